This is an optimization exercise on Yosys and OpenROAD, whose aim is small area, not a production implementation.
Only simulation tests tie the RTL to the original design; equivalence was not proved.
Order is by start time. A run may have started before the one above it ended, and the first run may already hold edits.
Some runs may be left out. An edit can pass the tests and still lose a function that they never use.
Power figures rest on the tool's default switching activity, not on a simulated workload.

==> flow/constraint.sdc <==
create_clock -name core_clock -period 8.0 [get_ports {clk}]
set_input_delay 1.6000 -clock core_clock [delete_from_list [all_inputs] [get_ports {clk}]]
set_output_delay 1.6000 -clock core_clock [all_outputs]
set_load 0.01 [all_outputs]
==> flow/run.sh <==
#!/bin/bash
# synth_recipe.tcl (not shown) runs the flow's synth.tcl, then flattens the netlist and writes it again
# the make line also repeats each setting of config.mk as NAME=value (left out here)
make -C /OpenROAD-flow-scripts/flow DESIGN_CONFIG=/design/flow/config.mk WORK_HOME=/design/flow/orfs CLKGATE_MAP_FILE= SYNTH_SCRIPT=/design/flow/synth_recipe.tcl finish
==> flow/design.v <==
module RoundRobinPortPriority #(
    parameter PORTCOUNT = 4,
    parameter PORTADDRWIDTH = 2,
    parameter ROUNDROBINEN = 1
)(
    input clk,
    input clk_en,
    input sync_rst,
    input [PORTCOUNT-1:0] PortACKVector,
    output [PORTADDRWIDTH-1:0] PortSelection
);
        reg  [PORTADDRWIDTH-1:0] PriorityIndex;
        wire                     PriorityIndexTrigger = ((|PortACKVector) && clk_en) || sync_rst;
        wire [PORTADDRWIDTH-1:0] NextPriorityIndex = (sync_rst) ? 0 : PriorityIndex + 1;
        always_ff @(posedge clk) begin
            if (PriorityIndexTrigger) begin
                PriorityIndex <= NextPriorityIndex;
            end
        end
        wire [PORTADDRWIDTH:0] ShiftAmount = {'0, PriorityIndex[PORTADDRWIDTH-1:0]};
        wire [(2*PORTCOUNT)-1:0] DoubledPortACKVector = {PortACKVector, PortACKVector};
        wire [(2*PORTCOUNT)-1:0] ShiftedPortACKVector_Tmp = DoubledPortACKVector >> ShiftAmount;
        wire [PORTCOUNT-1:0] ShiftedPortACKVector = ShiftedPortACKVector_Tmp[PORTCOUNT-1:0];
        wire [PORTCOUNT-1:0] IsolatedLowerBit = ShiftedPortACKVector & -ShiftedPortACKVector;
        wire [PORTCOUNT-1:0] Bitmask [PORTADDRWIDTH-1:0];
        wire [PORTADDRWIDTH-1:0] BitScanResult;
        genvar CurrentMask;
        genvar CurrentBit;
        generate
            for (CurrentMask = 0; CurrentMask < PORTADDRWIDTH; CurrentMask = CurrentMask + 1) begin : MaskScan
                for (CurrentBit = 0; CurrentBit < PORTCOUNT; CurrentBit = CurrentBit + 1) begin : BitScan
                    assign Bitmask[CurrentMask][CurrentBit] = (CurrentBit & (1 << CurrentMask)) >> CurrentMask;
                end
                assign BitScanResult[CurrentMask] = |(IsolatedLowerBit & Bitmask[CurrentMask]);
            end
        endgenerate
        assign PortSelection = BitScanResult + PriorityIndex;
endmodule
module MemWritebackMux #(
    parameter DATABITWIDTH = 16,
    parameter INPUTPORTCOUNT = 4,
    parameter PORTADDRWIDTH = 2,
    parameter REGADDRBITWIDTH = 4
)(
    input clk,
    input clk_en,
    input sync_rst,
    output [INPUTPORTCOUNT-1:0]                       MemWritebackREQ,
    input  [INPUTPORTCOUNT-1:0]                       MemWritebackACK,
    input  [INPUTPORTCOUNT-1:0]    [DATABITWIDTH-1:0] MemWritebackDataIn,
    input  [INPUTPORTCOUNT-1:0] [REGADDRBITWIDTH-1:0] MemWritebackAddrIn,
    output                       RegWriteEn,
    output    [DATABITWIDTH-1:0] RegWriteData,
    output [REGADDRBITWIDTH-1:0] RegWriteAddr
);
    wire [INPUTPORTCOUNT-1:0] PortACKVector = MemWritebackACK;
    wire  [PORTADDRWIDTH-1:0] PortSelection;
    RoundRobinPortPriority #(
        .PORTCOUNT    (INPUTPORTCOUNT),
        .PORTADDRWIDTH(PORTADDRWIDTH)
    ) RRPortPriority (
        .clk          (clk),
        .clk_en       (clk_en),
        .sync_rst     (sync_rst),
        .PortACKVector(PortACKVector),
        .PortSelection(PortSelection)
    );
    logic [INPUTPORTCOUNT-1:0] RequestMask;
    always_comb begin : RequestMaskGen
        RequestMask = 0;
        RequestMask[PortSelection] = 1'b1;
    end
    assign MemWritebackREQ = MemWritebackACK & RequestMask;
    assign RegWriteEn = |MemWritebackACK;
    assign RegWriteData = MemWritebackDataIn[PortSelection];
    assign RegWriteAddr = MemWritebackAddrIn[PortSelection];
endmodule
module HandshakeFIFO #(
	parameter DATABITWIDTH = 16,
	parameter FIFODEPTH = 4,
	parameter FIFODEPTHBITWIDTH = 2
)(
	input clk,
    input clk_en,
	input sync_rst,
	output 				      dInREQ,
	input  				      dInACK,
	input  [DATABITWIDTH-1:0] dIN,
	input  					  dOutREQ,
	output 					  dOutACK,
	output [DATABITWIDTH-1:0] dOUT
);
	reg  [FIFODEPTHBITWIDTH:0] Head;
	wire 					   FIFOWriteEn = dInREQ && dInACK;
	wire       				   HeadTrigger = FIFOWriteEn || sync_rst;
	wire [FIFODEPTHBITWIDTH:0] NextHead = (sync_rst) ? 0 : Head + 1;
	always_ff @(posedge clk) begin
		if (HeadTrigger) begin
			Head <= NextHead;
		end
	end
	reg  [FIFODEPTHBITWIDTH:0] Tail;
	wire					   FIFOReadEn = dOutREQ && dOutACK;
	wire       				   TailTrigger = FIFOReadEn || sync_rst;
	wire [FIFODEPTHBITWIDTH:0] NextTail = (sync_rst) ? 0 : Tail + 1;
	always_ff @(posedge clk) begin
		if (TailTrigger) begin
			Tail <= NextTail;
		end
	end
	wire HeadTailLowerCompare = Head[FIFODEPTHBITWIDTH-1:0] == Tail[FIFODEPTHBITWIDTH-1:0];
	wire HeadTailUpperCompare = Head[FIFODEPTHBITWIDTH] ^ Tail[FIFODEPTHBITWIDTH];
	wire FIFOFullCheck = HeadTailLowerCompare && HeadTailUpperCompare;
	wire FIFOEmtpyCheck = HeadTailLowerCompare && ~HeadTailUpperCompare;
	reg  [DATABITWIDTH-1:0] FIFOMem [FIFODEPTH-1:0];
	always_ff @(posedge clk) begin
		if (FIFOWriteEn) begin
			FIFOMem[Head[FIFODEPTHBITWIDTH-1:0]] <= dIN;
		end
	end
	assign dOUT = ~FIFOEmtpyCheck ? FIFOMem[Tail[FIFODEPTHBITWIDTH-1:0]] : 0;
	assign dInREQ = ~FIFOFullCheck && clk_en;
	assign dOutACK = ~FIFOEmtpyCheck && clk_en;
endmodule
module FixedMemory #(
    parameter DATABITWIDTH = 16,
    parameter REGADDRBITWIDTH = 4
)(
    input clk,
    input clk_en,
    input        FlashEn,
    input  [9:0] FlashAddr,
    input [15:0] FlashData,
    output                       LoadStore_REQ,
    input                        LoadStore_ACK,
    input                  [3:0] MinorOpcodeIn,
    input  [REGADDRBITWIDTH-1:0] DestRegisterIn,
    input     [DATABITWIDTH-1:0] DataAddrIn,
    input     [DATABITWIDTH-1:0] DataIn,
    input                        Writeback_REQ,
    output                       Writeback_ACK,
    output [REGADDRBITWIDTH-1:0] DestRegisterOut,
    output    [DATABITWIDTH-1:0] DataOut
);
        logic [DATABITWIDTH-1:0] StoreValue_Tmp;
        always_comb begin : DataInMux
            case (MinorOpcodeIn[1:0])
                2'b01  : StoreValue_Tmp = DataIn;  
                2'b10  : StoreValue_Tmp = 16'hFFFF;  
                2'b11  : StoreValue_Tmp = 16'hFFFF;  
                default: StoreValue_Tmp = DataAddrIn[0] ? {DataIn[7:0], DataRead[7:0]} : {DataRead[15:8], DataIn[7:0]} ;  
            endcase
        end
    reg  [DATABITWIDTH-1:0] DataMemory [31:0];
    wire              [4:0] MemAddr = FlashEn ? FlashAddr[5:1] : {DataAddrIn[5:1]};
    wire                    DataMemoryWriteTrigger = (~MinorOpcodeIn[3] && MinorOpcodeIn[2] && LoadStore_ACK && clk_en) || (FlashEn && clk_en);
    wire [DATABITWIDTH-1:0] NextStoreData = FlashEn ? FlashData : StoreValue_Tmp;
    always_ff @(posedge clk) begin
        if (DataMemoryWriteTrigger) begin
            DataMemory[MemAddr] <= NextStoreData;
        end
    end
    wire[DATABITWIDTH-1:0] DataRead = DataMemoryWriteTrigger ? '0 : DataMemory[DataAddrIn[5:1]];
        logic [DATABITWIDTH-1:0] DataOut_Tmp;
        always_comb begin : DataOutMux
            case (MinorOpcodeIn[1:0])
                2'b01  : DataOut_Tmp = DataRead;  
                2'b10  : DataOut_Tmp = 16'hFFFF;  
                2'b11  : DataOut_Tmp = 16'hFFFF;  
                default: DataOut_Tmp = DataAddrIn[0] ? {'0, DataRead[15:8]} : {'0, DataRead[7:0]} ;  
            endcase
        end
    assign DataOut = DataOut_Tmp;
    assign LoadStore_REQ = (~MinorOpcodeIn[3] && MinorOpcodeIn[2]) ? LoadStore_ACK : Writeback_REQ;
    assign Writeback_ACK = LoadStore_ACK && ~DataMemoryWriteTrigger;
    assign DestRegisterOut = DestRegisterIn;
endmodule
module LoadStoreUnit #(
    parameter DATABITWIDTH = 16,
    parameter REGADDRBITWIDTH = 4
)(
    input clk,
    input clk_en,
    input sync_rst,
    output                       LoadStore_REQ,
    input                        LoadStore_ACK,
    input                  [3:0] LoadStore_MinorOpcode,
    input     [DATABITWIDTH-1:0] LoadStore_MemoryAddress,
    input     [DATABITWIDTH-1:0] LoadStore_StoreValue,
    input  [REGADDRBITWIDTH-1:0] LoadStore_DestinationRegister,
    input                        IOManager_REQ,
    output                       IOManager_ACK,
    output                 [3:0] IOManager_MinorOpcode,
    output    [DATABITWIDTH-1:0] IOManager_MemoryAddress,
    output    [DATABITWIDTH-1:0] IOManager_StoreValue,
    output [REGADDRBITWIDTH-1:0] IOManager_DestinationRegister,
    input                        Cache_REQ,
    output                       Cache_ACK,
    output                 [3:0] Cache_MinorOpcode,
    output    [DATABITWIDTH-1:0] Cache_MemoryAddress,
    output    [DATABITWIDTH-1:0] Cache_StoreValue,
    output [REGADDRBITWIDTH-1:0] Cache_DestinationRegister,
    input                        FixedMemory_REQ,
    output                       FixedMemory_ACK,
    output                 [3:0] FixedMemory_MinorOpcode,
    output    [DATABITWIDTH-1:0] FixedMemory_MemoryAddress,
    output    [DATABITWIDTH-1:0] FixedMemory_StoreValue,
    output [REGADDRBITWIDTH-1:0] FixedMemory_DestinationRegister
);
        wire [DATABITWIDTH-1:0] MemoryAddress = LoadStore_MemoryAddress;
        wire CacheSel = MemoryAddress > 1023;
        wire IOSel = (MemoryAddress < 512) && (MemoryAddress > 383);
        wire [1:0] PortSel = {CacheSel, IOSel};
        logic [3:0] ACKMask;
        always_comb begin : ACKMaskGen
            ACKMask = 0;
            ACKMask[PortSel] = LoadStore_ACK;
        end
        logic LoadStore_REQ_Tmp;
        always_comb begin : LoadStore_REQMux
            case (PortSel)
                2'b01  : LoadStore_REQ_Tmp = IOManager_REQ;
                2'b10  : LoadStore_REQ_Tmp = Cache_REQ;
                2'b11  : LoadStore_REQ_Tmp = 1'b0;
                default: LoadStore_REQ_Tmp = FixedMemory_REQ;  
            endcase
        end
        assign LoadStore_REQ = LoadStore_REQ_Tmp;
        assign IOManager_ACK = ACKMask[1];
        assign IOManager_MinorOpcode = LoadStore_MinorOpcode;
        assign IOManager_MemoryAddress = LoadStore_MemoryAddress;
        assign IOManager_StoreValue = LoadStore_StoreValue;
        assign IOManager_DestinationRegister = LoadStore_DestinationRegister;
        assign Cache_ACK = ACKMask[2];
        assign Cache_MinorOpcode = LoadStore_MinorOpcode;
        assign Cache_MemoryAddress = LoadStore_MemoryAddress;
        assign Cache_StoreValue = LoadStore_StoreValue;
        assign Cache_DestinationRegister = LoadStore_DestinationRegister;
        assign FixedMemory_ACK = ACKMask[0];
        assign FixedMemory_MinorOpcode = LoadStore_MinorOpcode;
        assign FixedMemory_MemoryAddress = LoadStore_MemoryAddress;
        assign FixedMemory_StoreValue = LoadStore_StoreValue;
        assign FixedMemory_DestinationRegister = LoadStore_DestinationRegister;
endmodule
module WritebackMux #(
    parameter DATABITWIDTH = 16,
    parameter REGADDRBITWIDTH = 4
)(
    input                        RegAWriteEn,
    input                        JumpAndLinkEn,
    input  [REGADDRBITWIDTH-1:0] RegWriteAddr,
    input                  [1:0] WritebackSource,
    input     [DATABITWIDTH-1:0] JumpAndLinkResultIn,
    input     [DATABITWIDTH-1:0] ALU0ResultIn,
    input     [DATABITWIDTH-1:0] ALU1ResultIn,
    output    [DATABITWIDTH-1:0] WritebackResultOut,
    output [REGADDRBITWIDTH-1:0] WritebackRegAddr,
    output                       RegisterWriteEn
);
    logic  [DATABITWIDTH:0] Result_tmp;
    wire              [1:0] WritebackSourceCond;
    assign                  WritebackSourceCond[0] = WritebackSource[0];
    assign                  WritebackSourceCond[1] = WritebackSource[1];
    always_comb begin : ResultMux
        case (WritebackSourceCond)
            2'b01  : Result_tmp = JumpAndLinkResultIn;
            2'b10  : Result_tmp = ALU0ResultIn;
            2'b11  : Result_tmp = ALU1ResultIn;
            default: Result_tmp = '0;  
        endcase
    end
    assign WritebackResultOut = Result_tmp;
    assign WritebackRegAddr = JumpAndLinkEn ? 4'hf : RegWriteAddr;
    assign RegisterWriteEn = RegAWriteEn;
endmodule
module ALU_Simple0 #(
    parameter BITWIDTH = 16
)(
    input  [BITWIDTH-1:0] Data_InA,
    input  [BITWIDTH-1:0] Data_InB,
    input                 ALU_Enable,
    input           [3:0] Opcode,
    output [BITWIDTH-1:0] ResultOut
);
    wire [BITWIDTH-1:0] ANDResult = Data_InA & Data_InB;
    wire [BITWIDTH-1:0] XORResult = Data_InA ^ Data_InB;
    wire [BITWIDTH-1:0] ORResult = Data_InA | Data_InB;
    wire   [BITWIDTH:0] AddResultTmp = {1'b0, Data_InA} + {1'b0, Data_InB};
    wire [BITWIDTH-1:0] AddResult = AddResultTmp[BITWIDTH-1:0];
    wire [BITWIDTH-1:0] CarryCheckResult = {'0, AddResultTmp[BITWIDTH]};
    wire   [BITWIDTH:0] SubResultTmp = {1'b0, Data_InA} + {1'b0, Data_InB};
    wire [BITWIDTH-1:0] SubResult = SubResultTmp[BITWIDTH-1:0];
    wire [BITWIDTH-1:0] BorrowCheckResult = {'0, SubResultTmp[BITWIDTH]};
    logic [BITWIDTH-1:0] TempOutput;
    always_comb begin : ALU_Simple0_OperationSelectionMux
        case (Opcode)
            4'h1   : TempOutput = Data_InB + 1;       
            4'h2   : TempOutput = SubResult;          
            4'h3   : TempOutput = Data_InB - 1;       
            4'h4   : TempOutput = ANDResult;          
            4'h5   : TempOutput = XORResult;          
            4'h6   : TempOutput = ORResult;           
            4'h7   : TempOutput = Data_InB;           
            4'h8   : TempOutput = CarryCheckResult;   
            4'h9   : TempOutput = 16'h0;              
            4'hA   : TempOutput = BorrowCheckResult;  
            4'hB   : TempOutput = 16'h0;              
            4'hC   : TempOutput = ~ANDResult;         
            4'hD   : TempOutput = ~XORResult;         
            4'hE   : TempOutput = ~ORResult;          
            4'hF   : TempOutput = ~Data_InB;          
            default: TempOutput = AddResult;          
        endcase
    end
    assign ResultOut = TempOutput;
endmodule
module ALU_Simple1 #(
    parameter BITWIDTH = 16
)(
    input  [BITWIDTH-1:0] Data_InA,
    input  [BITWIDTH-1:0] Data_InB,
    input                 ALU_Enable,
    input           [3:0] Opcode,
    output [BITWIDTH-1:0] ResultOut
);
    localparam INDEXBITWIDTH = $clog2(BITWIDTH);
    wire                     IndexZeroCheck = Data_InB[INDEXBITWIDTH:0] == 0;
    wire                     OutOfBoundsCheck = (Data_InB[INDEXBITWIDTH:0] > BITWIDTH);
    wire   [INDEXBITWIDTH:0] BitIndex_temp = Data_InB[INDEXBITWIDTH:0] - 1;
    wire [INDEXBITWIDTH-1:0] BitIndex = BitIndex_temp[INDEXBITWIDTH-1:0];
    logic [BITWIDTH-1:0] BitSelectOneHot_tmp;
    always_comb begin : BitSelection
        BitSelectOneHot_tmp = 0;
        BitSelectOneHot_tmp[BitIndex] = 1'b1;
    end
    wire [BITWIDTH-1:0] BitSelectOneHot = (IndexZeroCheck || OutOfBoundsCheck) ? 0 : BitSelectOneHot_tmp;
    wire [BITWIDTH-1:0] BitSetResult = Data_InA | BitSelectOneHot;
    wire [BITWIDTH-1:0] BitClearResult = Data_InA & ~BitSelectOneHot;     
    wire [BITWIDTH-1:0] BitFlipResult = Data_InA ^ BitSelectOneHot;      
    wire [BITWIDTH-1:0] BitSelectResult = {BITWIDTH{Data_InA[BitIndex]}};
    wire IfSignedGreater = $signed(Data_InA) >= $signed(Data_InB);
    wire IfUnsignedGreater = $unsigned(Data_InA) >= $unsigned(Data_InB); 
    wire [INDEXBITWIDTH:0] ShiftAmount = {'0, Data_InB[INDEXBITWIDTH-1:0]};
    wire [(2*BITWIDTH)-1:0] RotateRightInput = {Data_InA, Data_InA};
    wire [(2*BITWIDTH)-1:0] RotateRightResult = RotateRightInput >> ShiftAmount;
    wire [BITWIDTH-1:0] ShiftRightResult = Data_InA >> ShiftAmount[INDEXBITWIDTH-1:0];
    wire [BITWIDTH-1:0] ArithmeticRightResult = $signed(Data_InA) >>> ShiftAmount[INDEXBITWIDTH-1:0];
    wire [BITWIDTH-1:0] ShiftLeftResult = Data_InA << ShiftAmount[INDEXBITWIDTH-1:0];
        genvar ReversingIndex;
        wire [BITWIDTH-1:0] ReversedData_InB;
        generate
            for (ReversingIndex = 0; ReversingIndex < BITWIDTH; ReversingIndex = ReversingIndex + 1) begin : BitFlip
                assign ReversedData_InB[ReversingIndex] = Data_InB[BITWIDTH-ReversingIndex-1];
            end
        endgenerate
        wire [BITWIDTH-1:0] ScanInput = Opcode[0] ? Data_InB : ReversedData_InB;
        wire [BITWIDTH-1:0] IsolatedLowerBit = ScanInput & -ScanInput;
        wire [BITWIDTH-1:0] Bitmask [INDEXBITWIDTH-1:0];
        wire [INDEXBITWIDTH-1:0] BitScanResult_temp;
        genvar CurrentMask;
        genvar CurrentBit;
        generate
            for (CurrentMask = 0; CurrentMask < INDEXBITWIDTH; CurrentMask = CurrentMask + 1) begin : MaskScan
                for (CurrentBit = 0; CurrentBit < BITWIDTH; CurrentBit = CurrentBit + 1) begin : BitScan
                    assign Bitmask[CurrentMask][CurrentBit] = (CurrentBit & (1 << CurrentMask)) >> CurrentMask;
                end
                assign BitScanResult_temp[CurrentMask] = |(IsolatedLowerBit & Bitmask[CurrentMask]);
            end
        endgenerate
        wire                    IfBZero = Data_InB == 0;
        logic [INDEXBITWIDTH:0] BitScanResult_Offset;
        wire              [1:0] BitScanResult_Condition;
        assign                  BitScanResult_Condition[0] = Opcode[0];
        assign                  BitScanResult_Condition[1] = IfBZero;
        always_comb begin : BitScanResultMux
            case (BitScanResult_Condition)
                2'b01  : BitScanResult_Offset = BitScanResult_temp + 1;
                2'b10  : BitScanResult_Offset = 0;
                2'b11  : BitScanResult_Offset = 0;
                default: BitScanResult_Offset = BITWIDTH - BitScanResult_temp;
            endcase
        end
        wire [INDEXBITWIDTH:0] BitScanResult = BitScanResult_Offset;
    logic [BITWIDTH-1:0] TempOutput;
    always_comb begin : ALU_Simple0_OperationSelectionMux
        case (Opcode)
            4'h1   : TempOutput = BitClearResult;                   
            4'h2   : TempOutput = BitFlipResult;                    
            4'h3   : TempOutput = BitSelectResult;                  
            4'h4   : TempOutput = ShiftRightResult;                 
            4'h5   : TempOutput = RotateRightResult[BITWIDTH-1:0];  
            4'h6   : TempOutput = ArithmeticRightResult;            
            4'h7   : TempOutput = ShiftLeftResult;                  
            4'h8   : TempOutput = {'0, IfSignedGreater};            
            4'h9   : TempOutput = {'0, ~IfSignedGreater};           
            4'hA   : TempOutput = {'0, IfUnsignedGreater};          
            4'hB   : TempOutput = {'0, ~IfUnsignedGreater};         
            4'hC   : TempOutput = {'0, BitScanResult};              
            4'hD   : TempOutput = {'0, BitScanResult};              
            4'hE   : TempOutput = ReversedData_InB;                 
            4'hF   : TempOutput = '0;                               
            default: TempOutput = BitSetResult;                     
        endcase
    end
    assign ResultOut = TempOutput;
endmodule                
module ProgramCounter #(
    parameter DATABITWIDTH = 16
)(
    input clk,
    input clk_en,
    input sync_rst,
    input                     PCEn,
    input                     StallEn,
    input                     BranchEn,
    input                     RelativeEn,
    input  [DATABITWIDTH-1:0] BranchOffset,
    input  [DATABITWIDTH-1:0] ComparisonValue,
    input  [DATABITWIDTH-1:0] BranchDest,
    input                     JumpEn,
    input                     JumpRelativeEn,
    input  [DATABITWIDTH-1:0] JumpOffset,
    input  [DATABITWIDTH-1:0] JumpDest,
    output [DATABITWIDTH-1:0] InstructionAddrOut,
    output [DATABITWIDTH-1:0] JumpAndLinkAddrOut
);
    reg    [DATABITWIDTH-1:0] PCReg;
    wire                      AEqualsZero = ComparisonValue == 0;
    wire                      ProgramCounterTrigger = (JumpEn && PCEn && ~StallEn && clk_en) || (AEqualsZero && BranchEn && PCEn && ~StallEn && clk_en) || (~BranchEn && PCEn && ~StallEn && clk_en) || sync_rst;
    logic  [DATABITWIDTH-1:0] NextProgramCounter;
    wire   [DATABITWIDTH-1:0] ProgramCounterPlusOne = PCReg + 1;
    wire   [1:0] NextPCCondition;
    assign       NextPCCondition[0] = ~JumpEn && PCEn && ~sync_rst;
    assign       NextPCCondition[1] = (JumpEn || BranchEn) && ~sync_rst;
    always_comb begin : NextRegMux
        case (NextPCCondition)
            2'b01  : NextProgramCounter = ProgramCounterPlusOne;
            2'b10  : NextProgramCounter = JumpRelativeEn ? (PCReg + JumpDest) : (JumpDest + JumpOffset);
            2'b11  : NextProgramCounter = RelativeEn ? (PCReg + BranchDest) : (BranchDest + BranchOffset);
            default: NextProgramCounter = '0;  
        endcase
    end
    always_ff @(posedge clk) begin
        if (ProgramCounterTrigger) begin
            PCReg <= NextProgramCounter;
        end
    end
    assign InstructionAddrOut = PCReg;
    assign JumpAndLinkAddrOut = PCReg - 1;
endmodule
module InstructionIssue #(
    parameter DATABITWIDTH = 16,
    parameter TAGBITWIDTH = 6,
    parameter REGADDRBITWIDTH = 4
)(
    input                  [3:0] MinorOpcode,
    input                  [4:0] FunctionalUnitEnable,
    input                  [1:0] WriteBackSourceIn,
    input                        WritebackEnIn,
    input  [REGADDRBITWIDTH-1:0] WritebackRegAddr,
    input     [DATABITWIDTH-1:0] RegADataIn,
    input     [DATABITWIDTH-1:0] RegBDataIn,
    output                    BranchEn,
    output                    ALU0_Enable,
    output                    ALU1_Enable,
    output              [3:0] ALU_MinorOpcode,
    output [DATABITWIDTH-1:0] Data_A,
    output [DATABITWIDTH-1:0] Data_B,
    input                         LoadStore_REQ,
    output                        LoadStore_ACK,
    output  IssueCongestionStallOut,
    output                       RegWriteEn,
    output                 [1:0] WriteBackSourceOut,
    output [REGADDRBITWIDTH-1:0] RegWriteAddrOut
);
    assign BranchEn = FunctionalUnitEnable[4];
    assign ALU0_Enable = FunctionalUnitEnable[0];
    assign ALU1_Enable = FunctionalUnitEnable[1];
    assign ALU_MinorOpcode = MinorOpcode;
    assign Data_A = RegADataIn;
    assign Data_B = RegBDataIn;
    assign WriteBackSourceOut = WriteBackSourceIn;
    assign RegWriteAddrOut = WritebackRegAddr;
    assign RegWriteEn = WritebackEnIn;
    assign IssueCongestionStallOut = LoadStore_ACK && ~LoadStore_REQ;
    assign LoadStore_ACK = FunctionalUnitEnable[3];
endmodule
module ImmediateMux #(
    parameter DATABITWIDTH = 16
)(
    input                     ImmediateEn,
    input                     UpperImmediateEn,
    input  [DATABITWIDTH-1:0] ADataIn,
    input  [DATABITWIDTH-1:0] BDataIn,
    input  [DATABITWIDTH-1:0] ImmediateIn, 
    output [DATABITWIDTH-1:0] BDataOut
);
    wire [DATABITWIDTH-1:0] UpperImmediateResult = {ImmediateIn[DATABITWIDTH-1:(DATABITWIDTH/2)], ADataIn[(DATABITWIDTH/2)-1:0]};
    logic [DATABITWIDTH-1:0] NextBDataOut;
    wire  [1:0] NextBDataOutCondition;
    assign NextBDataOutCondition[0] = ImmediateEn;
    assign NextBDataOutCondition[1] = UpperImmediateEn;
    always_comb begin : NextBMux
        case (NextBDataOutCondition)
            2'b01  : NextBDataOut = ImmediateIn;
            2'b11  : NextBDataOut = UpperImmediateResult;
            default: NextBDataOut = BDataIn;  
        endcase
    end
    assign BDataOut = NextBDataOut;
endmodule
module ForwardingSystem #(
    parameter DATABITWIDTH = 16,
    parameter REGISTERCOUNT = 16,
    parameter REGADDRBITWIDTH = 4
)(
    input clk,
    input clk_en,
    input sync_rst,
    input                        RegAWriteEn,
    input                        RegAReadEn,
    input  [REGADDRBITWIDTH-1:0] RegAAddr,
    input     [DATABITWIDTH-1:0] RegAData,
    input                        RegBReadEn,
    input  [REGADDRBITWIDTH-1:0] RegBAddr,
    input     [DATABITWIDTH-1:0] RegBData,
    input     [DATABITWIDTH-1:0] Forward0Data,
    input                        Forward1Valid,
    input     [DATABITWIDTH-1:0] Forward1Data,
    input  [REGADDRBITWIDTH-1:0] Forward1RegAddr,
    output    [DATABITWIDTH-1:0] FwdADataOut,
    output    [DATABITWIDTH-1:0] FwdBDataOut
);
        reg  [REGADDRBITWIDTH:0] WriteAddressCheck;
        wire                     WriteAddressCheckTrigger = clk_en || sync_rst;
        wire [REGADDRBITWIDTH:0] NextWriteAddressCheck = (sync_rst) ? 0 : {RegAWriteEn, RegAAddr};
        always_ff @(posedge clk) begin
            if (WriteAddressCheckTrigger) begin
                WriteAddressCheck <= NextWriteAddressCheck;
            end
        end
        wire Forward0toAEn = WriteAddressCheck[REGADDRBITWIDTH] && RegAReadEn && (WriteAddressCheck[REGADDRBITWIDTH-1:0] == RegAAddr[REGADDRBITWIDTH-1:0]);
        wire Forward0toBEn = WriteAddressCheck[REGADDRBITWIDTH] && RegBReadEn && (WriteAddressCheck[REGADDRBITWIDTH-1:0] == RegBAddr[REGADDRBITWIDTH-1:0]);
        wire Forward1toAEn = Forward1Valid && RegAReadEn && (Forward1RegAddr == RegAAddr);
        wire Forward1toBEn = Forward1Valid && RegBReadEn && (Forward1RegAddr == RegBAddr);
        logic [DATABITWIDTH-1:0] NextADataOut;
        wire  [1:0] NextADataOutCondition;
        assign NextADataOutCondition[0] = Forward0toAEn;
        assign NextADataOutCondition[1] = Forward1toAEn;
        always_comb begin : NextAMux
            case (NextADataOutCondition)
                2'b01  : NextADataOut = Forward0Data;
                2'b10  : NextADataOut = Forward1Data;
                default: NextADataOut = RegAData;  
            endcase
        end
        assign FwdADataOut = NextADataOut;
        logic [DATABITWIDTH-1:0] NextBDataOut;
        wire  [1:0] NextBDataOutCondition;
        assign NextBDataOutCondition[0] = Forward0toBEn;
        assign NextBDataOutCondition[1] = Forward1toBEn;
        always_comb begin : NextBMux
            case (NextBDataOutCondition)
                2'b01  : NextBDataOut = Forward0Data;
                2'b10  : NextBDataOut = Forward1Data;
                default: NextBDataOut = RegBData;  
            endcase
        end
        assign FwdBDataOut = NextBDataOut;
endmodule
module RegisterFile_Cell #(
    parameter BITWIDTH = 16,
    parameter REGADDRBITWIDTH = 4
)(
    input clk,
    input clk_en,
    input sync_rst,
    input                 Write_En,
    input  [BITWIDTH-1:0] DataIn,
    input                 Dirty_Set,
    input                 Mem_Write_En,
    input  [BITWIDTH-1:0] Mem_DataIn,
    output [BITWIDTH-1:0] DataOut,
    output                DirtyBitOut
);
    reg   [BITWIDTH-1:0] Register;
    wire                 RegisterTrigger = (Write_En && clk_en) || (Mem_Write_En && clk_en) || sync_rst;
    logic [BITWIDTH-1:0] NextRegister;
    wire  [1:0] NextRegisterCondition;
    assign NextRegisterCondition[0] = (Write_En) && ~sync_rst;
    assign NextRegisterCondition[1] = (Mem_Write_En) && ~sync_rst;
    always_comb begin : NextRegisterMux
        case (NextRegisterCondition)
            2'b01  : NextRegister = DataIn;
            2'b10  : NextRegister = Mem_DataIn;
            2'b11  : NextRegister = Mem_DataIn;
            default: NextRegister = 0;  
        endcase
    end
    always_ff @(posedge clk) begin
        if (RegisterTrigger) begin
            Register <= NextRegister;
        end
    end
    reg  DirtyBit;
    wire DirtyBitTrigger = (Dirty_Set && clk_en) || (Mem_Write_En && clk_en) || sync_rst;
    wire NextDirtyBit = Dirty_Set && ~Mem_Write_En && ~sync_rst;
    always_ff @(posedge clk) begin
        if (DirtyBitTrigger) begin
            DirtyBit <= NextDirtyBit;
        end
    end
    assign DataOut = Register;
    assign DirtyBitOut = DirtyBit && ~Mem_Write_En;
endmodule
module RegisterFile #(
    parameter DATABITWIDTH = 16,
    parameter REGISTERCOUNT = 16,
    parameter REGADDRBITWIDTH = 4
)(
    input clk,
    input clk_en,
    input sync_rst,
    input                        DirtyBitTrigger,
    input  [REGADDRBITWIDTH-1:0] ReadA_Address,
    input                        ReadA_En,
    output    [DATABITWIDTH-1:0] ReadA_Data,
    input  [REGADDRBITWIDTH-1:0] ReadB_Address,
    input                        ReadB_En,
    output    [DATABITWIDTH-1:0] ReadB_Data,
    input  [REGADDRBITWIDTH-1:0] Mem_Write_Address,
    input                        Mem_Write_En,
    input     [DATABITWIDTH-1:0] Mem_Write_Data,
    input  [REGADDRBITWIDTH-1:0] Write_Address,
    input                        Write_En,
    input     [DATABITWIDTH-1:0] Write_Data,
    output RegistersSync,
    output RegisterStallOut
);
    logic [REGISTERCOUNT-1:0] WriteDecodeVector;
    always_comb begin : WriteDecoder
        WriteDecodeVector = 0;
        WriteDecodeVector[Write_Address] = 1'b1;
    end
    logic [REGISTERCOUNT-1:0] MemWriteDecodeVector;
    always_comb begin : MemWriteDecoder
        MemWriteDecodeVector = 0;
        MemWriteDecodeVector[Mem_Write_Address] = 1'b1;
    end
    logic [REGISTERCOUNT-1:0] DirtyBitDecodeVector;
    always_comb begin : DirtyBitDecoder
        DirtyBitDecodeVector = 0;
        DirtyBitDecodeVector[ReadA_Address] = 1'b1;
    end
    wire  [DATABITWIDTH-1:0] DataOutVector [REGISTERCOUNT-1:0];
    wire [REGISTERCOUNT-1:0] DirtyBitOutVector;
    generate
        genvar RegisterIndex;
        for (RegisterIndex = 0; RegisterIndex < REGISTERCOUNT; RegisterIndex = RegisterIndex + 1) begin : RegisterGeneration
            if (RegisterIndex == 0) begin
                assign DataOutVector[RegisterIndex] = 0;
                assign DirtyBitOutVector[RegisterIndex] = 1'b0;
            end
            else begin
                wire LocalDirtyBitSet = DirtyBitDecodeVector[RegisterIndex] && DirtyBitTrigger;
                wire LocalMemWriteEn = MemWriteDecodeVector[RegisterIndex] && Mem_Write_En;
                wire LocalWriteEn = WriteDecodeVector[RegisterIndex] && Write_En;
                RegisterFile_Cell #(
                    .BITWIDTH(DATABITWIDTH),
                    .REGADDRBITWIDTH(REGADDRBITWIDTH)
                ) RegisterCell (
                    .clk           (clk),
                    .clk_en        (clk_en),
                    .sync_rst      (sync_rst),
                    .Write_En      (LocalWriteEn),
                    .DataIn        (Write_Data),
                    .Dirty_Set     (LocalDirtyBitSet),
                    .Mem_Write_En  (LocalMemWriteEn),
                    .Mem_DataIn    (Mem_Write_Data),
                    .DataOut       (DataOutVector[RegisterIndex]),
                    .DirtyBitOut   (DirtyBitOutVector[RegisterIndex])
                );
            end
        end
    endgenerate
    wire   StallA = DirtyBitOutVector[ReadA_Address] && ReadA_En;
    wire   StallB = DirtyBitOutVector[ReadB_Address] && ReadB_En;
    reg  RegisterStallBuffer;
    wire RegisterStall = StallA || StallB;
    wire RegisterStallBufferTrigger = (Mem_Write_En && clk_en) || (DirtyBitTrigger && clk_en) || sync_rst;
    wire NextRegisterStallBuffer = RegisterStall && ~sync_rst;
    always_ff @(posedge clk) begin
        if (RegisterStallBufferTrigger) begin
            RegisterStallBuffer <= NextRegisterStallBuffer;
        end
    end
    assign RegistersSync = DirtyBitOutVector == 0;
    assign RegisterStallOut = RegisterStall || RegisterStallBuffer;
    assign ReadA_Data = DataOutVector[ReadA_Address];
    assign ReadB_Data = DataOutVector[ReadB_Address];
endmodule
module StallControl (
    input clk,
    input clk_en,
    input sync_rst,
    input  InstructionValid,
    input  BranchStallIn,
    input  RegisterStallIn,
    input  IssueCongestionStallIn,
    input  HaltStallIn,
    output Halted,
    output StallEn
);
    reg  BranchStallDelay;
    wire BranchStallDelayTrigger = clk_en || sync_rst;
    wire NextBranchStallDelay = InstructionValid && BranchStallIn && ~sync_rst;
    always_ff @(posedge clk) begin
        if (BranchStallDelayTrigger) begin
            BranchStallDelay <= NextBranchStallDelay;
        end
    end
    reg  HaltCapture;
    wire HaltCaptureTrigger = (~HaltCapture && clk_en) || sync_rst;
    wire NextHaltCapture = HaltStallIn && ~sync_rst;
    always_ff @(posedge clk) begin
        if (HaltCaptureTrigger) begin
            HaltCapture <= NextHaltCapture;
        end
    end
    assign Halted = HaltCapture;
    assign StallEn = BranchStallDelay || RegisterStallIn || IssueCongestionStallIn || HaltStallIn || HaltCapture;
endmodule
module InstructionDecoder #(
    parameter DATABITWIDTH = 16
)(
    input                     clk,
    input              [15:0] InstructionIn,
    input                     InstructionInValid,
    output                    DirtyBitTrigger,
    output              [4:0] FunctionalUnitEnable,
    output              [1:0] WritebackSource,
    output              [3:0] MinorOpcodeOut,
    output                    ImmediateEn,
    output                    UpperImmediateEn,
    output [DATABITWIDTH-1:0] ImmediateOut,
    output                    RegAReadEn,
    output                    RegAWriteEn,
    output              [3:0] RegAAddr,
    output                    RegBReadEn,
    output              [3:0] RegBAddr,
    output                    BranchStall,
    output                    RelativeEn,
    output [DATABITWIDTH-1:0] BranchOffset,
    output                    JumpEn,
    output                    JumpAndLinkEn,
    output                    HaltEn
);
    wire   [7:0] HaltingComparison = {InstructionIn[15:12], InstructionIn[7:4]}; 
    assign       HaltEn = (HaltingComparison == 8'h2F) && InstructionInValid;
    assign JumpEn = ~BranchStall && ~JumpAndLink && OperationBitVector[15];
    wire   JumpAndLink = OperationBitVector[14];
    assign JumpAndLinkEn = JumpAndLink;
    assign RelativeEn = InstructionIn[12];
    assign BranchOffset = {'0, InstructionIn[7:4], 3'b0};
    wire   UpperAAddrEn = InstructionIn[15] && InstructionIn[12];
    assign RegAAddr = UpperAAddrEn ? {InstructionIn[11:10], 1'b0, InstructionIn[14]} : InstructionIn[11:8];
    assign RegBAddr = InstructionIn[3:0];
    assign MinorOpcodeOut = ImmediateEn ? 4'h7 : InstructionIn[7:4];
    logic [DATABITWIDTH:0] ImmediateOut_tmp;
    wire [1:0] ImmediateCondition;
    assign ImmediateCondition[0] = InstructionIn[12] || JumpEn || FunctionalUnitEnable[4];
    assign ImmediateCondition[1] = InstructionIn[13] || JumpEn || FunctionalUnitEnable[4];
    wire [DATABITWIDTH-1:0] SignedImmediate = (JumpEn || FunctionalUnitEnable[4]) ? {{DATABITWIDTH-10{InstructionIn[9]}}, InstructionIn[9:0]} : {{DATABITWIDTH-10{~OperationBitVector[15]}}, InstructionIn[9:0]};
    always_comb begin : ImmediateMux
		  case (ImmediateCondition)
            2'b01  : ImmediateOut_tmp = {'0, InstructionIn[9:0]};
            2'b10  : ImmediateOut_tmp = {'0, InstructionIn[7:0], 8'h0}; 
            2'b11  : ImmediateOut_tmp =  SignedImmediate;
            default: ImmediateOut_tmp = {'0, InstructionIn[7:0]}; 
        endcase
    end
    assign ImmediateOut = ImmediateOut_tmp[DATABITWIDTH-1:0];
    logic [15:0] OperationBitVector;
    wire BranchStall_tmp = ~(RegAAddr == 0);
    wire [4:0] InstructionConditon = {InstructionInValid, InstructionIn[15:12]};
    always_comb begin : InstructionDecoderDecoder
        casez (InstructionConditon)
            5'b1_0000 : OperationBitVector = 16'b00_0_1_1_1_0_0_10_00001_0;  
            5'b1_0001 : OperationBitVector = 16'b00_0_1_1_1_0_0_11_00010_0;  
            5'b1_0010 : OperationBitVector = 16'b00_0_1_0_1_0_0_00_00100_1;  
            5'b1_0011 : OperationBitVector = 16'b00_0_1_0_1_0_0_00_01000_1;  
            5'b1_1000 : OperationBitVector = {2'b11, 1'b1, 13'b1_1_1_0_0_01_10000_0};  
            5'b1_1001 : OperationBitVector = {2'b11, 1'b1, 13'b0_1_1_0_1_01_10000_0};  
            5'b1_1010 : OperationBitVector = {2'b10, BranchStall_tmp, 7'b1_0_1_0_0_00, BranchStall_tmp, 5'b0000_0};  
            5'b1_1011 : OperationBitVector = {2'b10, BranchStall_tmp, 7'b0_0_1_0_1_00, BranchStall_tmp, 5'b0000_0};  
            5'b1_1110 : OperationBitVector = 16'b00_0_0_1_1_1_1_10_00000_0;  
            5'b1_11?? : OperationBitVector = 16'b00_0_0_1_0_0_1_10_00000_0;  
            default   : OperationBitVector = 0;
        endcase
    end
    assign DirtyBitTrigger = OperationBitVector[0] && ~MinorOpcodeOut[3] && ~MinorOpcodeOut[2];
    assign FunctionalUnitEnable = OperationBitVector[5:1];
    assign WritebackSource = OperationBitVector[7:6];
    assign ImmediateEn = OperationBitVector[8];
    assign UpperImmediateEn = OperationBitVector[9];
    assign RegAReadEn = OperationBitVector[10];
    assign RegAWriteEn = OperationBitVector[11];
    assign RegBReadEn = OperationBitVector[12];
    assign BranchStall = OperationBitVector[13];
endmodule
module CPU #(
    parameter DATABITWIDTH = 16
)(
    input clk,
    input clk_en,
    input sync_rst,
    input  SystemEn,
    output HaltOut,
    output             [15:0] InstAddr,
    input              [15:0] InstData,
    input                    DataFlashEn,
    input              [9:0] FlashAddr,
    input [DATABITWIDTH-1:0] FlashData,
    output                    IOOutACK,
    input                     IOOutREQ,
    output              [3:0] IOMinorOpcode,
    output [DATABITWIDTH-1:0] IOOutAddress,
    output [DATABITWIDTH-1:0] IOOutData,
    output              [3:0] IOOutDestReg,
    input                     IOInACK,
    output                    IOInREQ,
    input               [3:0] IOInDestReg,
    input  [DATABITWIDTH-1:0] IOInData,
    output [DATABITWIDTH-1:0] RegisterWriteData_OUT,
    output                    RegisterWriteEn_OUT,
    output              [3:0] RegisterWriteAddr_OUT    
);
    localparam REGISTERCOUNT = 16;
    localparam REGADDRBITWIDTH = (REGISTERCOUNT == 1) ? 1 : $clog2(REGISTERCOUNT);
    localparam TAGADDRESSPADDING = 2;
    localparam TAGBITWIDTH = REGADDRBITWIDTH + TAGADDRESSPADDING;
    localparam MEMWB_INPUTPORTCOUNT = 4;
    localparam MEMWB_PORTADDRWIDTH = (MEMWB_INPUTPORTCOUNT == 1) ? 1 : $clog2(MEMWB_INPUTPORTCOUNT);
    localparam MEMWB_COMPLEXALUPORT = 0;
    localparam MEMWB_FIXEDMEMPORT = 1;
    localparam MEMWB_CACHEPORT = 2;
    localparam MEMWB_IOPORT = 3;
    assign RegisterWriteData_OUT = Write_Data;
    assign RegisterWriteEn_OUT = Write_En;
    assign RegisterWriteAddr_OUT = Write_Address;
            wire [15:0] InstructionAddress = InstructionAddrOut[15:0];
            wire [15:0] s0_InstructionOut;
            assign InstAddr = InstructionAddress;
            assign s0_InstructionOut = InstData;
            wire s0_InstructionValid = SystemEn && ~StallEn;
            reg  [16:0] Stage0Buffer;
            wire        Stage0BufferTrigger = (SystemEn && clk_en) || sync_rst;
            wire [16:0] NextStage0Buffer = (sync_rst) ? 0 : {s0_InstructionValid, s0_InstructionOut};
            always_ff @(posedge clk) begin
                if (Stage0BufferTrigger) begin
                    Stage0Buffer <= NextStage0Buffer;
                end
            end
            wire        s1_InstructionValid = Stage0Buffer[16];
            wire [15:0] s1_InstructionOut = Stage0Buffer[15:0];
            wire                [15:0] InstructionIn = s1_InstructionOut;
            wire                       InstructionInValid = s1_InstructionValid;
            wire                       DirtyBitTrigger;
            wire                 [4:0] FunctionalUnitEnable;
            wire                 [1:0] WritebackSource;
            wire                 [3:0] MinorOpcodeOut;
            wire                       ImmediateEn;
            wire                       UpperImmediateEn;
            wire    [DATABITWIDTH-1:0] ImmediateOut;
            wire                       RegAReadEn;
            wire                       RegAWriteEn;
            wire [REGADDRBITWIDTH-1:0] RegAAddr;
            wire                       RegBReadEn;
            wire [REGADDRBITWIDTH-1:0] RegBAddr;
            wire                       BranchStall;
            wire                       s1_RelativeEn;
            wire    [DATABITWIDTH-1:0] s1_BranchOffset;
            wire                       JumpEn;
            wire                       s1_JumpAndLinkEn;
            wire                       HaltEn;
            InstructionDecoder #(
                .DATABITWIDTH(DATABITWIDTH)
            ) InstDecoder (
                .clk                 (clk),
                .InstructionIn       (InstructionIn),
                .InstructionInValid  (InstructionInValid),
                .DirtyBitTrigger     (DirtyBitTrigger),
                .FunctionalUnitEnable(FunctionalUnitEnable),
                .WritebackSource     (WritebackSource), 
                .MinorOpcodeOut      (MinorOpcodeOut),
                .ImmediateEn         (ImmediateEn),
                .UpperImmediateEn    (UpperImmediateEn),
                .ImmediateOut        (ImmediateOut),
                .RegAReadEn          (RegAReadEn),
                .RegAWriteEn         (RegAWriteEn),
                .RegAAddr            (RegAAddr),
                .RegBReadEn          (RegBReadEn),
                .RegBAddr            (RegBAddr),
                .BranchStall         (BranchStall),
                .RelativeEn          (s1_RelativeEn),
                .BranchOffset        (s1_BranchOffset),
                .JumpEn              (JumpEn),
                .JumpAndLinkEn       (s1_JumpAndLinkEn),
                .HaltEn              (HaltEn)
            );
            wire InstructionValid = s1_InstructionValid;
            wire BranchStallIn = BranchStall;
            wire RegisterStallIn = RegisterStall;
            wire IssueCongestionStallIn = IssueCongestionStallOut;
            wire Halted;
            wire StallEn;
            StallControl StallCtl (
                .clk                   (clk),
                .clk_en                (clk_en),
                .sync_rst              (sync_rst),
                .InstructionValid      (InstructionValid),
                .BranchStallIn         (BranchStallIn),
                .RegisterStallIn       (RegisterStallIn),
                .IssueCongestionStallIn(IssueCongestionStallIn),
                .HaltStallIn           (HaltEn),
                .Halted                (Halted), 
                .StallEn               (StallEn)
            );
            wire                       Reg_DirtyBitTrigger = DirtyBitTrigger;
            wire [REGADDRBITWIDTH-1:0] ReadA_Address = RegAAddr;
            wire                       ReadA_En = RegAReadEn;
            wire    [DATABITWIDTH-1:0] ReadA_Data;
            wire [REGADDRBITWIDTH-1:0] ReadB_Address = RegBAddr;
            wire                       ReadB_En = RegBReadEn;
            wire    [DATABITWIDTH-1:0] ReadB_Data;
            wire [REGADDRBITWIDTH-1:0] Mem_Write_Address = MemWBMux_RegWriteAddr;
            wire                       Mem_Write_En = MemWBMux_RegWriteEn;
            wire    [DATABITWIDTH-1:0] Mem_Write_Data = MemWBMux_RegWriteData;
            wire [REGADDRBITWIDTH-1:0] Write_Address = WritebackRegAddr;
            wire                       Write_En = RegisterWriteEn;
            wire    [DATABITWIDTH-1:0] Write_Data = WritebackResultOut;
            wire                       RegistersSync;
            wire                       RegisterStall;
            RegisterFile #(
                .DATABITWIDTH(DATABITWIDTH),
                .REGISTERCOUNT(REGISTERCOUNT),
                .REGADDRBITWIDTH(REGADDRBITWIDTH)
            ) RegFile (
                .clk              (clk),
                .clk_en           (clk_en),
                .sync_rst         (sync_rst),
                .DirtyBitTrigger  (Reg_DirtyBitTrigger),
                .ReadA_Address    (ReadA_Address),
                .ReadA_En         (ReadA_En),
                .ReadA_Data       (ReadA_Data),
                .ReadB_Address    (ReadB_Address),
                .ReadB_En         (ReadB_En),
                .ReadB_Data       (ReadB_Data),
                .Mem_Write_Address(Mem_Write_Address),
                .Mem_Write_En     (Mem_Write_En),
                .Mem_Write_Data   (Mem_Write_Data),
                .Write_Address    (Write_Address),
                .Write_En         (Write_En),
                .Write_Data       (Write_Data),
                .RegistersSync    (RegistersSync),
                .RegisterStallOut (RegisterStall)
            );
            assign HaltOut = RegistersSync && StallEn && Halted;
            wire                       RegAWriteEnIn = RegAWriteEn;
            wire                       Fwd_RegAReadEn = RegAReadEn;
            wire [REGADDRBITWIDTH-1:0] Fwd_RegAAddr = RegAAddr;
            wire    [DATABITWIDTH-1:0] RegAData = ReadA_Data;
            wire                       Fwd_RegBReadEn = RegBReadEn;
            wire [REGADDRBITWIDTH-1:0] Fwd_RegBAddr = RegBAddr;
            wire    [DATABITWIDTH-1:0] RegBData = ReadB_Data;
            wire    [DATABITWIDTH-1:0] Forward0Data = WritebackResultOut;
            wire                       Forward1Valid = MemWBMux_RegWriteEn;
            wire    [DATABITWIDTH-1:0] Forward1Data = MemWBMux_RegWriteData;
            wire [REGADDRBITWIDTH-1:0] Forward1RegAddr = MemWBMux_RegWriteAddr;
            wire    [DATABITWIDTH-1:0] FwdADataOut;
            wire    [DATABITWIDTH-1:0] FwdBDataOut;
            ForwardingSystem #(
                .DATABITWIDTH   (DATABITWIDTH),
                .REGISTERCOUNT  (REGISTERCOUNT),
                .REGADDRBITWIDTH(REGADDRBITWIDTH)
            ) ForwardingSys (
                .clk            (clk),
                .clk_en         (clk_en),
                .sync_rst       (sync_rst),
                .RegAWriteEn    (RegAWriteEnIn),
                .RegAReadEn     (Fwd_RegAReadEn),
                .RegAAddr       (Fwd_RegAAddr),
                .RegAData       (RegAData),
                .RegBReadEn     (Fwd_RegBReadEn),
                .RegBAddr       (Fwd_RegBAddr),
                .RegBData       (RegBData),
                .Forward0Data   (Forward0Data),
                .Forward1Valid  (Forward1Valid),
                .Forward1Data   (Forward1Data),
                .Forward1RegAddr(Forward1RegAddr),
                .FwdADataOut    (FwdADataOut),
                .FwdBDataOut    (FwdBDataOut)
            );
            wire                    Imm_ImmediateEn = ImmediateEn;
            wire                    Imm_UpperImmediateEn = UpperImmediateEn;
            wire [DATABITWIDTH-1:0] BDataIn = FwdBDataOut;
            wire [DATABITWIDTH-1:0] ADataIn = FwdADataOut;
            wire [DATABITWIDTH-1:0] ImmediateIn = ImmediateOut;
            wire [DATABITWIDTH-1:0] BDataOut;
            ImmediateMux #(
                .DATABITWIDTH(DATABITWIDTH)
            ) ImmMux (
                .ImmediateEn     (Imm_ImmediateEn),
                .UpperImmediateEn(Imm_UpperImmediateEn),
                .ADataIn         (ADataIn),
                .BDataIn         (BDataIn),
                .ImmediateIn     (ImmediateIn),
                .BDataOut        (BDataOut)
            );
            wire                 [3:0] MinorOpcode = MinorOpcodeOut;
            wire                 [4:0] FunctionalUnitEnableIn = FunctionalUnitEnable;
            wire                 [1:0] WriteBackSourceIn = WritebackSource;
            wire                       WritebackEnIn = RegAWriteEn;
            wire [REGADDRBITWIDTH-1:0] WritebackRegAddrIn = RegAAddr;
            wire    [DATABITWIDTH-1:0] RegADataIn = FwdADataOut;
            wire    [DATABITWIDTH-1:0] RegBDataIn = BDataOut;
            wire                       s1_BranchEn;
            wire    [DATABITWIDTH-1:0] s1_BranchComparisonValue;
            wire    [DATABITWIDTH-1:0] s1_BranchDest;
            wire                       s1_ALU0_Enable;
            wire                       s1_ALU1_Enable;
            wire                 [3:0] s1_MinorOpcode;
            wire    [DATABITWIDTH-1:0] s1_Data_InA;
            wire    [DATABITWIDTH-1:0] s1_Data_InB;
            wire                       s1_LoadStore_REQ = s1_LoadStoreFIFO_dInREQ;
            wire                       s1_LoadStore_ACK;
            wire                       IssueCongestionStallOut;
            wire                       s1_RegWriteEn;
            wire                 [1:0] s1_WriteBackSourceOut;
            wire [REGADDRBITWIDTH-1:0] s1_RegWriteAddrOut;
            InstructionIssue #(
                .DATABITWIDTH   (DATABITWIDTH),
                .TAGBITWIDTH    (TAGBITWIDTH),
                .REGADDRBITWIDTH(REGADDRBITWIDTH)
            ) InstIssue (
                .MinorOpcode            (MinorOpcode),
                .FunctionalUnitEnable   (FunctionalUnitEnableIn),
                .WriteBackSourceIn      (WriteBackSourceIn),
                .WritebackEnIn          (WritebackEnIn),
                .WritebackRegAddr       (WritebackRegAddrIn),
                .RegADataIn             (RegADataIn),
                .RegBDataIn             (RegBDataIn),
                .BranchEn               (s1_BranchEn),
                .ALU0_Enable            (s1_ALU0_Enable),
                .ALU1_Enable            (s1_ALU1_Enable),
                .ALU_MinorOpcode        (s1_MinorOpcode),
                .Data_A                 (s1_Data_InA),
                .Data_B                 (s1_Data_InB),
                .LoadStore_REQ          (s1_LoadStore_REQ),
                .LoadStore_ACK          (s1_LoadStore_ACK),
                .IssueCongestionStallOut(IssueCongestionStallOut),
                .RegWriteEn             (s1_RegWriteEn),
                .WriteBackSourceOut     (s1_WriteBackSourceOut),
                .RegWriteAddrOut        (s1_RegWriteAddrOut)
            );
            localparam S1BUFFERINBITWIDTH_FUE = DATABITWIDTH + 4;
            localparam S1BUFFERINBITWIDTH_META = (DATABITWIDTH * 2) + 4;
            localparam S1BUFFERINBITWIDTH_WRITEBACK = REGADDRBITWIDTH + 4;
            wire [S1BUFFERINBITWIDTH_FUE-1:0]s1_FunctionalUnitEnable = {s1_BranchEn, s1_ALU0_Enable, s1_ALU1_Enable, s1_RelativeEn, s1_BranchOffset};
            wire [S1BUFFERINBITWIDTH_META-1:0]s1_MetaDataIssue = {s1_MinorOpcode, s1_Data_InA, s1_Data_InB};
            wire [S1BUFFERINBITWIDTH_WRITEBACK-1:0] s1_RegWriteIssue = {s1_JumpAndLinkEn, s1_RegWriteEn, s1_WriteBackSourceOut, s1_RegWriteAddrOut};
            localparam S1BUFFERBITWIDTH = S1BUFFERINBITWIDTH_FUE + S1BUFFERINBITWIDTH_META + S1BUFFERINBITWIDTH_WRITEBACK;
            reg  [S1BUFFERBITWIDTH-1:0] Stage1Buffer;
            wire                        Stage1BufferTrigger = (SystemEn && clk_en) || sync_rst;
            wire [S1BUFFERBITWIDTH-1:0] NextStage1Buffer = (sync_rst) ? 0 : {s1_FunctionalUnitEnable, s1_MetaDataIssue, s1_RegWriteIssue};
            always_ff @(posedge clk) begin
                if (Stage1BufferTrigger) begin
                    Stage1Buffer <= NextStage1Buffer;
                end
            end
            localparam S1BUFFEROUTBITWIDTH_METAUPPER = S1BUFFERINBITWIDTH_META + S1BUFFERINBITWIDTH_WRITEBACK;
            wire [S1BUFFERINBITWIDTH_FUE-1:0]s2_FunctionalUnitEnable = Stage1Buffer[S1BUFFERBITWIDTH-1:S1BUFFEROUTBITWIDTH_METAUPPER];
            wire [S1BUFFERINBITWIDTH_META-1:0]s2_MetaDataIssue = Stage1Buffer[S1BUFFEROUTBITWIDTH_METAUPPER-1:S1BUFFERINBITWIDTH_WRITEBACK];
            wire [S1BUFFERINBITWIDTH_WRITEBACK-1:0]s2_RegWriteIssue = Stage1Buffer[S1BUFFERINBITWIDTH_WRITEBACK-1:0];
            localparam S1LSUFIFOBITWIDTH = 4 + (DATABITWIDTH*2) + REGADDRBITWIDTH;
            wire                         s1_LoadStoreFIFO_dInREQ;
            wire                         s1_LoadStoreFIFO_dInACK = s1_LoadStore_ACK;
            wire [S1LSUFIFOBITWIDTH-1:0] s1_LoadStoreFIFO_dIN = {s1_MinorOpcode, s1_Data_InB, s1_Data_InA, s1_RegWriteAddrOut};   
            wire                         s1_LoadStoreFIFO_dOutREQ = s2_LoadStore_REQ;
            wire                         s1_LoadStoreFIFO_dOutACK;
            wire [S1LSUFIFOBITWIDTH-1:0] s1_LoadStoreFIFO_dOUT;
            HandshakeFIFO #(
                .DATABITWIDTH     (S1LSUFIFOBITWIDTH),
                .FIFODEPTH        (4),
                .FIFODEPTHBITWIDTH(2)
            ) s1_LoadStoreFIFO (
                .clk     (clk),
                .clk_en  (clk_en),
                .sync_rst(sync_rst),
                .dInREQ  (s1_LoadStoreFIFO_dInREQ),
                .dInACK  (s1_LoadStoreFIFO_dInACK),
                .dIN     (s1_LoadStoreFIFO_dIN),
                .dOutREQ (s1_LoadStoreFIFO_dOutREQ),
                .dOutACK (s1_LoadStoreFIFO_dOutACK),
                .dOUT    (s1_LoadStoreFIFO_dOUT)
            );
            wire                    s2_BranchEn = s2_FunctionalUnitEnable[DATABITWIDTH+3];
            wire                    s2_ALU0_Enable = s2_FunctionalUnitEnable[DATABITWIDTH+2];
            wire                    s2_ALU1_Enable = s2_FunctionalUnitEnable[DATABITWIDTH+1];
            wire                    s2_RelativeEn = s2_FunctionalUnitEnable[DATABITWIDTH];
            wire [DATABITWIDTH-1:0] s2_BranchOffset = s2_FunctionalUnitEnable[DATABITWIDTH-1:0];
            wire              [3:0] s2_MinorOpcode = s2_MetaDataIssue[((DATABITWIDTH*2)+4)-1:(DATABITWIDTH*2)];
            wire [DATABITWIDTH-1:0] s2_Data_A = s2_MetaDataIssue[(DATABITWIDTH*2)-1:DATABITWIDTH];
            wire [DATABITWIDTH-1:0] s2_Data_B = s2_MetaDataIssue[DATABITWIDTH-1:0];
            wire                       s2_JumpAndLinkEn = s2_RegWriteIssue[REGADDRBITWIDTH+3];
            wire                       s2_RegWriteEn = s2_RegWriteIssue[REGADDRBITWIDTH+2];
            wire                 [1:0] s2_WriteBackSourceOut = s2_RegWriteIssue[(REGADDRBITWIDTH+2)-1:REGADDRBITWIDTH];
            wire [REGADDRBITWIDTH-1:0] s2_RegWriteAddrOut = s2_RegWriteIssue[REGADDRBITWIDTH-1:0];
            wire                    PCEn = SystemEn;
            wire                    PC_StallEn = StallEn;
            wire                    BranchEn = s2_BranchEn;
            wire [DATABITWIDTH-1:0] ComparisonValue = s2_Data_A;
            wire [DATABITWIDTH-1:0] BranchDest = s2_Data_B;
            wire                    PC_JumpEn = JumpEn;
            wire [DATABITWIDTH-1:0] PC_JumpDest = s1_Data_InB;
            wire [DATABITWIDTH-1:0] InstructionAddrOut;
            wire [DATABITWIDTH-1:0] JumpAndLinkAddrOut;
            ProgramCounter #(
                .DATABITWIDTH(DATABITWIDTH)
            ) PC (
                .clk               (clk),
                .clk_en            (clk_en),
                .sync_rst          (sync_rst),
                .PCEn              (PCEn),
                .StallEn           (PC_StallEn),
                .BranchEn          (BranchEn),
                .RelativeEn        (s2_RelativeEn),
                .BranchOffset      (s2_BranchOffset),
                .ComparisonValue   (ComparisonValue),
                .BranchDest        (BranchDest),
                .JumpEn            (PC_JumpEn),
                .JumpRelativeEn    (s1_RelativeEn),
                .JumpOffset        (s1_BranchOffset),
                .JumpDest          (PC_JumpDest),
                .InstructionAddrOut(InstructionAddrOut),
                .JumpAndLinkAddrOut(JumpAndLinkAddrOut)
            );
            wire [DATABITWIDTH-1:0] ALU0_Data_InA = s2_Data_A;
            wire [DATABITWIDTH-1:0] ALU0_Data_InB = s2_Data_B;
            wire                    ALU0_Enable = s2_ALU0_Enable;
            wire              [3:0] ALU0_Opcode = s2_MinorOpcode;
            wire [DATABITWIDTH-1:0] ALU0_ResultOut;
            ALU_Simple0 #(
                .BITWIDTH(16)
            ) ALU_0 (
                .Data_InA  (ALU0_Data_InA),
                .Data_InB  (ALU0_Data_InB),
                .ALU_Enable(ALU0_Enable),
                .Opcode    (ALU0_Opcode),
                .ResultOut (ALU0_ResultOut)
            );
            wire [DATABITWIDTH-1:0] ALU1_Data_InA = s2_Data_A;
            wire [DATABITWIDTH-1:0] ALU1_Data_InB = s2_Data_B;
            wire                    ALU1_Enable = s2_ALU1_Enable;
            wire              [3:0] ALU1_Opcode = s2_MinorOpcode;
            wire [DATABITWIDTH-1:0] ALU1_ResultOut;
            ALU_Simple1 #(
                .BITWIDTH(16)
            ) ALU_1 (
                .Data_InA  (ALU1_Data_InA),
                .Data_InB  (ALU1_Data_InB),
                .ALU_Enable(ALU1_Enable),
                .Opcode    (ALU1_Opcode),
                .ResultOut (ALU1_ResultOut)
            );
            wire                       WBMux_RegAWriteEn = s2_RegWriteEn;
            wire                       WBMux_JumpAndLinkEn = s2_JumpAndLinkEn;
            wire [REGADDRBITWIDTH-1:0] WBMux_RegWriteAddr = s2_RegWriteAddrOut;
            wire                 [1:0] WBMux_WritebackSource = s2_WriteBackSourceOut;
            wire    [DATABITWIDTH-1:0] JumpAndLinkResultIn = JumpAndLinkAddrOut;
            wire    [DATABITWIDTH-1:0] ALU0ResultIn = ALU0_ResultOut;
            wire    [DATABITWIDTH-1:0] ALU1ResultIn = ALU1_ResultOut;
            wire    [DATABITWIDTH-1:0] WritebackResultOut;
            wire [REGADDRBITWIDTH-1:0] WritebackRegAddr;
            wire                       RegisterWriteEn;
            WritebackMux #(
                .DATABITWIDTH(16)
            ) WBMux (
                .RegAWriteEn        (WBMux_RegAWriteEn),
                .JumpAndLinkEn      (WBMux_JumpAndLinkEn),
                .RegWriteAddr       (WBMux_RegWriteAddr),
                .WritebackSource    (WBMux_WritebackSource),
                .JumpAndLinkResultIn(JumpAndLinkResultIn),
                .ALU0ResultIn       (ALU0ResultIn),
                .ALU1ResultIn       (ALU1ResultIn),
                .WritebackResultOut (WritebackResultOut),
                .WritebackRegAddr   (WritebackRegAddr),
                .RegisterWriteEn    (RegisterWriteEn)
            );
            localparam S2LSUMAUPPERLIMIT = REGADDRBITWIDTH + (DATABITWIDTH*2);
            localparam S2LSUSVUPPERLIMIT = REGADDRBITWIDTH + DATABITWIDTH;
            wire s2_LoadStore_REQ;
            wire s2_LoadStore_ACK = s1_LoadStoreFIFO_dOutACK;
            wire                  [3:0] s2_LoadStore_MinorOpcode = s1_LoadStoreFIFO_dOUT[S1LSUFIFOBITWIDTH-1:S2LSUMAUPPERLIMIT];
            wire     [DATABITWIDTH-1:0] s2_LoadStore_MemoryAddress = s1_LoadStoreFIFO_dOUT[S2LSUMAUPPERLIMIT-1:S2LSUSVUPPERLIMIT];
            wire     [DATABITWIDTH-1:0] s2_LoadStore_StoreValue = s1_LoadStoreFIFO_dOUT[S2LSUSVUPPERLIMIT-1:REGADDRBITWIDTH];
            wire  [REGADDRBITWIDTH-1:0] s2_LoadStore_DestinationRegister = s1_LoadStoreFIFO_dOUT[REGADDRBITWIDTH-1:0];
            wire                       Cache_REQ = 1'b0;
            wire                       Cache_ACK;
            wire                 [3:0] Cache_MinorOpcode;
            wire    [DATABITWIDTH-1:0] Cache_MemoryAddress;
            wire    [DATABITWIDTH-1:0] Cache_StoreValue;
            wire [REGADDRBITWIDTH-1:0] Cache_DestinationRegister;
            wire                       FixedMemory_REQ = FixedMem_LoadStore_REQ;
            wire                       FixedMemory_ACK;
            wire                 [3:0] FixedMemory_MinorOpcode;
            wire    [DATABITWIDTH-1:0] FixedMemory_MemoryAddress;
            wire    [DATABITWIDTH-1:0] FixedMemory_StoreValue;
            wire [REGADDRBITWIDTH-1:0] FixedMemory_DestinationRegister;
            LoadStoreUnit #(
                .DATABITWIDTH   (DATABITWIDTH),
                .REGADDRBITWIDTH(REGADDRBITWIDTH)
            ) LSUnit (
                .clk                            (clk),
                .clk_en                         (clk_en),
                .sync_rst                       (sync_rst),
                .LoadStore_REQ                  (s2_LoadStore_REQ),
                .LoadStore_ACK                  (s2_LoadStore_ACK),
                .LoadStore_MinorOpcode          (s2_LoadStore_MinorOpcode),
                .LoadStore_MemoryAddress        (s2_LoadStore_MemoryAddress),
                .LoadStore_StoreValue           (s2_LoadStore_StoreValue),
                .LoadStore_DestinationRegister  (s2_LoadStore_DestinationRegister),
                .IOManager_REQ                  (IOOutREQ),
                .IOManager_ACK                  (IOOutACK),
                .IOManager_MinorOpcode          (IOMinorOpcode),
                .IOManager_MemoryAddress        (IOOutAddress),
                .IOManager_StoreValue           (IOOutData),
                .IOManager_DestinationRegister  (IOOutDestReg),
                .Cache_REQ                      (Cache_REQ),
                .Cache_ACK                      (Cache_ACK),
                .Cache_MinorOpcode              (Cache_MinorOpcode),
                .Cache_MemoryAddress            (Cache_MemoryAddress),
                .Cache_StoreValue               (Cache_StoreValue),
                .Cache_DestinationRegister      (Cache_DestinationRegister),
                .FixedMemory_REQ                (FixedMemory_REQ),
                .FixedMemory_ACK                (FixedMemory_ACK),
                .FixedMemory_MinorOpcode        (FixedMemory_MinorOpcode),
                .FixedMemory_MemoryAddress      (FixedMemory_MemoryAddress),
                .FixedMemory_StoreValue         (FixedMemory_StoreValue),
                .FixedMemory_DestinationRegister(FixedMemory_DestinationRegister)
            );
            wire                       FixedMem_LoadStore_REQ;
            wire                       FixedMem_LoadStore_ACK = FixedMemory_ACK;
            wire                 [3:0] FixedMem_MinorOpcodeIn = FixedMemory_MinorOpcode;
            wire [REGADDRBITWIDTH-1:0] FixedMem_DestRegisterIn = FixedMemory_DestinationRegister;
            wire    [DATABITWIDTH-1:0] FixedMem_DataAddrIn = FixedMemory_MemoryAddress;
            wire    [DATABITWIDTH-1:0] FixedMem_DataIn = FixedMemory_StoreValue;
            wire                       FixedMem_Writeback_REQ = s3_FixedMemoryFIFO_dInREQ;
            wire                       FixedMem_Writeback_ACK;
            wire [REGADDRBITWIDTH-1:0] FixedMem_DestRegisterOut;
            wire    [DATABITWIDTH-1:0] FixedMem_DataOut;
            FixedMemory #(
                .DATABITWIDTH   (DATABITWIDTH),
                .REGADDRBITWIDTH(REGADDRBITWIDTH)
            ) FixedMem (
                .clk            (clk),
                .clk_en         (clk_en),
                .FlashEn        (DataFlashEn),
                .FlashAddr      (FlashAddr),
                .FlashData      (FlashData),
                .LoadStore_REQ  (FixedMem_LoadStore_REQ),
                .LoadStore_ACK  (FixedMem_LoadStore_ACK),
                .MinorOpcodeIn  (FixedMem_MinorOpcodeIn),
                .DestRegisterIn (FixedMem_DestRegisterIn),
                .DataAddrIn     (FixedMem_DataAddrIn),
                .DataIn         (FixedMem_DataIn),
                .Writeback_REQ  (FixedMem_Writeback_REQ),
                .Writeback_ACK  (FixedMem_Writeback_ACK),
                .DestRegisterOut(FixedMem_DestRegisterOut),
                .DataOut        (FixedMem_DataOut)
            );
            localparam S3FMFIFOBITWIDTH = REGADDRBITWIDTH + DATABITWIDTH;
            wire                        s3_FixedMemoryFIFO_dInREQ;
            wire                        s3_FixedMemoryFIFO_dInACK = FixedMem_Writeback_ACK;
            wire [S3FMFIFOBITWIDTH-1:0] s3_FixedMemoryFIFO_dIN = {FixedMem_DestRegisterOut, FixedMem_DataOut};   
            wire                        s3_FixedMemoryFIFO_dOutREQ = MemWritebackREQ[MEMWB_FIXEDMEMPORT];
            wire                        s3_FixedMemoryFIFO_dOutACK;
            wire [S3FMFIFOBITWIDTH-1:0] s3_FixedMemoryFIFO_dOUT;
            HandshakeFIFO #(
                .DATABITWIDTH     (S3FMFIFOBITWIDTH),
                .FIFODEPTH        (4),
                .FIFODEPTHBITWIDTH(2)
            ) s3_FixedMemoryFIFO (
                .clk     (clk),
                .clk_en  (clk_en),
                .sync_rst(sync_rst),
                .dInREQ  (s3_FixedMemoryFIFO_dInREQ),
                .dInACK  (s3_FixedMemoryFIFO_dInACK),
                .dIN     (s3_FixedMemoryFIFO_dIN),
                .dOutREQ (s3_FixedMemoryFIFO_dOutREQ),
                .dOutACK (s3_FixedMemoryFIFO_dOutACK),
                .dOUT    (s3_FixedMemoryFIFO_dOUT)
            );
            wire [REGADDRBITWIDTH-1:0] s3_FixedMemory_AddrOut = s3_FixedMemoryFIFO_dOUT[S3FMFIFOBITWIDTH-1:DATABITWIDTH];
            wire    [DATABITWIDTH-1:0] s3_FixedMemory_dOut = s3_FixedMemoryFIFO_dOUT[DATABITWIDTH-1:0];
            wire   [MEMWB_INPUTPORTCOUNT-1:0] MemWritebackREQ;
            wire   [MEMWB_INPUTPORTCOUNT-1:0] MemWritebackACK;
            assign                            MemWritebackACK[MEMWB_COMPLEXALUPORT] = 1'b0;
            assign                            MemWritebackACK[MEMWB_FIXEDMEMPORT] = s3_FixedMemoryFIFO_dOutACK;
            assign                            MemWritebackACK[MEMWB_CACHEPORT] = 1'b0;
            assign                            MemWritebackACK[MEMWB_IOPORT] = IOInACK;
            wire   [MEMWB_INPUTPORTCOUNT-1:0] [DATABITWIDTH-1:0] MemWritebackDataIn;
            assign                            MemWritebackDataIn[MEMWB_COMPLEXALUPORT] = '0;
            assign                            MemWritebackDataIn[MEMWB_FIXEDMEMPORT] = s3_FixedMemory_dOut;
            assign                            MemWritebackDataIn[MEMWB_CACHEPORT] = '0;
            assign                            MemWritebackDataIn[MEMWB_IOPORT] = IOInData;
            wire   [MEMWB_INPUTPORTCOUNT-1:0] [REGADDRBITWIDTH-1:0] MemWritebackAddrIn;
            assign                            MemWritebackAddrIn[MEMWB_COMPLEXALUPORT] = '0;
            assign                            MemWritebackAddrIn[MEMWB_FIXEDMEMPORT] = s3_FixedMemory_AddrOut;
            assign                            MemWritebackAddrIn[MEMWB_CACHEPORT] = '0;
            assign                            MemWritebackAddrIn[MEMWB_IOPORT] = IOInDestReg;
            wire                              MemWBMux_RegWriteEn;
            wire           [DATABITWIDTH-1:0] MemWBMux_RegWriteData;
            wire        [REGADDRBITWIDTH-1:0] MemWBMux_RegWriteAddr;
            MemWritebackMux #(
                .DATABITWIDTH   (DATABITWIDTH),
                .INPUTPORTCOUNT (MEMWB_INPUTPORTCOUNT),
                .PORTADDRWIDTH  (MEMWB_PORTADDRWIDTH),
                .REGADDRBITWIDTH(REGADDRBITWIDTH)
            ) MemWBMux (
                .clk     (clk),
                .clk_en  (clk_en),
                .sync_rst(sync_rst),
                .MemWritebackREQ   (MemWritebackREQ),
                .MemWritebackACK   (MemWritebackACK),
                .MemWritebackDataIn(MemWritebackDataIn),
                .MemWritebackAddrIn(MemWritebackAddrIn),
                .RegWriteEn        (MemWBMux_RegWriteEn),
                .RegWriteData      (MemWBMux_RegWriteData),
                .RegWriteAddr      (MemWBMux_RegWriteAddr)
            );
            assign IOInREQ = MemWritebackREQ[MEMWB_IOPORT];
endmodule
==> flow/config.mk <==
export PLATFORM = sky130hd
export DESIGN_NAME = CPU
export DESIGN_NICKNAME = CPU
export VERILOG_FILES = /design/flow/design.v
export SDC_FILE = /design/flow/constraint.sdc
export NUM_CORES = 4
export LEC_CHECK = 0
export CAP_MARGIN = 20
export CORE_MARGIN = 2
export CORE_UTILIZATION = 40
export SLEW_MARGIN = 20
==> results.yml, run 1 <==
critical_path:
  worst_path_max_delay_cell: "clkdlybuf4s50_1"
  path_buf_inv: 5
  start_kind: "input port"
  path_class: "in2out"
  critPathMostFrequentCell: "buf_4"
  crit_path_max_incr_delay_ns: 0.54
  cp_top_family: "buffers and inverters"
  arrival_ns: 6.17
  worstPathMaxFanout: 7
  crit_chain: "clkdlybuf4s50_1 > o31ai_2 > nor2b_4 > nor2_1 > ha_1 > o21ba_2 > a221oi_4 > and3_1 > a41oi_2 > buf_4 > ha_2 > o31ai_1 > a41oi_1 > nor2b_1 > nor2b_1 > buf_4 > nand2_1 > nand2_1 > nand4_1 > nor4_4 > buf_4 > clkdlybuf4s50_1"
  cp-end-kind: "primary output"
  cp.required_ns: 6.40
final_layout:
  layout-drive-gt1-share_pct: 14.21
  area_growth_pct: 15.53
  design_area_sq_mm: 0.07067
  nNetsFinal: 6012
drt:
  totalWireLength_um: 251000
  post_drt_wl_per_cell_um: 31.78
  antenna_left: 0
  drtIter0Drc: 8232
  vias: 51660
  firstDrtPassIters: 7
  routed_via_density: 6.542
  drc: 0
sta:
  relSlewSlack_pct: 11.93
  finalCritPeriodShare_pct: 97.12
  tightest_slew_ns: 1.321
  grt_setup_unrepaired: "yes"
  setup_violations: 0
  clock.fmax_ghz: 0.1287
  hold_violations: 0
  maxSlewViolCount: 0
  fin_skew_ns: 0.08071
  final.min_clock_period_ns: 7.769
  tns_ns: 0
floorplan:
  die_y_um: 395.1
  core_area_sq_mm: 0.1519
  pin_count: 149
  rows: 143
  die_area_sq_mm: 0.1561
  start_util_pct: 40.27
  die_width_um: 395.1
clock_network:
  cts_hold_buf: 0
  clock_path_buffers: 3
  cts_sinks: 1116
  root_buffer: "clkbuf_16"
  h-tree-depth: 3
  cts_tree: "done"
  cts-buffers-inserted: 117
  clock_latency_ns: 0.76
  clk_pin_slew_ns: 0.06
grt:
  grt_overflow: 0
  grt_pass1_vias: 48120
  antenna_found_initial: 18
  grt_pass1_wl_um: 353900
  grt_usage_pct: 31.07
  grt_max_degree: 131
logic_synthesis:
  synth_cell_type_count: 109
  yosys_warnings: 17
  synth_most_common_cell: "edfxtp_1"
  ys_async_sr_fraction_pct: 0
  synth-edff-count: 1112
  synth_top_area_cell: "edfxtp_1"
  yosys-top-cells-count: "edfxtp_1 (1112), nand2_1 (773), nand3_1 (350)"
  synth_area_sq_mm: 0.06117
  syn_inst: 5540
  ys_seq_elements: 1116
  ys_top_cells_by_area: "edfxtp_1 (55%), nand2_1 (4.7%), ha_1 (3.4%), mux4_2 (3.1%), o22ai_1 (2.9%)"
  yosysSeqAreaShare_pct: 54.72
  synth_top_area_share_pct: 54.59
  synth_ff_type: "edfxtp_1"
  synth.avg_cell_area_sq_um: 11.04
placed_design:
  place.gp.congestion: 1.042
  portBuffers: 143
  dp_hpwl_um: 167600
  placed_area_sq_mm: 0.06672
power:
  powerDensity_mw_per_mm2: 243.0
  p_leak_nw: 24.86
  total_power_w: 0.01717
  ir_drop_mv: 0.1892
run:
  drv_cap: 0
status:
  status: "finished clean"
hold_path:
  min_path_type: "reg2reg"
==> timing repair <==
action | in CTS | in global routing
gates resized for setup | 3 | 19
setup endpoints to repair | 1 | 5
gates cloned | 0 | 0
pin swaps | 0 | 3
setup buffers | 0 | 1
==> power breakdown <==
group          internal [W]  switching (W)
Clock               0.00302        0.00239
Sequential          0.00678       0.000229
Combinational       0.00156        0.00320
Total                0.0114        0.00582
==> layout make-up <==
| type | count | area (sq um) |
|---|---|---|
| Antenna cell | 2 | 5.005 |
| Clock buffer | 140 | 3014 |
| Clock inverter | 73 | 744.5 |
| Fill cell | 13950 | 81230 |
| Inverter | 140 | 541.8 |
| Multi-Input combinational cell | 3846 | 25820 |
| Sequential cell | 1116 | 33470 |
| Tap cell | 2030 | 2540 |
| Timing Repair Buffer | 549 | 4537 |
==> worst reg2reg max path: cells and delay by family, from the launching register on <==
kind | cells | cell delay, ns
and+or+nand+nor | 5 | 0.89
adders and majority gates | 2 | 0.62
DFF | 1 | 0.50
xor gates and xnor gates | 1 | 0.15
buffers and inverters | 4 | 0.82
AOI/OAI and AO/OA | 18 | 4.13
==> path summary, 6_finish.rpt <==
| kind | startpoint | endpoint | slack [ns] | depth (start not counted) |
|---|---|---|---|---|
| hold reg to reg | s1_LoadStoreFIFO.Tail[1]$_SDFFCE_PP0N_ | register | 0.60 | 2 |
| setup / recovery | clk_en | HaltOut | 0.23 | 22 |
| setup reg to reg | Stage1Buffer[8]$_SDFFCE_PP0P_ | PC.PCReg[14]$_DFFE_PP_ | 0.62 | 30 |
| hold / removal | s1_LoadStoreFIFO.Tail[1]$_SDFFCE_PP0N_ | register | 0.60 | 2 |
==> cells in the final DEF, fill, tap and decap left out, types with 96 or more instances in the layout <==
cell / Yosys / routed
a21oi_1: 166 / 158
a22oi_1: 169 / 168
a311oi_1: 103 / 103
buf_4: 6 / 400
clkbuf_16: 0 / 117
clkdlybuf4s50_1: 0 / 141
edfxtp_1: 1112 / 1112
ha_1: 167 / 164
inv_1: 130 / 130
nand2_1: 773 / 770
nand3_1: 350 / 348
nor2_1: 302 / 301
nor2b_1: 97 / 96
o21ai_0: 168 / 159
o22ai_1: 282 / 282
xnor2_1: 110 / 110
==> layer usage <==
layer / GRT usage (%) / wire (um)
met5: 0 / 50
met4: 15.63 / 15000
met3: 9.359 / 32460
met2: 44.88 / 105400
met1: 42.21 / 98050
==> per-stage QoR <==
stage / util, % / hold slack, ns / setup WS (ns) / cells
after floorplan: - / 0.4798 / 0.01094 / 5540
after detailed placement: 43.92 / 0.5962 / -0.7162 / 7677
after CTS: 46.40 / 0.6040 / 0.04232 / 7890
after global routing: 46.52 / 0.6267 / -0.09754 / 7894
final: 46.53 / 0.5997 / 0.2306 / 7896
after global placement: 43.91 / 0.5801 / -0.7018 / 7676
==> state kept, by name, summed over array words and instances (netlist names), named ones only <==
name,flops
MemWBMux.RRPortPriority.PriorityIndex,2
s1_LoadStoreFIFO.Tail,3
StallCtl.BranchStallDelay,1
s1_LoadStoreFIFO.FIFOMem,160
s1_LoadStoreFIFO.Head,3
StallCtl.HaltCapture,1
s3_FixedMemoryFIFO.Head,3
ForwardingSys.WriteAddressCheck,5
FixedMem.DataMemory,512
s3_FixedMemoryFIFO.Tail,3
Stage1Buffer,50
RegFile.RegisterGeneration.genblk1.RegisterCell.Register,240
RegFile.RegisterGeneration.genblk1.RegisterCell.DirtyBit,15
PC.PCReg,16
RegFile.RegisterStallBuffer,1
Stage0Buffer,17
s3_FixedMemoryFIFO.FIFOMem,80
==> cell families after synthesis <==
group | Yosys count | share of synthesized area, %
multiplexers | 164 | 4.469
flip-flops | 1116 | 54.72
AND/OR/NAND/NOR | 1957 | 14.95
buffers and inverters | 578 | 3.749
adder cells (fa/ha/maj) | 173 | 3.612
AO/OA/AOI/OAI | 1393 | 16.22
XOR/XNOR | 159 | 2.289
==> run 2: changes to the inputs <==
==> flow/design.v (replaced) <==
module RoundRobinPortPriority #(
    parameter PORTCOUNT = 4,
    parameter PORTADDRWIDTH = 2,
    parameter ROUNDROBINEN = 1
)(
    input clk,
    input clk_en,
    input sync_rst,
    input [PORTCOUNT-1:0] PortACKVector,
    output [PORTADDRWIDTH-1:0] PortSelection
);
        reg  [PORTADDRWIDTH-1:0] PriorityIndex;
        wire                     PriorityIndexTrigger = ((|PortACKVector) && clk_en) || sync_rst;
        wire [PORTADDRWIDTH-1:0] NextPriorityIndex = (sync_rst) ? 0 : PriorityIndex + 1;
        always_ff @(posedge clk) begin
            if (PriorityIndexTrigger) begin
                PriorityIndex <= NextPriorityIndex;
            end
        end
        wire [PORTADDRWIDTH:0] ShiftAmount = {'0, PriorityIndex[PORTADDRWIDTH-1:0]};
        wire [(2*PORTCOUNT)-1:0] DoubledPortACKVector = {PortACKVector, PortACKVector};
        wire [(2*PORTCOUNT)-1:0] ShiftedPortACKVector_Tmp = DoubledPortACKVector >> ShiftAmount;
        wire [PORTCOUNT-1:0] ShiftedPortACKVector = ShiftedPortACKVector_Tmp[PORTCOUNT-1:0];
        wire [PORTCOUNT-1:0] IsolatedLowerBit = ShiftedPortACKVector & -ShiftedPortACKVector;
        wire [PORTCOUNT-1:0] Bitmask [PORTADDRWIDTH-1:0];
        wire [PORTADDRWIDTH-1:0] BitScanResult;
        genvar CurrentMask;
        genvar CurrentBit;
        generate
            for (CurrentMask = 0; CurrentMask < PORTADDRWIDTH; CurrentMask = CurrentMask + 1) begin : MaskScan
                for (CurrentBit = 0; CurrentBit < PORTCOUNT; CurrentBit = CurrentBit + 1) begin : BitScan
                    assign Bitmask[CurrentMask][CurrentBit] = (CurrentBit & (1 << CurrentMask)) >> CurrentMask;
                end
                assign BitScanResult[CurrentMask] = |(IsolatedLowerBit & Bitmask[CurrentMask]);
            end
        endgenerate
        assign PortSelection = BitScanResult + PriorityIndex;
endmodule
module MemWritebackMux #(
    parameter DATABITWIDTH = 16,
    parameter INPUTPORTCOUNT = 4,
    parameter PORTADDRWIDTH = 2,
    parameter REGADDRBITWIDTH = 4
)(
    input clk,
    input clk_en,
    input sync_rst,
    output [INPUTPORTCOUNT-1:0]                       MemWritebackREQ,
    input  [INPUTPORTCOUNT-1:0]                       MemWritebackACK,
    input  [INPUTPORTCOUNT-1:0]    [DATABITWIDTH-1:0] MemWritebackDataIn,
    input  [INPUTPORTCOUNT-1:0] [REGADDRBITWIDTH-1:0] MemWritebackAddrIn,
    output                       RegWriteEn,
    output    [DATABITWIDTH-1:0] RegWriteData,
    output [REGADDRBITWIDTH-1:0] RegWriteAddr
);
    wire [INPUTPORTCOUNT-1:0] PortACKVector = MemWritebackACK;
    wire  [PORTADDRWIDTH-1:0] PortSelection;
    RoundRobinPortPriority #(
        .PORTCOUNT    (INPUTPORTCOUNT),
        .PORTADDRWIDTH(PORTADDRWIDTH)
    ) RRPortPriority (
        .clk          (clk),
        .clk_en       (clk_en),
        .sync_rst     (sync_rst),
        .PortACKVector(PortACKVector),
        .PortSelection(PortSelection)
    );
    logic [INPUTPORTCOUNT-1:0] RequestMask;
    always_comb begin : RequestMaskGen
        RequestMask = 0;
        RequestMask[PortSelection] = 1'b1;
    end
    assign MemWritebackREQ = MemWritebackACK & RequestMask;
    assign RegWriteEn = |MemWritebackACK;
    assign RegWriteData = MemWritebackDataIn[PortSelection];
    assign RegWriteAddr = MemWritebackAddrIn[PortSelection];
endmodule
module HandshakeFIFO #(
    parameter DATABITWIDTH = 16
)(
    input clk,
    input sync_rst,
    input                     Push,
    input  [DATABITWIDTH-1:0] dIN,
    input                     Pop,
    output                    Full,
    output                    NotEmpty,
    output [DATABITWIDTH-1:0] dOUT
);
    reg [2:0] Head;
    always_ff @(posedge clk) begin
        if (sync_rst) begin
            Head <= 3'b000;
        end
        else if (Push) begin
            Head <= Head + 3'b001;
        end
    end
    reg [2:0] Tail;
    always_ff @(posedge clk) begin
        if (sync_rst) begin
            Tail <= 3'b000;
        end
        else if (Pop) begin
            Tail <= Tail + 3'b001;
        end
    end
    wire LowerEqual = Head[1:0] == Tail[1:0];
    wire UpperDiffer = Head[2] ^ Tail[2];
    assign Full = LowerEqual && UpperDiffer;
    assign NotEmpty = ~(LowerEqual && ~UpperDiffer);
    reg [DATABITWIDTH-1:0] FIFOMem [3:0];
    always_ff @(posedge clk) begin
        if (Push) begin
            FIFOMem[Head[1:0]] <= dIN;
        end
    end
    assign dOUT = (FIFOMem[0] & {DATABITWIDTH{Tail[1:0] == 2'd0}}) | (FIFOMem[1] & {DATABITWIDTH{Tail[1:0] == 2'd1}}) |
                  (FIFOMem[2] & {DATABITWIDTH{Tail[1:0] == 2'd2}}) | (FIFOMem[3] & {DATABITWIDTH{Tail[1:0] == 2'd3}});
endmodule
module FixedMemory #(
    parameter DATABITWIDTH = 16,
    parameter REGADDRBITWIDTH = 4
)(
    input clk,
    input clk_en,
    input        FlashEn,
    input  [9:0] FlashAddr,
    input [15:0] FlashData,
    output                       LoadStore_REQ,
    input                        LoadStore_ACK,
    input                  [3:0] MinorOpcodeIn,
    input  [REGADDRBITWIDTH-1:0] DestRegisterIn,
    input     [DATABITWIDTH-1:0] DataAddrIn,
    input     [DATABITWIDTH-1:0] DataIn,
    input                        Writeback_REQ,
    output                       Writeback_ACK,
    output [REGADDRBITWIDTH-1:0] DestRegisterOut,
    output    [DATABITWIDTH-1:0] DataOut
);
        logic [DATABITWIDTH-1:0] StoreValue_Tmp;
        always_comb begin : DataInMux
            case (MinorOpcodeIn[1:0])
                2'b01  : StoreValue_Tmp = DataIn;  
                2'b10  : StoreValue_Tmp = 16'hFFFF;  
                2'b11  : StoreValue_Tmp = 16'hFFFF;  
                default: StoreValue_Tmp = DataAddrIn[0] ? {DataIn[7:0], DataRead[7:0]} : {DataRead[15:8], DataIn[7:0]} ;  
            endcase
        end
    reg  [DATABITWIDTH-1:0] DataMemory [31:0];
    wire              [4:0] MemAddr = FlashEn ? FlashAddr[5:1] : {DataAddrIn[5:1]};
    wire                    DataMemoryWriteTrigger = (~MinorOpcodeIn[3] && MinorOpcodeIn[2] && LoadStore_ACK && clk_en) || (FlashEn && clk_en);
    wire [DATABITWIDTH-1:0] NextStoreData = FlashEn ? FlashData : StoreValue_Tmp;
    always_ff @(posedge clk) begin
        if (DataMemoryWriteTrigger) begin
            DataMemory[MemAddr] <= NextStoreData;
        end
    end
    wire[DATABITWIDTH-1:0] DataRead = DataMemoryWriteTrigger ? '0 : DataMemory[DataAddrIn[5:1]];
        logic [DATABITWIDTH-1:0] DataOut_Tmp;
        always_comb begin : DataOutMux
            case (MinorOpcodeIn[1:0])
                2'b01  : DataOut_Tmp = DataRead;  
                2'b10  : DataOut_Tmp = 16'hFFFF;  
                2'b11  : DataOut_Tmp = 16'hFFFF;  
                default: DataOut_Tmp = DataAddrIn[0] ? {'0, DataRead[15:8]} : {'0, DataRead[7:0]} ;  
            endcase
        end
    assign DataOut = DataOut_Tmp;
    assign LoadStore_REQ = (~MinorOpcodeIn[3] && MinorOpcodeIn[2]) ? LoadStore_ACK : Writeback_REQ;
    assign Writeback_ACK = LoadStore_ACK && ~DataMemoryWriteTrigger;
    assign DestRegisterOut = DestRegisterIn;
endmodule
module LoadStoreUnit #(
    parameter DATABITWIDTH = 16,
    parameter REGADDRBITWIDTH = 4
)(
    input clk,
    input clk_en,
    input sync_rst,
    output                       LoadStore_REQ,
    input                        LoadStore_ACK,
    input                  [3:0] LoadStore_MinorOpcode,
    input     [DATABITWIDTH-1:0] LoadStore_MemoryAddress,
    input     [DATABITWIDTH-1:0] LoadStore_StoreValue,
    input  [REGADDRBITWIDTH-1:0] LoadStore_DestinationRegister,
    input                        IOManager_REQ,
    output                       IOManager_ACK,
    output                 [3:0] IOManager_MinorOpcode,
    output    [DATABITWIDTH-1:0] IOManager_MemoryAddress,
    output    [DATABITWIDTH-1:0] IOManager_StoreValue,
    output [REGADDRBITWIDTH-1:0] IOManager_DestinationRegister,
    input                        Cache_REQ,
    output                       Cache_ACK,
    output                 [3:0] Cache_MinorOpcode,
    output    [DATABITWIDTH-1:0] Cache_MemoryAddress,
    output    [DATABITWIDTH-1:0] Cache_StoreValue,
    output [REGADDRBITWIDTH-1:0] Cache_DestinationRegister,
    input                        FixedMemory_REQ,
    output                       FixedMemory_ACK,
    output                 [3:0] FixedMemory_MinorOpcode,
    output    [DATABITWIDTH-1:0] FixedMemory_MemoryAddress,
    output    [DATABITWIDTH-1:0] FixedMemory_StoreValue,
    output [REGADDRBITWIDTH-1:0] FixedMemory_DestinationRegister
);
        wire [DATABITWIDTH-1:0] MemoryAddress = LoadStore_MemoryAddress;
        wire CacheSel = MemoryAddress > 1023;
        wire IOSel = (MemoryAddress < 512) && (MemoryAddress > 383);
        wire [1:0] PortSel = {CacheSel, IOSel};
        logic [3:0] ACKMask;
        always_comb begin : ACKMaskGen
            ACKMask = 0;
            ACKMask[PortSel] = LoadStore_ACK;
        end
        logic LoadStore_REQ_Tmp;
        always_comb begin : LoadStore_REQMux
            case (PortSel)
                2'b01  : LoadStore_REQ_Tmp = IOManager_REQ;
                2'b10  : LoadStore_REQ_Tmp = Cache_REQ;
                2'b11  : LoadStore_REQ_Tmp = 1'b0;
                default: LoadStore_REQ_Tmp = FixedMemory_REQ;  
            endcase
        end
        assign LoadStore_REQ = LoadStore_REQ_Tmp;
        assign IOManager_ACK = ACKMask[1];
        assign IOManager_MinorOpcode = LoadStore_MinorOpcode;
        assign IOManager_MemoryAddress = LoadStore_MemoryAddress;
        assign IOManager_StoreValue = LoadStore_StoreValue;
        assign IOManager_DestinationRegister = LoadStore_DestinationRegister;
        assign Cache_ACK = ACKMask[2];
        assign Cache_MinorOpcode = LoadStore_MinorOpcode;
        assign Cache_MemoryAddress = LoadStore_MemoryAddress;
        assign Cache_StoreValue = LoadStore_StoreValue;
        assign Cache_DestinationRegister = LoadStore_DestinationRegister;
        assign FixedMemory_ACK = ACKMask[0];
        assign FixedMemory_MinorOpcode = LoadStore_MinorOpcode;
        assign FixedMemory_MemoryAddress = LoadStore_MemoryAddress;
        assign FixedMemory_StoreValue = LoadStore_StoreValue;
        assign FixedMemory_DestinationRegister = LoadStore_DestinationRegister;
endmodule
module WritebackMux #(
    parameter DATABITWIDTH = 16,
    parameter REGADDRBITWIDTH = 4
)(
    input                        RegAWriteEn,
    input                        JumpAndLinkEn,
    input  [REGADDRBITWIDTH-1:0] RegWriteAddr,
    input                  [1:0] WritebackSource,
    input     [DATABITWIDTH-1:0] JumpAndLinkResultIn,
    input     [DATABITWIDTH-1:0] ALU0ResultIn,
    input     [DATABITWIDTH-1:0] ALU1ResultIn,
    output    [DATABITWIDTH-1:0] WritebackResultOut,
    output [REGADDRBITWIDTH-1:0] WritebackRegAddr,
    output                       RegisterWriteEn
);
    logic  [DATABITWIDTH:0] Result_tmp;
    wire              [1:0] WritebackSourceCond;
    assign                  WritebackSourceCond[0] = WritebackSource[0];
    assign                  WritebackSourceCond[1] = WritebackSource[1];
    always_comb begin : ResultMux
        case (WritebackSourceCond)
            2'b01  : Result_tmp = JumpAndLinkResultIn;
            2'b10  : Result_tmp = ALU0ResultIn;
            2'b11  : Result_tmp = ALU1ResultIn;
            default: Result_tmp = '0;  
        endcase
    end
    assign WritebackResultOut = Result_tmp;
    assign WritebackRegAddr = JumpAndLinkEn ? 4'hf : RegWriteAddr;
    assign RegisterWriteEn = RegAWriteEn;
endmodule
module ALU_Simple0 (
    input  [15:0] Data_InA,
    input  [15:0] Data_InB,
    input         Unit,
    input   [3:0] Opcode,
    output [15:0] ResultOut
);
    wire [15:0] A = Data_InA;
    wire [15:0] B = Data_InB;
    wire [4:0]  Op = {Unit, Opcode};
    wire        Signed  = ~Opcode[1];
    wire        XZero = ~Unit && (Opcode[1:0] == 2'b01);
    wire        XOnes = ~Unit && (Opcode[1:0] == 2'b11);
    wire [15:0] AddX = XOnes ? 16'hffff : XZero ? 16'h0000 : {A[15] ^ (Unit && Signed), A[14:0]};
    wire [15:0] AddY = B ^ {16{Unit}} ^ {Unit && Signed, 15'h0};
    wire        AddCin = Unit || XZero;
    wire [15:0] Sum;
    wire        Carry;
    assign {Carry, Sum} = {1'b0, AddX} + {1'b0, AddY} + {16'h0, AddCin};
    wire [4:0]  Index5 = B[4:0];
    wire        IndexInvalid = (Index5 == 5'd0) || (Index5[4] && |Index5[3:0]);
    wire [3:0]  BitIndex = B[3:0] - 4'd1;
    logic [15:0] OneHot;
    always_comb begin
        OneHot = 16'h0;
        OneHot[BitIndex] = ~IndexInvalid;
    end
    wire [15:0] Z = Unit ? OneHot : B;
    logic [3:0] Table;
    always_comb begin
        case (Op)
            5'h04  : Table = 4'b1000;  
            5'h05  : Table = 4'b0110;  
            5'h06  : Table = 4'b1110;  
            5'h07  : Table = 4'b1010;  
            5'h0C  : Table = 4'b0111;  
            5'h0D  : Table = 4'b1001;  
            5'h0E  : Table = 4'b0001;  
            5'h0F  : Table = 4'b0101;  
            5'h10  : Table = 4'b1110;  
            5'h11  : Table = 4'b0100;  
            5'h12  : Table = 4'b0110;  
            default: Table = 4'b0000;
        endcase
    end
    logic [15:0] LogicOut;
    always_comb begin
        for (int k = 0; k < 16; k = k + 1) begin
            LogicOut[k] = Table[{A[k], Z[k]}];
        end
    end
    wire [3:0]  ShiftAmt = B[3:0];
    wire        IsBitSel = (Opcode[2:0] == 3'b011);
    wire        IsLeft = (Opcode[1:0] == 2'b11);
    wire [3:0]  RotAmt = IsBitSel ? BitIndex : IsLeft ? (4'd0 - ShiftAmt) : ShiftAmt;
    wire [31:0] RotFull = {A, A} >> RotAmt;
    wire [15:0] Rot = RotFull[15:0];
    logic [15:0] Thermo;
    always_comb begin
        for (int k = 0; k < 16; k = k + 1) begin
            Thermo[k] = (ShiftAmt <= k);
        end
    end
    logic [15:0] ShiftMask;  
    logic [15:0] ShiftOut;
    always_comb begin
        for (int k = 0; k < 16; k = k + 1) begin
            ShiftMask[k] = (Opcode[1:0] == 2'b01) ? 1'b1 : (Opcode[1:0] == 2'b11) ? Thermo[k] : Thermo[15-k];
        end
        for (int k = 0; k < 16; k = k + 1) begin
            ShiftOut[k] = ShiftMask[k] ? Rot[k] : (Opcode[1:0] == 2'b10) && A[15];
        end
    end
    logic [15:0] ReversedB;
    always_comb begin
        for (int k = 0; k < 16; k = k + 1) begin
            ReversedB[k] = B[15-k];
        end
    end
    wire [15:0] ScanInput = Opcode[0] ? B : ReversedB;
    logic [3:0] LowIndex;
    always_comb begin
        LowIndex = 4'd0;
        for (int k = 15; k >= 0; k = k - 1) begin
            if (ScanInput[k]) LowIndex = k[3:0];
        end
    end
    wire        BZero = (B == 16'h0);
    wire [4:0]  ScanResult = BZero ? 5'd0 : Opcode[0] ? ({1'b0, LowIndex} + 5'd1) : (5'd16 - {1'b0, LowIndex});
    wire SelSum   = ~Unit && (Opcode[3:2] == 2'b00);
    wire SelShift = Unit && (Opcode[3:2] == 2'b01);
    wire SelBitSel = Unit && (Opcode == 4'h3);
    wire SelFlag  = (Opcode[3:2] == 2'b10) && (Unit || ~Opcode[0]);
    wire SelScan  = Unit && (Opcode[3:1] == 3'b110);
    wire SelRev   = Unit && (Opcode == 4'he);
    wire Flag = Carry ^ (Unit && Opcode[0]);
    assign ResultOut = ({16{SelSum}} & Sum) | LogicOut | ({16{SelShift}} & ShiftOut) | ({16{SelBitSel}} & {16{Rot[0]}}) |
                       {15'h0, SelFlag && Flag} | ({16{SelScan}} & {11'h0, ScanResult}) | ({16{SelRev}} & ReversedB);
endmodule
module ALU_Simple1 #(
    parameter BITWIDTH = 16
)(
    input  [BITWIDTH-1:0] A,
    input  [BITWIDTH-1:0] B,
    input                 Cin,
    output [BITWIDTH-1:0] Sum,
    output                Cout
);
    wire [BITWIDTH:0] Carry;
    assign Carry[0] = Cin;
    genvar i;
    generate
        for (i = 0; i < BITWIDTH; i = i + 1) begin : FullAdders
            assign Sum[i] = A[i] ^ B[i] ^ Carry[i];
            assign Carry[i+1] = (A[i] & B[i]) | (Carry[i] & (A[i] ^ B[i]));
        end
    endgenerate
    assign Cout = Carry[BITWIDTH];
endmodule
module ProgramCounter #(
    parameter DATABITWIDTH = 16
)(
    input clk,
    input clk_en,
    input sync_rst,
    input                     PCEn,
    input                     StallEn,
    input                     BranchEn,
    input                     RelativeEn,
    input  [DATABITWIDTH-1:0] BranchOffset,
    input  [DATABITWIDTH-1:0] ComparisonValue,
    input  [DATABITWIDTH-1:0] BranchDest,
    input                     JumpEn,
    input                     JumpRelativeEn,
    input  [DATABITWIDTH-1:0] JumpOffset,
    input  [DATABITWIDTH-1:0] JumpDest,
    output [DATABITWIDTH-1:0] InstructionAddrOut,
    output [DATABITWIDTH-1:0] JumpAndLinkAddrOut
);
    reg    [DATABITWIDTH-1:0] PCReg;
    wire                      AEqualsZero = ComparisonValue == 0;
    wire                      ProgramCounterTrigger = (JumpEn && PCEn && ~StallEn && clk_en) || (AEqualsZero && BranchEn && PCEn && ~StallEn && clk_en) || (~BranchEn && PCEn && ~StallEn && clk_en) || sync_rst;
    logic  [DATABITWIDTH-1:0] NextProgramCounter;
    wire   [DATABITWIDTH-1:0] ProgramCounterPlusOne = PCReg + 1;
    wire   [1:0] NextPCCondition;
    assign       NextPCCondition[0] = ~JumpEn && PCEn && ~sync_rst;
    assign       NextPCCondition[1] = (JumpEn || BranchEn) && ~sync_rst;
    always_comb begin : NextRegMux
        case (NextPCCondition)
            2'b01  : NextProgramCounter = ProgramCounterPlusOne;
            2'b10  : NextProgramCounter = JumpRelativeEn ? (PCReg + JumpDest) : (JumpDest + JumpOffset);
            2'b11  : NextProgramCounter = RelativeEn ? (PCReg + BranchDest) : (BranchDest + BranchOffset);
            default: NextProgramCounter = '0;  
        endcase
    end
    always_ff @(posedge clk) begin
        if (ProgramCounterTrigger) begin
            PCReg <= NextProgramCounter;
        end
    end
    assign InstructionAddrOut = PCReg;
    assign JumpAndLinkAddrOut = PCReg - 1;
endmodule
module InstructionIssue #(
    parameter DATABITWIDTH = 16,
    parameter TAGBITWIDTH = 6,
    parameter REGADDRBITWIDTH = 4
)(
    input                  [3:0] MinorOpcode,
    input                  [4:0] FunctionalUnitEnable,
    input                  [1:0] WriteBackSourceIn,
    input                        WritebackEnIn,
    input  [REGADDRBITWIDTH-1:0] WritebackRegAddr,
    input     [DATABITWIDTH-1:0] RegADataIn,
    input     [DATABITWIDTH-1:0] RegBDataIn,
    output                    BranchEn,
    output                    ALU0_Enable,
    output                    ALU1_Enable,
    output              [3:0] ALU_MinorOpcode,
    output [DATABITWIDTH-1:0] Data_A,
    output [DATABITWIDTH-1:0] Data_B,
    input                         LoadStore_REQ,
    output                        LoadStore_ACK,
    output  IssueCongestionStallOut,
    output                       RegWriteEn,
    output                 [1:0] WriteBackSourceOut,
    output [REGADDRBITWIDTH-1:0] RegWriteAddrOut
);
    assign BranchEn = FunctionalUnitEnable[4];
    assign ALU0_Enable = FunctionalUnitEnable[0];
    assign ALU1_Enable = FunctionalUnitEnable[1];
    assign ALU_MinorOpcode = MinorOpcode;
    assign Data_A = RegADataIn;
    assign Data_B = RegBDataIn;
    assign WriteBackSourceOut = WriteBackSourceIn;
    assign RegWriteAddrOut = WritebackRegAddr;
    assign RegWriteEn = WritebackEnIn;
    assign IssueCongestionStallOut = LoadStore_ACK && ~LoadStore_REQ;
    assign LoadStore_ACK = FunctionalUnitEnable[3];
endmodule
module ImmediateMux #(
    parameter DATABITWIDTH = 16
)(
    input                     ImmediateEn,
    input                     UpperImmediateEn,
    input  [DATABITWIDTH-1:0] ADataIn,
    input  [DATABITWIDTH-1:0] BDataIn,
    input  [DATABITWIDTH-1:0] ImmediateIn, 
    output [DATABITWIDTH-1:0] BDataOut
);
    wire [DATABITWIDTH-1:0] UpperImmediateResult = {ImmediateIn[DATABITWIDTH-1:(DATABITWIDTH/2)], ADataIn[(DATABITWIDTH/2)-1:0]};
    logic [DATABITWIDTH-1:0] NextBDataOut;
    wire  [1:0] NextBDataOutCondition;
    assign NextBDataOutCondition[0] = ImmediateEn;
    assign NextBDataOutCondition[1] = UpperImmediateEn;
    always_comb begin : NextBMux
        case (NextBDataOutCondition)
            2'b01  : NextBDataOut = ImmediateIn;
            2'b11  : NextBDataOut = UpperImmediateResult;
            default: NextBDataOut = BDataIn;  
        endcase
    end
    assign BDataOut = NextBDataOut;
endmodule
module ForwardingSystem #(
    parameter DATABITWIDTH = 16,
    parameter REGISTERCOUNT = 16,
    parameter REGADDRBITWIDTH = 4
)(
    input clk,
    input clk_en,
    input sync_rst,
    input                        RegAWriteEn,
    input                        RegAReadEn,
    input  [REGADDRBITWIDTH-1:0] RegAAddr,
    input     [DATABITWIDTH-1:0] RegAData,
    input                        RegBReadEn,
    input  [REGADDRBITWIDTH-1:0] RegBAddr,
    input     [DATABITWIDTH-1:0] RegBData,
    input     [DATABITWIDTH-1:0] Forward0Data,
    input                        Forward1Valid,
    input     [DATABITWIDTH-1:0] Forward1Data,
    input  [REGADDRBITWIDTH-1:0] Forward1RegAddr,
    output    [DATABITWIDTH-1:0] FwdADataOut,
    output    [DATABITWIDTH-1:0] FwdBDataOut
);
        reg  [REGADDRBITWIDTH:0] WriteAddressCheck;
        wire                     WriteAddressCheckTrigger = clk_en || sync_rst;
        wire [REGADDRBITWIDTH:0] NextWriteAddressCheck = (sync_rst) ? 0 : {RegAWriteEn, RegAAddr};
        always_ff @(posedge clk) begin
            if (WriteAddressCheckTrigger) begin
                WriteAddressCheck <= NextWriteAddressCheck;
            end
        end
        wire Forward0toAEn = WriteAddressCheck[REGADDRBITWIDTH] && RegAReadEn && (WriteAddressCheck[REGADDRBITWIDTH-1:0] == RegAAddr[REGADDRBITWIDTH-1:0]);
        wire Forward0toBEn = WriteAddressCheck[REGADDRBITWIDTH] && RegBReadEn && (WriteAddressCheck[REGADDRBITWIDTH-1:0] == RegBAddr[REGADDRBITWIDTH-1:0]);
        wire Forward1toAEn = Forward1Valid && RegAReadEn && (Forward1RegAddr == RegAAddr);
        wire Forward1toBEn = Forward1Valid && RegBReadEn && (Forward1RegAddr == RegBAddr);
        logic [DATABITWIDTH-1:0] NextADataOut;
        wire  [1:0] NextADataOutCondition;
        assign NextADataOutCondition[0] = Forward0toAEn;
        assign NextADataOutCondition[1] = Forward1toAEn;
        always_comb begin : NextAMux
            case (NextADataOutCondition)
                2'b01  : NextADataOut = Forward0Data;
                2'b10  : NextADataOut = Forward1Data;
                default: NextADataOut = RegAData;  
            endcase
        end
        assign FwdADataOut = NextADataOut;
        logic [DATABITWIDTH-1:0] NextBDataOut;
        wire  [1:0] NextBDataOutCondition;
        assign NextBDataOutCondition[0] = Forward0toBEn;
        assign NextBDataOutCondition[1] = Forward1toBEn;
        always_comb begin : NextBMux
            case (NextBDataOutCondition)
                2'b01  : NextBDataOut = Forward0Data;
                2'b10  : NextBDataOut = Forward1Data;
                default: NextBDataOut = RegBData;  
            endcase
        end
        assign FwdBDataOut = NextBDataOut;
endmodule
module RegisterFile_Cell #(
    parameter BITWIDTH = 16,
    parameter REGADDRBITWIDTH = 4
)(
    input clk,
    input clk_en,
    input sync_rst,
    input                 Write_En,
    input  [BITWIDTH-1:0] DataIn,
    input                 Dirty_Set,
    input                 Mem_Write_En,
    input  [BITWIDTH-1:0] Mem_DataIn,
    output [BITWIDTH-1:0] DataOut,
    output                DirtyBitOut
);
    reg   [BITWIDTH-1:0] Register;
    wire                 RegisterTrigger = (Write_En && clk_en) || (Mem_Write_En && clk_en) || sync_rst;
    logic [BITWIDTH-1:0] NextRegister;
    wire  [1:0] NextRegisterCondition;
    assign NextRegisterCondition[0] = (Write_En) && ~sync_rst;
    assign NextRegisterCondition[1] = (Mem_Write_En) && ~sync_rst;
    always_comb begin : NextRegisterMux
        case (NextRegisterCondition)
            2'b01  : NextRegister = DataIn;
            2'b10  : NextRegister = Mem_DataIn;
            2'b11  : NextRegister = Mem_DataIn;
            default: NextRegister = 0;  
        endcase
    end
    always_ff @(posedge clk) begin
        if (RegisterTrigger) begin
            Register <= NextRegister;
        end
    end
    reg  DirtyBit;
    wire DirtyBitTrigger = (Dirty_Set && clk_en) || (Mem_Write_En && clk_en) || sync_rst;
    wire NextDirtyBit = Dirty_Set && ~Mem_Write_En && ~sync_rst;
    always_ff @(posedge clk) begin
        if (DirtyBitTrigger) begin
            DirtyBit <= NextDirtyBit;
        end
    end
    assign DataOut = Register;
    assign DirtyBitOut = DirtyBit && ~Mem_Write_En;
endmodule
module RegisterFile #(
    parameter DATABITWIDTH = 16,
    parameter REGISTERCOUNT = 16,
    parameter REGADDRBITWIDTH = 4
)(
    input clk,
    input clk_en,
    input sync_rst,
    input                        DirtyBitTrigger,
    input  [REGADDRBITWIDTH-1:0] ReadA_Address,
    input                        ReadA_En,
    output    [DATABITWIDTH-1:0] ReadA_Data,
    input  [REGADDRBITWIDTH-1:0] ReadB_Address,
    input                        ReadB_En,
    output    [DATABITWIDTH-1:0] ReadB_Data,
    input  [REGADDRBITWIDTH-1:0] Mem_Write_Address,
    input                        Mem_Write_En,
    input     [DATABITWIDTH-1:0] Mem_Write_Data,
    input  [REGADDRBITWIDTH-1:0] Write_Address,
    input                        Write_En,
    input     [DATABITWIDTH-1:0] Write_Data,
    output RegistersSync,
    output RegisterStallOut
);
    logic [REGISTERCOUNT-1:0] WriteDecodeVector;
    always_comb begin : WriteDecoder
        WriteDecodeVector = 0;
        WriteDecodeVector[Write_Address] = 1'b1;
    end
    logic [REGISTERCOUNT-1:0] MemWriteDecodeVector;
    always_comb begin : MemWriteDecoder
        MemWriteDecodeVector = 0;
        MemWriteDecodeVector[Mem_Write_Address] = 1'b1;
    end
    logic [REGISTERCOUNT-1:0] DirtyBitDecodeVector;
    always_comb begin : DirtyBitDecoder
        DirtyBitDecodeVector = 0;
        DirtyBitDecodeVector[ReadA_Address] = 1'b1;
    end
    wire  [DATABITWIDTH-1:0] DataOutVector [REGISTERCOUNT-1:0];
    wire [REGISTERCOUNT-1:0] DirtyBitOutVector;
    generate
        genvar RegisterIndex;
        for (RegisterIndex = 0; RegisterIndex < REGISTERCOUNT; RegisterIndex = RegisterIndex + 1) begin : RegisterGeneration
            if (RegisterIndex == 0) begin
                assign DataOutVector[RegisterIndex] = 0;
                assign DirtyBitOutVector[RegisterIndex] = 1'b0;
            end
            else begin
                wire LocalDirtyBitSet = DirtyBitDecodeVector[RegisterIndex] && DirtyBitTrigger;
                wire LocalMemWriteEn = MemWriteDecodeVector[RegisterIndex] && Mem_Write_En;
                wire LocalWriteEn = WriteDecodeVector[RegisterIndex] && Write_En;
                RegisterFile_Cell #(
                    .BITWIDTH(DATABITWIDTH),
                    .REGADDRBITWIDTH(REGADDRBITWIDTH)
                ) RegisterCell (
                    .clk           (clk),
                    .clk_en        (clk_en),
                    .sync_rst      (sync_rst),
                    .Write_En      (LocalWriteEn),
                    .DataIn        (Write_Data),
                    .Dirty_Set     (LocalDirtyBitSet),
                    .Mem_Write_En  (LocalMemWriteEn),
                    .Mem_DataIn    (Mem_Write_Data),
                    .DataOut       (DataOutVector[RegisterIndex]),
                    .DirtyBitOut   (DirtyBitOutVector[RegisterIndex])
                );
            end
        end
    endgenerate
    wire   StallA = DirtyBitOutVector[ReadA_Address] && ReadA_En;
    wire   StallB = DirtyBitOutVector[ReadB_Address] && ReadB_En;
    reg  RegisterStallBuffer;
    wire RegisterStall = StallA || StallB;
    wire RegisterStallBufferTrigger = (Mem_Write_En && clk_en) || (DirtyBitTrigger && clk_en) || sync_rst;
    wire NextRegisterStallBuffer = RegisterStall && ~sync_rst;
    always_ff @(posedge clk) begin
        if (RegisterStallBufferTrigger) begin
            RegisterStallBuffer <= NextRegisterStallBuffer;
        end
    end
    assign RegistersSync = DirtyBitOutVector == 0;
    assign RegisterStallOut = RegisterStall || RegisterStallBuffer;
    assign ReadA_Data = DataOutVector[ReadA_Address];
    assign ReadB_Data = DataOutVector[ReadB_Address];
endmodule
module StallControl (
    input clk,
    input clk_en,
    input sync_rst,
    input  InstructionValid,
    input  BranchStallIn,
    input  RegisterStallIn,
    input  IssueCongestionStallIn,
    input  HaltStallIn,
    output Halted,
    output StallEn
);
    reg  BranchStallDelay;
    wire BranchStallDelayTrigger = clk_en || sync_rst;
    wire NextBranchStallDelay = InstructionValid && BranchStallIn && ~sync_rst;
    always_ff @(posedge clk) begin
        if (BranchStallDelayTrigger) begin
            BranchStallDelay <= NextBranchStallDelay;
        end
    end
    reg  HaltCapture;
    wire HaltCaptureTrigger = (~HaltCapture && clk_en) || sync_rst;
    wire NextHaltCapture = HaltStallIn && ~sync_rst;
    always_ff @(posedge clk) begin
        if (HaltCaptureTrigger) begin
            HaltCapture <= NextHaltCapture;
        end
    end
    assign Halted = HaltCapture;
    assign StallEn = BranchStallDelay || RegisterStallIn || IssueCongestionStallIn || HaltStallIn || HaltCapture;
endmodule
module InstructionDecoder #(
    parameter DATABITWIDTH = 16
)(
    input                     clk,
    input              [15:0] InstructionIn,
    input                     InstructionInValid,
    output                    DirtyBitTrigger,
    output              [4:0] FunctionalUnitEnable,
    output              [1:0] WritebackSource,
    output              [3:0] MinorOpcodeOut,
    output                    ImmediateEn,
    output                    UpperImmediateEn,
    output [DATABITWIDTH-1:0] ImmediateOut,
    output                    RegAReadEn,
    output                    RegAWriteEn,
    output              [3:0] RegAAddr,
    output                    RegBReadEn,
    output              [3:0] RegBAddr,
    output                    BranchStall,
    output                    RelativeEn,
    output [DATABITWIDTH-1:0] BranchOffset,
    output                    JumpEn,
    output                    JumpAndLinkEn,
    output                    HaltEn
);
    wire   [7:0] HaltingComparison = {InstructionIn[15:12], InstructionIn[7:4]}; 
    assign       HaltEn = (HaltingComparison == 8'h2F) && InstructionInValid;
    assign JumpEn = ~BranchStall && ~JumpAndLink && OperationBitVector[15];
    wire   JumpAndLink = OperationBitVector[14];
    assign JumpAndLinkEn = JumpAndLink;
    assign RelativeEn = InstructionIn[12];
    assign BranchOffset = {'0, InstructionIn[7:4], 3'b0};
    wire   UpperAAddrEn = InstructionIn[15] && InstructionIn[12];
    assign RegAAddr = UpperAAddrEn ? {InstructionIn[11:10], 1'b0, InstructionIn[14]} : InstructionIn[11:8];
    assign RegBAddr = InstructionIn[3:0];
    assign MinorOpcodeOut = ImmediateEn ? 4'h7 : InstructionIn[7:4];
    logic [DATABITWIDTH:0] ImmediateOut_tmp;
    wire [1:0] ImmediateCondition;
    assign ImmediateCondition[0] = InstructionIn[12] || JumpEn || FunctionalUnitEnable[4];
    assign ImmediateCondition[1] = InstructionIn[13] || JumpEn || FunctionalUnitEnable[4];
    wire [DATABITWIDTH-1:0] SignedImmediate = (JumpEn || FunctionalUnitEnable[4]) ? {{DATABITWIDTH-10{InstructionIn[9]}}, InstructionIn[9:0]} : {{DATABITWIDTH-10{~OperationBitVector[15]}}, InstructionIn[9:0]};
    always_comb begin : ImmediateMux
		  case (ImmediateCondition)
            2'b01  : ImmediateOut_tmp = {'0, InstructionIn[9:0]};
            2'b10  : ImmediateOut_tmp = {'0, InstructionIn[7:0], 8'h0}; 
            2'b11  : ImmediateOut_tmp =  SignedImmediate;
            default: ImmediateOut_tmp = {'0, InstructionIn[7:0]}; 
        endcase
    end
    assign ImmediateOut = ImmediateOut_tmp[DATABITWIDTH-1:0];
    logic [15:0] OperationBitVector;
    wire BranchStall_tmp = ~(RegAAddr == 0);
    wire [4:0] InstructionConditon = {InstructionInValid, InstructionIn[15:12]};
    always_comb begin : InstructionDecoderDecoder
        casez (InstructionConditon)
            5'b1_0000 : OperationBitVector = 16'b00_0_1_1_1_0_0_10_00001_0;  
            5'b1_0001 : OperationBitVector = 16'b00_0_1_1_1_0_0_11_00010_0;  
            5'b1_0010 : OperationBitVector = 16'b00_0_1_0_1_0_0_00_00100_1;  
            5'b1_0011 : OperationBitVector = 16'b00_0_1_0_1_0_0_00_01000_1;  
            5'b1_1000 : OperationBitVector = {2'b11, 1'b1, 13'b1_1_1_0_0_01_10000_0};  
            5'b1_1001 : OperationBitVector = {2'b11, 1'b1, 13'b0_1_1_0_1_01_10000_0};  
            5'b1_1010 : OperationBitVector = {2'b10, BranchStall_tmp, 7'b1_0_1_0_0_00, BranchStall_tmp, 5'b0000_0};  
            5'b1_1011 : OperationBitVector = {2'b10, BranchStall_tmp, 7'b0_0_1_0_1_00, BranchStall_tmp, 5'b0000_0};  
            5'b1_1110 : OperationBitVector = 16'b00_0_0_1_1_1_1_10_00000_0;  
            5'b1_11?? : OperationBitVector = 16'b00_0_0_1_0_0_1_10_00000_0;  
            default   : OperationBitVector = 0;
        endcase
    end
    assign DirtyBitTrigger = OperationBitVector[0] && ~MinorOpcodeOut[3] && ~MinorOpcodeOut[2];
    assign FunctionalUnitEnable = OperationBitVector[5:1];
    assign WritebackSource = OperationBitVector[7:6];
    assign ImmediateEn = OperationBitVector[8];
    assign UpperImmediateEn = OperationBitVector[9];
    assign RegAReadEn = OperationBitVector[10];
    assign RegAWriteEn = OperationBitVector[11];
    assign RegBReadEn = OperationBitVector[12];
    assign BranchStall = OperationBitVector[13];
endmodule
module CPU #(
    parameter DATABITWIDTH = 16
)(
    input clk,
    input clk_en,
    input sync_rst,
    input  SystemEn,
    output HaltOut,
    output             [15:0] InstAddr,
    input              [15:0] InstData,
    input                    DataFlashEn,
    input              [9:0] FlashAddr,
    input [DATABITWIDTH-1:0] FlashData,
    output                    IOOutACK,
    input                     IOOutREQ,
    output              [3:0] IOMinorOpcode,
    output [DATABITWIDTH-1:0] IOOutAddress,
    output [DATABITWIDTH-1:0] IOOutData,
    output              [3:0] IOOutDestReg,
    input                     IOInACK,
    output                    IOInREQ,
    input               [3:0] IOInDestReg,
    input  [DATABITWIDTH-1:0] IOInData,
    output [DATABITWIDTH-1:0] RegisterWriteData_OUT,
    output                    RegisterWriteEn_OUT,
    output              [3:0] RegisterWriteAddr_OUT
);
    wire        StallEn;
    reg         s1_Valid;
    reg  [15:0] s1_Inst;
    always_ff @(posedge clk) begin
        if (sync_rst) begin
            s1_Valid <= 1'b0;
        end
        else if (SystemEn && clk_en) begin
            s1_Valid <= ~StallEn;
        end
    end
    always_ff @(posedge clk) begin
        if (SystemEn && clk_en) begin
            s1_Inst <= InstData;
        end
    end
    wire [3:0] Opc = s1_Inst[15:12];
    wire       OpALU0   = (Opc == 4'h0);
    wire       OpALU1   = (Opc == 4'h1);
    wire       OpCplx   = (Opc == 4'h2);
    wire       OpMem    = (Opc == 4'h3);
    wire       OpJAL    = (Opc[3:1] == 3'b100);
    wire       OpBranch = (Opc[3:1] == 3'b101);
    wire       OpImmAny = (Opc[3:2] == 2'b11);
    wire       OpUpper  = (Opc == 4'he);
    wire [3:0] RegAAddr = (s1_Inst[15] && s1_Inst[12]) ? {s1_Inst[11:10], 1'b0, s1_Inst[14]} : s1_Inst[11:8];
    wire [3:0] RegBAddr = s1_Inst[3:0];
    wire       RegANonZero = |RegAAddr;
    wire       JAL       = s1_Valid && OpJAL;
    wire       BranchV   = s1_Valid && OpBranch;
    wire       JumpEn    = BranchV && ~RegANonZero;
    wire       BranchFUE = JAL || (BranchV && RegANonZero);
    wire       BranchStall = BranchFUE;
    wire       MemEn     = s1_Valid && OpMem;
    wire       RegAReadEn  = s1_Valid && (~Opc[2] || OpUpper);
    wire       RegBReadEn  = s1_Valid && ((Opc[3:2] == 2'b00) || (Opc == 4'h8) || (Opc == 4'ha));
    wire       RegAWriteEn = s1_Valid && (OpALU0 || OpALU1 || OpJAL || OpImmAny);
    wire       ImmOp     = (Opc == 4'h9) || (Opc == 4'hb) || OpImmAny;
    wire [3:0] MinorOp   = ImmOp ? 4'h7 : s1_Inst[7:4];
    wire       DirtyBitTrigger = s1_Valid && (OpCplx || OpMem) && ~s1_Inst[7] && ~s1_Inst[6];
    wire       HaltEn    = s1_Valid && OpCplx && (s1_Inst[7:4] == 4'hf);
    wire [1:0] WBSrc = {s1_Valid && (OpALU0 || OpALU1 || OpImmAny), s1_Valid && (OpALU1 || OpJAL)};
    wire RegisterStall;
    wire IssueCongestionStall;
    reg  BranchStallDelay;
    reg  HaltCapture;
    always_ff @(posedge clk) begin
        if (sync_rst) begin
            BranchStallDelay <= 1'b0;
        end
        else if (clk_en) begin
            BranchStallDelay <= BranchStall;
        end
    end
    always_ff @(posedge clk) begin
        if (sync_rst) begin
            HaltCapture <= 1'b0;
        end
        else if (~HaltCapture && clk_en) begin
            HaltCapture <= HaltEn;
        end
    end
    assign StallEn = BranchStallDelay || RegisterStall || IssueCongestionStall || HaltEn || HaltCapture;
    wire        FM_NotEmpty;
    wire [3:0]  FM_DestOut;
    wire [15:0] FM_DataOut;
    reg  [1:0]  PriorityIndex;
    wire        FM_Offer = FM_NotEmpty && clk_en;
    wire        SelIO = IOInACK && (~FM_Offer || PriorityIndex[1]);
    wire        SelFM = FM_Offer && ~SelIO;
    wire        MemWE = FM_Offer || IOInACK;
    wire [3:0]  MemWAddr = SelIO ? IOInDestReg : FM_DestOut;
    wire [15:0] MemWData = SelIO ? IOInData : FM_DataOut;
    assign IOInREQ = SelIO;
    always_ff @(posedge clk) begin
        if (sync_rst) begin
            PriorityIndex <= 2'b00;
        end
        else if (MemWE && clk_en) begin
            PriorityIndex <= PriorityIndex + 2'b01;
        end
    end
    wire        s2_WE;
    wire [3:0]  s2_WA;
    wire [15:0] WBResult;
    reg  [15:0] Regs  [15:1];
    wire [15:0] MemWDataRst = MemWData & {16{~sync_rst}};
    wire [15:0] WBResultRst = WBResult & {16{~sync_rst}};
    reg  [15:1] Dirty;
    wire [15:0] DirtyOut;
    assign DirtyOut[0] = 1'b0;
    genvar r;
    generate
        for (r = 1; r < 16; r = r + 1) begin : RF
            wire LocalWE  = s2_WE && (s2_WA == r);
            wire LocalMWE = (SelIO && (IOInDestReg == r)) || (SelFM && (FM_DestOut == r));
            wire LocalDS  = DirtyBitTrigger && (RegAAddr == r);
            always_ff @(posedge clk) begin
                if (((LocalMWE || LocalWE) && clk_en) || sync_rst) begin
                    Regs[r] <= LocalMWE ? MemWDataRst : WBResultRst;
                end
            end
            always_ff @(posedge clk) begin
                if (sync_rst) begin
                    Dirty[r] <= 1'b0;
                end
                else if ((LocalDS || LocalMWE) && clk_en) begin
                    Dirty[r] <= LocalDS && ~LocalMWE;
                end
            end
            assign DirtyOut[r] = Dirty[r] && ~LocalMWE;
        end
    endgenerate
    wire StallA = DirtyOut[RegAAddr] && RegAReadEn;
    wire StallB = DirtyOut[RegBAddr] && RegBReadEn;
    reg  RegisterStallBuffer;
    always_ff @(posedge clk) begin
        if (sync_rst) begin
            RegisterStallBuffer <= 1'b0;
        end
        else if ((MemWE || DirtyBitTrigger) && clk_en) begin
            RegisterStallBuffer <= StallA || StallB;
        end
    end
    assign RegisterStall = StallA || StallB || RegisterStallBuffer;
    wire RegistersSync = ~|DirtyOut;
    reg        WAC_Valid;
    reg  [3:0] WAC_Addr;
    always_ff @(posedge clk) begin
        if (sync_rst) begin
            WAC_Valid <= 1'b0;
        end
        else if (clk_en) begin
            WAC_Valid <= RegAWriteEn;
        end
    end
    always_ff @(posedge clk) begin
        if (clk_en) begin
            WAC_Addr <= RegAAddr;
        end
    end
    wire F0A = WAC_Valid && RegAReadEn && (WAC_Addr == RegAAddr);
    wire F0B = WAC_Valid && RegBReadEn && (WAC_Addr == RegBAddr);
    wire F1A_IO = SelIO && RegAReadEn && (IOInDestReg == RegAAddr);
    wire F1A_FM = SelFM && RegAReadEn && (FM_DestOut == RegAAddr);
    wire F1B_IO = SelIO && RegBReadEn && (IOInDestReg == RegBAddr);
    wire F1B_FM = SelFM && RegBReadEn && (FM_DestOut == RegBAddr);
    wire F1A = F1A_IO || F1A_FM;
    wire F1B = F1B_IO || F1B_FM;
    wire SelA0   = F0A && ~F1A;
    wire SelA1IO = F1A_IO && ~F0A;
    wire SelA1FM = F1A_FM && ~F0A;
    wire SelAR   = ~(F0A ^ F1A);
    wire SelB0   = F0B && ~F1B;
    wire SelB1IO = F1B_IO && ~F0B;
    wire SelB1FM = F1B_FM && ~F0B;
    wire SelBR   = ~(F0B ^ F1B);
    logic [15:0] DataA;
    logic [15:0] FwdB;
    always_comb begin
        DataA = ({16{SelA0}} & WBResult) | ({16{SelA1IO}} & IOInData) | ({16{SelA1FM}} & FM_DataOut);
        FwdB  = ({16{SelB0}} & WBResult) | ({16{SelB1IO}} & IOInData) | ({16{SelB1FM}} & FM_DataOut);
        for (int i = 1; i < 16; i = i + 1) begin
            DataA = DataA | (Regs[i] & {16{SelAR && (RegAAddr == i)}});
            FwdB  = FwdB  | (Regs[i] & {16{SelBR && (RegBAddr == i)}});
        end
    end
    logic [15:0] DataB;
    always_comb begin
        if (~ImmOp) begin
            DataB = FwdB;
        end
        else if (~Opc[2]) begin
            DataB = {{6{s1_Inst[9]}}, s1_Inst[9:0]};
        end
        else begin
            case (Opc[1:0])
                2'b00  : DataB = {8'h00, s1_Inst[7:0]};
                2'b01  : DataB = {6'h00, s1_Inst[9:0]};
                2'b10  : DataB = {s1_Inst[7:0], DataA[7:0]};
                default: DataB = {6'h3f, s1_Inst[9:0]};
            endcase
        end
    end
    wire [15:0] ALUResult;
    ALU_Simple0 ALU (
        .Data_InA (DataA),
        .Data_InB (DataB),
        .Unit     (OpALU1),
        .Opcode   (MinorOp),
        .ResultOut(ALUResult)
    );
    wire [15:0] TargetAbs;
    wire        TargetCarry;
    assign TargetAbs[2:0] = DataB[2:0];
    assign {TargetCarry, TargetAbs[15:3]} = {1'b0, DataB[15:3]} + {10'h0, s1_Inst[7:4]};
    wire [15:0] NextV = (OpALU0 || OpALU1) ? ALUResult :
                        (OpImmAny || s1_Inst[12]) ? DataB : TargetAbs;
    reg         s2_WE_r;
    reg  [1:0]  s2_WB;
    reg         s2_BranchEn;
    reg  [3:0]  s2_WA_r;
    reg  [15:0] s2_V;
    reg         s2_AZero;
    reg         s2_Rel;
    wire        Stage1Load = SystemEn && clk_en;
    always_ff @(posedge clk) begin
        if (sync_rst) begin
            s2_WE_r     <= 1'b0;
            s2_WB       <= 2'b00;
            s2_BranchEn <= 1'b0;
        end
        else if (Stage1Load) begin
            s2_WE_r     <= RegAWriteEn;
            s2_WB       <= WBSrc;
            s2_BranchEn <= BranchFUE;
        end
    end
    always_ff @(posedge clk) begin
        if (Stage1Load) begin
            s2_WA_r  <= OpJAL ? 4'hf : RegAAddr;
            s2_V     <= NextV;
            s2_AZero <= (DataA == 16'h0);
            s2_Rel   <= s1_Inst[12];
        end
    end
    assign s2_WE = s2_WE_r;
    assign s2_WA = s2_WA_r;
    reg  [15:0] PCReg;
    wire [15:0] PCAddend = JumpEn ? DataB : s2_BranchEn ? s2_V : 16'h1;
    wire [15:0] PCSum;
    wire        PCSumCarry;
    assign {PCSumCarry, PCSum} = {1'b0, PCReg} + {1'b0, PCAddend};
    wire [15:0] NextPC = JumpEn ? (s1_Inst[12] ? PCSum : TargetAbs) :
                         (s2_BranchEn && ~s2_Rel) ? s2_V : PCSum;
    always_ff @(posedge clk) begin
        if (sync_rst) begin
            PCReg <= 16'h0;
        end
        else if (SystemEn && ~StallEn && clk_en && (JumpEn || ~s2_BranchEn || s2_AZero)) begin
            PCReg <= NextPC;
        end
    end
    assign InstAddr = PCReg;
    wire [15:0] PCMinusOne;
    wire        PCMinusOneCarry;
    assign {PCMinusOneCarry, PCMinusOne} = {1'b0, PCReg} + 17'h0ffff;
    assign WBResult = (s2_WB == 2'b01) ? PCMinusOne : s2_WB[1] ? s2_V : 16'h0;
    assign RegisterWriteData_OUT = WBResult;
    assign RegisterWriteEn_OUT = s2_WE;
    assign RegisterWriteAddr_OUT = s2_WA;
    assign HaltOut = RegistersSync && StallEn && HaltCapture;
    wire        LS_Full;
    wire        LS_NotEmpty;
    wire        LS_Push = ~LS_Full && clk_en && MemEn;
    wire        LS_Pop;
    wire [39:0] LS_Out;
    assign IssueCongestionStall = MemEn && ~(~LS_Full && clk_en);
    HandshakeFIFO #(
        .DATABITWIDTH(40)
    ) LSFIFO (
        .clk     (clk),
        .sync_rst(sync_rst),
        .Push    (LS_Push),
        .dIN     ({MinorOp, DataB, DataA, RegAAddr}),
        .Pop     (LS_Pop),
        .Full    (LS_Full),
        .NotEmpty(LS_NotEmpty),
        .dOUT    (LS_Out)
    );
    wire [3:0]  LS_Minor = LS_Out[39:36];
    wire [15:0] LS_Addr  = LS_Out[35:20];
    wire [15:0] LS_Value = LS_Out[19:4];
    wire [3:0]  LS_Dest  = LS_Out[3:0];
    wire LS_Offer = LS_NotEmpty && clk_en;
    wire CacheSel = |LS_Addr[15:10];
    wire IOSel    = ~|LS_Addr[15:9] && LS_Addr[8] && LS_Addr[7];
    wire FMSel    = ~CacheSel && ~IOSel;
    assign IOOutACK      = IOSel && LS_Offer;
    assign IOMinorOpcode = LS_Minor;
    assign IOOutAddress  = LS_Addr;
    assign IOOutData     = LS_Value;
    assign IOOutDestReg  = LS_Dest;
    wire FM_Full;
    wire IsStore   = ~LS_Minor[3] && LS_Minor[2];
    wire FM_ACK    = FMSel && LS_Offer;
    wire FM_InREQ  = ~FM_Full && clk_en;
    wire MemWrite  = (IsStore && FM_ACK) || (DataFlashEn && clk_en);
    wire FM_Push   = FM_InREQ && FM_ACK && ~MemWrite;
    assign LS_Pop  = LS_Offer && ((IOSel && IOOutREQ) || (FMSel && (IsStore || FM_InREQ)));
    logic [15:0] StoreValue;
    always_comb begin
        case (LS_Minor[1:0])
            2'b01  : StoreValue = LS_Value;
            2'b10  : StoreValue = 16'hffff;
            2'b11  : StoreValue = 16'hffff;
            default: StoreValue = LS_Addr[0] ? {LS_Value[7:0], 8'h00} : {8'h00, LS_Value[7:0]};
        endcase
    end
    reg  [15:0] DataMemory [31:0];
    wire [4:0]  MemAddr = DataFlashEn ? FlashAddr[5:1] : LS_Addr[5:1];
    wire [15:0] MemWriteData = DataFlashEn ? FlashData : StoreValue;
    always_ff @(posedge clk) begin
        if (MemWrite) begin
            DataMemory[MemAddr] <= MemWriteData;
        end
    end
    logic [15:0] DataRead;
    always_comb begin
        DataRead = 16'h0;
        for (int i = 0; i < 32; i = i + 1) begin
            DataRead = DataRead | (DataMemory[i] & {16{LS_Addr[5:1] == i}});
        end
    end
    logic [15:0] LoadValue;
    always_comb begin
        case (LS_Minor[1:0])
            2'b01  : LoadValue = DataRead;
            2'b10  : LoadValue = 16'hffff;
            2'b11  : LoadValue = 16'hffff;
            default: LoadValue = LS_Addr[0] ? {8'h00, DataRead[15:8]} : {8'h00, DataRead[7:0]};
        endcase
    end
    wire [19:0] FM_Out;
    HandshakeFIFO #(
        .DATABITWIDTH(20)
    ) FMFIFO (
        .clk     (clk),
        .sync_rst(sync_rst),
        .Push    (FM_Push),
        .dIN     ({LS_Dest, LoadValue}),
        .Pop     (SelFM),
        .Full    (FM_Full),
        .NotEmpty(FM_NotEmpty),
        .dOUT    (FM_Out)
    );
    assign FM_DestOut = FM_Out[19:16];
    assign FM_DataOut = FM_Out[15:0];
endmodule
--- a/flow/config.mk
+++ b/flow/config.mk
@@ -5,7 +5,8 @@
 export SDC_FILE = /design/flow/constraint.sdc
 export NUM_CORES = 4
 export LEC_CHECK = 0
+export ABC_AREA = 1
 export CAP_MARGIN = 20
 export CORE_MARGIN = 2
-export CORE_UTILIZATION = 40
+export CORE_UTILIZATION = 50
 export SLEW_MARGIN = 20
==> run 2 against run 1 <==
Compared with the run above: fmax grew 3.7%; die area is 28% lower; synthesized cell count grew 2.7%; global-route usage is 6.5 points higher; final cell count fell by 3.4%; area after synthesis decreased by 10%; worst hold slack worse by 0.15 ns; sequential share of layout area up 2.6 points; clock skew fell by 0.039 ns; clock-buffer cell count is 11 lower; non-clock buffer count is 23 higher; routed wire length shrank 15%.
==> results.yml, run 2 <==
status:
  status: "finished clean"
floorplan:
  die_y_um: 335.1
  core_area_sq_mm: 0.1089
  die_area_sq_mm: 0.1123
  start_util_pct: 50.35
  pin_count: 149
  rows: 121
  die_width_um: 335.1
final_layout:
  final_util_pct: 59.08
  fillers: 9281
  largest_reg_flops: 512
  final_cell_mix: "nand2_1 (1566), edfxtp_1 (1034), o21ai_0 (460)"
  largest_register: "DataMemory"
  layout-drive-gt1-share_pct: 12.84
  nNetsFinal: 6260
  mostFrequentLayoutCell: "nand2_1"
  area_growth_pct: 17.34
power:
  p_leak_nw: 24.50
  powerDensity_mw_per_mm2: 221.1
  ir_drop_mv: 0.2025
drt:
  post_drt_wl_per_cell_um: 28.06
  routed_via_density: 6.103
  drc: 0
  vias: 46540
  drtIter0Drc: 6149
  totalWireLength_um: 214000
  antenna_left: 0
  firstDrtPassIters: 6
grt:
  grt-busiest-layer: "met2"
  grt_usage_pct: 37.58
  grt_max_degree: 43
  antenna_found_initial: 13
  gr-usage-met1_pct: 51.24
  use_met3_pct: 7.126
  use_met2_pct: 58.57
  grt_pass1_wl_um: 303300
  grt_pass1_vias: 43010
  grt_overflow: 0
logic_synthesis:
  yosys-top-cells-count: "nand2_1 (1566), edfxtp_1 (1034), o21ai_0 (471)"
  synth_top_area_cell: "edfxtp_1"
  syn_inst: 5691
  synth_most_common_cell: "nand2_1"
  synth_area_sq_mm: 0.05481
  ys_async_sr_fraction_pct: 0
  synth.avg_cell_area_sq_um: 9.631
  synth_cell_type_count: 71
  yosys_warnings: 5
  ys_seq_elements: 1088
  synth_ff_type: "edfxtp_1"
  synth_top_area_share_pct: 56.65
  ys_top_cells_by_area: "edfxtp_1 (57%), nand2_1 (11%), o21ai_0 (4.3%), inv_1 (3.1%), nor2_1 (2.9%)"
  yosysSeqAreaShare_pct: 58.62
  synth-edff-count: 1034
critical_path:
  arrival_ns: 8.07
  reg2reg_from: "FMFIFO.Tail[0]$_SDFFE_PP0P_"
  cp.required_ns: 8.58
  start_kind: "input port"
  worst_path_max_delay_cell: "clkdlybuf4s50_1"
  worstPathMaxFanout: 5
  ff2ff_setup_slack_ns: 0.72
  worst_r2r_path_depth: 52
  path_class: "in2reg"
  critPathMostFrequentCell: "nand2_1"
  crit_path_max_incr_delay_ns: 0.61
  r2r_end: "s2_V[0]$_DFFE_PP_"
  cp-end-kind: "register"
clock_network:
  cts_tree: "done"
  clk_pin_slew_ns: 0.06
  cts_hold_buf: 0
  cts-buffers-inserted: 113
  root_buffer: "clkbuf_16"
  clock_latency_ns: 0.74
  postCtsSetupRepairBufs: 0
  cts_sinks: 1088
  h-tree-depth: 3
  clock_path_buffers: 3
hold_path:
  whs_endpoint: "PriorityIndex[0]$_SDFFE_PP0P_"
  min_path_type: "reg2reg"
  whs_path_depth: 1
  min_from: "PriorityIndex[0]$_SDFFE_PP0P_"
sta:
  tns_ns: 0
  grt_setup_unrepaired: "no"
  clock.fmax_ghz: 0.1335
  finalCritPeriodShare_pct: 93.61
  hold_violations: 0
  fin_skew_ns: 0.04127
  maxSlewViolCount: 0
  tightest_slew_ns: 1.206
  setup_violations: 0
  relSlewSlack_pct: 19.58
  final.min_clock_period_ns: 7.489
placed_design:
  portBuffers: 143
  place.gp.congestion: 1.022
  dp_hpwl_um: 151400
run:
  drv_cap: 0
-- run 2: cell count changes in the layout (fill, tap and decap cells not counted), sizes merged, moves of 97 or more --
cell | previous run | this run
nand2 | 773 | 1587
inv | 141 | 487
o21ai | 180 | 500
o22ai | 283 | 64
a22oi | 169 | 21
nor2 | 303 | 444
nand4 | 40 | 144
a311oi | 103 | 0
xnor2 | 110 | 8
ha | 167 | 67
nor2b | 97 | 0
-- run 2: worst max-delay path: cells and delay by family --
family,cells,cell delay (ns)
compound gates,12,2.14
simple gates,23,2.09
buf+inv,10,1.63
fa+ha+maj,2,0.59
-- run 2: how the worst max path moves through the flow --
stage,start,to,slack (ns),depth (start not counted)
after floorplan,IOInACK,s2_V[0]$_DFFE_PP_,0.74,44
after global placement,IOInACK,s2_V[0]$_DFFE_PP_,-0.29,48
after detailed placement,clk_en,s2_V[0]$_DFFE_PP_,-0.31,46
after CTS,FMFIFO.Tail[0]$_SDFFE_PP0P_,s2_V[0]$_DFFE_PP_,0.27,51
after global routing,IOInDestReg[1],s2_V[0]$_DFFE_PP_,0.02,49
final,IOInACK,s2_V[0]$_DFFE_PP_,0.51,47
-- run 2: cells by family (layout without fill, tap and decap cells) --
kind of cell | after synthesis | in the layout | share of synthesized area [%]
AOI/OAI and AO/OA | 1186 | 1186 | 13.64
xor gates and xnor gates | 48 | 48 | 0.7670
adders and majority gates | 71 | 71 | 1.676
buffers and inverters | 752 | 1270 | 5.497
DFF | 1088 | 1088 | 58.62
other | 0 | 3 | 0
and+or+nand+nor | 2546 | 2546 | 19.80
-- run 2: repair_timing --
action / in CTS / in global routing
hold endpoints to repair: 0 / 0
setup endpoints to repair: 0 / 10
resized for setup: 0 / 14
-- run 2: stage by stage --
stage	power, W	worst slack (ns)	instance area (sq um)	std cells	hold WS (ns)
6_report	0.01422	0.5110	64310	7626	0.4528
5_1_grt	0.01463	0.02138	64310	7624	0.4844
4_1_cts	0.01416	0.2696	64200	7620	0.4496
3_3_place_gp	0.008911	-0.2860	60450	7415	0.4343
2_1_floorplan	0.007854	0.7414	54810	5691	0.4227
3_5_place_dp	0.008922	-0.3050	60480	7416	0.4411
-- run 2: cell type report --
class	count	area, sq um	area share [%]
multi-input combinational	3851	20090	31.23
inverter	494	1862	2.895
tap	1414	1769	2.751
antenna	3	7.507	0.01167
timing repair buffer	572	4747	7.381
sequential	1088	32130	49.96
clock inverter	75	803.3	1.249
clock buffer	129	2909	4.523
-- run 2: routing by layer --
layer | wire length, um | vias to the layer above
li1 | - | 20950
met1 | 84080 | 22340
met2 | 95390 | 2683
met3 | 22510 | 558
met4 | 11950 | 12
met5 | 70 | -
-- run 2: where the power goes --
group	leakage (nW)	internal, W	switching (W)
Combinational	12.6	0.000748	0.00169
Clock	1.80	0.00303	0.00229
Sequential	10.1	0.00638	0.0000885
==> run 3: changes to the inputs <==
--- a/flow/design.v
+++ b/flow/design.v
@@ -1,80 +1,3 @@
-module RoundRobinPortPriority #(
-    parameter PORTCOUNT = 4,
-    parameter PORTADDRWIDTH = 2,
-    parameter ROUNDROBINEN = 1
-)(
-    input clk,
-    input clk_en,
-    input sync_rst,
-    input [PORTCOUNT-1:0] PortACKVector,
-    output [PORTADDRWIDTH-1:0] PortSelection
-);
-        reg  [PORTADDRWIDTH-1:0] PriorityIndex;
-        wire                     PriorityIndexTrigger = ((|PortACKVector) && clk_en) || sync_rst;
-        wire [PORTADDRWIDTH-1:0] NextPriorityIndex = (sync_rst) ? 0 : PriorityIndex + 1;
-        always_ff @(posedge clk) begin
-            if (PriorityIndexTrigger) begin
-                PriorityIndex <= NextPriorityIndex;
-            end
-        end
-        wire [PORTADDRWIDTH:0] ShiftAmount = {'0, PriorityIndex[PORTADDRWIDTH-1:0]};
-        wire [(2*PORTCOUNT)-1:0] DoubledPortACKVector = {PortACKVector, PortACKVector};
-        wire [(2*PORTCOUNT)-1:0] ShiftedPortACKVector_Tmp = DoubledPortACKVector >> ShiftAmount;
-        wire [PORTCOUNT-1:0] ShiftedPortACKVector = ShiftedPortACKVector_Tmp[PORTCOUNT-1:0];
-        wire [PORTCOUNT-1:0] IsolatedLowerBit = ShiftedPortACKVector & -ShiftedPortACKVector;
-        wire [PORTCOUNT-1:0] Bitmask [PORTADDRWIDTH-1:0];
-        wire [PORTADDRWIDTH-1:0] BitScanResult;
-        genvar CurrentMask;
-        genvar CurrentBit;
-        generate
-            for (CurrentMask = 0; CurrentMask < PORTADDRWIDTH; CurrentMask = CurrentMask + 1) begin : MaskScan
-                for (CurrentBit = 0; CurrentBit < PORTCOUNT; CurrentBit = CurrentBit + 1) begin : BitScan
-                    assign Bitmask[CurrentMask][CurrentBit] = (CurrentBit & (1 << CurrentMask)) >> CurrentMask;
-                end
-                assign BitScanResult[CurrentMask] = |(IsolatedLowerBit & Bitmask[CurrentMask]);
-            end
-        endgenerate
-        assign PortSelection = BitScanResult + PriorityIndex;
-endmodule
-module MemWritebackMux #(
-    parameter DATABITWIDTH = 16,
-    parameter INPUTPORTCOUNT = 4,
-    parameter PORTADDRWIDTH = 2,
-    parameter REGADDRBITWIDTH = 4
-)(
-    input clk,
-    input clk_en,
-    input sync_rst,
-    output [INPUTPORTCOUNT-1:0]                       MemWritebackREQ,
-    input  [INPUTPORTCOUNT-1:0]                       MemWritebackACK,
-    input  [INPUTPORTCOUNT-1:0]    [DATABITWIDTH-1:0] MemWritebackDataIn,
-    input  [INPUTPORTCOUNT-1:0] [REGADDRBITWIDTH-1:0] MemWritebackAddrIn,
-    output                       RegWriteEn,
-    output    [DATABITWIDTH-1:0] RegWriteData,
-    output [REGADDRBITWIDTH-1:0] RegWriteAddr
-);
-    wire [INPUTPORTCOUNT-1:0] PortACKVector = MemWritebackACK;
-    wire  [PORTADDRWIDTH-1:0] PortSelection;
-    RoundRobinPortPriority #(
-        .PORTCOUNT    (INPUTPORTCOUNT),
-        .PORTADDRWIDTH(PORTADDRWIDTH)
-    ) RRPortPriority (
-        .clk          (clk),
-        .clk_en       (clk_en),
-        .sync_rst     (sync_rst),
-        .PortACKVector(PortACKVector),
-        .PortSelection(PortSelection)
-    );
-    logic [INPUTPORTCOUNT-1:0] RequestMask;
-    always_comb begin : RequestMaskGen
-        RequestMask = 0;
-        RequestMask[PortSelection] = 1'b1;
-    end
-    assign MemWritebackREQ = MemWritebackACK & RequestMask;
-    assign RegWriteEn = |MemWritebackACK;
-    assign RegWriteData = MemWritebackDataIn[PortSelection];
-    assign RegWriteAddr = MemWritebackAddrIn[PortSelection];
-endmodule
 module HandshakeFIFO #(
     parameter DATABITWIDTH = 16
 )(
@@ -238,36 +161,33 @@
         assign FixedMemory_StoreValue = LoadStore_StoreValue;
         assign FixedMemory_DestinationRegister = LoadStore_DestinationRegister;
 endmodule
-module WritebackMux #(
-    parameter DATABITWIDTH = 16,
-    parameter REGADDRBITWIDTH = 4
-)(
-    input                        RegAWriteEn,
-    input                        JumpAndLinkEn,
-    input  [REGADDRBITWIDTH-1:0] RegWriteAddr,
-    input                  [1:0] WritebackSource,
-    input     [DATABITWIDTH-1:0] JumpAndLinkResultIn,
-    input     [DATABITWIDTH-1:0] ALU0ResultIn,
-    input     [DATABITWIDTH-1:0] ALU1ResultIn,
-    output    [DATABITWIDTH-1:0] WritebackResultOut,
-    output [REGADDRBITWIDTH-1:0] WritebackRegAddr,
-    output                       RegisterWriteEn
+module WritebackMux (
+    input  A1,
+    input  A2,
+    input  B1,
+    input  B2,
+    input  C1,
+    input  C2,
+    output Y
 );
-    logic  [DATABITWIDTH:0] Result_tmp;
-    wire              [1:0] WritebackSourceCond;
-    assign                  WritebackSourceCond[0] = WritebackSource[0];
-    assign                  WritebackSourceCond[1] = WritebackSource[1];
-    always_comb begin : ResultMux
-        case (WritebackSourceCond)
-            2'b01  : Result_tmp = JumpAndLinkResultIn;
-            2'b10  : Result_tmp = ALU0ResultIn;
-            2'b11  : Result_tmp = ALU1ResultIn;
-            default: Result_tmp = '0;  
-        endcase
-    end
-    assign WritebackResultOut = Result_tmp;
-    assign WritebackRegAddr = JumpAndLinkEn ? 4'hf : RegWriteAddr;
-    assign RegisterWriteEn = RegAWriteEn;
+    assign Y = ~((A1 & A2) | (B1 & B2) | (C1 & C2));
+endmodule
+module MemWritebackMux (
+    input  S,
+    input  A0,
+    input  A1,
+    output Y
+);
+    assign Y = ~(S ? A1 : A0);
+endmodule
+module RoundRobinPortPriority (
+    input  A1,
+    input  A2,
+    input  B1,
+    input  B2,
+    output Y
+);
+    assign Y = ~((A1 & A2) | (B1 & B2));
 endmodule
 module ALU_Simple0 (
     input  [15:0] Data_InA,
@@ -905,8 +825,8 @@
     wire [3:0]  s2_WA;
     wire [15:0] WBResult;
     reg  [15:0] Regs  [15:1];
-    wire [15:0] MemWDataRst = MemWData & {16{~sync_rst}};
-    wire [15:0] WBResultRst = WBResult & {16{~sync_rst}};
+    wire [15:0] MemWDataRstN = ~(MemWData & {16{~sync_rst}});
+    wire [15:0] WBResultRstN = ~(WBResult & {16{~sync_rst}});
     reg  [15:1] Dirty;
     wire [15:0] DirtyOut;
     assign DirtyOut[0] = 1'b0;
@@ -916,9 +836,18 @@
             wire LocalWE  = s2_WE && (s2_WA == r);
             wire LocalMWE = (SelIO && (IOInDestReg == r)) || (SelFM && (FM_DestOut == r));
             wire LocalDS  = DirtyBitTrigger && (RegAAddr == r);
+            wire [15:0] NextReg;
+            for (genvar wb = 0; wb < 16; wb = wb + 1) begin : WriteMux
+                MemWritebackMux WriteMuxBit (
+                    .S (LocalMWE),
+                    .A0(WBResultRstN[wb]),
+                    .A1(MemWDataRstN[wb]),
+                    .Y (NextReg[wb])
+                );
+            end
             always_ff @(posedge clk) begin
                 if (((LocalMWE || LocalWE) && clk_en) || sync_rst) begin
-                    Regs[r] <= LocalMWE ? MemWDataRst : WBResultRst;
+                    Regs[r] <= NextReg;
                 end
             end
             always_ff @(posedge clk) begin
@@ -976,16 +905,65 @@
     wire SelB1IO = F1B_IO && ~F0B;
     wire SelB1FM = F1B_FM && ~F0B;
     wire SelBR   = ~(F0B ^ F1B);
-    logic [15:0] DataA;
-    logic [15:0] FwdB;
+    logic [14:0] RegSelA;
+    logic [14:0] RegSelB;
     always_comb begin
-        DataA = ({16{SelA0}} & WBResult) | ({16{SelA1IO}} & IOInData) | ({16{SelA1FM}} & FM_DataOut);
-        FwdB  = ({16{SelB0}} & WBResult) | ({16{SelB1IO}} & IOInData) | ({16{SelB1FM}} & FM_DataOut);
-        for (int i = 1; i < 16; i = i + 1) begin
-            DataA = DataA | (Regs[i] & {16{SelAR && (RegAAddr == i)}});
-            FwdB  = FwdB  | (Regs[i] & {16{SelBR && (RegBAddr == i)}});
+        for (int i = 0; i < 15; i = i + 1) begin
+            RegSelA[i] = (RegAAddr == i + 1);
+            RegSelB[i] = (RegBAddr == i + 1);
         end
     end
+    wire [15:0] RegAGroupN [4:0];
+    wire [15:0] RegBGroupN [4:0];
+    wire [15:0] FwdAN;
+    wire [15:0] FwdBN;
+    genvar rg, rb;
+    generate
+        for (rb = 0; rb < 16; rb = rb + 1) begin : RegReadBits
+            for (rg = 0; rg < 5; rg = rg + 1) begin : RegReadGroups
+                WritebackMux ReadAOIA (
+                    .A1(RegSelA[3*rg]),
+                    .A2(Regs[3*rg+1][rb]),
+                    .B1(RegSelA[3*rg+1]),
+                    .B2(Regs[3*rg+2][rb]),
+                    .C1(RegSelA[3*rg+2]),
+                    .C2(Regs[3*rg+3][rb]),
+                    .Y (RegAGroupN[rg][rb])
+                );
+                WritebackMux ReadAOIB (
+                    .A1(RegSelB[3*rg]),
+                    .A2(Regs[3*rg+1][rb]),
+                    .B1(RegSelB[3*rg+1]),
+                    .B2(Regs[3*rg+2][rb]),
+                    .C1(RegSelB[3*rg+2]),
+                    .C2(Regs[3*rg+3][rb]),
+                    .Y (RegBGroupN[rg][rb])
+                );
+            end
+            WritebackMux FwdAOIA (
+                .A1(SelA0),
+                .A2(WBResult[rb]),
+                .B1(SelA1IO),
+                .B2(IOInData[rb]),
+                .C1(SelA1FM),
+                .C2(FM_DataOut[rb]),
+                .Y (FwdAN[rb])
+            );
+            WritebackMux FwdAOIB (
+                .A1(SelB0),
+                .A2(WBResult[rb]),
+                .B1(SelB1IO),
+                .B2(IOInData[rb]),
+                .C1(SelB1FM),
+                .C2(FM_DataOut[rb]),
+                .Y (FwdBN[rb])
+            );
+        end
+    endgenerate
+    wire [15:0] ReadA = ~(RegAGroupN[0] & RegAGroupN[1] & RegAGroupN[2] & RegAGroupN[3] & RegAGroupN[4]);
+    wire [15:0] ReadB = ~(RegBGroupN[0] & RegBGroupN[1] & RegBGroupN[2] & RegBGroupN[3] & RegBGroupN[4]);
+    wire [15:0] DataA = ~FwdAN | (ReadA & {16{SelAR}});
+    wire [15:0] FwdB  = ~FwdBN | (ReadB & {16{SelBR}});
     logic [15:0] DataB;
     always_comb begin
         if (~ImmOp) begin
@@ -1004,13 +982,101 @@
         end
     end
     wire [15:0] ALUResult;
-    ALU_Simple0 ALU (
-        .Data_InA (DataA),
-        .Data_InB (DataB),
-        .Unit     (OpALU1),
-        .Opcode   (MinorOp),
-        .ResultOut(ALUResult)
-    );
+    if (1) begin : ALU
+        wire [15:0] A = DataA;
+        wire [15:0] B = DataB;
+        wire        Unit = OpALU1;
+        wire [3:0]  Opcode = MinorOp;
+        wire [4:0]  Op = {Unit, Opcode};
+        wire        Signed  = ~Opcode[1];
+        wire        XZero = ~Unit && (Opcode[1:0] == 2'b01);
+        wire        XOnes = ~Unit && (Opcode[1:0] == 2'b11);
+        wire [15:0] AddX = XOnes ? 16'hffff : XZero ? 16'h0000 : {A[15] ^ (Unit && Signed), A[14:0]};
+        wire [15:0] AddY = B ^ {16{Unit}} ^ {Unit && Signed, 15'h0};
+        wire        AddCin = Unit || XZero;
+        wire [15:0] Sum;
+        wire        Carry;
+        assign {Carry, Sum} = {1'b0, AddX} + {1'b0, AddY} + {16'h0, AddCin};
+        wire [4:0]  Index5 = B[4:0];
+        wire        IndexInvalid = (Index5 == 5'd0) || (Index5[4] && |Index5[3:0]);
+        wire [3:0]  BitIndex = B[3:0] - 4'd1;
+        logic [15:0] OneHot;
+        always_comb begin
+            OneHot = 16'h0;
+            OneHot[BitIndex] = ~IndexInvalid;
+        end
+        wire [15:0] Z = Unit ? OneHot : B;
+        logic [3:0] Table;
+        always_comb begin
+            case (Op)
+                5'h04  : Table = 4'b1000;  
+                5'h05  : Table = 4'b0110;  
+                5'h06  : Table = 4'b1110;  
+                5'h07  : Table = 4'b1010;  
+                5'h0C  : Table = 4'b0111;  
+                5'h0D  : Table = 4'b1001;  
+                5'h0E  : Table = 4'b0001;  
+                5'h0F  : Table = 4'b0101;  
+                5'h10  : Table = 4'b1110;  
+                5'h11  : Table = 4'b0100;  
+                5'h12  : Table = 4'b0110;  
+                default: Table = 4'b0000;
+            endcase
+        end
+        logic [15:0] LogicOut;
+        always_comb begin
+            for (int k = 0; k < 16; k = k + 1) begin
+                LogicOut[k] = Table[{A[k], Z[k]}];
+            end
+        end
+        wire [3:0]  ShiftAmt = B[3:0];
+        wire        IsLeft = (Opcode[1:0] == 2'b11);
+        wire        IsBitSel = (Opcode[2:0] == 3'b011);
+        wire [3:0]  RotAmt = IsBitSel ? BitIndex : IsLeft ? (4'd0 - ShiftAmt) : ShiftAmt;
+        wire [31:0] RotFull = {A, A} >> RotAmt;
+        wire [15:0] Rot = RotFull[15:0];
+        logic [15:0] Thermo;
+        always_comb begin
+            for (int k = 0; k < 16; k = k + 1) begin
+                Thermo[k] = (ShiftAmt <= k);
+            end
+        end
+        logic [15:0] ShiftMask;  
+        logic [15:0] ShiftOut;
+        always_comb begin
+            for (int k = 0; k < 16; k = k + 1) begin
+                ShiftMask[k] = (Opcode[1:0] == 2'b01) ? 1'b1 : (Opcode[1:0] == 2'b11) ? Thermo[k] : Thermo[15-k];
+            end
+            for (int k = 0; k < 16; k = k + 1) begin
+                ShiftOut[k] = ShiftMask[k] ? Rot[k] : (Opcode[1:0] == 2'b10) && A[15];
+            end
+        end
+        logic [15:0] ReversedB;
+        always_comb begin
+            for (int k = 0; k < 16; k = k + 1) begin
+                ReversedB[k] = B[15-k];
+            end
+        end
+        wire [15:0] ScanInput = Opcode[0] ? B : ReversedB;
+        logic [3:0] LowIndex;
+        always_comb begin
+            LowIndex = 4'd0;
+            for (int k = 15; k >= 0; k = k - 1) begin
+                if (ScanInput[k]) LowIndex = k[3:0];
+            end
+        end
+        wire        BZero = (B == 16'h0);
+        wire [4:0]  ScanResult = BZero ? 5'd0 : Opcode[0] ? ({1'b0, LowIndex} + 5'd1) : (5'd16 - {1'b0, LowIndex});
+        wire SelSum   = ~Unit && (Opcode[3:2] == 2'b00);
+        wire SelShift = Unit && (Opcode[3:2] == 2'b01);
+        wire SelBitSel = Unit && (Opcode == 4'h3);
+        wire SelFlag  = (Opcode[3:2] == 2'b10) && (Unit || ~Opcode[0]);
+        wire SelScan  = Unit && (Opcode[3:1] == 3'b110);
+        wire SelRev   = Unit && (Opcode == 4'he);
+        wire Flag = Carry ^ (Unit && Opcode[0]);
+        assign ALUResult = ({16{SelSum}} & Sum) | LogicOut | ({16{SelShift}} & ShiftOut) | ({16{SelBitSel}} & {16{Rot[0]}}) |
+                           {15'h0, SelFlag && Flag} | ({16{SelScan}} & {11'h0, ScanResult}) | ({16{SelRev}} & ReversedB);
+    end
     wire [15:0] TargetAbs;
     wire        TargetCarry;
     assign TargetAbs[2:0] = DataB[2:0];
@@ -1076,19 +1142,40 @@
     wire        LS_Push = ~LS_Full && clk_en && MemEn;
     wire        LS_Pop;
     wire [39:0] LS_Out;
+    wire [39:0] LS_In = {MinorOp, DataB, DataA, RegAAddr};
     assign IssueCongestionStall = MemEn && ~(~LS_Full && clk_en);
-    HandshakeFIFO #(
-        .DATABITWIDTH(40)
-    ) LSFIFO (
-        .clk     (clk),
-        .sync_rst(sync_rst),
-        .Push    (LS_Push),
-        .dIN     ({MinorOp, DataB, DataA, RegAAddr}),
-        .Pop     (LS_Pop),
-        .Full    (LS_Full),
-        .NotEmpty(LS_NotEmpty),
-        .dOUT    (LS_Out)
-    );
+    if (1) begin : LSFIFO
+        reg [2:0] Head;
+        always_ff @(posedge clk) begin
+            if (sync_rst) begin
+                Head <= 3'b000;
+            end
+            else if (LS_Push) begin
+                Head <= Head + 3'b001;
+            end
+        end
+        reg [2:0] Tail;
+        always_ff @(posedge clk) begin
+            if (sync_rst) begin
+                Tail <= 3'b000;
+            end
+            else if (LS_Pop) begin
+                Tail <= Tail + 3'b001;
+            end
+        end
+        wire LowerEqual = Head[1:0] == Tail[1:0];
+        wire UpperDiffer = Head[2] ^ Tail[2];
+        assign LS_Full = LowerEqual && UpperDiffer;
+        assign LS_NotEmpty = ~(LowerEqual && ~UpperDiffer);
+        reg [40-1:0] FIFOMem [3:0];
+        always_ff @(posedge clk) begin
+            if (LS_Push) begin
+                FIFOMem[Head[1:0]] <= LS_In;
+            end
+        end
+        assign LS_Out = (FIFOMem[0] & {40{Tail[1:0] == 2'd0}}) | (FIFOMem[1] & {40{Tail[1:0] == 2'd1}}) |
+                      (FIFOMem[2] & {40{Tail[1:0] == 2'd2}}) | (FIFOMem[3] & {40{Tail[1:0] == 2'd3}});
+    end
     wire [3:0]  LS_Minor = LS_Out[39:36];
     wire [15:0] LS_Addr  = LS_Out[35:20];
     wire [15:0] LS_Value = LS_Out[19:4];
@@ -1126,11 +1213,36 @@
             DataMemory[MemAddr] <= MemWriteData;
         end
     end
+    logic [32:0] ReadSel;
+    always_comb begin
+        for (int i = 0; i < 32; i = i + 1) begin
+            ReadSel[i] = (LS_Addr[5:1] == i);
+        end
+        ReadSel[32] = 1'b0;
+    end
+    wire [15:0] DataMemoryPad = 16'h0;
+    wire [15:0] ReadGroupN [10:0];
+    genvar g, b;
+    generate
+        for (g = 0; g < 11; g = g + 1) begin : ReadGroups
+            for (b = 0; b < 16; b = b + 1) begin : ReadBits
+                WritebackMux ReadAOI (
+                    .A1(ReadSel[3*g]),
+                    .A2(DataMemory[3*g][b]),
+                    .B1(ReadSel[3*g+1]),
+                    .B2(DataMemory[3*g+1][b]),
+                    .C1(ReadSel[3*g+2]),
+                    .C2((3*g+2 < 32) ? DataMemory[(3*g+2) % 32][b] : 1'b0),
+                    .Y (ReadGroupN[g][b])
+                );
+            end
+        end
+    endgenerate
     logic [15:0] DataRead;
     always_comb begin
         DataRead = 16'h0;
-        for (int i = 0; i < 32; i = i + 1) begin
-            DataRead = DataRead | (DataMemory[i] & {16{LS_Addr[5:1] == i}});
+        for (int i = 0; i < 11; i = i + 1) begin
+            DataRead = DataRead | ~ReadGroupN[i];
         end
     end
     logic [15:0] LoadValue;
@@ -1143,18 +1255,39 @@
         endcase
     end
     wire [19:0] FM_Out;
-    HandshakeFIFO #(
-        .DATABITWIDTH(20)
-    ) FMFIFO (
-        .clk     (clk),
-        .sync_rst(sync_rst),
-        .Push    (FM_Push),
-        .dIN     ({LS_Dest, LoadValue}),
-        .Pop     (SelFM),
-        .Full    (FM_Full),
-        .NotEmpty(FM_NotEmpty),
-        .dOUT    (FM_Out)
-    );
+    wire [19:0] FM_In = {LS_Dest, LoadValue};
+    if (1) begin : FMFIFO
+        reg [2:0] Head;
+        always_ff @(posedge clk) begin
+            if (sync_rst) begin
+                Head <= 3'b000;
+            end
+            else if (FM_Push) begin
+                Head <= Head + 3'b001;
+            end
+        end
+        reg [2:0] Tail;
+        always_ff @(posedge clk) begin
+            if (sync_rst) begin
+                Tail <= 3'b000;
+            end
+            else if (SelFM) begin
+                Tail <= Tail + 3'b001;
+            end
+        end
+        wire LowerEqual = Head[1:0] == Tail[1:0];
+        wire UpperDiffer = Head[2] ^ Tail[2];
+        assign FM_Full = LowerEqual && UpperDiffer;
+        assign FM_NotEmpty = ~(LowerEqual && ~UpperDiffer);
+        reg [20-1:0] FIFOMem [3:0];
+        always_ff @(posedge clk) begin
+            if (FM_Push) begin
+                FIFOMem[Head[1:0]] <= FM_In;
+            end
+        end
+        assign FM_Out = (FIFOMem[0] & {20{Tail[1:0] == 2'd0}}) | (FIFOMem[1] & {20{Tail[1:0] == 2'd1}}) |
+                      (FIFOMem[2] & {20{Tail[1:0] == 2'd2}}) | (FIFOMem[3] & {20{Tail[1:0] == 2'd3}});
+    end
     assign FM_DestOut = FM_Out[19:16];
     assign FM_DataOut = FM_Out[15:0];
 endmodule
==> flow/flow/run.sh (new file) <==
#!/bin/bash
set -euo pipefail
export BUFFER_PORTS_ARGS="-buffer_cell sky130_fd_sc_hd__buf_1"
export CTS_ARGS="-sink_clustering_enable -repair_clock_nets -dont_use_dummy_load -sink_clustering_size 20 -sink_clustering_max_diameter 60 -buf_list sky130_fd_sc_hd__clkbuf_16"
bash standard.sh > standard_make.log 2>&1
==> flow/standard.sh (new file) <==
#!/bin/bash
# synth_recipe.tcl (not shown) runs the flow's synth.tcl, then flattens the netlist and writes it again
# the make line also repeats each setting of config.mk as NAME=value (left out here)
make -C /OpenROAD-flow-scripts/flow DESIGN_CONFIG=/design/flow/config.mk WORK_HOME=/design/flow/orfs CLKGATE_MAP_FILE= SYNTH_SCRIPT=/design/flow/synth_recipe.tcl "${@:-finish}"
--- a/flow/config.mk
+++ b/flow/config.mk
@@ -5,8 +5,9 @@
 export SDC_FILE = /design/flow/constraint.sdc
 export NUM_CORES = 4
 export LEC_CHECK = 0
-export ABC_AREA = 1
 export CAP_MARGIN = 20
 export CORE_MARGIN = 2
 export CORE_UTILIZATION = 50
 export SLEW_MARGIN = 20
+export SYNTH_HIERARCHICAL = 1
+export SYNTH_MINIMUM_KEEP_SIZE = 0
removed: flow/run.sh
==> run 3 against run 2 <==
Compared with the run above: largest power group unchanged; still clean; clock power down 27%; critical endpoint is now s2_V[2]$_DFFE_PP_; worst hold slack better by 0.045 ns; routed wire length down 14%; sequential power down 0.8%; critical path depth down 23; non-clock buffer count down 193; final cell count down 25%; sequential cell count unchanged; worst setup slack worse by 0.26 ns.
==> results.yml, run 3 <==
sta:
  finalCritPeriodShare_pct: 96.87
  clock.fmax_ghz: 0.1290
  relSlewSlack_pct: 23.17
  tightest_slew_ns: 1.152
  fin_skew_ns: 0.07545
  grt_setup_unrepaired: "no"
  hold_violations: 0
  final.min_clock_period_ns: 7.750
  tns_ns: 0
  maxSlewViolCount: 0
  setup_violations: 0
drt:
  firstDrtPassIters: 13
  totalWireLength_um: 183800
  routed_via_density: 6.965
  drtIter0Drc: 7123
  drc: 0
  post_drt_wl_per_cell_um: 32.23
  antenna_left: 0
  vias: 39730
logic_synthesis:
  synth-edff-count: 1034
  yosys_warnings: 9
  ys_seq_elements: 1088
  synth_cell_type_count: 102
  synth_most_common_cell: "edfxtp_1"
  yosysSeqAreaShare_pct: 61.11
  synth_top_area_cell: "edfxtp_1"
  syn_inst: 3988
  synth.avg_cell_area_sq_um: 13.19
  yosys-top-cells-count: "edfxtp_1 (1034), a222oi_1 (369), mux2i_1 (313)"
  synth_ff_type: "edfxtp_1"
  synth_top_area_share_pct: 59.05
  ys_top_cells_by_area: "edfxtp_1 (59%), a222oi_1 (7.0%), mux2i_1 (6.0%), nand2_1 (2.2%), dfxtp_1 (2.1%)"
  synth_area_sq_mm: 0.05258
  ys_async_sr_fraction_pct: 0
grt:
  grt_usage_pct: 33.47
  grt_pass1_vias: 37500
  grt_overflow: 0
  grt_max_degree: 63
  grt_pass1_wl_um: 262400
  antenna_found_initial: 8
floorplan:
  die_y_um: 328.3
  die_area_sq_mm: 0.1078
  die_width_um: 328.3
  rows: 118
  core_area_sq_mm: 0.1039
  start_util_pct: 50.59
  pin_count: 149
power:
  ir_drop_mv: 0.1802
  powerDensity_mw_per_mm2: 208.0
  p_leak_nw: 19.42
critical_path:
  ff2ff_setup_slack_ns: 0.25
  cp-end-kind: "register"
  path_class: "reg2reg"
  start_kind: "register"
  arrival_ns: 8.06
  crit_path_max_incr_delay_ns: 0.73
  crit_chain: "inv_1 > ha_1 > buf_4 > a22o_1 > a221oi_2 > xnor2_1 > nand2_1 > nor4_1 > a31oi_1 > ha_1 > a222oi_1 > nand3_1 > o21ai_1 > or2_2 > and2_0 > buf_4 > ha_1 > xnor2_1 > a21oi_2 > buf_4 > mux2i_1 > o31ai_1 > a2111oi_0 > a32oi_1"
  cp.required_ns: 8.31
  path_buf_inv: 4
  worstPathMaxFanout: 14
  cp_top_family: "compound AO/OA/AOI/OAI gates"
  worst_path_max_delay_cell: "a2111oi_0"
clock_network:
  clk_pin_slew_ns: 0.06
  clock_path_buffers: 3
  cts_tree: "done"
  root_buffer: "clkbuf_16"
  clock_latency_ns: 0.69
  cts-buffers-inserted: 90
  h-tree-depth: 3
  cts_sinks: 1088
  postCtsSetupRepairBufs: 0
final_layout:
  layout-drive-gt1-share_pct: 10.92
  area_growth_pct: 11.37
  nNetsFinal: 4467
  final_cell_mix: "edfxtp_1 (1034), a222oi_1 (369), mux2i_1 (313)"
  fillers: 8702
  design_area_sq_mm: 0.05856
  largest_reg_flops: 512
  largest_register: "DataMemory"
  mostFrequentLayoutCell: "edfxtp_1"
placed_design:
  placed_area_sq_mm: 0.05628
  dp_hpwl_um: 126700
  place.gp.congestion: 0.9847
  portBuffers: 143
status:
  status: "finished clean"
run:
  drv_cap: 0
hold_path:
  min_path_type: "reg2reg"
run 3: path summary, 6_finish.rpt:
check | from | to | cells after the start
worst min-delay path | s2_WB[0]$_SDFFE_PP0P_ | s2_WB[0]$_SDFFE_PP0P_ | 2
worst min register to register | s2_WB[0]$_SDFFE_PP0P_ | s2_WB[0]$_SDFFE_PP0P_ | 2
worst max-delay path | FMFIFO.Tail[0]$_SDFFE_PP0P_ | s2_V[2]$_DFFE_PP_ | 24
worst max register to register | FMFIFO.Tail[0]$_SDFFE_PP0P_ | s2_V[2]$_DFFE_PP_ | 24
run 3: area by class of cell:
| type | count | area, sq um | share of cell area, % |
|---|---|---|---|
| Sequential cell | 1088 | 32130 | 54.86 |
| Multi-Input combinational cell | 2681 | 19810 | 33.83 |
| Timing Repair Buffer | 379 | 2318 | 3.959 |
| Clock buffer | 90 | 2252 | 3.846 |
| Tap cell | 1380 | 1727 | 2.948 |
| Inverter | 85 | 319.1 | 0.5448 |
| Antenna cell | 1 | 2.502 | 0.004273 |
run 3: worst min-delay path: cells and delay by family (launching register included):
kind             cells  cell delay (ns)
AND/OR/NAND/NOR      1             0.06
AO/OA/AOI/OAI        1             0.05
flip-flops           1             0.33
run 3: cell families (layout without fill, tap and decap cells):
| group | after synthesis | count (layout) | share of synthesized area, % |
|---|---|---|---|
| compound gates | 1089 | 1089 | 16.79 |
| simple gates | 1012 | 1012 | 9.047 |
| fa+ha+maj | 73 | 73 | 1.794 |
| flops | 1088 | 1088 | 61.11 |
| mux | 356 | 356 | 7.265 |
| other cells | 1 | 33 | 0.007132 |
| xor+xnor | 119 | 119 | 2.023 |
| buf+inv | 250 | 554 | 1.965 |
run 3: modules after synthesis (local to each module, per instance):
module,times used,cells,flops+latches,cell area (sq um)
MemWritebackMux,240,1,0,10.01
WritebackMux,368,1,0,10.01
CPU,1,3380,1088,46500
run 3: power breakdown:
part | total [W] | internal, W | switching (W)
Clock | 0.00387 | 0.00197 | 0.00190
Sequential | 0.00642 | 0.00635 | 0.0000689
Combinational | 0.00189 | 0.000638 | 0.00125
run 3: repair_timing:
item	4_1_cts	5_1_grt
hold buffers	0	0
endpoints found under the setup margin	0	6
gates resized for setup	0	3
run 3: per-stage QoR:
stage	worst slack [ns]	power (W)	std cells	util, %	hold WS [ns]
after floorplan	0.2547	0.007679	4019	-	0.4418
after detailed placement	0.03725	0.008367	5613	54.15	0.4818
final	0.2501	0.01218	5704	56.34	0.4976
after global placement	-0.05600	0.008361	5612	54.14	0.4797
after global routing	0.002763	0.01250	5703	56.34	0.5149
after CTS	0.3554	0.01216	5703	56.32	0.4933
run 3: routing by layer:
layer | track usage [%] | wire length (um)
met5 | 0 | 82
met4 | 14.38 | 9024
met3 | 5.482 | 18580
met2 | 52.15 | 83270
met1 | 46.59 | 72870
==> run 4: changes to the inputs <==
==> flow/run.sh (new file) <==
#!/bin/bash
# synth_recipe.tcl (not shown) runs the flow's synth.tcl, then flattens the netlist and writes it again
# the make line also repeats each setting of config.mk as NAME=value (left out here)
make -C /OpenROAD-flow-scripts/flow DESIGN_CONFIG=/design/flow/config.mk WORK_HOME=/design/flow/orfs CLKGATE_MAP_FILE= SYNTH_SCRIPT=/design/flow/synth_recipe.tcl finish
removed: flow/flow/run.sh
removed: flow/standard.sh
==> run 4 against run 3 <==
Compared with the run above: still clean on timing, DRC and antenna; critical path type is now in2reg; clock skew is 0.014 ns lower; sequential power is essentially flat; synthesized cell count did not move; largest cell class unchanged; worst setup slack improved by 0.36 ns; highest routed layer unchanged; core utilization grew 2.4 points.
==> results.yml, run 4 <==
final_layout:
  layout-drive-gt1-share_pct: 12.72
  final_cell_mix: "edfxtp_1 (1034), a222oi_1 (369), mux2i_1 (313)"
  nNetsFinal: 4503
  seq_area_sq_mm: 0.03213
  design_area_sq_mm: 0.06102
  mostFrequentLayoutCell: "edfxtp_1"
  fillers: 8486
  largest_reg_flops: 512
  multi_input_area_sq_mm: 0.01985
  largest_register: "DataMemory"
  final_util_pct: 58.71
  area_growth_pct: 16.04
logic_synthesis:
  yosys_warnings: 9
  synth_ff_type: "edfxtp_1"
  synth_area_sq_mm: 0.05258
  synth.avg_cell_area_sq_um: 13.19
  synth_cell_type_count: 102
  ys_seq_elements: 1088
  yosys-top-cells-count: "edfxtp_1 (1034), a222oi_1 (369), mux2i_1 (313)"
  ys_async_sr_fraction_pct: 0
  syn_inst: 3988
  synth-edff-count: 1034
  synth_top_area_share_pct: 59.05
  yosysSeqAreaShare_pct: 61.11
  synth_top_area_cell: "edfxtp_1"
  ys_top_cells_by_area: "edfxtp_1 (59%), a222oi_1 (7.0%), mux2i_1 (6.0%), nand2_1 (2.2%), dfxtp_1 (2.1%)"
  synth_most_common_cell: "edfxtp_1"
placed_design:
  place.gp.congestion: 1.009
  dp_hpwl_um: 129800
  place_ws_ns: 0.005341
  placed_area_sq_mm: 0.05730
  portBuffers: 143
sta:
  final.min_clock_period_ns: 7.390
  maxSlewViolCount: 0
  clock.fmax_ghz: 0.1353
  finalCritPeriodShare_pct: 92.38
  grt_setup_unrepaired: "no"
  relSlewSlack_pct: 13.02
  tightest_slew_ns: 1.291
  fin_skew_ns: 0.06163
  setup_violations: 0
  tns_ns: 0
  layout_setup_ws_ns: 0.6096
  hold_violations: 0
power:
  p_leak_nw: 20.54
  ir_drop_mv: 0.1965
  total_power_w: 0.01359
  powerDensity_mw_per_mm2: 222.8
grt:
  gr-usage-met1_pct: 47.10
  antenna_found_initial: 6
  grt-busiest-layer: "met2"
  grt_pass1_vias: 37520
  use_met2_pct: 52.43
  grt_pass1_wl_um: 264600
  use_met3_pct: 6.042
  grt_max_degree: 53
  grt_usage_pct: 33.75
  grt_overflow: 0
drt:
  post_drt_wl_per_cell_um: 32.04
  drtIter0Drc: 6770
  firstDrtPassIters: 13
  totalWireLength_um: 186800
  vias: 40220
  drc: 0
  routed_via_density: 6.901
  antenna_left: 0
critical_path:
  reg2reg_from: "FMFIFO.Tail[0]$_SDFFE_PP0P_"
  ff2ff_setup_slack_ns: 0.71
  cp-end-kind: "register"
  start_kind: "input port"
  arrival_ns: 7.76
  critPathLaunch: "IOInDestReg[1]"
  worstPathMaxFanout: 3
  path_class: "in2reg"
  r2r_end: "s2_V[0]$_DFFE_PP_"
  cp-endpoint: "s2_V[0]$_DFFE_PP_"
  worst_r2r_path_depth: 28
  cp.required_ns: 8.36
clock_network:
  clock_path_buffers: 3
  clock_latency_ns: 0.73
  cts_tree: "done"
  cts-buffers-inserted: 111
  h-tree-depth: 3
  cts_sinks: 1088
  cts_hold_buf: 0
  root_buffer: "clkbuf_16"
  clk_pin_slew_ns: 0.06
floorplan:
  die_y_um: 328.3
  core_area_sq_mm: 0.1039
  pin_count: 149
  rows: 118
  die_area_sq_mm: 0.1078
  start_util_pct: 50.59
  die_width_um: 328.3
status:
  status: "finished clean"
hold_path:
  min_path_type: "reg2reg"
run:
  drv_cap: 0
==> run 4: cell counts after synthesis <==
Identical to the previous run, type by type.
==> run 4: where the power goes <==
| part | leakage (nW) | internal (W) | total, W | switching [W] |
|---|---|---|---|---|
| logic | 8.71 | 0.000684 | 0.00196 | 0.00127 |
| clock network | 1.78 | 0.00297 | 0.00521 | 0.00224 |
| registers | 10.0 | 0.00635 | 0.00642 | 0.0000698 |
| total | 20.5 | 0.0100 | 0.0136 | 0.00358 |
==> run 4: Yosys stat by module, one instance, submodules excluded <==
module | cells inside | area [sq um] | times used
CPU | 3380 | 46500 | 1
MemWritebackMux | 1 | 10.01 | 240
WritebackMux | 1 | 10.01 | 368
==> run 4: layout make-up <==
cell class	instances	area share (%)
Timing Repair Buffer	394	5.493
Clock inverter	51	0.8325
Sequential cell	1088	52.66
Multi-Input combinational cell	2681	32.53
Antenna cell	1	0.004101
Clock buffer	149	5.132
Tap cell	1380	2.830
Inverter	85	0.5229
==> run 4: metrics by stage <==
stage               std cells  hold slack (ns)
CTS                      5827           0.4975
finish                   5829           0.5036
global route             5828           0.5184
floorplan                4019           0.4418
detailed placement       5627           0.4858
global placement         5625           0.4789
==> run 4: kinds of logic (layout without fill, tap and decap cells) <==
| family | after synthesis | count (layout) | synth area share, % |
|---|---|---|---|
| simple gates | 1012 | 1012 | 9.047 |
| compound gates | 1089 | 1089 | 16.79 |
| flops | 1088 | 1088 | 61.11 |
| other cells | 1 | 33 | 0.007132 |
| mux | 356 | 356 | 7.265 |
| xor+xnor | 119 | 119 | 2.023 |
| fa+ha+maj | 73 | 73 | 1.794 |
| buf+inv | 250 | 679 | 1.965 |
==> run 4: worst min path at each step <==
stage | startpoint | end | depth (start not counted)
2_1_floorplan | s1_Inst[12]$_DFFE_PP_ | s2_Rel$_DFFE_PP_ | 0
4_1_cts | s2_WB[0]$_SDFFE_PP0P_ | s2_WB[0]$_SDFFE_PP0P_ | 2
6_report | BranchStallDelay$_SDFFE_PP0P_ | BranchStallDelay$_SDFFE_PP0P_ | 2
5_1_grt | s2_WB[0]$_SDFFE_PP0P_ | s2_WB[0]$_SDFFE_PP0P_ | 2
3_5_place_dp | s2_WB[0]$_SDFFE_PP0P_ | s2_WB[0]$_SDFFE_PP0P_ | 2
3_3_place_gp | s2_WB[0]$_SDFFE_PP0P_ | s2_WB[0]$_SDFFE_PP0P_ | 2
==> run 4: repair_timing <==
item / CTS / global route
resized for setup: 0 / 7
buffers inserted: 0 / 0
setup endpoints to repair: 0 / 4
endpoints found under the hold margin: 0 / 0
==> run 4: critical path, stage by stage <==
cell and delay [ns]:
clkdlybuf4s50_1 0.59, xor2_1 0.22, nor4_1 0.51, a31oi_1 0.19
ha_1 0.29, a222oi_1 0.51, nand3_1 0.17, o21ai_1 0.27
or2_2 0.20, and2_0 0.16, inv_1 0.07, xnor2_1 0.14
fa_1 0.46, fa_1 0.43, nor2b_1 0.12, o21ai_0 0.10
a21boi_0 0.26, o21ai_0 0.19, a211oi_1 0.37, nor2_1 0.10
a21oi_1 0.24, a31oi_1 0.22, mux2i_1 0.19, a32oi_1 0.15
==> run 4: routing by layer <==
layer | up-vias | routed length (um)
met3 | 392 | 18470
met1 | 20170 | 74920
met5 | - | 23
met2 | 2370 | 85000
li1 | 17290 | -
met4 | 4 | 8355
==> run 5: changes to the inputs <==
==> flow/design.v (replaced) <==
module Aoi222 (
    input  A1,
    input  A2,
    input  B1,
    input  B2,
    input  C1,
    input  C2,
    output Y
);
    assign Y = ~((A1 & A2) | (B1 & B2) | (C1 & C2));
endmodule
module Mux4Gate (
    input  S0,
    input  S1,
    input  D0,
    input  D1,
    input  D2,
    input  D3,
    output Y
);
    assign Y = S1 ? (S0 ? D3 : D2) : (S0 ? D1 : D0);
endmodule
module CPU #(
    parameter DATABITWIDTH = 16
)(
    input clk,
    input clk_en,
    input sync_rst,
    input  SystemEn,
    output HaltOut,
    output             [15:0] InstAddr,
    input              [15:0] InstData,
    input                    DataFlashEn,
    input              [9:0] FlashAddr,
    input [DATABITWIDTH-1:0] FlashData,
    output                    IOOutACK,
    input                     IOOutREQ,
    output              [3:0] IOMinorOpcode,
    output [DATABITWIDTH-1:0] IOOutAddress,
    output [DATABITWIDTH-1:0] IOOutData,
    output              [3:0] IOOutDestReg,
    input                     IOInACK,
    output                    IOInREQ,
    input               [3:0] IOInDestReg,
    input  [DATABITWIDTH-1:0] IOInData,
    output [DATABITWIDTH-1:0] RegisterWriteData_OUT,
    output                    RegisterWriteEn_OUT,
    output              [3:0] RegisterWriteAddr_OUT
);
    wire        StallEn;
    reg         s1_Valid;
    reg  [15:0] s1_Inst;
    always_ff @(posedge clk) begin
        if (sync_rst) begin
            s1_Valid <= 1'b0;
        end
        else if (SystemEn && clk_en) begin
            s1_Valid <= ~StallEn;
        end
    end
    always_ff @(posedge clk) begin
        if (SystemEn && clk_en) begin
            s1_Inst <= InstData;
        end
    end
    wire [3:0] Opc = s1_Inst[15:12];
    wire       OpALU0   = (Opc == 4'h0);
    wire       OpALU1   = (Opc == 4'h1);
    wire       OpCplx   = (Opc == 4'h2);
    wire       OpMem    = (Opc == 4'h3);
    wire       OpJAL    = (Opc[3:1] == 3'b100);
    wire       OpBranch = (Opc[3:1] == 3'b101);
    wire       OpImmAny = (Opc[3:2] == 2'b11);
    wire       OpUpper  = (Opc == 4'he);
    wire [3:0] RegAAddr = (s1_Inst[15] && s1_Inst[12]) ? {s1_Inst[11:10], 1'b0, s1_Inst[14]} : s1_Inst[11:8];
    wire [3:0] RegBAddr = s1_Inst[3:0];
    wire       RegANonZero = |RegAAddr;
    wire       JAL       = s1_Valid && OpJAL;
    wire       BranchV   = s1_Valid && OpBranch;
    wire       JumpEn    = BranchV && ~RegANonZero;
    wire       BranchFUE = JAL || (BranchV && RegANonZero);
    wire       BranchStall = BranchFUE;
    wire       MemEn     = s1_Valid && OpMem;
    wire       RegAReadEn  = s1_Valid && (~Opc[2] || OpUpper);
    wire       RegBReadEn  = s1_Valid && ((Opc[3:2] == 2'b00) || (Opc == 4'h8) || (Opc == 4'ha));
    wire       RegAWriteEn = s1_Valid && (OpALU0 || OpALU1 || OpJAL || OpImmAny);
    wire       ImmOp     = (Opc == 4'h9) || (Opc == 4'hb) || OpImmAny;
    wire [3:0] MinorOp   = ImmOp ? 4'h7 : s1_Inst[7:4];
    wire       DirtyBitTrigger = s1_Valid && (OpCplx || OpMem) && ~s1_Inst[7] && ~s1_Inst[6];
    wire       HaltEn    = s1_Valid && OpCplx && (s1_Inst[7:4] == 4'hf);
    wire [1:0] WBSrc = {s1_Valid && (OpALU0 || OpALU1 || OpImmAny), s1_Valid && (OpALU1 || OpJAL)};
    wire RegisterStall;
    wire IssueCongestionStall;
    reg  BranchStallDelay;
    reg  HaltCapture;
    always_ff @(posedge clk) begin
        if (sync_rst) begin
            BranchStallDelay <= 1'b0;
        end
        else if (clk_en) begin
            BranchStallDelay <= BranchStall;
        end
    end
    always_ff @(posedge clk) begin
        if (sync_rst) begin
            HaltCapture <= 1'b0;
        end
        else if (~HaltCapture && clk_en) begin
            HaltCapture <= HaltEn;
        end
    end
    assign StallEn = BranchStallDelay || RegisterStall || IssueCongestionStall || HaltEn || HaltCapture;
    wire        FM_NotEmpty;
    wire [3:0]  FM_DestOut;
    wire [15:0] FM_DataOut;
    reg  [1:0]  PriorityIndex;
    wire        FM_Offer = FM_NotEmpty && clk_en;
    wire        SelIO = IOInACK && (~FM_Offer || PriorityIndex[1]);
    wire        SelFM = FM_Offer && ~SelIO;
    wire        MemWE = FM_Offer || IOInACK;
    wire [3:0]  MemWAddr = SelIO ? IOInDestReg : FM_DestOut;
    wire [15:0] MemWData = SelIO ? IOInData : FM_DataOut;
    assign IOInREQ = SelIO;
    always_ff @(posedge clk) begin
        if (sync_rst) begin
            PriorityIndex <= 2'b00;
        end
        else if (MemWE && clk_en) begin
            PriorityIndex <= PriorityIndex + 2'b01;
        end
    end
    wire        s2_WE;
    wire [3:0]  s2_WA;
    wire [15:0] WBResult;
    reg  [15:0] RegsN [15:1];
    wire [15:0] Regs  [15:1];
    reg  [15:1] Dirty;
    wire [15:0] DirtyOut;
    assign DirtyOut[0] = 1'b0;
    genvar r;
    generate
        for (r = 1; r < 16; r = r + 1) begin : RF
            wire LocalWE  = s2_WE && (s2_WA == r);
            wire LocalMWE = (SelIO && (IOInDestReg == r)) || (SelFM && (FM_DestOut == r));
            wire LocalDS  = DirtyBitTrigger && (RegAAddr == r);
            wire SelMem  = LocalMWE && clk_en && ~sync_rst;
            wire SelALU  = LocalWE && clk_en && ~LocalMWE && ~sync_rst;
            wire SelHold = ~SelMem && ~SelALU && ~sync_rst;
            wire [15:0] NextRegN;
            for (genvar wb = 0; wb < 16; wb = wb + 1) begin : WriteMux
                Aoi222 WriteAOI (
                    .A1(SelMem),
                    .A2(MemWData[wb]),
                    .B1(SelALU),
                    .B2(WBResult[wb]),
                    .C1(SelHold),
                    .C2(Regs[r][wb]),
                    .Y (NextRegN[wb])
                );
            end
            always_ff @(posedge clk) begin
                RegsN[r] <= NextRegN;
            end
            assign Regs[r] = ~RegsN[r];
            always_ff @(posedge clk) begin
                if (sync_rst) begin
                    Dirty[r] <= 1'b0;
                end
                else if ((LocalDS || LocalMWE) && clk_en) begin
                    Dirty[r] <= LocalDS && ~LocalMWE;
                end
            end
            assign DirtyOut[r] = Dirty[r] && ~LocalMWE;
        end
    endgenerate
    wire StallA = DirtyOut[RegAAddr] && RegAReadEn;
    wire StallB = DirtyOut[RegBAddr] && RegBReadEn;
    reg  RegisterStallBuffer;
    always_ff @(posedge clk) begin
        if (sync_rst) begin
            RegisterStallBuffer <= 1'b0;
        end
        else if ((MemWE || DirtyBitTrigger) && clk_en) begin
            RegisterStallBuffer <= StallA || StallB;
        end
    end
    assign RegisterStall = StallA || StallB || RegisterStallBuffer;
    wire RegistersSync = ~|DirtyOut;
    reg        WAC_Valid;
    reg  [3:0] WAC_Addr;
    always_ff @(posedge clk) begin
        if (sync_rst) begin
            WAC_Valid <= 1'b0;
        end
        else if (clk_en) begin
            WAC_Valid <= RegAWriteEn;
        end
    end
    always_ff @(posedge clk) begin
        if (clk_en) begin
            WAC_Addr <= RegAAddr;
        end
    end
    wire F0A = WAC_Valid && RegAReadEn && (WAC_Addr == RegAAddr);
    wire F0B = WAC_Valid && RegBReadEn && (WAC_Addr == RegBAddr);
    wire F1A_IO = SelIO && RegAReadEn && (IOInDestReg == RegAAddr);
    wire F1A_FM = SelFM && RegAReadEn && (FM_DestOut == RegAAddr);
    wire F1B_IO = SelIO && RegBReadEn && (IOInDestReg == RegBAddr);
    wire F1B_FM = SelFM && RegBReadEn && (FM_DestOut == RegBAddr);
    wire F1A = F1A_IO || F1A_FM;
    wire F1B = F1B_IO || F1B_FM;
    wire SelA0   = F0A && ~F1A;
    wire SelA1IO = F1A_IO && ~F0A;
    wire SelA1FM = F1A_FM && ~F0A;
    wire SelAR   = ~(F0A ^ F1A);
    wire SelB0   = F0B && ~F1B;
    wire SelB1IO = F1B_IO && ~F0B;
    wire SelB1FM = F1B_FM && ~F0B;
    wire SelBR   = ~(F0B ^ F1B);
    logic [14:0] RegSelA;
    logic [14:0] RegSelB;
    always_comb begin
        for (int i = 0; i < 15; i = i + 1) begin
            RegSelA[i] = (RegAAddr == i + 1);
            RegSelB[i] = (RegBAddr == i + 1);
        end
    end
    wire [15:0] RegAGroupN [4:0];
    wire [15:0] RegBGroupN [4:0];
    wire [15:0] FwdAN;
    wire [15:0] FwdBN;
    genvar rg, rb;
    generate
        for (rb = 0; rb < 16; rb = rb + 1) begin : RegReadBits
            for (rg = 0; rg < 5; rg = rg + 1) begin : RegReadGroups
                Aoi222 ReadAOIA (
                    .A1(RegSelA[3*rg]),
                    .A2(Regs[3*rg+1][rb]),
                    .B1(RegSelA[3*rg+1]),
                    .B2(Regs[3*rg+2][rb]),
                    .C1(RegSelA[3*rg+2]),
                    .C2(Regs[3*rg+3][rb]),
                    .Y (RegAGroupN[rg][rb])
                );
                Aoi222 ReadAOIB (
                    .A1(RegSelB[3*rg]),
                    .A2(Regs[3*rg+1][rb]),
                    .B1(RegSelB[3*rg+1]),
                    .B2(Regs[3*rg+2][rb]),
                    .C1(RegSelB[3*rg+2]),
                    .C2(Regs[3*rg+3][rb]),
                    .Y (RegBGroupN[rg][rb])
                );
            end
            Aoi222 FwdAOIA (
                .A1(SelA0),
                .A2(WBResult[rb]),
                .B1(SelA1IO),
                .B2(IOInData[rb]),
                .C1(SelA1FM),
                .C2(FM_DataOut[rb]),
                .Y (FwdAN[rb])
            );
            Aoi222 FwdAOIB (
                .A1(SelB0),
                .A2(WBResult[rb]),
                .B1(SelB1IO),
                .B2(IOInData[rb]),
                .C1(SelB1FM),
                .C2(FM_DataOut[rb]),
                .Y (FwdBN[rb])
            );
        end
    endgenerate
    wire [15:0] ReadA = ~(RegAGroupN[0] & RegAGroupN[1] & RegAGroupN[2] & RegAGroupN[3] & RegAGroupN[4]);
    wire [15:0] ReadB = ~(RegBGroupN[0] & RegBGroupN[1] & RegBGroupN[2] & RegBGroupN[3] & RegBGroupN[4]);
    wire [15:0] DataA = ~FwdAN | (ReadA & {16{SelAR}});
    wire [15:0] FwdB  = ~FwdBN | (ReadB & {16{SelBR}});
    logic [15:0] DataB;
    always_comb begin
        if (~ImmOp) begin
            DataB = FwdB;
        end
        else if (~Opc[2]) begin
            DataB = {{6{s1_Inst[9]}}, s1_Inst[9:0]};
        end
        else begin
            case (Opc[1:0])
                2'b00  : DataB = {8'h00, s1_Inst[7:0]};
                2'b01  : DataB = {6'h00, s1_Inst[9:0]};
                2'b10  : DataB = {s1_Inst[7:0], DataA[7:0]};
                default: DataB = {6'h3f, s1_Inst[9:0]};
            endcase
        end
    end
    wire [15:0] TargetAbs;
    wire        TargetCarry;
    assign TargetAbs[2:0] = DataB[2:0];
    assign {TargetCarry, TargetAbs[15:3]} = {1'b0, DataB[15:3]} + {10'h0, s1_Inst[7:4]};
    reg         s2_WE_r;
    reg  [1:0]  s2_WB;
    reg         s2_BranchEn;
    reg  [3:0]  s2_WA_r;
    reg  [15:0] s2_A;
    reg  [15:0] s2_B;
    reg  [3:0]  s2_Op;
    reg  [3:0]  s2_Offset;
    reg         s2_Rel;
    wire        Stage1Load = SystemEn && clk_en;
    always_ff @(posedge clk) begin
        if (sync_rst) begin
            s2_WE_r     <= 1'b0;
            s2_WB       <= 2'b00;
            s2_BranchEn <= 1'b0;
        end
        else if (Stage1Load) begin
            s2_WE_r     <= RegAWriteEn;
            s2_WB       <= WBSrc;
            s2_BranchEn <= BranchFUE;
        end
    end
    always_ff @(posedge clk) begin
        if (Stage1Load) begin
            s2_WA_r  <= OpJAL ? 4'hf : RegAAddr;
            s2_A      <= DataA;
            s2_B      <= DataB;
            s2_Op     <= MinorOp;
            s2_Offset <= s1_Inst[7:4];
            s2_Rel    <= s1_Inst[12];
        end
    end
    assign s2_WE = s2_WE_r;
    assign s2_WA = s2_WA_r;
    wire [15:0] ALUResult;
    if (1) begin : ALU
        wire [15:0] A = s2_A;
        wire [15:0] B = s2_B;
        wire        Unit = s2_WB[0];
        wire [3:0]  Opcode = s2_Op;
        wire [4:0]  Op = {Unit, Opcode};
        wire        Signed  = ~Opcode[1];
        wire        XZero = ~Unit && (Opcode[1:0] == 2'b01);
        wire        XOnes = ~Unit && (Opcode[1:0] == 2'b11);
        wire [15:0] AddX = XOnes ? 16'hffff : XZero ? 16'h0000 : {A[15] ^ (Unit && Signed), A[14:0]};
        wire [15:0] AddY = B ^ {16{Unit}} ^ {Unit && Signed, 15'h0};
        wire        AddCin = Unit || XZero;
        wire [15:0] Sum;
        wire        Carry;
        assign {Carry, Sum} = {1'b0, AddX} + {1'b0, AddY} + {16'h0, AddCin};
        wire [4:0]  Index5 = B[4:0];
        wire        IndexInvalid = (Index5 == 5'd0) || (Index5[4] && |Index5[3:0]);
        wire [3:0]  BitIndex = B[3:0] - 4'd1;
        logic [15:0] OneHot;
        always_comb begin
            OneHot = 16'h0;
            OneHot[BitIndex] = ~IndexInvalid;
        end
        wire [15:0] Z = Unit ? OneHot : B;
        logic [3:0] Table;
        always_comb begin
            case (Op)
                5'h04  : Table = 4'b1000;  
                5'h05  : Table = 4'b0110;  
                5'h06  : Table = 4'b1110;  
                5'h07  : Table = 4'b1010;  
                5'h0C  : Table = 4'b0111;  
                5'h0D  : Table = 4'b1001;  
                5'h0E  : Table = 4'b0001;  
                5'h0F  : Table = 4'b0101;  
                5'h10  : Table = 4'b1110;  
                5'h11  : Table = 4'b0100;  
                5'h12  : Table = 4'b0110;  
                default: Table = 4'b0000;
            endcase
        end
        wire [15:0] LogicOut;
        for (genvar k = 0; k < 16; k = k + 1) begin : LogicBits
            Mux4Gate LogicLUT (
                .S0(Z[k]),
                .S1(A[k]),
                .D0(Table[0]),
                .D1(Table[1]),
                .D2(Table[2]),
                .D3(Table[3]),
                .Y (LogicOut[k])
            );
        end
        wire [3:0]  ShiftAmt = B[3:0];
        wire        IsLeft = (Opcode[1:0] == 2'b11);
        wire        IsBitSel = (Opcode[2:0] == 3'b011);
        wire [3:0]  RotAmt = IsBitSel ? BitIndex : IsLeft ? (4'd0 - ShiftAmt) : ShiftAmt;
        wire [31:0] RotFull = {A, A} >> RotAmt;
        wire [15:0] Rot = RotFull[15:0];
        logic [15:0] Thermo;
        always_comb begin
            for (int k = 0; k < 16; k = k + 1) begin
                Thermo[k] = (ShiftAmt <= k);
            end
        end
        logic [15:0] ShiftMask;  
        logic [15:0] ShiftOut;
        always_comb begin
            for (int k = 0; k < 16; k = k + 1) begin
                ShiftMask[k] = (Opcode[1:0] == 2'b01) ? 1'b1 : (Opcode[1:0] == 2'b11) ? Thermo[k] : Thermo[15-k];
            end
            for (int k = 0; k < 16; k = k + 1) begin
                ShiftOut[k] = ShiftMask[k] ? Rot[k] : (Opcode[1:0] == 2'b10) && A[15];
            end
        end
        logic [15:0] ReversedB;
        always_comb begin
            for (int k = 0; k < 16; k = k + 1) begin
                ReversedB[k] = B[15-k];
            end
        end
        wire [15:0] ScanInput = Opcode[0] ? B : ReversedB;
        logic [3:0] LowIndex;
        always_comb begin
            LowIndex = 4'd0;
            for (int k = 15; k >= 0; k = k - 1) begin
                if (ScanInput[k]) LowIndex = k[3:0];
            end
        end
        wire        BZero = (B == 16'h0);
        wire [4:0]  ScanResult = BZero ? 5'd0 : Opcode[0] ? ({1'b0, LowIndex} + 5'd1) : (5'd16 - {1'b0, LowIndex});
        wire SelSum   = ~Unit && (Opcode[3:2] == 2'b00);
        wire SelShift = Unit && (Opcode[3:2] == 2'b01);
        wire SelBitSel = Unit && (Opcode == 4'h3);
        wire SelFlag  = (Opcode[3:2] == 2'b10) && (Unit || ~Opcode[0]);
        wire SelScan  = Unit && (Opcode[3:1] == 3'b110);
        wire SelRev   = Unit && (Opcode == 4'he);
        wire Flag = Carry ^ (Unit && Opcode[0]);
        assign ALUResult = ({16{SelSum}} & Sum) | LogicOut | ({16{SelShift}} & ShiftOut) | ({16{SelBitSel}} & {16{Rot[0]}}) |
                           {15'h0, SelFlag && Flag} | ({16{SelScan}} & {11'h0, ScanResult}) | ({16{SelRev}} & ReversedB);
    end
    wire        s2_AZero = (s2_A == 16'h0);
    wire [15:0] BranchAbs;
    wire        BranchCarry;
    assign BranchAbs[2:0] = s2_B[2:0];
    assign {BranchCarry, BranchAbs[15:3]} = {1'b0, s2_B[15:3]} + {10'h0, s2_Offset};
    reg  [15:0] PCReg;
    wire [15:0] PCAddend = JumpEn ? DataB : s2_BranchEn ? s2_B : 16'h1;
    wire [15:0] PCSum;
    wire        PCSumCarry;
    assign {PCSumCarry, PCSum} = {1'b0, PCReg} + {1'b0, PCAddend};
    wire [15:0] NextPC = JumpEn ? (s1_Inst[12] ? PCSum : TargetAbs) :
                         (s2_BranchEn && ~s2_Rel) ? BranchAbs : PCSum;
    always_ff @(posedge clk) begin
        if (sync_rst) begin
            PCReg <= 16'h0;
        end
        else if (SystemEn && ~StallEn && clk_en && (JumpEn || ~s2_BranchEn || s2_AZero)) begin
            PCReg <= NextPC;
        end
    end
    assign InstAddr = PCReg;
    wire [15:0] PCMinusOne;
    wire        PCMinusOneCarry;
    assign {PCMinusOneCarry, PCMinusOne} = {1'b0, PCReg} + 17'h0ffff;
    assign WBResult = (s2_WB == 2'b01) ? PCMinusOne : s2_WB[1] ? ALUResult : 16'h0;
    assign RegisterWriteData_OUT = WBResult;
    assign RegisterWriteEn_OUT = s2_WE;
    assign RegisterWriteAddr_OUT = s2_WA;
    assign HaltOut = RegistersSync && StallEn && HaltCapture;
    wire        LS_Full;
    wire        LS_NotEmpty;
    wire        LS_Push = ~LS_Full && clk_en && MemEn;
    wire        LS_Pop;
    wire [39:0] LS_Out;
    wire [39:0] LS_In = {MinorOp, DataB, DataA, RegAAddr};
    assign IssueCongestionStall = MemEn && ~(~LS_Full && clk_en);
    if (1) begin : LSFIFO
        reg [2:0] Head;
        always_ff @(posedge clk) begin
            if (sync_rst) begin
                Head <= 3'b000;
            end
            else if (LS_Push) begin
                Head <= Head + 3'b001;
            end
        end
        reg [2:0] Tail;
        always_ff @(posedge clk) begin
            if (sync_rst) begin
                Tail <= 3'b000;
            end
            else if (LS_Pop) begin
                Tail <= Tail + 3'b001;
            end
        end
        wire LowerEqual = Head[1:0] == Tail[1:0];
        wire UpperDiffer = Head[2] ^ Tail[2];
        assign LS_Full = LowerEqual && UpperDiffer;
        assign LS_NotEmpty = ~(LowerEqual && ~UpperDiffer);
        reg [40-1:0] FIFOMem [3:0];
        always_ff @(posedge clk) begin
            if (LS_Push) begin
                FIFOMem[Head[1:0]] <= LS_In;
            end
        end
        wire [3:0] ReadSel;
        for (genvar e = 0; e < 4; e = e + 1) begin : ReadSelects
            assign ReadSel[e] = (Tail[1:0] == e);
        end
        wire [39:0] ReadLowN;
        for (genvar fb = 0; fb < 40; fb = fb + 1) begin : ReadBits
            Aoi222 ReadAOI (
                .A1(ReadSel[0]),
                .A2(FIFOMem[0][fb]),
                .B1(ReadSel[1]),
                .B2(FIFOMem[1][fb]),
                .C1(ReadSel[2]),
                .C2(FIFOMem[2][fb]),
                .Y (ReadLowN[fb])
            );
        end
        assign LS_Out = ~ReadLowN | (FIFOMem[3] & {40{ReadSel[3]}});
    end
    wire [3:0]  LS_Minor = LS_Out[39:36];
    wire [15:0] LS_Addr  = LS_Out[35:20];
    wire [15:0] LS_Value = LS_Out[19:4];
    wire [3:0]  LS_Dest  = LS_Out[3:0];
    wire LS_Offer = LS_NotEmpty && clk_en;
    wire CacheSel = |LS_Addr[15:10];
    wire IOSel    = ~|LS_Addr[15:9] && LS_Addr[8] && LS_Addr[7];
    wire FMSel    = ~CacheSel && ~IOSel;
    assign IOOutACK      = IOSel && LS_Offer;
    assign IOMinorOpcode = LS_Minor;
    assign IOOutAddress  = LS_Addr;
    assign IOOutData     = LS_Value;
    assign IOOutDestReg  = LS_Dest;
    wire FM_Full;
    wire IsStore   = ~LS_Minor[3] && LS_Minor[2];
    wire FM_ACK    = FMSel && LS_Offer;
    wire FM_InREQ  = ~FM_Full && clk_en;
    wire MemWrite  = (IsStore && FM_ACK) || (DataFlashEn && clk_en);
    wire FM_Push   = FM_InREQ && FM_ACK && ~MemWrite;
    assign LS_Pop  = LS_Offer && ((IOSel && IOOutREQ) || (FMSel && (IsStore || FM_InREQ)));
    logic [15:0] StoreValue;
    always_comb begin
        case (LS_Minor[1:0])
            2'b01  : StoreValue = LS_Value;
            2'b10  : StoreValue = 16'hffff;
            2'b11  : StoreValue = 16'hffff;
            default: StoreValue = LS_Addr[0] ? {LS_Value[7:0], 8'h00} : {8'h00, LS_Value[7:0]};
        endcase
    end
    reg  [15:0] DataMemory [31:0];
    wire [4:0]  MemAddr = DataFlashEn ? FlashAddr[5:1] : LS_Addr[5:1];
    wire [15:0] MemWriteData = DataFlashEn ? FlashData : StoreValue;
    always_ff @(posedge clk) begin
        if (MemWrite) begin
            DataMemory[MemAddr] <= MemWriteData;
        end
    end
    logic [32:0] ReadSel;
    always_comb begin
        for (int i = 0; i < 32; i = i + 1) begin
            ReadSel[i] = (LS_Addr[5:1] == i);
        end
        ReadSel[32] = 1'b0;
    end
    wire [15:0] DataMemoryPad = 16'h0;
    wire [15:0] ReadGroupN [10:0];
    genvar g, b;
    generate
        for (g = 0; g < 11; g = g + 1) begin : ReadGroups
            for (b = 0; b < 16; b = b + 1) begin : ReadBits
                Aoi222 ReadAOI (
                    .A1(ReadSel[3*g]),
                    .A2(DataMemory[3*g][b]),
                    .B1(ReadSel[3*g+1]),
                    .B2(DataMemory[3*g+1][b]),
                    .C1(ReadSel[3*g+2]),
                    .C2((3*g+2 < 32) ? DataMemory[(3*g+2) % 32][b] : 1'b0),
                    .Y (ReadGroupN[g][b])
                );
            end
        end
    endgenerate
    logic [15:0] DataRead;
    always_comb begin
        DataRead = 16'h0;
        for (int i = 0; i < 11; i = i + 1) begin
            DataRead = DataRead | ~ReadGroupN[i];
        end
    end
    logic [15:0] LoadValue;
    always_comb begin
        case (LS_Minor[1:0])
            2'b01  : LoadValue = DataRead;
            2'b10  : LoadValue = 16'hffff;
            2'b11  : LoadValue = 16'hffff;
            default: LoadValue = LS_Addr[0] ? {8'h00, DataRead[15:8]} : {8'h00, DataRead[7:0]};
        endcase
    end
    wire [19:0] FM_Out;
    wire [19:0] FM_In = {LS_Dest, LoadValue};
    if (1) begin : FMFIFO
        reg [2:0] Head;
        always_ff @(posedge clk) begin
            if (sync_rst) begin
                Head <= 3'b000;
            end
            else if (FM_Push) begin
                Head <= Head + 3'b001;
            end
        end
        reg [2:0] Tail;
        always_ff @(posedge clk) begin
            if (sync_rst) begin
                Tail <= 3'b000;
            end
            else if (SelFM) begin
                Tail <= Tail + 3'b001;
            end
        end
        wire LowerEqual = Head[1:0] == Tail[1:0];
        wire UpperDiffer = Head[2] ^ Tail[2];
        assign FM_Full = LowerEqual && UpperDiffer;
        assign FM_NotEmpty = ~(LowerEqual && ~UpperDiffer);
        reg [20-1:0] FIFOMem [3:0];
        always_ff @(posedge clk) begin
            if (FM_Push) begin
                FIFOMem[Head[1:0]] <= FM_In;
            end
        end
        wire [3:0] ReadSel;
        for (genvar e = 0; e < 4; e = e + 1) begin : ReadSelects
            assign ReadSel[e] = (Tail[1:0] == e);
        end
        wire [19:0] ReadLowN;
        for (genvar fb = 0; fb < 20; fb = fb + 1) begin : ReadBits
            Aoi222 ReadAOI (
                .A1(ReadSel[0]),
                .A2(FIFOMem[0][fb]),
                .B1(ReadSel[1]),
                .B2(FIFOMem[1][fb]),
                .C1(ReadSel[2]),
                .C2(FIFOMem[2][fb]),
                .Y (ReadLowN[fb])
            );
        end
        assign FM_Out = ~ReadLowN | (FIFOMem[3] & {20{ReadSel[3]}});
    end
    assign FM_DestOut = FM_Out[19:16];
    assign FM_DataOut = FM_Out[15:0];
endmodule
==> flow/flow/run.sh (new file) <==
#!/bin/bash
set -euo pipefail
export BUFFER_PORTS_ARGS="-buffer_cell sky130_fd_sc_hd__buf_1"
export CTS_ARGS="-sink_clustering_enable -repair_clock_nets -dont_use_dummy_load -sink_clustering_size 20 -sink_clustering_max_diameter 60 -buf_list sky130_fd_sc_hd__clkbuf_16"
bash standard.sh > standard_make.log 2>&1
==> flow/standard.sh (new file) <==
#!/bin/bash
# synth_recipe.tcl (not shown) runs the flow's synth.tcl, then flattens the netlist and writes it again
# the make line also repeats each setting of config.mk as NAME=value (left out here)
make -C /OpenROAD-flow-scripts/flow DESIGN_CONFIG=/design/flow/config.mk WORK_HOME=/design/flow/orfs CLKGATE_MAP_FILE= SYNTH_SCRIPT=/design/flow/synth_recipe.tcl "${@:-finish}"
removed: flow/run.sh
==> run 5 against run 4 <==
Compared with the run above: still clean; die area shrank 3.5%; routed wire length shrank 1.8%; synthesized cell count grew 2.8%; power shrank 18%; clock-buffer cell count shrank 59; worst setup slack lost 0.12 ns; sequential share of layout area grew 0.58 points; fmax shrank 1.6%; sequential cell count grew 23; worst hold slack is essentially flat; final cell count grew 0.29%; critical path depth grew 6; critical path type is now reg2reg.
==> results.yml, run 5 <==
final_layout:
  final_cell_mix: "edfxtp_1 (817), a222oi_1 (668), nand2_1 (353)"
  largest_register: "DataMemory"
  area_growth_pct: 12.71
  design_area_sq_mm: 0.05714
  fillers: 8399
  mostFrequentLayoutCell: "edfxtp_1"
  layout-drive-gt1-share_pct: 11.36
  largest_reg_flops: 512
  seq_area_sq_mm: 0.03042
  multi_input_area_sq_mm: 0.01908
  nNetsFinal: 4631
critical_path:
  critPathLaunch: "s2_Op[0]$_DFFE_PP_"
  r2r_end: "PCReg[15]$_SDFFE_PP0P_"
  worst_r2r_path_depth: 30
  critPathMostFrequentCell: "o21ai_0"
  worst_path_max_delay_cell: "or4b_2"
  reg2reg_from: "s2_Op[0]$_DFFE_PP_"
  cp-endpoint: "PCReg[15]$_SDFFE_PP0P_"
  worstPathMaxFanout: 6
  cp.required_ns: 8.48
  cp-end-kind: "register"
  ff2ff_setup_slack_ns: 0.49
  path_class: "reg2reg"
  start_kind: "register"
  arrival_ns: 7.98
  path_buf_inv: 1
  crit_path_max_incr_delay_ns: 0.63
  cp_top_family: "compound AO/OA/AOI/OAI gates"
  cp.depth: 30
floorplan:
  rows: 116
  die_y_um: 322.4
  pin_count: 149
  start_util_pct: 50.55
  die_width_um: 322.4
  die_area_sq_mm: 0.1040
  core_area_sq_mm: 0.1003
sta:
  hold_violations: 0
  tns_ns: 0
  finalCritPeriodShare_pct: 93.87
  fin_skew_ns: 0.1260
  tightest_slew_ns: 1.190
  setup_violations: 0
  relSlewSlack_pct: 20.40
  final.min_clock_period_ns: 7.509
  maxSlewViolCount: 0
  grt_setup_unrepaired: "no"
  clock.fmax_ghz: 0.1332
run:
  drv_cap: 0
placed_design:
  placed_area_sq_mm: 0.05485
  dp_hpwl_um: 126700
  place.gp.congestion: 1.026
  portBuffers: 143
clock_network:
  cts-buffers-inserted: 90
  cts_sinks: 1111
  root_buffer: "clkbuf_16"
  h-tree-depth: 3
  clock_path_buffers: 3
  clock_latency_ns: 0.71
  clk_pin_slew_ns: 0.07
  cts_tree: "done"
logic_synthesis:
  yosys-top-cells-count: "edfxtp_1 (817), a222oi_1 (668), nand2_1 (353)"
  yosysSeqAreaShare_pct: 60.00
  synth.avg_cell_area_sq_um: 12.36
  ys_seq_elements: 1111
  yosys_warnings: 9
  synth_cell_type_count: 95
  synth_top_area_share_pct: 48.39
  ys_top_cells_by_area: "edfxtp_1 (48%), a222oi_1 (13%), dfxtp_1 (12%), nand2_1 (2.6%), inv_1 (2.4%)"
  synth_area_sq_mm: 0.05069
  syn_inst: 4100
  synth_ff_type: "edfxtp_1"
  synth_top_area_cell: "edfxtp_1"
  ys_async_sr_fraction_pct: 0
  synth_most_common_cell: "edfxtp_1"
  synth-edff-count: 817
grt:
  grt_pass1_wl_um: 261800
  grt_usage_pct: 34.42
  grt_overflow: 0
  antenna_found_initial: 7
  grt_max_degree: 52
  grt_pass1_vias: 37280
drt:
  firstDrtPassIters: 17
  post_drt_wl_per_cell_um: 31.37
  antenna_left: 0
  drc: 0
  totalWireLength_um: 183400
  drtIter0Drc: 9254
  routed_via_density: 7.022
  vias: 41050
hold_path:
  min_path_type: "reg2reg"
power:
  ir_drop_mv: 0.1704
  p_leak_nw: 20.94
  powerDensity_mw_per_mm2: 193.9
status:
  status: "finished clean"
-- run 5: changes by cell type after synthesis, sizes merged, moves of 36 or more --
cell	previous run	this run
a21oi	93	144
a222oi	369	668
a22oi	127	3
dfxtp	54	294
edfxtp	1034	817
inv	83	323
mux2i	313	49
nand2	310	354
nor2	268	232
o21ai	151	114
-- run 5: stage by stage --
step / std cells / setup slack (ns) / utilization, % / total power (W) / hold WS (ns)
after floorplan: 4131 / 0.2811 / - / 0.006896 / 0.4244
after global placement: 5754 / 0.5203 / 54.68 / 0.007276 / 0.4829
after detailed placement: 5754 / 0.5259 / 54.69 / 0.007283 / 0.4952
after CTS: 5844 / 0.4341 / 56.93 / 0.01108 / 0.5037
after global routing: 5845 / 0.009810 / 56.97 / 0.01137 / 0.5217
final: 5846 / 0.4907 / 56.97 / 0.01108 / 0.5039
-- run 5: worst min-delay path: stages, from the launching register on --
cell and delay, ns:
dfxtp_1 0.29, inv_1 0.07, a222oi_1 0.08
-- run 5: kinds of logic after synthesis --
logic type,Yosys count,synth area share (%)
xor gates and xnor gates,125,2.234
AOI/OAI and AO/OA,1227,20.34
adders and majority gates,72,1.851
muxes,92,2.707
DFF,1111,60.00
other,1,0.007397
buffers and inverters,459,3.574
and+or+nand+nor,1013,9.283
-- run 5: layout make-up --
type	instances	area share, %
antenna	1	0.004380
tap	1357	2.972
multi-input combinational	2561	33.39
clock buffer	90	3.942
sequential	1111	53.24
timing repair buffer	397	4.288
inverter	329	2.161
-- run 5: worst min-delay path by stage --
stage,start,to,slack (ns),cells past startpoint
after floorplan,s1_Inst[12]$_DFFE_PP_,s2_Rel$_DFFE_PP_,0.42,0
after global placement,RegsN[7][10]$_DFF_P_,RegsN[7][10]$_DFF_P_,0.48,2
after detailed placement,RegsN[7][2]$_DFF_P_,RegsN[7][2]$_DFF_P_,0.50,2
after CTS,RegsN[14][4]$_DFF_P_,RegsN[14][4]$_DFF_P_,0.50,2
after global routing,RegsN[5][11]$_DFF_P_,RegsN[5][11]$_DFF_P_,0.52,2
final,RegsN[14][4]$_DFF_P_,RegsN[14][4]$_DFF_P_,0.50,2
-- run 5: metal layers --
| layer | part of all wire [%] | track usage, % | vias up |
|---|---|---|---|
| met1 | 40 | 49.09 | 20240 |
| met3 | 12 | 7.327 | 383 |
| met5 | 0.024 | 0 | - |
| li1 | - | - | 17740 |
| met4 | 4.6 | 13.60 | 6 |
| met2 | 44 | 51.46 | 2685 |
-- run 5: timing repair --
item	in CTS	in global routing
hold buffers	0	0
setup endpoints to repair	0	4
setup buffers	0	1
resized for setup	0	3
hold endpoints to repair	0	0
-- run 5: power breakdown --
| group | total [W] | switching [W] | internal (W) | leakage, nW |
|---|---|---|---|---|
| logic | 0.000916 | 0.000635 | 0.000282 | 10.1 |
| registers | 0.00628 | 0.0000592 | 0.00622 | 9.70 |
| clock network | 0.00389 | 0.00191 | 0.00197 | 1.11 |
-- run 5: Yosys stat by module, one instance, submodules excluded --
module,flip-flops and latches,cells,area (sq um),copies in the design
CPU,1111,3416,43650,1
Mux4Gate,0,1,22.52,16
Aoi222,0,1,10.01,668
==> run 6: changes to the inputs <==
==> flow/flow/run.sh (replaced) <==
#!/bin/bash
set -euo pipefail
export BUFFER_PORTS_ARGS="-buffer_cell sky130_fd_sc_hd__buf_1"
export CTS_ARGS="-sink_clustering_enable -repair_clock_nets -dont_use_dummy_load -sink_clustering_size 28 -sink_clustering_max_diameter 90 -buf_list sky130_fd_sc_hd__clkbuf_16"
bash standard.sh > standard_make.log 2>&1
==> run 6 against run 5 <==
Compared with the run above: fmax up 0.81%; combinational power hardly changed; routed wire length down 0.69%; die area is the same.
==> results.yml, run 6 <==
final_layout:
  nNetsFinal: 4590
  mostFrequentLayoutCell: "edfxtp_1"
  layout-drive-gt1-share_pct: 10.52
  final_cell_mix: "edfxtp_1 (817), a222oi_1 (668), nand2_1 (353)"
  instances_no_fill: 5805
  largest_reg_flops: 512
  final_util_pct: 55.94
  area_growth_pct: 10.67
  largest_register: "DataMemory"
grt:
  antenna_found_initial: 6
  grt_pass1_vias: 36860
  grt_overflow: 0
  grt_max_degree: 52
  grt_pass1_wl_um: 259900
  grt_usage_pct: 34.12
drt:
  drc: 0
  post_drt_wl_per_cell_um: 31.37
  firstDrtPassIters: 23
  antenna_left: 0
  vias: 40710
  totalWireLength_um: 182100
  routed_via_density: 7.013
  drtIter0Drc: 9453
floorplan:
  start_util_pct: 50.55
  core_area_sq_mm: 0.1003
  die_y_um: 322.4
  pin_count: 149
  rows: 116
  die_width_um: 322.4
  die_area_sq_mm: 0.1040
power:
  p_comb_share_pct: 9.1
  power_frac_clock_pct: 28.2
  power_frac_seq_pct: 62.7
  powerDensity_mw_per_mm2: 178.3
  p_leak_nw: 20.43
  ir_drop_mv: 0.1732
  p_sw_w: 0.002412
  p_int_w: 0.007594
  p_sw_share_pct: 24.11
placed_design:
  portBuffers: 143
  place.gp.congestion: 1.026
  place_ws_ns: 0.5259
  place_inst: 5754
  dp_hpwl_um: 126700
clock_network:
  clk_pin_slew_ns: 0.10
  h-tree-depth: 2
  clock_latency_ns: 0.71
  cts_sinks: 1111
  cts-buffers-inserted: 49
  clock_path_buffers: 3
  root_buffer: "clkbuf_16"
  cts_hold_buf: 0
  cts_tree: "done"
critical_path:
  reg2reg_from: "s2_Op[0]$_DFFE_PP_"
  cp.depth: 31
  critPathLaunch: "s2_Op[0]$_DFFE_PP_"
  cp-end-kind: "register"
  worstPathMaxFanout: 6
  start_kind: "register"
  cp-endpoint: "PCReg[14]$_SDFFE_PP0P_"
  critPathMostFrequentCell: "o21ai_0"
  crit_path_max_incr_delay_ns: 0.51
  worst_r2r_path_depth: 31
  path_class: "reg2reg"
  cp.required_ns: 8.56
  path_buf_inv: 1
  arrival_ns: 8.01
  ff2ff_setup_slack_ns: 0.55
  r2r_end: "PCReg[14]$_SDFFE_PP0P_"
  cp_top_family: "compound AO/OA/AOI/OAI gates"
  worst_path_max_delay_cell: "edfxtp_1"
logic_synthesis:
  synth_top_area_share_pct: 48.39
  syn_inst: 4100
  synth_cell_type_count: 95
  synth-edff-count: 817
  synth_ff_type: "edfxtp_1"
  ys_top_cells_by_area: "edfxtp_1 (48%), a222oi_1 (13%), dfxtp_1 (12%), nand2_1 (2.6%), inv_1 (2.4%)"
  synth_top_area_cell: "edfxtp_1"
  yosysSeqAreaShare_pct: 60.00
  ys_seq_elements: 1111
  synth_area_sq_mm: 0.05069
  ys_async_sr_fraction_pct: 0
  yosys-top-cells-count: "edfxtp_1 (817), a222oi_1 (668), nand2_1 (353)"
  yosys_warnings: 9
  synth_most_common_cell: "edfxtp_1"
  synth.avg_cell_area_sq_um: 12.36
sta:
  tns_ns: 0
  maxSlewViolCount: 0
  hold_violations: 0
  finalCritPeriodShare_pct: 93.11
  tightest_slew_ns: 1.212
  layout_setup_ws_ns: 0.5510
  clock.fmax_ghz: 0.1342
  setup_violations: 0
  final.min_clock_period_ns: 7.449
  relSlewSlack_pct: 18.35
  grt_setup_unrepaired: "no"
  fin_skew_ns: 0.1321
hold_path:
  min_path_type: "reg2reg"
run:
  drv_cap: 0
status:
  status: "finished clean"
-- run 6: cell counts after synthesis --
No cell type changed its count.
-- run 6: cell families after synthesis --
group | synth area share, %
adders and majority gates | 1.851
other | 0.007397
AOI/OAI and AO/OA | 20.34
and+or+nand+nor | 9.283
DFF | 60.00
buffers and inverters | 3.574
xor gates and xnor gates | 2.234
muxes | 2.707
-- run 6: repair_timing --
action	CTS	global route
resized for setup	0	2
endpoints found under the hold margin	0	0
setup buffers	0	1
setup endpoints to repair	0	2
-- run 6: per-module statistics from Yosys, one instance, submodules excluded --
| module | flops+latches | times used | cells inside |
|---|---|---|---|
| Mux4Gate | 0 | 16 | 1 |
| Aoi222 | 0 | 668 | 1 |
| CPU | 1111 | 1 | 3416 |
-- run 6: how the worst min path moves through the flow --
stage	from	end	cells after the start
6_report	RegsN[5][11]$_DFF_P_	RegsN[5][11]$_DFF_P_	2
5_1_grt	RegsN[5][11]$_DFF_P_	RegsN[5][11]$_DFF_P_	2
4_1_cts	RegsN[7][11]$_DFF_P_	RegsN[7][11]$_DFF_P_	2
3_5_place_dp	RegsN[7][2]$_DFF_P_	RegsN[7][2]$_DFF_P_	2
3_3_place_gp	RegsN[7][10]$_DFF_P_	RegsN[7][10]$_DFF_P_	2
2_1_floorplan	s1_Inst[12]$_DFFE_PP_	s2_Rel$_DFFE_PP_	0
-- run 6: per-layer routing --
metal	global-route usage, %	wire, um
met5	0	39
met3	6.825	20890
met4	13.75	8475
met1	48.80	73030
met2	51.04	79680
-- run 6: area by class of cell --
class / instances / area [sq um]
antenna: 1 / 2.502
fill: 8490 / 44180
inverter: 329 / 1235
multi-input combinational: 2561 / 19070
tap: 1357 / 1698
timing repair buffer: 397 / 2450
clock buffer: 49 / 1226
sequential: 1111 / 30420
-- run 6: through the flow --
step | power (W) | cell area (sq um) | hold WS (ns)
global route | 0.01027 | 56100 | 0.5263
global placement | 0.007276 | 54840 | 0.4829
finish | 0.01001 | 56110 | 0.5087
detailed placement | 0.007283 | 54850 | 0.4952
floorplan | 0.006896 | 50810 | 0.4244
CTS | 0.01001 | 56070 | 0.5088
-- run 6: worst min-delay path, cell delays in order (launching register included) --
cell	delay, ns
dfxtp_1	0.31
inv_1	0.07
a222oi_1	0.08
-- run 6: power groups by stage --
stage / sequential (W) / combinational (W) / clock (W)
floorplan: 0.00637 / 0.000524 / 0
global placement: 0.00640 / 0.000874 / 0
detailed placement: 0.00640 / 0.000881 / 0
CTS: 0.00627 / 0.000884 / 0.00286
global route: 0.00628 / 0.000962 / 0.00303
finish: 0.00627 / 0.000915 / 0.00282
==> run 7: changes to the inputs <==
--- a/flow/design.v
+++ b/flow/design.v
@@ -439,7 +439,8 @@
     assign BranchAbs[2:0] = s2_B[2:0];
     assign {BranchCarry, BranchAbs[15:3]} = {1'b0, s2_B[15:3]} + {10'h0, s2_Offset};
     reg  [15:0] PCReg;
-    wire [15:0] PCAddend = JumpEn ? DataB : s2_BranchEn ? s2_B : 16'h1;
+    wire [15:0] JumpImmediate = {{6{s1_Inst[9]}}, s1_Inst[9:0]};
+    wire [15:0] PCAddend = JumpEn ? JumpImmediate : s2_BranchEn ? s2_B : 16'h1;
     wire [15:0] PCSum;
     wire        PCSumCarry;
     assign {PCSumCarry, PCSum} = {1'b0, PCReg} + {1'b0, PCAddend};
==> run 7 against run 6 <==
Compared with the run above: still clean; sequential power barely moved; fmax fell by 1.8%; register-to-register slack got worse by 0.07 ns; via count fell by 1.2%; non-clock buffer count fell by 27; clock-buffer cell count rose by 1; worst setup slack got worse by 0.13 ns; clock skew rose by 0.0059 ns; synthesized cell count rose by 0.71%; global-route usage fell by 0.79 points.
==> results.yml, run 7 <==
status:
  status: "finished clean"
sta:
  tns_ns: 0
  maxSlewViolCount: 0
  fin_skew_ns: 0.1380
  finalCritPeriodShare_pct: 94.79
  setup_violations: 0
  hold_violations: 0
  final.min_clock_period_ns: 7.583
  grt_setup_unrepaired: "no"
  clock.fmax_ghz: 0.1319
  layout_setup_ws_ns: 0.4166
  tightest_slew_ns: 1.249
  whs_ns: 0.5102
  relSlewSlack_pct: 16.50
critical_path:
  path_class: "reg2out"
  arrival_ns: 5.98
  ff2ff_setup_slack_ns: 0.48
  start_kind: "register"
  reg2reg_from: "s2_Op[1]$_DFFE_PP_"
  worstPathMaxFanout: 17
  cp-endpoint: "RegisterWriteData_OUT[10]"
  cp-end-kind: "primary output"
  critPathLaunch: "s2_Op[1]$_DFFE_PP_"
  cp.required_ns: 6.40
  worst_r2r_path_depth: 28
  r2r_end: "PCReg[12]$_SDFFE_PP0P_"
power:
  ir_drop_mv: 0.1782
  powerDensity_mw_per_mm2: 179.0
  p_leak_nw: 20.45
logic_synthesis:
  synth_top_area_cell: "edfxtp_1"
  yosys-top-cells-count: "edfxtp_1 (817), a222oi_1 (668), nand2_1 (357)"
  yosys_warnings: 9
  ys_async_sr_fraction_pct: 0
  ys_top_cells_by_area: "edfxtp_1 (48%), a222oi_1 (13%), dfxtp_1 (12%), nand2_1 (2.6%), inv_1 (2.4%)"
  yosysSeqAreaShare_pct: 59.92
  synth_area_sq_mm: 0.05076
  synth_ff_type: "edfxtp_1"
  synth_top_area_share_pct: 48.33
  ys_seq_elements: 1111
  syn_inst: 4129
  synth.avg_cell_area_sq_um: 12.29
  synth_cell_type_count: 94
  synth-edff-count: 817
  synth_most_common_cell: "edfxtp_1"
clock_network:
  clock_latency_ns: 0.72
  cts_tree: "done"
  cts_resized: 0
  clock_path_buffers: 3
  cts-buffers-inserted: 50
  h-tree-depth: 2
  root_buffer: "clkbuf_16"
  cts_hold_buf: 0
  cts_sinks: 1111
  clk_pin_slew_ns: 0.10
  postCtsSetupRepairBufs: 0
drt:
  drtIter0Drc: 8993
  routed.top_layer: "met5"
  totalWireLength_um: 178800
  routed_via_density: 6.925
  wl_met2_um: 78810
  vias: 40230
  firstDrtPassIters: 17
  antenna_left: 0
  drc: 0
  post_drt_wl_per_cell_um: 30.78
  met1_length_um: 71750
  dr_wl_met3_um: 20560
floorplan:
  die_area_sq_mm: 0.1041
  rows: 116
  die_y_um: 322.6
  die_width_um: 322.6
  start_util_pct: 50.54
  core_area_sq_mm: 0.1004
  pin_count: 149
final_layout:
  mostFrequentLayoutCell: "edfxtp_1"
  layout-drive-gt1-share_pct: 10.08
  final_cell_mix: "edfxtp_1 (817), a222oi_1 (668), nand2_1 (357)"
  largest_reg_flops: 512
  largest_register: "DataMemory"
  area_growth_pct: 10.43
  nNetsFinal: 4594
grt:
  grt_max_degree: 44
  grt_usage_pct: 33.33
  grt_pass1_vias: 36130
  antenna_found_initial: 15
  grt_pass1_wl_um: 254300
  grt_overflow: 0
placed_design:
  dp_hpwl_um: 122900
  portBuffers: 143
  place_ws_ns: 0.8016
  place.gp.congestion: 1.038
run:
  drv_cap: 0
hold_path:
  min_path_type: "reg2reg"
## run 7: changes by cell type after synthesis, moves of 9 or more
cell,before,now
nor2_1,232,268
nor3_1,68,59
clkbuf_1,83,100
a31oi_1,59,48
nor2b_1,23,37
## run 7: final cells by class
type / instances / area, sq um
fill: 8620 / 44380
sequential: 1111 / 30420
multi-input combinational: 2590 / 19190
timing repair buffer: 370 / 2265
tap: 1357 / 1698
clock buffer: 50 / 1251
inverter: 324 / 1216
antenna: 7 / 17.52
## run 7: kinds of logic after synthesis
logic type / share of synthesized area [%]
AO/OA/AOI/OAI: 20.25
XOR/XNOR: 2.255
adder cells (fa/ha/maj): 1.997
buffers and inverters: 3.510
flip-flops: 59.92
multiplexers: 2.576
other: 0.007387
AND/OR/NAND/NOR: 9.480
## run 7: per-stage QoR
| step | cell area [sq um] | std cells | total power, W | utilization, % |
|---|---|---|---|---|
| floorplan | 50880 | 4160 | 0.006905 | - |
| global placement | 54700 | 5748 | 0.007270 | 54.46 |
| detailed placement | 54740 | 5750 | 0.007279 | 54.50 |
| CTS | 55990 | 5800 | 0.01004 | 55.75 |
| global route | 56040 | 5804 | 0.01030 | 55.80 |
| finish | 56060 | 5809 | 0.01003 | 55.81 |
## run 7: how the worst min path moves through the flow
stage / from / endpoint / cells after the start
2_1_floorplan: BranchStallDelay$_SDFFE_PP0P_ / BranchStallDelay$_SDFFE_PP0P_ / 2
3_3_place_gp: BranchStallDelay$_SDFFE_PP0P_ / BranchStallDelay$_SDFFE_PP0P_ / 2
3_5_place_dp: BranchStallDelay$_SDFFE_PP0P_ / BranchStallDelay$_SDFFE_PP0P_ / 2
4_1_cts: RegsN[10][0]$_DFF_P_ / RegsN[10][0]$_DFF_P_ / 2
5_1_grt: RegsN[2][5]$_DFF_P_ / RegsN[2][5]$_DFF_P_ / 2
6_report: RegsN[2][5]$_DFF_P_ / RegsN[2][5]$_DFF_P_ / 2
## run 7: per-module statistics from Yosys, one instance, submodules excluded
| module | times used | cells inside | flip-flops and latches |
|---|---|---|---|
| CPU | 1 | 3445 | 1111 |
| Mux4Gate | 16 | 1 | 0 |
| Aoi222 | 668 | 1 | 0 |
## run 7: report_power, final
part / switching (W) / leakage, nW / internal (W)
registers: 0.0000585 / 9.75 / 0.00622
logic: 0.000628 / 10.1 / 0.000279
clock network: 0.00173 / 0.616 / 0.00112
## run 7: worst max-delay path, cell delays in order (launching register included)
cell       delay (ns)
edfxtp_1         0.50
inv_1            0.12
ha_1             0.31
nand2b_1         0.11
buf_4            0.19
a21oi_1          0.11
fa_1             0.51
fa_1             0.43
nor2b_1          0.12
o21ai_0          0.09
a21boi_0         0.35
o31ai_1          0.17
a21oi_1          0.30
xnor2_1          0.18
o21ai_0          0.12
a2111oi_0        0.85
o22ai_2          0.40
buf_4            0.33
buf_1            0.15
## run 7: layer usage
metal,vias up,track usage (%)
met2,2483,49.58
met5,-,0
met1,19830,47.88
met4,12,13.29
met3,303,6.793
li1,17600,-
==> run 8: changes to the inputs <==
==> flow/flow/run.sh (replaced) <==
#!/bin/bash
set -euo pipefail
export BUFFER_PORTS_ARGS="-buffer_cell sky130_fd_sc_hd__buf_1"
export CTS_ARGS="-sink_clustering_enable -repair_clock_nets -dont_use_dummy_load -sink_clustering_size 24 -sink_clustering_max_diameter 80 -buf_list sky130_fd_sc_hd__clkbuf_16"
bash standard.sh > standard_make.log 2>&1
==> run 8 against run 7 <==
Compared with the run above: fmax is essentially flat; non-clock buffer count is the same; core utilization grew 0.14 points; clock skew shrank 0.017 ns; synthesized cell count is the same; largest cell class unchanged; highest routed layer unchanged.
==> results.yml, run 8 <==
placed_design:
  dp_hpwl_um: 122900
  place_inst: 5750
  place.gp.congestion: 1.038
  portBuffers: 143
critical_path:
  path_class: "reg2out"
  cp-end-kind: "primary output"
  start_kind: "register"
  worst_r2r_path_depth: 28
  cp.required_ns: 6.40
  arrival_ns: 5.98
  worstPathMaxFanout: 17
sta:
  hold_violations: 0
  whs_ns: 0.5068
  tightest_slew_ns: 1.281
  setup_violations: 0
  final.min_clock_period_ns: 7.584
  finalCritPeriodShare_pct: 94.80
  grt_setup_unrepaired: "no"
  fin_skew_ns: 0.1210
  tns_ns: 0
  relSlewSlack_pct: 14.32
  clock.fmax_ghz: 0.1319
  maxSlewViolCount: 0
clock_network:
  postCtsSetupRepairBufs: 0
  cts_resized: 0
  clock_path_buffers: 3
  cts_tree: "done"
  cts_hold_buf: 0
  clk_pin_slew_ns: 0.10
  cts-buffers-inserted: 56
  root_buffer: "clkbuf_16"
  clock_latency_ns: 0.72
  cts_sinks: 1111
  h-tree-depth: 2
drt:
  drc: 0
  drtIter0Drc: 8801
  firstDrtPassIters: 13
  totalWireLength_um: 179500
  antenna_left: 0
  routed_via_density: 6.923
  post_drt_wl_per_cell_um: 30.88
  vias: 40240
logic_synthesis:
  ys_top_cells_by_area: "edfxtp_1 (48%), a222oi_1 (13%), dfxtp_1 (12%), nand2_1 (2.6%), inv_1 (2.4%)"
  synth-edff-count: 817
  synth_ff_type: "edfxtp_1"
  synth_cell_type_count: 94
  yosys-top-cells-count: "edfxtp_1 (817), a222oi_1 (668), nand2_1 (357)"
  synth_top_area_cell: "edfxtp_1"
  syn_inst: 4129
  synth_most_common_cell: "edfxtp_1"
  ys_async_sr_fraction_pct: 0
  yosysSeqAreaShare_pct: 59.92
  yosys_warnings: 9
  synth_top_area_share_pct: 48.33
  ys_seq_elements: 1111
  synth_area_sq_mm: 0.05076
  synth.avg_cell_area_sq_um: 12.29
final_layout:
  largest_register: "DataMemory"
  nNetsFinal: 4600
  area_growth_pct: 10.71
  largest_reg_flops: 512
  mostFrequentLayoutCell: "edfxtp_1"
  instances_no_fill: 5813
  final_util_pct: 55.96
  final_cell_mix: "edfxtp_1 (817), a222oi_1 (668), nand2_1 (357)"
  layout-drive-gt1-share_pct: 10.20
grt:
  grt_overflow: 0
  grt_pass1_vias: 36210
  grt_pass1_wl_um: 255100
  grt_max_degree: 44
  antenna_found_initial: 14
  grt_usage_pct: 33.44
floorplan:
  core_area_sq_mm: 0.1004
  die_y_um: 322.6
  rows: 116
  die_area_sq_mm: 0.1041
  die_width_um: 322.6
  pin_count: 149
  start_util_pct: 50.54
run:
  drv_cap: 0
status:
  status: "finished clean"
power:
  p_leak_nw: 20.53
  powerDensity_mw_per_mm2: 181.5
  ir_drop_mv: 0.1843
  total_power_w: 0.01020
hold_path:
  whs_path_depth: 2
  min_path_type: "reg2reg"
## run 8: layout make-up
class	instances	area [sq um]
inverter	324	1216
sequential	1111	30420
fill	8606	44230
multi-input combinational	2590	19190
timing repair buffer	370	2265
tap	1357	1698
clock buffer	56	1401
antenna	5	12.51
## run 8: per-layer routing
metal,routed length (um),track usage (%)
met4,7560,13.24
met3,20400,6.957
met5,84,0
met2,79180,49.76
met1,72290,47.99
## run 8: metrics by stage
stage / instance area, sq um / setup slack [ns]
floorplan: 50880 / 1.401
global placement: 54700 / 0.8693
detailed placement: 54740 / 0.8016
CTS: 56140 / 0.4437
global route: 56190 / 0.1223
finish: 56200 / 0.4163
## run 8: worst paths after layout
check                              endpoint                start  slack, ns
setup / recovery  RegisterWriteData_OUT[10]   s2_Op[1]$_DFFE_PP_       0.42
hold / removal          RegsN[4][5]$_DFF_P_  RegsN[4][5]$_DFF_P_       0.51
hold reg to reg         RegsN[4][5]$_DFF_P_  RegsN[4][5]$_DFF_P_       0.51
setup reg to reg     PCReg[12]$_SDFFE_PP0P_   s2_Op[1]$_DFFE_PP_       0.57
## run 8: kinds of logic after synthesis
| group | Yosys count | share of synthesized area (%) |
|---|---|---|
| buffers and inverters | 459 | 3.510 |
| xor gates and xnor gates | 129 | 2.255 |
| AOI/OAI and AO/OA | 1215 | 20.25 |
| muxes | 90 | 2.576 |
| and+or+nand+nor | 1046 | 9.480 |
| DFF | 1111 | 59.92 |
| adders and majority gates | 78 | 1.997 |
| other | 1 | 0.007387 |
## run 8: power by group
group | switching, W | internal (W) | total [W]
clock network | 0.00177 | 0.00124 | 0.00302
registers | 0.0000579 | 0.00622 | 0.00627
logic | 0.000630 | 0.000279 | 0.000909
total | 0.00246 | 0.00774 | 0.0102
## run 8: Yosys stat by module (local to each module, per instance)
module | flip-flops and latches | cells | times used | area [sq um]
Aoi222 | 0 | 1 | 668 | 10.01
Mux4Gate | 0 | 1 | 16 | 22.52
CPU | 1111 | 3445 | 1 | 43720
## run 8: critical path, stage by stage, from the launching register on
cell and delay [ns]:
edfxtp_1 0.49, inv_1 0.12, ha_1 0.31, nand2b_1 0.11, buf_4 0.19, a21oi_1 0.11
fa_1 0.51, fa_1 0.43, nor2b_1 0.12, o21ai_0 0.09, a21boi_0 0.35, o31ai_1 0.18
a21oi_1 0.30, xnor2_1 0.17, o21ai_0 0.11, a2111oi_0 0.84, o22ai_2 0.41, buf_4 0.33
buf_1 0.15
==> run 9: changes to the inputs <==
==> flow/flow/run.sh (replaced) <==
#!/bin/bash
set -euo pipefail
export BUFFER_PORTS_ARGS="-buffer_cell sky130_fd_sc_hd__buf_1"
export CTS_ARGS="-sink_clustering_enable -repair_clock_nets -dont_use_dummy_load -sink_clustering_size 28 -sink_clustering_max_diameter 90 -buf_list sky130_fd_sc_hd__clkbuf_16"
bash standard.sh > standard_make.log 2>&1
==> flow/config.mk (replaced) <==
export PLATFORM = sky130hd
export DESIGN_NAME = CPU
export DESIGN_NICKNAME = CPU
export VERILOG_FILES = /design/flow/design.v
export SDC_FILE = /design/flow/constraint.sdc
export NUM_CORES = 4
export LEC_CHECK = 0
export CAP_MARGIN = 10
export CORE_MARGIN = 2
export CORE_UTILIZATION = 55
export SLEW_MARGIN = 10
export SYNTH_HIERARCHICAL = 1
export SYNTH_MINIMUM_KEEP_SIZE = 0
==> run 9 against run 8 <==
Compared with the run above: worst hold slack better by 0.0012 ns; largest cell class unchanged; sequential power hardly changed; sequential share of layout area grew 0.40 points; clock power shrank 4%; largest power group unchanged.
==> results.yml, run 9 <==
status:
  status: "finished clean"
clock_network:
  cts_tree: "done"
  clock_latency_ns: 0.71
  clock_path_buffers: 3
  cts_resized: 0
  postCtsSetupRepairBufs: 0
  cts_sinks: 1111
  cts-buffers-inserted: 51
  clk_pin_slew_ns: 0.09
  h-tree-depth: 2
  cts_hold_buf: 0
  root_buffer: "clkbuf_16"
logic_synthesis:
  synth.avg_cell_area_sq_um: 12.29
  synth_ff_type: "edfxtp_1"
  yosysSeqAreaShare_pct: 59.92
  synth_area_sq_mm: 0.05076
  ys_top_cells_by_area: "edfxtp_1 (48%), a222oi_1 (13%), dfxtp_1 (12%), nand2_1 (2.6%), inv_1 (2.4%)"
  yosys-top-cells-count: "edfxtp_1 (817), a222oi_1 (668), nand2_1 (357)"
  synth_cell_type_count: 94
  synth_xor_area_share_pct: 2.255
  synth_mux_area_share_pct: 2.576
  synth_top_family_by_area: "compound AO/OA/AOI/OAI gates"
  synth-compound-area-share_pct: 20.25
  synth-edff-count: 817
  yosys.area_share.adder_pct: 1.996
  synth_top_area_share_pct: 48.33
  synth_simple_gate_area_share_pct: 9.480
  ys_async_sr_fraction_pct: 0
  ys_seq_elements: 1111
  synth_most_common_cell: "edfxtp_1"
  syn_inst: 4129
  yosys_warnings: 9
  synth_top_area_cell: "edfxtp_1"
sta:
  grt_setup_unrepaired: "no"
  tightest_slew_ns: 1.351
  clock.fmax_ghz: 0.1325
  relSlewSlack_pct: 9.668
  hold_violations: 0
  setup_violations: 0
  fin_skew_ns: 0.1141
  finalCritPeriodShare_pct: 94.33
  tns_ns: 0
  maxSlewViolCount: 0
  final.min_clock_period_ns: 7.546
power:
  p_leak_nw: 20.42
  p_sw_w: 0.002445
  p_int_w: 0.007633
  p_sw_share_pct: 24.26
  p_comb_share_pct: 9.0
  powerDensity_mw_per_mm2: 180.6
  power_frac_seq_pct: 62.2
  ir_drop_mv: 0.2133
  power_frac_clock_pct: 28.8
critical_path:
  arrival_ns: 5.95
  cp-end-kind: "primary output"
  worstPathMaxFanout: 14
  cp.required_ns: 6.40
  start_kind: "register"
  path_class: "reg2out"
floorplan:
  core_area_sq_mm: 0.09152
  rows: 111
  pin_count: 149
  start_util_pct: 55.46
  die_area_sq_mm: 0.09474
  die_width_um: 307.8
  die_y_um: 307.8
placed_design:
  dp_hpwl_um: 122700
  placed_area_sq_mm: 0.05450
  portBuffers: 143
  place.gp.congestion: 1.034
drt:
  routed.top_layer: "met5"
  vias: 40450
  totalWireLength_um: 178500
  drc: 0
  drtIter0Drc: 8488
  met1_length_um: 69030
  dr_wl_met3_um: 21570
  post_drt_wl_per_cell_um: 31.74
  wl_met2_um: 78490
  antenna_left: 0
  routed_via_density: 7.193
  firstDrtPassIters: 14
final_layout:
  fillers: 7380
  design_area_sq_mm: 0.05579
  multi_input_area_sq_mm: 0.01923
  seq_area_sq_mm: 0.03042
  layout-drive-gt1-share_pct: 9.743
  largest_register: "DataMemory"
  final_cell_mix: "edfxtp_1 (817), a222oi_1 (668), nand2_1 (357)"
  final_util_pct: 60.95
  area_growth_pct: 9.899
  nNetsFinal: 4583
  mostFrequentLayoutCell: "edfxtp_1"
  largest_reg_flops: 512
grt:
  grt_pass1_vias: 36880
  grt_overflow: 0
  grt_pass1_wl_um: 255400
  antenna_found_initial: 12
  grt_usage_pct: 36.85
  grt_max_degree: 64
run:
  drv_cap: 0
hold_path:
  min_path_type: "reg2reg"
[run 9: cell types whose count changed in the layout (fill, tap and decap cells not counted), moves of 5 or more]
cell and delta:
nor2_2 -7, a21oi_2 -9, clkbuf_16 -5, buf_4 -10, a21oi_4 +8, nor2_1 +7
[run 9: final cells by class]
type / count / area share (%)
multi-input cells: 2590 / 34.47
well taps: 1186 / 2.660
clock buffers: 51 / 2.288
repair buffers: 358 / 3.862
inverters: 324 / 2.180
diodes: 3 / 0.01346
flip-flops and latches: 1111 / 54.53
[run 9: worst paths after layout]
| kind | from | end | slack [ns] | depth (start not counted) |
|---|---|---|---|---|
| min | RegsN[2][4]$_DFF_P_ | RegsN[2][4]$_DFF_P_ | 0.51 | 2 |
| max | s2_Op[1]$_DFFE_PP_ | RegisterWriteData_OUT[14] | 0.45 | 18 |
| max reg2reg | s2_Op[1]$_DFFE_PP_ | PCReg[10]$_SDFFE_PP0P_ | 0.59 | 29 |
| min reg2reg | RegsN[2][4]$_DFF_P_ | RegsN[2][4]$_DFF_P_ | 0.51 | 2 |
[run 9: critical path, cell delays in order (launching register included)]
cell and delay [ns]:
edfxtp_1 0.47, ha_1 0.50, inv_1 0.29, nor2_1 0.16, a21oi_1 0.08, fa_1 0.51, fa_1 0.43, nor2b_1 0.13
o21ai_0 0.14, a21boi_0 0.33, o31ai_1 0.15, a21oi_1 0.31, nand4_1 0.15, a41oi_1 0.36, xor2_1 0.18, nand2_1 0.08
a41oi_2 0.62, buf_4 0.26, buf_1 0.15
[run 9: modules after synthesis, one instance, submodules excluded]
module    flip-flops and latches  times used
Mux4Gate                       0          16
CPU                         1111           1
Aoi222                         0         668
[run 9: layer usage]
metal	vias up	track usage (%)
met5	-	0.1550
met4	12	16.35
met3	379	7.708
met2	2661	55.56
met1	19850	51.60
li1	17550	-
[run 9: stage by stage]
stage	instances	hold slack [ns]	total power [W]	worst slack, ns
2_1_floorplan	4160	0.4617	0.006905	1.401
3_3_place_gp	5568	0.4855	0.007267	0.8273
3_5_place_dp	5568	0.4942	0.007274	0.7596
4_1_cts	5619	0.5087	0.01006	0.5286
5_1_grt	5620	0.5259	0.01032	0.07770
6_report	5623	0.5080	0.01008	0.4537
[run 9: cell families (layout without fill, tap and decap cells)]
logic type	after synthesis	count (layout)
and+or+nand+nor	1046	1046
other	1	35
buffers and inverters	459	733
AOI/OAI and AO/OA	1215	1215
xor gates and xnor gates	129	129
muxes	90	90
DFF	1111	1111
adders and majority gates	78	78
[run 9: power by group through the flow]
stage / clock network [W] / registers [W] / logic, W
finish: 0.00290 / 0.00627 / 0.000911
CTS: 0.00291 / 0.00627 / 0.000879
global route: 0.00309 / 0.00627 / 0.000964
floorplan: 0 / 0.00637 / 0.000531
global placement: 0 / 0.00640 / 0.000870
detailed placement: 0 / 0.00640 / 0.000876

[separate check: timing with driven ports]
The flow's constraints put no driver on any port. The routed layouts listed below were extracted and timed again, unchanged, in two steps.
Step 1 assumes that a clkbuf_16 drives the clock port and a buf_2 every other input.
Step 2 moves the port delays by t, midway between the first and last clock arrival at a register: inputs arrive t later, outputs are due t later. That takes back most of the time a late clock gives input paths.
Three values: ideal, step 1, step 2; two values: the first two.
run	t (ns)	setup slack, ns	worst hold slack (ns)
run 1	0.818	0.231 / 0.196 / -0.484	0.600 / 0.600 / 0.600
run 2	0.795	0.511 / 0.561 / -0.234	0.453 / 0.453 / 0.453
run 3	0.738	0.250 / 0.250 / -0.022	0.498 / 0.498 / 0.498
run 4	0.775	0.610 / 0.668 / -0.107	0.504 / 0.504 / 0.504
run 5	0.724	0.491 / 0.491 / 0.491	0.504 / 0.504 / 0.504
run 6	0.717	0.551 / 0.551 / 0.551	0.509 / 0.509 / 0.509
run 7	0.717	0.417 / 0.348 / 0.483	0.510 / 0.510 / 0.510
run 8	0.726	0.416 / 0.347 / 0.574	0.507 / 0.507 / 0.507
run 9	0.729	0.454 / 0.379 / 0.543	0.508 / 0.508 / 0.508
With both steps, setup timing fails in run 1, run 2, run 3 and run 4, where it was met with ideal ports. The setup slack of run 2, which loses most, moves by +0.050 ns with the drivers and by -0.745 ns with both steps.
